Source: an optimization exercise on an open RTL-to-GDS flow (aim: small area, a short achievable clock period and few clock cycles). Production flows keep margins and buffers that such runs may drop.
RTL that was checked went through simulation tests only; none was proved equivalent to the original.
Order is by start time. A run may have started before the one above it ended, and the first run may already hold edits.
The series may have gaps, and a smaller design here may also do less where the tests do not look.
The RTL of runs 3, 4, 12 and 13 was laid out without a check of its function.
No activity file was given, so power comes from the tool's default toggle rates.

$ cat flow/design.v
`timescale 1ns / 1ps
module HDC(
    input clk,
    input [127:0] vectorA, vectorB,
    output [7:0] distance
    );
reg [127:0] vector;
always @(posedge clk)
	vector <= vectorA ^ vectorB;
HWC u_hwc(
    .clk(clk),
    .vector(vector),
    .weight(distance)
    );
endmodule
module HWC(
    input clk,
    input [127:0] vector,
    output reg [7:0] weight
    );
reg [6:0] W1, W2;
always @(posedge clk) begin
        W1     <= vector[000]
                + vector[001]
                + vector[002]
                + vector[003]
                + vector[004]
                + vector[005]
                + vector[006]
                + vector[007]
                + vector[008]
                + vector[009]
                + vector[010]
                + vector[011]
                + vector[012]
                + vector[013]
                + vector[014]
                + vector[015]
                + vector[016]
                + vector[017]
                + vector[018]
                + vector[019]
                + vector[020]
                + vector[021]
                + vector[022]
                + vector[023]
                + vector[024]
                + vector[025]
                + vector[026]
                + vector[027]
                + vector[028]
                + vector[029]
                + vector[030]
                + vector[031]
                + vector[032]
                + vector[033]
                + vector[034]
                + vector[035]
                + vector[036]
                + vector[037]
                + vector[038]
                + vector[039]
                + vector[040]
                + vector[041]
                + vector[042]
                + vector[043]
                + vector[044]
                + vector[045]
                + vector[046]
                + vector[047]
                + vector[048]
                + vector[049]
                + vector[050]
                + vector[051]
                + vector[052]
                + vector[053]
                + vector[054]
                + vector[055]
                + vector[056]
                + vector[057]
                + vector[058]
                + vector[059]
                + vector[060]
                + vector[061]
                + vector[062]
                + vector[063];
end
always @(posedge clk) begin
       W2      <= vector[064]
                + vector[065]
                + vector[066]
                + vector[067]
                + vector[068]
                + vector[069]
                + vector[070]
                + vector[071]
                + vector[072]
                + vector[073]
                + vector[074]
                + vector[075]
                + vector[076]
                + vector[077]
                + vector[078]
                + vector[079]
                + vector[080]
                + vector[081]
                + vector[082]
                + vector[083]
                + vector[084]
                + vector[085]
                + vector[086]
                + vector[087]
                + vector[088]
                + vector[089]
                + vector[090]
                + vector[091]
                + vector[092]
                + vector[093]
                + vector[094]
                + vector[095]
                + vector[096]
                + vector[097]
                + vector[098]
                + vector[099]
                + vector[100]
                + vector[101]
                + vector[102]
                + vector[103]
                + vector[104]
                + vector[105]
                + vector[106]
                + vector[107]
                + vector[108]
                + vector[109]
                + vector[110]
                + vector[111]
                + vector[112]
                + vector[113]
                + vector[114]
                + vector[115]
                + vector[116]
                + vector[117]
                + vector[118]
                + vector[119]
                + vector[120]
                + vector[121]
                + vector[122]
                + vector[123]
                + vector[124]
                + vector[125]
                + vector[126]
                + vector[127];
end
always @(posedge clk)
    weight <= W1 + W2;
endmodule
`timescale 1ns / 1ps
module match_core(
    input clk,en,clear,
    input [147:0]coor_des_Main, coor_des_Slave,
    output [9:0]index_Slave,
    output [19:0]coor_Slave,
    output reg [7:0] min_hd,
    output done
    );
wire [127:0] des_Main, des_Slave;
wire [7:0] hd_MS;  
assign des_Main = coor_des_Main[127:0];
assign des_Slave = coor_des_Slave[127:0];
HDC u_HDC(
    .clk(clk),
    .vectorA(des_Main),
    .vectorB(des_Slave),
    .distance(hd_MS)
    );
localparam HDC_latency = 3;
reg [HDC_latency:0] _delay;
integer i;
always @(posedge clk) begin
    for(i=0; i<HDC_latency; i=i+1)
        _delay[i+1] <= _delay[i];
    _delay[0] <= en;
end
wire HDC_valid; 
assign HDC_valid = _delay[HDC_latency-1];
reg  [19:0]__delay[HDC_latency-1:0];
always @(posedge clk) begin
    for(i=0; i<HDC_latency-1; i=i+1)
        __delay[i+1] <= __delay[i];
    __delay[0] <= coor_des_Slave[147:128];
end
wire [19:0]coor_Slave_temp; 
assign coor_Slave_temp = __delay[HDC_latency-1];
wire hd_update;
assign hd_update = HDC_valid? min_hd > hd_MS : 0;
reg [19:0] coor_;
always @(posedge clk) begin
    coor_ <= hd_update ? coor_Slave_temp : coor_;
    if(clear)
        coor_ <= 20'bx;
end
always @(posedge clk) begin
    min_hd <= hd_update ? hd_MS : min_hd;
    if(clear)
        min_hd <= 8'hFF;
end
reg [9:0] index_cnt;
always @(posedge clk) begin
    if(HDC_valid)
        index_cnt <= index_cnt + 1;
    if(clear)
        index_cnt <= 0;
end
reg [9:0] index_;
always @(posedge clk) begin
    if(hd_update)
        index_ <= index_cnt;
end
assign index_Slave = index_;
assign coor_Slave = coor_;
assign done = ~_delay[HDC_latency-1] & _delay[HDC_latency];
endmodule
`timescale 1ns / 1ps
module Match_Ctrl #(
    parameter Match_Threshold = 10,
    parameter PSR = 5  
)
(
    input clk,
    input rst,
    input start,
    output [59:0] dout,
    output dout_valid,
    output match_done,
    input wire [9:0] DesNum_RP,
    input wire [9:0] DesNum_RR,
    input wire [9:0] DesNum_RL,
    output  [9:0] R_R_addr,
    input [147:0] R_R_data,
    output  [9:0] R_P_addr,
    input [147:0] R_P_data,
    output [9:0] R_L_addr,
    input [147:0] R_L_data
    );
localparam  IDEL          = 4'd0, 
            LOAD_RR       = 4'd1,
            LOAD_RR_2     = 4'd2,
            LOAD_RR_3     = 4'd3,
            LOAD_RR_4     = 4'd4,
            MC_WORKING    = 4'd5,
            TRANSFER      = 4'd6,
            TRANSFER_2    = 4'd7,
            TRANSFER_3    = 4'd8,
            TRANSFER_4    = 4'd9,
            DONE          = 4'd10,
            CLEAR         = 4'b1111,
            UNK           = 4'bXXXX;
reg [147:0] coor_des_Main_1,coor_des_Main_2,coor_des_Main_3,coor_des_Main_4;
wire [147:0] coor_des_Slave,coor_des_Slave_LR;
assign coor_des_Slave = R_P_data;
assign coor_des_Slave_LR = R_R_data;
wire [9:0] index_Slave_1,index_Slave_2,index_Slave_3,index_Slave_4;
wire [19:0] coor_Slave_1,coor_Slave_2,coor_Slave_3,coor_Slave_4;
wire [7:0] minHD_Slave_1,minHD_Slave_2,minHD_Slave_3,minHD_Slave_4;
wire [9:0] index_Slave_1_LR,index_Slave_2_LR,index_Slave_3_LR,index_Slave_4_LR;
wire [19:0] coor_Slave_1_LR,coor_Slave_2_LR,coor_Slave_3_LR,coor_Slave_4_LR;
wire [7:0] minHD_Slave_1_LR,minHD_Slave_2_LR,minHD_Slave_3_LR,minHD_Slave_4_LR;
reg [3:0] state;
reg [9:0] RL_addr, RR_addr, RP_addr;
wire [59:0] txFifo_dout;
reg [59:0] txFifo_din;
reg txFifo_wr_en;
wire txFifo_rd_en,txFifo_empty;
wire match_core_done, match_core_done_LR;
reg Slave_valid, Slave_valid_RR;
reg mc_clr; 
reg [10:0] cnt;
reg [4:1] core_enable;
reg [1:0] match_core_done_both;
wire zero;
assign zero = (DesNum_RL==0) || (DesNum_RR==0) || (DesNum_RP==0); 
always @(posedge clk) begin
    if(rst) begin
        state <= IDEL;
        RL_addr <= 0;
        RR_addr <= 0;
        RP_addr <= 0;
        mc_clr <= 1;
        match_core_done_both <= 0;
        Slave_valid <= 0;
        Slave_valid_RR <= 0;
        core_enable <= 0;
    end
    else begin
        case(state) 
            IDEL: begin
                state <= IDEL;
                RL_addr <= 0;
                RR_addr <= 0;
                RP_addr <= 0;
                mc_clr <= 1;
                match_core_done_both <= 0;
                Slave_valid <= 0;
                Slave_valid_RR <= 0;
                core_enable <= 0;
                if(start == 1)
                    state <= zero? DONE : CLEAR;
            end
            LOAD_RR: begin
                coor_des_Main_1 <= R_L_data;
                RL_addr <= RL_addr + 1;
                core_enable <= 4'b1111;
                state <= LOAD_RR_2;
                if(RL_addr==DesNum_RL) begin
                    core_enable <= 4'b0001;
                    state <= MC_WORKING;
                end
            end
            LOAD_RR_2: begin
                coor_des_Main_2 <= R_L_data;
                RL_addr <= RL_addr + 1;
                core_enable <= 4'b1111;
                state <= LOAD_RR_3;
                if(RL_addr==DesNum_RL) begin
                    core_enable <= 4'b0011;
                    state <= MC_WORKING;
                end
            end
            LOAD_RR_3: begin
                coor_des_Main_3 <= R_L_data;
                RL_addr <= RL_addr + 1;
                core_enable <= 4'b1111;
                state <= LOAD_RR_4;
                if(RL_addr==DesNum_RL) begin
                    core_enable <= 4'b0111;
                    state <= MC_WORKING;
                end
            end
            LOAD_RR_4: begin
                coor_des_Main_4 <= R_L_data;
                state <= MC_WORKING;
                core_enable <= 4'b1111;
                if(RL_addr==DesNum_RL) begin
                    core_enable <= 4'b1111;
                end
            end
            MC_WORKING: begin
                mc_clr <= 0;
                Slave_valid <= 1;
                Slave_valid_RR <= 1;
                RR_addr <= RR_addr + 1;
                RP_addr <= RP_addr + 1;
                if(RP_addr >= DesNum_RP) begin  
                    RP_addr <= RP_addr;  
                    Slave_valid <= 0;
                    if(match_core_done) begin  
                        match_core_done_both[0] <= 1'b1;
                    end
                end
                if(RR_addr >= DesNum_RR) begin  
                    RR_addr <= RR_addr;
                    Slave_valid_RR <= 0;
                    if(match_core_done_LR) begin
                        match_core_done_both[1] <= 1'b1;
                    end
                end
                if(match_core_done_both == 2'b11)
                    state <= TRANSFER;
            end
            TRANSFER: begin  
                state <= TRANSFER_2;
            end
            TRANSFER_2: begin  
                state <= TRANSFER_3;
            end
            TRANSFER_3: begin  
                state <= TRANSFER_4;
            end
            TRANSFER_4: begin  
                state <= CLEAR; 
                if(core_enable != 4'b1111)
                    state <= DONE;
            end
            CLEAR: begin
                RR_addr <= 0;
                RP_addr <= 0;
                mc_clr <= 1;
                match_core_done_both <= 0;
                cnt <= 0;
                core_enable <= 0;
                RL_addr <= RL_addr + 1; 
                core_enable <= 4'b1111;
                state <= LOAD_RR; 
                if(RL_addr==DesNum_RL) begin
                    core_enable <= 4'b0000;
                    state <= DONE;
                end
            end
            DONE: begin
                state <= IDEL;
            end
            default: state <= UNK;
        endcase
     end
end
function [9:0] col_distance; 
    input [9:0] col_A, col_B;
    col_distance = col_A>col_B ? col_A-col_B : col_B-col_A;
endfunction
always @* begin
    txFifo_din = coor_Slave_1;
    txFifo_wr_en = 0;
case(state)
    TRANSFER: begin  
        txFifo_din = {coor_Slave_1_LR,coor_Slave_1,coor_des_Main_1[147:128]};
        if(minHD_Slave_1 < Match_Threshold && core_enable[1] && col_distance(coor_Slave_1_LR[9:0],coor_des_Main_1[137:128])<PSR)
            txFifo_wr_en = 1;
    end
    TRANSFER_2: begin  
        txFifo_din =  {coor_Slave_2_LR,coor_Slave_2,coor_des_Main_2[147:128]};
        if(minHD_Slave_2 < Match_Threshold && core_enable[2] && col_distance(coor_Slave_2_LR[9:0],coor_des_Main_2[137:128])<PSR)
            txFifo_wr_en = 1;
    end
    TRANSFER_3: begin  
        txFifo_din =  {coor_Slave_3_LR,coor_Slave_3,coor_des_Main_3[147:128]};
        if(minHD_Slave_3 < Match_Threshold && core_enable[3] && col_distance(coor_Slave_3_LR[9:0],coor_des_Main_3[137:128])<PSR)
            txFifo_wr_en = 1;
    end
    TRANSFER_4: begin  
        txFifo_din =  {coor_Slave_4_LR,coor_Slave_4,coor_des_Main_4[147:128]};
        if(minHD_Slave_4 < Match_Threshold && core_enable[4] && col_distance(coor_Slave_4_LR[9:0],coor_des_Main_4[137:128])<PSR)
            txFifo_wr_en = 1;
    end
endcase
end
match_core u_core_1(
    .clk(clk),
    .en(Slave_valid),
    .clear(mc_clr),
    .coor_des_Main(coor_des_Main_1),
    .coor_des_Slave(coor_des_Slave),
    .index_Slave(index_Slave_1),
    .coor_Slave(coor_Slave_1),
    .min_hd(minHD_Slave_1),
    .done(match_core_done)  
    );
match_core u_core_2(
    .clk(clk),
    .en(Slave_valid),
    .clear(mc_clr),
    .coor_des_Main(coor_des_Main_2),
    .coor_des_Slave(coor_des_Slave),
    .index_Slave(index_Slave_2),
    .min_hd(minHD_Slave_2),
    .coor_Slave(coor_Slave_2)
    );
match_core u_core_3(
    .clk(clk),
    .en(Slave_valid),
    .clear(mc_clr),
    .coor_des_Main(coor_des_Main_3),
    .coor_des_Slave(coor_des_Slave),
    .index_Slave(index_Slave_3),
    .min_hd(minHD_Slave_3),
    .coor_Slave(coor_Slave_3)
    );
match_core u_core_4(
    .clk(clk),
    .en(Slave_valid),
    .clear(mc_clr),
    .coor_des_Main(coor_des_Main_4),
    .coor_des_Slave(coor_des_Slave),
    .index_Slave(index_Slave_4),
    .min_hd(minHD_Slave_4),
    .coor_Slave(coor_Slave_4)
    );
match_core u_core_1_LR(
    .clk(clk),
    .en(Slave_valid_RR),
    .clear(mc_clr),
    .coor_des_Main(coor_des_Main_1),
    .coor_des_Slave(coor_des_Slave_LR),
    .index_Slave(index_Slave_1_LR),
    .coor_Slave(coor_Slave_1_LR),
    .min_hd(minHD_Slave_1_LR),
    .done(match_core_done_LR)
    );
match_core u_core_2_LR(
    .clk(clk),
    .en(Slave_valid_RR),
    .clear(mc_clr),
    .coor_des_Main(coor_des_Main_2),
    .coor_des_Slave(coor_des_Slave_LR),
    .index_Slave(index_Slave_2_LR),
    .min_hd(minHD_Slave_2_LR),
    .coor_Slave(coor_Slave_2_LR)
    );
match_core u_core_3_LR(
    .clk(clk),
    .en(Slave_valid_RR),
    .clear(mc_clr),
    .coor_des_Main(coor_des_Main_3),
    .coor_des_Slave(coor_des_Slave_LR),
    .index_Slave(index_Slave_3_LR),
    .min_hd(minHD_Slave_3_LR),
    .coor_Slave(coor_Slave_3_LR)
    );
match_core u_core_4_LR(
    .clk(clk),
    .en(Slave_valid_RR),
    .clear(mc_clr),
    .coor_des_Main(coor_des_Main_4),
    .coor_des_Slave(coor_des_Slave_LR),
    .index_Slave(index_Slave_4_LR),
    .min_hd(minHD_Slave_4_LR),
    .coor_Slave(coor_Slave_4_LR)
    );
assign R_L_addr = RL_addr;
assign R_R_addr = RR_addr;
assign R_P_addr = RP_addr;
assign dout = txFifo_din;
assign dout_valid = txFifo_wr_en;
assign match_done = state == DONE;
endmodule
$ cat flow/run.sh
#!/bin/bash
# synth_recipe.tcl (not shown) runs the flow's synth.tcl, then flattens the netlist and writes it again
# the make line also repeats each setting of config.mk as NAME=value (left out here)
make -C /OpenROAD-flow-scripts/flow DESIGN_CONFIG=/design/flow/config.mk WORK_HOME=/design/flow/orfs CLKGATE_MAP_FILE= SYNTH_SCRIPT=/design/flow/synth_recipe.tcl finish
$ cat flow/config.mk
export PLATFORM = sky130hd
export DESIGN_NAME = Match_Ctrl
export DESIGN_NICKNAME = Match_Ctrl
export VERILOG_FILES = /design/flow/design.v
export SDC_FILE = /design/flow/constraint.sdc
export NUM_CORES = 4
export LEC_CHECK = 0
export CAP_MARGIN = 20
export CORE_MARGIN = 2
export CORE_UTILIZATION = 40
export SLEW_MARGIN = 20
$ cat flow/constraint.sdc
create_clock -name core_clock -period 6.6 [get_ports {clk}]
set_input_delay 1.3200 -clock core_clock [delete_from_list [all_inputs] [get_ports {clk}]]
set_output_delay 1.3200 -clock core_clock [all_outputs]
set_load 0.01 [all_outputs]
==> notes.md, run 1 <==
- Status: no timing/DRC/antenna violations
- Share of cells above drive strength 1: 5.59%
- Fin. Hold Viols: 0
- CP bufs+invs: 2
- Hold-fix buffers at CTS: 0
- Crit share post-route: 98.5%
- RR Startpoint: u_core_1.u_HDC.vector[2]$_DFF_P_
- EDFF count, synth: 752
- Die width: ~500 um
- Final-report max-slew violation count: 0
- Total routed wirelength: 261000 um
- Die Area: 253000 um2
- Critical Path Start: u_core_1.u_HDC.vector[2]$_DFF_P_
- Mapped cell area: roughly 100000 um2
- First-pass GRT wire length: around 380000 um
- CP delay by family, top: adder cells
- Final ANT Viol Nets: 0
- Via density: 4.56
- Commonest non-fill, non-tap cell in the layout: inv_1
- Fmax: roughly 150 MHz
- Crit path launch type: register
- Area of placed instances: 110000 um2
- DR vias: 55100
- RSZ-0062 raised after global routing: true
- Ys async rst share: 0%
- Final design area excluding fillers: 118000 um2
- Die Span Y: 503 um
- Vias in the first global route: between 50000 and 60000
- Seq/Total Area, Yosys: 51.5%
- Mapped Cells: 7771
- Initial antenna violation count: 59
- Clock Latency Late Sink: 0.88 ns
- Area Overhead vs Synth: 18.2%
- Predominant post-synthesis flop cell: dfxtp_1
- Synthesized flop and latch total: 2187
- CTS tree: built
- Iter 0 DRT Violations: 3421
- Sink Count: 2187
- Clk buf depth: 3
- Overall Global Routing Usage: between 20% and 30%
- Worst-path fanout max: 2
- CP endpoint kind: register
- 1st-pass router iterations: 5
- Post-synthesis average cell area: 12.8 um2
- Grt total ovfl: 0
- Met3 Use GR: 3.86%
- CTS Root Cell: clkbuf_16
- Synth unique cells: 81
- Drt drc: 0
- Fin nets: 10300
- Critical-path cell list: inv_1 -> fa_1 -> fa_1 -> fa_2 -> fa_1 -> fa_2 -> fa_2 -> fa_1 -> fa_1 -> fa_1 -> inv_1 -> ha_2 -> fa_2 -> a21oi_1 -> nor2_1 -> nor2_2 -> nor2b_1 -> o21ai_1 -> nand2b_1
- Number of setup buffers added after CTS: 0
- Initial core utilization: 40.2%
- Final HPWL DP: ~200000 um
- Crit path arrival time: about 7.2 ns
- MaxCap Viol Count: 0
- Filler Cell Count: about 22000
- Final worst path period need: 6.50 ns
- Clock slew at reported path FFs: 0.06 ns
- Yosys warns: 5
- Routed len/inst: approximately 22 um
- Slew @ Worst Pin: between 1 and 1.5 ns
- CP Class: reg -> reg
- Most frequent CP cell: fa_1
- Final setup violation count: 0
- Core Region: 248000 um2
- Final clock skew: 0.0930 ns
- CP max stage delay: 0.65 ns
- I/O pin total: 569
- Crit-path slowest cell: fa_2
- GPL Wtd Cong: 0.890
- Worst Path Required: 7.32 ns
- Gr busiest metal: met2
- Pin count of the biggest net entering global routing: 85
- Row count: 183
- M2 GR Usage: 33.2%
- Num CTS Buffers: 228
- Max transition margin: around a third
- Most frequent cells in the layout: 1795 x inv_1, 1435 x dfxtp_1, 1084 x xor2_1, 852 x fa_1, 752 x edfxtp_1
- IO Port Bufs: 568
- R2R setup slack: 0.10 ns
- Met1 GRT Util: 29.0%
- H-tree depth: 4
- Worst hold path type: reg -> reg
- Worst Min Path Start: u_core_3_LR.__delay[0][4]$_DFF_P_
## layer usage
| layer | routed length (um) | part of all wire (%) | vias to the layer above |
|---|---|---|---|
| met5 | 327 | 0.13 | - |
| met4 | 5470 | 2.1 | 50 |
| met3 | 16500 | 6.3 | 361 |
| met2 | 120000 | 46 | 1439 |
| met1 | 119000 | 45 | 27500 |
| li1 | - | - | 25700 |
## final cells by class
| type | instances | area (um2) | share of cell area [%] |
|---|---|---|---|
| Timing Repair Buffer | 594 | 5990 | 5.09 |
| Antenna cell | 14 | 35.0 | 0.0297 |
| Multi-Input combinational cell | 3706 | 41500 | 35.2 |
| Inverter | 1797 | 6750 | 5.73 |
| Clock inverter | 101 | 1270 | 1.08 |
| Sequential cell | 2187 | 51300 | 43.6 |
| Tap cell | 3330 | 4170 | 3.54 |
| Clock buffer | 334 | 6800 | 5.77 |
## synthesized netlist by cell type (44+ instances only)
cell         n  area, um2
fa_1       880      17600
o21ai_0     83        415
nor2_1     116        435
clkbuf_1    65        244
edfxtp_1   752      22600
xor2_1    1084       9490
ha_1       475       5940
dfxtp_1   1435      28700
mux2i_1     56        561
nand2_1    108        405
o21bai_1    44        330
a21o_1      79        593
xnor2_1     88        771
a21oi_1    179        896
inv_1     1797       6750
## registers in the layout, summed over array words and instances (netlist names), 60 cells and up
signal / flops
coor_des_Main_4: 148
u_core_3.u_HDC.vector: 128
u_core_2_LR.u_HDC.vector: 128
coor_des_Main_3: 148
u_core_4.u_HDC.vector: 128
u_core_4.__delay: 60
u_core_2.u_HDC.vector: 128
u_core_4_LR.u_HDC.vector: 128
u_core_1.u_HDC.vector: 128
u_core_1_LR.u_HDC.vector: 128
u_core_3_LR.__delay: 60
coor_des_Main_1: 148
u_core_3_LR.u_HDC.vector: 128
coor_des_Main_2: 148
## final timing paths
check                                        to  cells after the start
max reg2reg  u_core_1.u_HDC.u_hwc.W1[6]$_DFF_P_                     19
max          u_core_1.u_HDC.u_hwc.W1[6]$_DFF_P_                     19
min           u_core_3_LR.__delay[1][4]$_DFF_P_                      0
min reg2reg   u_core_3_LR.__delay[1][4]$_DFF_P_                      0
## logic make-up (layout without fill, tap and decap cells)
| group | count (synthesis) | in the layout | share of synthesized area, % |
|---|---|---|---|
| fa+ha+maj | 1356 | 1356 | 23.6 |
| flops | 2187 | 2187 | 51.5 |
| simple gates | 467 | 467 | 2.40 |
| other cells | 0 | 14 | 0 |
| mux | 62 | 62 | 0.641 |
| buf+inv | 1878 | 2826 | 7.10 |
| compound gates | 649 | 649 | 4.44 |
| xor+xnor | 1172 | 1172 | 10.3 |
## worst reg2reg max path, cell delays in order (launching register included)
cell and delay (ns):
dfxtp_1 0.30, inv_1 0.05, fa_1 0.57, fa_1 0.47
fa_2 0.54, fa_1 0.61, fa_2 0.54, fa_2 0.65
fa_1 0.45, fa_1 0.46, fa_1 0.49, inv_1 0.04
ha_2 0.18, fa_2 0.40, a21oi_1 0.13, nor2_1 0.07
nor2_2 0.14, nor2b_1 0.06, o21ai_1 0.12, nand2b_1 0.06
## per-stage QoR
stage | setup TNS [ns] | util, % | worst slack [ns] | instances | hold slack (ns)
final | 0 | 47.5 | 0.100 | 12100 | 0.283
after global routing | -0.0665 | 47.5 | -0.0521 | 12100 | 0.306
after CTS | 0 | 47.4 | 0.00800 | 12000 | 0.287
after detailed placement | -0.000320 | 44.1 | -0.000320 | 11600 | 0.312
after global placement | -0.0478 | 44.1 | -0.0478 | 11600 | 0.310
after floorplan | -415.34 | - | -1.39 | 7771 | 0.310
## what timing repair did
action | 4_1_cts | 5_1_grt
setup endpoints to repair | 1 | 20
pin swaps | 1 | 29
resized for setup | 1 | 45
Testbench counts, summed over its fixed seeds: cycles 154,402.
Power of run 1 is left out: the tool's default activity adds up to more than one toggle a clock period on the data nets, which glitch-free logic cannot reach.
==> inputs of run 2 (changes only) <==
==> flow/design.v (replaced) <==
module hd_s1(input [127:0] a, input [127:0] b, output [39:0] y);
  wire [127:0] x = a ^ b;
  wire s1 = x[0] ^ x[1] ^ x[2];
  wire c2 = (x[0] & x[1]) | (x[0] & x[2]) | (x[1] & x[2]);
  wire s3 = x[3] ^ x[4] ^ x[5];
  wire c4 = (x[3] & x[4]) | (x[3] & x[5]) | (x[4] & x[5]);
  wire s5 = x[6] ^ x[7] ^ x[8];
  wire c6 = (x[6] & x[7]) | (x[6] & x[8]) | (x[7] & x[8]);
  wire s7 = x[9] ^ x[10] ^ x[11];
  wire c8 = (x[9] & x[10]) | (x[9] & x[11]) | (x[10] & x[11]);
  wire s9 = x[12] ^ x[13] ^ x[14];
  wire c10 = (x[12] & x[13]) | (x[12] & x[14]) | (x[13] & x[14]);
  wire s11 = x[15] ^ x[16] ^ x[17];
  wire c12 = (x[15] & x[16]) | (x[15] & x[17]) | (x[16] & x[17]);
  wire s13 = x[18] ^ x[19] ^ x[20];
  wire c14 = (x[18] & x[19]) | (x[18] & x[20]) | (x[19] & x[20]);
  wire s15 = x[21] ^ x[22] ^ x[23];
  wire c16 = (x[21] & x[22]) | (x[21] & x[23]) | (x[22] & x[23]);
  wire s17 = x[24] ^ x[25] ^ x[26];
  wire c18 = (x[24] & x[25]) | (x[24] & x[26]) | (x[25] & x[26]);
  wire s19 = x[27] ^ x[28] ^ x[29];
  wire c20 = (x[27] & x[28]) | (x[27] & x[29]) | (x[28] & x[29]);
  wire s21 = x[30] ^ x[31] ^ x[32];
  wire c22 = (x[30] & x[31]) | (x[30] & x[32]) | (x[31] & x[32]);
  wire s23 = x[33] ^ x[34] ^ x[35];
  wire c24 = (x[33] & x[34]) | (x[33] & x[35]) | (x[34] & x[35]);
  wire s25 = x[36] ^ x[37] ^ x[38];
  wire c26 = (x[36] & x[37]) | (x[36] & x[38]) | (x[37] & x[38]);
  wire s27 = x[39] ^ x[40] ^ x[41];
  wire c28 = (x[39] & x[40]) | (x[39] & x[41]) | (x[40] & x[41]);
  wire s29 = x[42] ^ x[43] ^ x[44];
  wire c30 = (x[42] & x[43]) | (x[42] & x[44]) | (x[43] & x[44]);
  wire s31 = x[45] ^ x[46] ^ x[47];
  wire c32 = (x[45] & x[46]) | (x[45] & x[47]) | (x[46] & x[47]);
  wire s33 = x[48] ^ x[49] ^ x[50];
  wire c34 = (x[48] & x[49]) | (x[48] & x[50]) | (x[49] & x[50]);
  wire s35 = x[51] ^ x[52] ^ x[53];
  wire c36 = (x[51] & x[52]) | (x[51] & x[53]) | (x[52] & x[53]);
  wire s37 = x[54] ^ x[55] ^ x[56];
  wire c38 = (x[54] & x[55]) | (x[54] & x[56]) | (x[55] & x[56]);
  wire s39 = x[57] ^ x[58] ^ x[59];
  wire c40 = (x[57] & x[58]) | (x[57] & x[59]) | (x[58] & x[59]);
  wire s41 = x[60] ^ x[61] ^ x[62];
  wire c42 = (x[60] & x[61]) | (x[60] & x[62]) | (x[61] & x[62]);
  wire s43 = x[63] ^ x[64] ^ x[65];
  wire c44 = (x[63] & x[64]) | (x[63] & x[65]) | (x[64] & x[65]);
  wire s45 = x[66] ^ x[67] ^ x[68];
  wire c46 = (x[66] & x[67]) | (x[66] & x[68]) | (x[67] & x[68]);
  wire s47 = x[69] ^ x[70] ^ x[71];
  wire c48 = (x[69] & x[70]) | (x[69] & x[71]) | (x[70] & x[71]);
  wire s49 = x[72] ^ x[73] ^ x[74];
  wire c50 = (x[72] & x[73]) | (x[72] & x[74]) | (x[73] & x[74]);
  wire s51 = x[75] ^ x[76] ^ x[77];
  wire c52 = (x[75] & x[76]) | (x[75] & x[77]) | (x[76] & x[77]);
  wire s53 = x[78] ^ x[79] ^ x[80];
  wire c54 = (x[78] & x[79]) | (x[78] & x[80]) | (x[79] & x[80]);
  wire s55 = x[81] ^ x[82] ^ x[83];
  wire c56 = (x[81] & x[82]) | (x[81] & x[83]) | (x[82] & x[83]);
  wire s57 = x[84] ^ x[85] ^ x[86];
  wire c58 = (x[84] & x[85]) | (x[84] & x[86]) | (x[85] & x[86]);
  wire s59 = x[87] ^ x[88] ^ x[89];
  wire c60 = (x[87] & x[88]) | (x[87] & x[89]) | (x[88] & x[89]);
  wire s61 = x[90] ^ x[91] ^ x[92];
  wire c62 = (x[90] & x[91]) | (x[90] & x[92]) | (x[91] & x[92]);
  wire s63 = x[93] ^ x[94] ^ x[95];
  wire c64 = (x[93] & x[94]) | (x[93] & x[95]) | (x[94] & x[95]);
  wire s65 = x[96] ^ x[97] ^ x[98];
  wire c66 = (x[96] & x[97]) | (x[96] & x[98]) | (x[97] & x[98]);
  wire s67 = x[99] ^ x[100] ^ x[101];
  wire c68 = (x[99] & x[100]) | (x[99] & x[101]) | (x[100] & x[101]);
  wire s69 = x[102] ^ x[103] ^ x[104];
  wire c70 = (x[102] & x[103]) | (x[102] & x[104]) | (x[103] & x[104]);
  wire s71 = x[105] ^ x[106] ^ x[107];
  wire c72 = (x[105] & x[106]) | (x[105] & x[107]) | (x[106] & x[107]);
  wire s73 = x[108] ^ x[109] ^ x[110];
  wire c74 = (x[108] & x[109]) | (x[108] & x[110]) | (x[109] & x[110]);
  wire s75 = x[111] ^ x[112] ^ x[113];
  wire c76 = (x[111] & x[112]) | (x[111] & x[113]) | (x[112] & x[113]);
  wire s77 = x[114] ^ x[115] ^ x[116];
  wire c78 = (x[114] & x[115]) | (x[114] & x[116]) | (x[115] & x[116]);
  wire s79 = x[117] ^ x[118] ^ x[119];
  wire c80 = (x[117] & x[118]) | (x[117] & x[119]) | (x[118] & x[119]);
  wire s81 = x[120] ^ x[121] ^ x[122];
  wire c82 = (x[120] & x[121]) | (x[120] & x[122]) | (x[121] & x[122]);
  wire s83 = x[123] ^ x[124] ^ x[125];
  wire c84 = (x[123] & x[124]) | (x[123] & x[125]) | (x[124] & x[125]);
  wire s85 = s1 ^ s3 ^ s5;
  wire c86 = (s1 & s3) | (s1 & s5) | (s3 & s5);
  wire s87 = s7 ^ s9 ^ s11;
  wire c88 = (s7 & s9) | (s7 & s11) | (s9 & s11);
  wire s89 = s13 ^ s15 ^ s17;
  wire c90 = (s13 & s15) | (s13 & s17) | (s15 & s17);
  wire s91 = s19 ^ s21 ^ s23;
  wire c92 = (s19 & s21) | (s19 & s23) | (s21 & s23);
  wire s93 = s25 ^ s27 ^ s29;
  wire c94 = (s25 & s27) | (s25 & s29) | (s27 & s29);
  wire s95 = s31 ^ s33 ^ s35;
  wire c96 = (s31 & s33) | (s31 & s35) | (s33 & s35);
  wire s97 = s37 ^ s39 ^ s41;
  wire c98 = (s37 & s39) | (s37 & s41) | (s39 & s41);
  wire s99 = s43 ^ s45 ^ s47;
  wire c100 = (s43 & s45) | (s43 & s47) | (s45 & s47);
  wire s101 = s49 ^ s51 ^ s53;
  wire c102 = (s49 & s51) | (s49 & s53) | (s51 & s53);
  wire s103 = s55 ^ s57 ^ s59;
  wire c104 = (s55 & s57) | (s55 & s59) | (s57 & s59);
  wire s105 = s61 ^ s63 ^ s65;
  wire c106 = (s61 & s63) | (s61 & s65) | (s63 & s65);
  wire s107 = s67 ^ s69 ^ s71;
  wire c108 = (s67 & s69) | (s67 & s71) | (s69 & s71);
  wire s109 = s73 ^ s75 ^ s77;
  wire c110 = (s73 & s75) | (s73 & s77) | (s75 & s77);
  wire s111 = s79 ^ s81 ^ s83;
  wire c112 = (s79 & s81) | (s79 & s83) | (s81 & s83);
  wire s113 = c2 ^ c4 ^ c6;
  wire c114 = (c2 & c4) | (c2 & c6) | (c4 & c6);
  wire s115 = c8 ^ c10 ^ c12;
  wire c116 = (c8 & c10) | (c8 & c12) | (c10 & c12);
  wire s117 = c14 ^ c16 ^ c18;
  wire c118 = (c14 & c16) | (c14 & c18) | (c16 & c18);
  wire s119 = c20 ^ c22 ^ c24;
  wire c120 = (c20 & c22) | (c20 & c24) | (c22 & c24);
  wire s121 = c26 ^ c28 ^ c30;
  wire c122 = (c26 & c28) | (c26 & c30) | (c28 & c30);
  wire s123 = c32 ^ c34 ^ c36;
  wire c124 = (c32 & c34) | (c32 & c36) | (c34 & c36);
  wire s125 = c38 ^ c40 ^ c42;
  wire c126 = (c38 & c40) | (c38 & c42) | (c40 & c42);
  wire s127 = c44 ^ c46 ^ c48;
  wire c128 = (c44 & c46) | (c44 & c48) | (c46 & c48);
  wire s129 = c50 ^ c52 ^ c54;
  wire c130 = (c50 & c52) | (c50 & c54) | (c52 & c54);
  wire s131 = c56 ^ c58 ^ c60;
  wire c132 = (c56 & c58) | (c56 & c60) | (c58 & c60);
  wire s133 = c62 ^ c64 ^ c66;
  wire c134 = (c62 & c64) | (c62 & c66) | (c64 & c66);
  wire s135 = c68 ^ c70 ^ c72;
  wire c136 = (c68 & c70) | (c68 & c72) | (c70 & c72);
  wire s137 = c74 ^ c76 ^ c78;
  wire c138 = (c74 & c76) | (c74 & c78) | (c76 & c78);
  wire s139 = c80 ^ c82 ^ c84;
  wire c140 = (c80 & c82) | (c80 & c84) | (c82 & c84);
  wire s141 = s85 ^ s87 ^ s89;
  wire c142 = (s85 & s87) | (s85 & s89) | (s87 & s89);
  wire s143 = s91 ^ s93 ^ s95;
  wire c144 = (s91 & s93) | (s91 & s95) | (s93 & s95);
  wire s145 = s97 ^ s99 ^ s101;
  wire c146 = (s97 & s99) | (s97 & s101) | (s99 & s101);
  wire s147 = s103 ^ s105 ^ s107;
  wire c148 = (s103 & s105) | (s103 & s107) | (s105 & s107);
  wire s149 = s109 ^ s111 ^ x[126];
  wire c150 = (s109 & s111) | (s109 & x[126]) | (s111 & x[126]);
  wire s151 = c86 ^ c88 ^ c90;
  wire c152 = (c86 & c88) | (c86 & c90) | (c88 & c90);
  wire s153 = c92 ^ c94 ^ c96;
  wire c154 = (c92 & c94) | (c92 & c96) | (c94 & c96);
  wire s155 = c98 ^ c100 ^ c102;
  wire c156 = (c98 & c100) | (c98 & c102) | (c100 & c102);
  wire s157 = c104 ^ c106 ^ c108;
  wire c158 = (c104 & c106) | (c104 & c108) | (c106 & c108);
  wire s159 = c110 ^ c112 ^ s113;
  wire c160 = (c110 & c112) | (c110 & s113) | (c112 & s113);
  wire s161 = s115 ^ s117 ^ s119;
  wire c162 = (s115 & s117) | (s115 & s119) | (s117 & s119);
  wire s163 = s121 ^ s123 ^ s125;
  wire c164 = (s121 & s123) | (s121 & s125) | (s123 & s125);
  wire s165 = s127 ^ s129 ^ s131;
  wire c166 = (s127 & s129) | (s127 & s131) | (s129 & s131);
  wire s167 = s133 ^ s135 ^ s137;
  wire c168 = (s133 & s135) | (s133 & s137) | (s135 & s137);
  wire s169 = c114 ^ c116 ^ c118;
  wire c170 = (c114 & c116) | (c114 & c118) | (c116 & c118);
  wire s171 = c120 ^ c122 ^ c124;
  wire c172 = (c120 & c122) | (c120 & c124) | (c122 & c124);
  wire s173 = c126 ^ c128 ^ c130;
  wire c174 = (c126 & c128) | (c126 & c130) | (c128 & c130);
  wire s175 = c132 ^ c134 ^ c136;
  wire c176 = (c132 & c134) | (c132 & c136) | (c134 & c136);
  assign y = {c176, c174, c172, c170, c140, c138, s175, s173, s171, s169, c168, c166, c164, c162, c160, c158, c156, c154, c152, s139, s167, s165, s163, s161, s159, s157, s155, s153, s151, c150, c148, c146, c144, c142, x[127], s149, s147, s145, s143, s141};
endmodule
module hd_s2(input [39:0] y, output [7:0] d);
  wire s1 = y[0] ^ y[1] ^ y[2];
  wire c2 = (y[0] & y[1]) | (y[0] & y[2]) | (y[1] & y[2]);
  wire s3 = y[3] ^ y[4] ^ y[5];
  wire c4 = (y[3] & y[4]) | (y[3] & y[5]) | (y[4] & y[5]);
  wire s5 = y[6] ^ y[7] ^ y[8];
  wire c6 = (y[6] & y[7]) | (y[6] & y[8]) | (y[7] & y[8]);
  wire s7 = y[9] ^ y[10] ^ y[11];
  wire c8 = (y[9] & y[10]) | (y[9] & y[11]) | (y[10] & y[11]);
  wire s9 = y[12] ^ y[13] ^ y[14];
  wire c10 = (y[12] & y[13]) | (y[12] & y[14]) | (y[13] & y[14]);
  wire s11 = y[15] ^ y[16] ^ y[17];
  wire c12 = (y[15] & y[16]) | (y[15] & y[17]) | (y[16] & y[17]);
  wire s13 = y[18] ^ y[19] ^ y[20];
  wire c14 = (y[18] & y[19]) | (y[18] & y[20]) | (y[19] & y[20]);
  wire s15 = y[21] ^ y[22] ^ y[23];
  wire c16 = (y[21] & y[22]) | (y[21] & y[23]) | (y[22] & y[23]);
  wire s17 = y[24] ^ y[25] ^ y[26];
  wire c18 = (y[24] & y[25]) | (y[24] & y[26]) | (y[25] & y[26]);
  wire s19 = y[27] ^ y[28] ^ y[29];
  wire c20 = (y[27] & y[28]) | (y[27] & y[29]) | (y[28] & y[29]);
  wire s21 = y[30] ^ y[31] ^ y[32];
  wire c22 = (y[30] & y[31]) | (y[30] & y[32]) | (y[31] & y[32]);
  wire s23 = y[33] ^ y[34] ^ y[35];
  wire c24 = (y[33] & y[34]) | (y[33] & y[35]) | (y[34] & y[35]);
  wire s25 = y[36] ^ y[37] ^ y[38];
  wire c26 = (y[36] & y[37]) | (y[36] & y[38]) | (y[37] & y[38]);
  wire s27 = c2 ^ c4 ^ s5;
  wire c28 = (c2 & c4) | (c2 & s5) | (c4 & s5);
  wire s29 = s7 ^ s9 ^ s11;
  wire c30 = (s7 & s9) | (s7 & s11) | (s9 & s11);
  wire s31 = c6 ^ c8 ^ c10;
  wire c32 = (c6 & c8) | (c6 & c10) | (c8 & c10);
  wire s33 = c12 ^ c14 ^ s15;
  wire c34 = (c12 & c14) | (c12 & s15) | (c14 & s15);
  wire s35 = s17 ^ s19 ^ s21;
  wire c36 = (s17 & s19) | (s17 & s21) | (s19 & s21);
  wire s37 = c16 ^ c18 ^ c20;
  wire c38 = (c16 & c18) | (c16 & c20) | (c18 & c20);
  wire s39 = c22 ^ c24 ^ s25;
  wire c40 = (c22 & c24) | (c22 & s25) | (c24 & s25);
  wire s41 = s27 ^ s29 ^ s13;
  wire c42 = (s27 & s29) | (s27 & s13) | (s29 & s13);
  wire s43 = c28 ^ c30 ^ s31;
  wire c44 = (c28 & c30) | (c28 & s31) | (c30 & s31);
  wire s45 = s33 ^ s35 ^ s23;
  wire c46 = (s33 & s35) | (s33 & s23) | (s35 & s23);
  wire s47 = c32 ^ c34 ^ c36;
  wire c48 = (c32 & c34) | (c32 & c36) | (c34 & c36);
  wire s49 = s37 ^ s39 ^ y[39];
  wire c50 = (s37 & s39) | (s37 & y[39]) | (s39 & y[39]);
  wire s51 = c38 ^ c40 ^ c26;
  wire c52 = (c38 & c40) | (c38 & c26) | (c40 & c26);
  wire s53 = c42 ^ s43 ^ s45;
  wire c54 = (c42 & s43) | (c42 & s45) | (s43 & s45);
  wire s55 = c44 ^ c46 ^ s47;
  wire c56 = (c44 & c46) | (c44 & s47) | (c46 & s47);
  wire s57 = c48 ^ c50 ^ s51;
  wire c58 = (c48 & c50) | (c48 & s51) | (c50 & s51);
  wire s59 = c54 ^ s55 ^ s49;
  wire c60 = (c54 & s55) | (c54 & s49) | (s55 & s49);
  wire s61 = c60 ^ c56 ^ s57;
  wire c62 = (c60 & c56) | (c60 & s57) | (c56 & s57);
  wire s63 = c62 ^ c58 ^ c52;
  wire c64 = (c62 & c58) | (c62 & c52) | (c58 & c52);
  wire [6:0] ra = {c64, s63, s61, s59, s53, s41, s1};
  wire [6:0] rb = {1'b0, 1'b0, 1'b0, 1'b0, 1'b0, 1'b0, s3};
  assign d = ra + rb;
endmodule
module hd_pipe(input clk, input [127:0] a, input [127:0] b, output [7:0] d);
  wire [39:0] y;
  reg [39:0] y_r;
  hd_s1 u_s1(.a(a), .b(b), .y(y));
  always @(posedge clk) y_r <= y;
  hd_s2 u_s2(.y(y_r), .d(d));
endmodule
`timescale 1ns / 1ps
module tracker(
    input clk, rst,
    input v, vP, vR, last,
    input [3:0] hdP,
    input ltP,
    input [7:0] hdR,
    input rok,
    output reg fin,
    output hit,
    output reg [9:0] bestP,
    output reg [9:0] bestR
    );
reg fresh;
reg [9:0] jt;
reg [3:0] minP;
reg [7:0] minR;
reg rokR;
wire first = fresh;
wire [9:0] jc = first ? 10'd0 : jt;
wire [3:0] baseP = first ? 4'hF : minP;
wire updP = v && vP && ltP && (hdP < baseP);
wire updR = v && vR && (first || (hdR < minR));
always @(posedge clk) begin
    if (v)
        jt <= jc + 10'd1;
    if (updP) begin
        minP <= hdP;
        bestP <= jc;
    end else if (v && first)
        minP <= 4'hF;
    if (updR) begin
        minR <= hdR;
        bestR <= jc;
        rokR <= rok;
    end
    if (rst) begin
        fresh <= 1'b1;
        fin <= 1'b0;
    end else begin
        if (v)
            fresh <= last;
        fin <= v && last;
    end
end
assign hit = (minP != 4'hF) && rokR;
endmodule
`timescale 1ns / 1ps
module Match_Ctrl #(
    parameter Match_Threshold = 10,
    parameter PSR = 5  
)
(
    input clk,
    input rst,
    input start,
    output [59:0] dout,
    output dout_valid,
    output match_done,
    input wire [9:0] DesNum_RP,
    input wire [9:0] DesNum_RR,
    input wire [9:0] DesNum_RL,
    output  [9:0] R_R_addr,
    input [147:0] R_R_data,
    output  [9:0] R_P_addr,
    input [147:0] R_P_data,
    output [9:0] R_L_addr,
    input [147:0] R_L_data
    );
localparam IDLE = 2'd0, RUN = 2'd1, DRAIN = 2'd2;
reg [1:0] state;
reg [9:0] a, aprev, j;
wire       fin, hit;
wire [9:0] bestP, bestR;
wire       rr_now = fin & hit;      
wire zero = (DesNum_RL == 10'd0) || (DesNum_RP == 10'd0) || (DesNum_RR == 10'd0);
wire [10:0] j1 = {1'b0, j} + 11'd1;
wire lastj = (j >= 10'd4) && (j1 >= {1'b0, DesNum_RP}) && (j1 >= {1'b0, DesNum_RR});
wire [9:0] a1 = a + 10'd1;
wire lastL = (a1 == DesNum_RL);
wire go    = (state == IDLE) && start && !zero;
wire issue = go || ((state == RUN) && !rr_now);
reg f1v, f1p, f1r, f1l;
reg f2v, f2p, f2r, f2l;
reg f3v, f3p, f3r, f3l;
reg rr_d1, done_r;
always @(posedge clk) begin
    f1p <= (j < DesNum_RP);
    f1r <= (j < DesNum_RR);
    f1l <= lastj;
    f2p <= f1p; f2r <= f1r; f2l <= f1l;
    f3p <= f2p; f3r <= f2r; f3l <= f2l;
    if (rst) begin
        state <= IDLE;
        a <= 0;
        j <= 0;
        f1v <= 0; f2v <= 0; f3v <= 0;
        rr_d1 <= 0;
        done_r <= 0;
    end else begin
        f1v <= issue;
        f2v <= f1v;
        f3v <= f2v;
        rr_d1 <= rr_now;
        done_r <= ((state == IDLE) && start && zero) || ((state == DRAIN) && fin);
        case (state)
            IDLE: begin
                a <= 0;
                j <= 0;
                if (go) begin
                    j <= 1;
                    state <= RUN;
                end
            end
            RUN: begin
                if (!rr_now) begin
                    if (lastj) begin
                        j <= 0;
                        a <= a1;
                        aprev <= a;
                        if (lastL)
                            state <= DRAIN;
                    end else
                        j <= j1[9:0];
                end
            end
            default: begin  
                if (fin)
                    state <= IDLE;
            end
        endcase
    end
end
wire [127:0] dL = R_L_data[127:0];
wire [9:0] rowL = R_L_data[137:128];
wire [9:0] rowR = R_R_data[137:128];
wire [10:0] rdiff = {1'b0, rowR} - {1'b0, rowL} + 11'd4;    
wire rowok = (rdiff <= 11'd8);
reg rok2;
always @(posedge clk)
    rok2 <= rowok;
wire [7:0] dP, dR;
hd_pipe u_hdP(.clk(clk), .a(dL), .b(R_P_data[127:0]), .d(dP));
hd_pipe u_hdR(.clk(clk), .a(dL), .b(R_R_data[127:0]), .d(dR));
reg [7:0] hdR;
reg [3:0] hdP;
reg ltP, rok3;
always @(posedge clk) begin
    hdR <= dR;
    hdP <= dP[3:0];
    ltP <= (dP < Match_Threshold);
    rok3 <= rok2;
end
tracker u_trk(
    .clk(clk), .rst(rst),
    .v(f3v), .vP(f3p), .vR(f3r), .last(f3l),
    .hdP(hdP), .ltP(ltP), .hdR(hdR), .rok(rok3),
    .fin(fin), .hit(hit), .bestP(bestP), .bestR(bestR)
);
assign R_L_addr = rr_now ? aprev : a;
assign R_P_addr = rr_now ? bestP : j;
assign R_R_addr = rr_now ? bestR : j;
assign dout = {R_R_data[147:128], R_P_data[147:128], R_L_data[147:128]};
assign dout_valid = rr_d1;
assign match_done = done_r;
endmodule
==> notes.md, run 2 <==
- Mapped Cells: 1512
- Via density: 4.62
- Max IR drop VDD: 1.42 mV
- Worst Path Required: 6.95 ns
- CP delay by family, top: adder cells
- Post-synthesis average cell area: ~11 um2
- Leak: 0.00916 uW
- Initial antenna violation count: 7
- Initial core utilization: 40.6%
- Drt drc: 0
- 1st-pass router iterations: 4
- Final HPWL DP: 42100 um
- Sink Count: 186
- Critical-path cell list: inv_1 -> fa_1 -> inv_1 -> fa_1 -> fa_1 -> fa_1 -> inv_1 -> fa_1 -> fa_1 -> inv_1 -> fa_1 -> nand4b_1 -> xnor2_1
- Synth unique cells: 56
- Commonest non-fill, non-tap cell in the layout: clkdlybuf4s50_1
- GPL Wtd Cong: 0.888
- Fmax: 240 MHz
- Worst hold path type: reg -> reg
- EDFF count, synth: 53
- Mapped cell area: 16200 um2
- Final worst path period need: 4.17 ns
- Crit-path slowest cell: fa_1
- RSZ-0062 raised after global routing: false
- CTS tree: built
- Yosys warns: 3
- Hold-fix buffers at CTS: 0
- Post-place setup slack: 2.36 ns
- Die Span Y: 205 um
- Die Area: around 42000 um2
- Share of cells above drive strength 1: 2.04%
- Area Overhead vs Synth: 35.1%
- Crit path launch type: register
- Top-count cell post-synth: inv_1
- MaxCap Viol Count: 0
- Storage cell area: 4250 um2
- Crit path arrival time: 4.52 ns
- Number of setup buffers added after CTS: 0
- Synthesized flop and latch total: 186
- Seq/Total Area, Yosys: 26.3%
- Routed len/inst: around 19 um
- Power per Cell Area: between 500 and 600 nW/um2
- Overall Global Routing Usage: 22.3%
- Num CTS Buffers: 17
- Yosys top cell area share: between 20 and 30%
- Worst-path fanout max: 3
- Slew @ Worst Pin: around 1.0 ns
- Total routed wirelength: 46400 um
- Fin nets: 2738
- Top cell type by total area after synthesis: fa_1
- Pin count of the biggest net entering global routing: 36
- Final design area excluding fillers: about 22000 um2
- Area of placed instances: 21200 um2
- Resized Gates After CTS: 0
- R2R setup slack: roughly 2.4 ns
- Predominant post-synthesis flop cell: dfxtp_1
- Max transition margin: 30.1%
- DR vias: 11500
- CP endpoint kind: register
- Grt total ovfl: 0
- Crit share post-route: a little over three fifths
- CP max stage delay: around 0.55 ns
- CP bufs+invs: 4
- Die width: about 210 um
- Registers with the most flip-flops: u_hdP.y_r (40), u_hdR.y_r (40)
- CP Class: reg -> reg
- Final ANT Viol Nets: 0
- Core Region: 39800 um2
- I/O pin total: 569
- Synth top cells by count: 267 x inv_1, 241 x fa_1, 230 x xnor2_1
- Final clock skew: 0.0144 ns
- Row count: 73
- Most frequent cells in the layout: 488 x clkdlybuf4s50_1, 267 x inv_1, 241 x fa_1, 230 x xnor2_1, 133 x dfxtp_1
- Status: no timing/DRC/antenna violations
- IO Port Bufs: slightly below 500
- Clk buf depth: 2
- Vias in the first global route: 12800
- Final setup violation count: 0
- Fin. Hold Viols: 0
- PnR worst setup slack: 2.43 ns
- CTS Root Cell: clkbuf_16
- Filler Cell Count: 3594
- Most frequent CP cell: fa_1
- Synth top area cells: fa_1 30%, dfxtp_1 16%, xnor2_1 12%, edfxtp_1 9.8%, inv_1 6.2%
- Clock slew at reported path FFs: 0.07 ns
- Iter 0 DRT Violations: ~470
- Final-report max-slew violation count: 0
- Clock Latency Late Sink: ~0.44 ns
- First-pass GRT wire length: 69900 um
- H-tree depth: 4
- TNS Setup: 0 ns
- Multi-input gate area: 10400 um2
- Ys async rst share: 0%
## run 2: changes by cell type after synthesis, sizes merged, moves of 142 or more
cell    previous run  this run
xor2            1084        70
a21oi            179        25
ha               475        77
edfxtp           752        53
inv             1797       267
xnor2             88       230
dfxtp           1435       133
fa               880       241
## run 2: area by class of cell
| class | instances | share of cell area [%] |
|---|---|---|
| multi-input combinational | 979 | 47.6 |
| timing repair buffer | 492 | 22.5 |
| sequential | 186 | 19.5 |
| inverter | 267 | 4.59 |
| tap | 525 | 3.01 |
| clock buffer | 19 | 1.98 |
| clock inverter | 13 | 0.710 |
| antenna | 9 | 0.103 |
## run 2: path summary, 6_finish.rpt
kind | end | from | depth (start not counted)
setup / recovery | hdR[6]$_DFF_P_ | u_hdR.y_r[22]$_DFF_P_ | 13
hold reg to reg | f2r$_DFF_P_ | f1r$_DFF_P_ | 0
hold / removal | f2r$_DFF_P_ | f1r$_DFF_P_ | 0
setup reg to reg | hdR[6]$_DFF_P_ | u_hdR.y_r[22]$_DFF_P_ | 13
## run 2: kinds of logic after synthesis
family | synth area share (%)
flops | 26.3
compound gates | 4.55
buf+inv | 9.48
fa+ha+maj | 35.8
simple gates | 7.49
mux | 0.124
xor+xnor | 16.3
## run 2: per-stage QoR
| step | std cells | hold WS (ns) | utilization, % | power [uW] |
|---|---|---|---|---|
| 2_1_floorplan | 1512 | 0.310 | - | 7910 |
| 3_3_place_gp | 2449 | 0.317 | 53.3 | 9800 |
| 3_5_place_dp | 2449 | 0.314 | 53.3 | 10100 |
| 4_1_cts | 2481 | 0.331 | 54.8 | 11100 |
| 5_1_grt | 2488 | 0.339 | 54.8 | 12300 |
| 6_report | 2490 | 0.329 | 54.8 | 11000 |
## run 2: layer usage
layer	GRT usage (%)	wire length [um]	up-vias
li1	-	-	5522
met1	26.5	18000	5511
met2	40.5	24500	396
met3	4.18	2720	62
met4	7.25	1120	2
met5	0.595	33	-
## run 2: where the power goes
group	internal (uW)	switching, uW
logic	3800	4320
registers	1650	172
clock network	570	461
total	6020	4950
## run 2: worst reg2reg max path: stages, from the launching register on
cell	delay, ns
dfxtp_1	0.34
inv_1	0.06
fa_1	0.50
inv_1	0.06
fa_1	0.44
fa_1	0.50
fa_1	0.55
inv_1	0.05
fa_1	0.41
fa_1	0.38
inv_1	0.09
fa_1	0.45
nand4b_1	0.15
xnor2_1	0.13
Testbench counts for the RTL of run 2, summed over its fixed seeds: cycles 533,308.
==> inputs of run 3 (changes only) <==
==> flow/design.v (replaced) <==
module fa3(input a, input b, input c, output s, output co);
  assign s = a ^ b ^ c;
  assign co = (a & b) | (a & c) | (b & c);
endmodule
module hd_s1(input [127:0] a, input [127:0] b, output [39:0] y);
  wire [127:0] x = a ^ b;
  wire s1, c2;
  fa3 u_s1(.a(x[0]), .b(x[1]), .c(x[2]), .s(s1), .co(c2));
  wire s3, c4;
  fa3 u_s3(.a(x[3]), .b(x[4]), .c(x[5]), .s(s3), .co(c4));
  wire s5, c6;
  fa3 u_s5(.a(x[6]), .b(x[7]), .c(x[8]), .s(s5), .co(c6));
  wire s7, c8;
  fa3 u_s7(.a(x[9]), .b(x[10]), .c(x[11]), .s(s7), .co(c8));
  wire s9, c10;
  fa3 u_s9(.a(x[12]), .b(x[13]), .c(x[14]), .s(s9), .co(c10));
  wire s11, c12;
  fa3 u_s11(.a(x[15]), .b(x[16]), .c(x[17]), .s(s11), .co(c12));
  wire s13, c14;
  fa3 u_s13(.a(x[18]), .b(x[19]), .c(x[20]), .s(s13), .co(c14));
  wire s15, c16;
  fa3 u_s15(.a(x[21]), .b(x[22]), .c(x[23]), .s(s15), .co(c16));
  wire s17, c18;
  fa3 u_s17(.a(x[24]), .b(x[25]), .c(x[26]), .s(s17), .co(c18));
  wire s19, c20;
  fa3 u_s19(.a(x[27]), .b(x[28]), .c(x[29]), .s(s19), .co(c20));
  wire s21, c22;
  fa3 u_s21(.a(x[30]), .b(x[31]), .c(x[32]), .s(s21), .co(c22));
  wire s23, c24;
  fa3 u_s23(.a(x[33]), .b(x[34]), .c(x[35]), .s(s23), .co(c24));
  wire s25, c26;
  fa3 u_s25(.a(x[36]), .b(x[37]), .c(x[38]), .s(s25), .co(c26));
  wire s27, c28;
  fa3 u_s27(.a(x[39]), .b(x[40]), .c(x[41]), .s(s27), .co(c28));
  wire s29, c30;
  fa3 u_s29(.a(x[42]), .b(x[43]), .c(x[44]), .s(s29), .co(c30));
  wire s31, c32;
  fa3 u_s31(.a(x[45]), .b(x[46]), .c(x[47]), .s(s31), .co(c32));
  wire s33, c34;
  fa3 u_s33(.a(x[48]), .b(x[49]), .c(x[50]), .s(s33), .co(c34));
  wire s35, c36;
  fa3 u_s35(.a(x[51]), .b(x[52]), .c(x[53]), .s(s35), .co(c36));
  wire s37, c38;
  fa3 u_s37(.a(x[54]), .b(x[55]), .c(x[56]), .s(s37), .co(c38));
  wire s39, c40;
  fa3 u_s39(.a(x[57]), .b(x[58]), .c(x[59]), .s(s39), .co(c40));
  wire s41, c42;
  fa3 u_s41(.a(x[60]), .b(x[61]), .c(x[62]), .s(s41), .co(c42));
  wire s43, c44;
  fa3 u_s43(.a(x[63]), .b(x[64]), .c(x[65]), .s(s43), .co(c44));
  wire s45, c46;
  fa3 u_s45(.a(x[66]), .b(x[67]), .c(x[68]), .s(s45), .co(c46));
  wire s47, c48;
  fa3 u_s47(.a(x[69]), .b(x[70]), .c(x[71]), .s(s47), .co(c48));
  wire s49, c50;
  fa3 u_s49(.a(x[72]), .b(x[73]), .c(x[74]), .s(s49), .co(c50));
  wire s51, c52;
  fa3 u_s51(.a(x[75]), .b(x[76]), .c(x[77]), .s(s51), .co(c52));
  wire s53, c54;
  fa3 u_s53(.a(x[78]), .b(x[79]), .c(x[80]), .s(s53), .co(c54));
  wire s55, c56;
  fa3 u_s55(.a(x[81]), .b(x[82]), .c(x[83]), .s(s55), .co(c56));
  wire s57, c58;
  fa3 u_s57(.a(x[84]), .b(x[85]), .c(x[86]), .s(s57), .co(c58));
  wire s59, c60;
  fa3 u_s59(.a(x[87]), .b(x[88]), .c(x[89]), .s(s59), .co(c60));
  wire s61, c62;
  fa3 u_s61(.a(x[90]), .b(x[91]), .c(x[92]), .s(s61), .co(c62));
  wire s63, c64;
  fa3 u_s63(.a(x[93]), .b(x[94]), .c(x[95]), .s(s63), .co(c64));
  wire s65, c66;
  fa3 u_s65(.a(x[96]), .b(x[97]), .c(x[98]), .s(s65), .co(c66));
  wire s67, c68;
  fa3 u_s67(.a(x[99]), .b(x[100]), .c(x[101]), .s(s67), .co(c68));
  wire s69, c70;
  fa3 u_s69(.a(x[102]), .b(x[103]), .c(x[104]), .s(s69), .co(c70));
  wire s71, c72;
  fa3 u_s71(.a(x[105]), .b(x[106]), .c(x[107]), .s(s71), .co(c72));
  wire s73, c74;
  fa3 u_s73(.a(x[108]), .b(x[109]), .c(x[110]), .s(s73), .co(c74));
  wire s75, c76;
  fa3 u_s75(.a(x[111]), .b(x[112]), .c(x[113]), .s(s75), .co(c76));
  wire s77, c78;
  fa3 u_s77(.a(x[114]), .b(x[115]), .c(x[116]), .s(s77), .co(c78));
  wire s79, c80;
  fa3 u_s79(.a(x[117]), .b(x[118]), .c(x[119]), .s(s79), .co(c80));
  wire s81, c82;
  fa3 u_s81(.a(x[120]), .b(x[121]), .c(x[122]), .s(s81), .co(c82));
  wire s83, c84;
  fa3 u_s83(.a(x[123]), .b(x[124]), .c(x[125]), .s(s83), .co(c84));
  wire s85, c86;
  fa3 u_s85(.a(s1), .b(s3), .c(s5), .s(s85), .co(c86));
  wire s87, c88;
  fa3 u_s87(.a(s7), .b(s9), .c(s11), .s(s87), .co(c88));
  wire s89, c90;
  fa3 u_s89(.a(s13), .b(s15), .c(s17), .s(s89), .co(c90));
  wire s91, c92;
  fa3 u_s91(.a(s19), .b(s21), .c(s23), .s(s91), .co(c92));
  wire s93, c94;
  fa3 u_s93(.a(s25), .b(s27), .c(s29), .s(s93), .co(c94));
  wire s95, c96;
  fa3 u_s95(.a(s31), .b(s33), .c(s35), .s(s95), .co(c96));
  wire s97, c98;
  fa3 u_s97(.a(s37), .b(s39), .c(s41), .s(s97), .co(c98));
  wire s99, c100;
  fa3 u_s99(.a(s43), .b(s45), .c(s47), .s(s99), .co(c100));
  wire s101, c102;
  fa3 u_s101(.a(s49), .b(s51), .c(s53), .s(s101), .co(c102));
  wire s103, c104;
  fa3 u_s103(.a(s55), .b(s57), .c(s59), .s(s103), .co(c104));
  wire s105, c106;
  fa3 u_s105(.a(s61), .b(s63), .c(s65), .s(s105), .co(c106));
  wire s107, c108;
  fa3 u_s107(.a(s67), .b(s69), .c(s71), .s(s107), .co(c108));
  wire s109, c110;
  fa3 u_s109(.a(s73), .b(s75), .c(s77), .s(s109), .co(c110));
  wire s111, c112;
  fa3 u_s111(.a(s79), .b(s81), .c(s83), .s(s111), .co(c112));
  wire s113, c114;
  fa3 u_s113(.a(c2), .b(c4), .c(c6), .s(s113), .co(c114));
  wire s115, c116;
  fa3 u_s115(.a(c8), .b(c10), .c(c12), .s(s115), .co(c116));
  wire s117, c118;
  fa3 u_s117(.a(c14), .b(c16), .c(c18), .s(s117), .co(c118));
  wire s119, c120;
  fa3 u_s119(.a(c20), .b(c22), .c(c24), .s(s119), .co(c120));
  wire s121, c122;
  fa3 u_s121(.a(c26), .b(c28), .c(c30), .s(s121), .co(c122));
  wire s123, c124;
  fa3 u_s123(.a(c32), .b(c34), .c(c36), .s(s123), .co(c124));
  wire s125, c126;
  fa3 u_s125(.a(c38), .b(c40), .c(c42), .s(s125), .co(c126));
  wire s127, c128;
  fa3 u_s127(.a(c44), .b(c46), .c(c48), .s(s127), .co(c128));
  wire s129, c130;
  fa3 u_s129(.a(c50), .b(c52), .c(c54), .s(s129), .co(c130));
  wire s131, c132;
  fa3 u_s131(.a(c56), .b(c58), .c(c60), .s(s131), .co(c132));
  wire s133, c134;
  fa3 u_s133(.a(c62), .b(c64), .c(c66), .s(s133), .co(c134));
  wire s135, c136;
  fa3 u_s135(.a(c68), .b(c70), .c(c72), .s(s135), .co(c136));
  wire s137, c138;
  fa3 u_s137(.a(c74), .b(c76), .c(c78), .s(s137), .co(c138));
  wire s139, c140;
  fa3 u_s139(.a(c80), .b(c82), .c(c84), .s(s139), .co(c140));
  wire s141, c142;
  fa3 u_s141(.a(s85), .b(s87), .c(s89), .s(s141), .co(c142));
  wire s143, c144;
  fa3 u_s143(.a(s91), .b(s93), .c(s95), .s(s143), .co(c144));
  wire s145, c146;
  fa3 u_s145(.a(s97), .b(s99), .c(s101), .s(s145), .co(c146));
  wire s147, c148;
  fa3 u_s147(.a(s103), .b(s105), .c(s107), .s(s147), .co(c148));
  wire s149, c150;
  fa3 u_s149(.a(s109), .b(s111), .c(x[126]), .s(s149), .co(c150));
  wire s151, c152;
  fa3 u_s151(.a(c86), .b(c88), .c(c90), .s(s151), .co(c152));
  wire s153, c154;
  fa3 u_s153(.a(c92), .b(c94), .c(c96), .s(s153), .co(c154));
  wire s155, c156;
  fa3 u_s155(.a(c98), .b(c100), .c(c102), .s(s155), .co(c156));
  wire s157, c158;
  fa3 u_s157(.a(c104), .b(c106), .c(c108), .s(s157), .co(c158));
  wire s159, c160;
  fa3 u_s159(.a(c110), .b(c112), .c(s113), .s(s159), .co(c160));
  wire s161, c162;
  fa3 u_s161(.a(s115), .b(s117), .c(s119), .s(s161), .co(c162));
  wire s163, c164;
  fa3 u_s163(.a(s121), .b(s123), .c(s125), .s(s163), .co(c164));
  wire s165, c166;
  fa3 u_s165(.a(s127), .b(s129), .c(s131), .s(s165), .co(c166));
  wire s167, c168;
  fa3 u_s167(.a(s133), .b(s135), .c(s137), .s(s167), .co(c168));
  wire s169, c170;
  fa3 u_s169(.a(c114), .b(c116), .c(c118), .s(s169), .co(c170));
  wire s171, c172;
  fa3 u_s171(.a(c120), .b(c122), .c(c124), .s(s171), .co(c172));
  wire s173, c174;
  fa3 u_s173(.a(c126), .b(c128), .c(c130), .s(s173), .co(c174));
  wire s175, c176;
  fa3 u_s175(.a(c132), .b(c134), .c(c136), .s(s175), .co(c176));
  assign y = {c176, c174, c172, c170, c140, c138, s175, s173, s171, s169, c168, c166, c164, c162, c160, c158, c156, c154, c152, s139, s167, s165, s163, s161, s159, s157, s155, s153, s151, c150, c148, c146, c144, c142, x[127], s149, s147, s145, s143, s141};
endmodule
module hd_s2(input [39:0] y, output [10:0] z);
  wire s1, c2;
  fa3 u_s1(.a(y[0]), .b(y[1]), .c(y[2]), .s(s1), .co(c2));
  wire s3, c4;
  fa3 u_s3(.a(y[3]), .b(y[4]), .c(y[5]), .s(s3), .co(c4));
  wire s5, c6;
  fa3 u_s5(.a(y[6]), .b(y[7]), .c(y[8]), .s(s5), .co(c6));
  wire s7, c8;
  fa3 u_s7(.a(y[9]), .b(y[10]), .c(y[11]), .s(s7), .co(c8));
  wire s9, c10;
  fa3 u_s9(.a(y[12]), .b(y[13]), .c(y[14]), .s(s9), .co(c10));
  wire s11, c12;
  fa3 u_s11(.a(y[15]), .b(y[16]), .c(y[17]), .s(s11), .co(c12));
  wire s13, c14;
  fa3 u_s13(.a(y[18]), .b(y[19]), .c(y[20]), .s(s13), .co(c14));
  wire s15, c16;
  fa3 u_s15(.a(y[21]), .b(y[22]), .c(y[23]), .s(s15), .co(c16));
  wire s17, c18;
  fa3 u_s17(.a(y[24]), .b(y[25]), .c(y[26]), .s(s17), .co(c18));
  wire s19, c20;
  fa3 u_s19(.a(y[27]), .b(y[28]), .c(y[29]), .s(s19), .co(c20));
  wire s21, c22;
  fa3 u_s21(.a(y[30]), .b(y[31]), .c(y[32]), .s(s21), .co(c22));
  wire s23, c24;
  fa3 u_s23(.a(y[33]), .b(y[34]), .c(y[35]), .s(s23), .co(c24));
  wire s25, c26;
  fa3 u_s25(.a(y[36]), .b(y[37]), .c(y[38]), .s(s25), .co(c26));
  wire s27, c28;
  fa3 u_s27(.a(c2), .b(c4), .c(s5), .s(s27), .co(c28));
  wire s29, c30;
  fa3 u_s29(.a(s7), .b(s9), .c(s11), .s(s29), .co(c30));
  wire s31, c32;
  fa3 u_s31(.a(c6), .b(c8), .c(c10), .s(s31), .co(c32));
  wire s33, c34;
  fa3 u_s33(.a(c12), .b(c14), .c(s15), .s(s33), .co(c34));
  wire s35, c36;
  fa3 u_s35(.a(s17), .b(s19), .c(s21), .s(s35), .co(c36));
  wire s37, c38;
  fa3 u_s37(.a(c16), .b(c18), .c(c20), .s(s37), .co(c38));
  wire s39, c40;
  fa3 u_s39(.a(c22), .b(c24), .c(s25), .s(s39), .co(c40));
  wire s41, c42;
  fa3 u_s41(.a(s27), .b(s29), .c(s13), .s(s41), .co(c42));
  wire s43, c44;
  fa3 u_s43(.a(c28), .b(c30), .c(s31), .s(s43), .co(c44));
  wire s45, c46;
  fa3 u_s45(.a(s33), .b(s35), .c(s23), .s(s45), .co(c46));
  wire s47, c48;
  fa3 u_s47(.a(c32), .b(c34), .c(c36), .s(s47), .co(c48));
  wire s49, c50;
  fa3 u_s49(.a(s37), .b(s39), .c(y[39]), .s(s49), .co(c50));
  wire s51, c52;
  fa3 u_s51(.a(c38), .b(c40), .c(c26), .s(s51), .co(c52));
  wire s53, c54;
  fa3 u_s53(.a(c42), .b(s43), .c(s45), .s(s53), .co(c54));
  wire s55, c56;
  fa3 u_s55(.a(c44), .b(c46), .c(s47), .s(s55), .co(c56));
  wire s57, c58;
  fa3 u_s57(.a(c48), .b(c50), .c(s51), .s(s57), .co(c58));
  assign z = {c52, c58, s57, c56, s49, s55, c54, s53, s41, s3, s1};
endmodule
module hd_s3(input [10:0] z, output [7:0] d);
  wire s1, c2;
  fa3 u_s1(.a(z[4]), .b(z[5]), .c(z[6]), .s(s1), .co(c2));
  wire s3 = z[7] ^ z[8];
  wire c4 = z[7] & z[8];
  wire s5 = z[9] ^ z[10];
  wire c6 = z[9] & z[10];
  wire [7:0] ra = {1'b0, c6, c4, c2, s1, z[3], z[2], z[0]};
  wire [7:0] rb = {1'b0, 1'b0, s5, s3, 1'b0, 1'b0, 1'b0, z[1]};
  cpa8 u_add(.a(ra), .b(rb), .s(d));
endmodule
module cpa8(input [7:0] a, input [7:0] b, output [7:0] s);
  wire [7:0] p = a ^ b;
  wire [7:0] g = a & b;
  wire G1_1 = g[1] | (p[1] & g[0]);
  wire P1_1 = p[1] & p[0];
  wire G1_3 = g[3] | (p[3] & g[2]);
  wire P1_3 = p[3] & p[2];
  wire G1_5 = g[5] | (p[5] & g[4]);
  wire P1_5 = p[5] & p[4];
  wire G1_7 = g[7] | (p[7] & g[6]);
  wire P1_7 = p[7] & p[6];
  wire G2_2 = g[2] | (p[2] & G1_1);
  wire P2_2 = p[2] & P1_1;
  wire G2_3 = G1_3 | (P1_3 & G1_1);
  wire P2_3 = P1_3 & P1_1;
  wire G2_6 = g[6] | (p[6] & G1_5);
  wire P2_6 = p[6] & P1_5;
  wire G2_7 = G1_7 | (P1_7 & G1_5);
  wire P2_7 = P1_7 & P1_5;
  wire G3_4 = g[4] | (p[4] & G2_3);
  wire P3_4 = p[4] & P2_3;
  wire G3_5 = G1_5 | (P1_5 & G2_3);
  wire P3_5 = P1_5 & P2_3;
  wire G3_6 = G2_6 | (P2_6 & G2_3);
  wire P3_6 = P2_6 & P2_3;
  wire G3_7 = G2_7 | (P2_7 & G2_3);
  wire P3_7 = P2_7 & P2_3;
  assign s = {p[7] ^ G3_6, p[6] ^ G3_5, p[5] ^ G3_4, p[4] ^ G2_3, p[3] ^ G2_2, p[2] ^ G1_1, p[1] ^ g[0], p[0]};
endmodule
`timescale 1ns / 1ps
module row_window(
    input [9:0] rowA,
    input [9:0] rowB,
    output ok
    );
wire [10:0] d = {1'b0, rowA} - {1'b0, rowB};
wire hi0 = (d[10:3] == 8'h00);
wire hi1 = (d[10:3] == 8'hFF);
assign ok = (hi0 && (d[2:0] <= 3'd4)) || (hi1 && d[2]);
endmodule
`timescale 1ns / 1ps
module Match_Ctrl #(
    parameter Match_Threshold = 10,
    parameter PSR = 5  
)
(
    input clk,
    input rst,
    input start,
    output [59:0] dout,
    output dout_valid,
    output match_done,
    input wire [9:0] DesNum_RP,
    input wire [9:0] DesNum_RR,
    input wire [9:0] DesNum_RL,
    output  [9:0] R_R_addr,
    input [147:0] R_R_data,
    output  [9:0] R_P_addr,
    input [147:0] R_P_data,
    output [9:0] R_L_addr,
    input [147:0] R_L_data
    );
localparam IDLE = 2'd0, RUN = 2'd1, DRAIN = 2'd2;
reg [1:0] state;
reg [9:0] a, aprev, j;
reg rr_q;                        
reg fin;                         
reg [9:0] bestP, bestR;
wire zero = (DesNum_RL == 10'd0) || (DesNum_RP == 10'd0) || (DesNum_RR == 10'd0);
wire [9:0] j1 = j + 10'd1;
wire lastj = (j >= 10'd4) && (j >= DesNum_RP - 10'd1) && (j >= DesNum_RR - 10'd1);
wire [9:0] a1 = a + 10'd1;
wire lastL = (a1 == DesNum_RL);
wire go    = (state == IDLE) && start && !zero;
wire issue = go || ((state == RUN) && !rr_q);
reg v1, p1, r1, l1;
reg v2, p2, r2, l2;
reg v3, p3, r3, l3;
reg v4, p4, r4, l4;
reg dv1, dv2, done1, done2;
always @(posedge clk) begin
    p1 <= (j < DesNum_RP);
    r1 <= (j < DesNum_RR);
    l1 <= lastj;
    p2 <= p1; r2 <= r1; l2 <= l1;
    p3 <= p2; r3 <= r2; l3 <= l2;
    p4 <= p3; r4 <= r3; l4 <= l3;
    if (rst) begin
        state <= IDLE;
        a <= 0;
        j <= 0;
        v1 <= 0; v2 <= 0; v3 <= 0; v4 <= 0;
        dv1 <= 0; dv2 <= 0;
        done1 <= 0; done2 <= 0;
    end else begin
        v1 <= issue;
        v2 <= v1;
        v3 <= v2;
        v4 <= v3;
        dv1 <= rr_q;
        dv2 <= dv1;
        done1 <= ((state == IDLE) && start && zero) || ((state == DRAIN) && fin);
        done2 <= done1;
        case (state)
            IDLE: begin
                a <= 0;
                j <= 0;
                if (go) begin
                    j <= 1;
                    state <= RUN;
                end
            end
            RUN: begin
                if (!rr_q) begin
                    if (lastj) begin
                        j <= 0;
                        a <= a1;
                        aprev <= a;
                        if (lastL)
                            state <= DRAIN;
                    end else
                        j <= j1;
                end
            end
            default: begin  
                if (fin)
                    state <= IDLE;
            end
        endcase
    end
end
wire [127:0] dL = R_L_data[127:0];
wire rowok;
row_window u_row(.rowA(R_R_data[137:128]), .rowB(R_L_data[137:128]), .ok(rowok));
wire [39:0] yP, yR;
reg  [39:0] yP1, yR1;
wire [10:0] zP, zR;
reg  [10:0] zP2, zR2;
wire [7:0] dP, dR;
reg rk2, rk3, rk4;
hd_s1 u_s1P(.a(dL), .b(R_P_data[127:0]), .y(yP));
hd_s1 u_s1R(.a(dL), .b(R_R_data[127:0]), .y(yR));
hd_s2 u_s2P(.y(yP1), .z(zP));
hd_s2 u_s2R(.y(yR1), .z(zR));
hd_s3 u_s3P(.z(zP2), .d(dP));
hd_s3 u_s3R(.z(zR2), .d(dR));
reg [7:0] hdR;
reg [3:0] hdP;
reg ltP;
always @(posedge clk) begin
    yP1 <= yP;
    yR1 <= yR;
    zP2 <= zP;
    zR2 <= zR;
    hdR <= dR;
    hdP <= dP[3:0];
    ltP <= (dP < Match_Threshold);
    rk2 <= rowok;
    rk3 <= rk2;
    rk4 <= rk3;
end
reg fresh;
reg [9:0] jt;
reg [3:0] minP;
reg [7:0] minR;
reg rokR;
wire first = fresh;
wire [9:0] jc = first ? 10'd0 : jt;
wire [3:0] baseP = first ? 4'hF : minP;
wire updP = v4 && p4 && ltP && (hdP < baseP);
wire updR = v4 && r4 && (first || (hdR < minR));
wire [3:0] minP_n = updP ? hdP : ((v4 && first) ? 4'hF : minP);
wire rokR_n = updR ? rk4 : rokR;
wire fin_n = v4 && l4;
always @(posedge clk) begin
    if (v4)
        jt <= jc + 10'd1;
    minP <= minP_n;
    if (updP)
        bestP <= jc;
    if (updR) begin
        minR <= hdR;
        bestR <= jc;
    end
    rokR <= rokR_n;
    if (rst) begin
        fresh <= 1'b1;
        fin <= 1'b0;
        rr_q <= 1'b0;
    end else begin
        if (v4)
            fresh <= l4;
        fin <= fin_n;
        rr_q <= fin_n && (minP_n != 4'hF) && rokR_n;
    end
end
reg [59:0] dout_r;
always @(posedge clk)
    dout_r <= {R_R_data[147:128], R_P_data[147:128], R_L_data[147:128]};
assign R_L_addr = rr_q ? aprev : a;
assign R_P_addr = rr_q ? bestP : j;
assign R_R_addr = rr_q ? bestR : j;
assign dout = dout_r;
assign dout_valid = dv2;
assign match_done = done2;
endmodule
--- a/flow/config.mk
+++ b/flow/config.mk
@@ -10,2 +10,4 @@
 export CORE_UTILIZATION = 40
 export SLEW_MARGIN = 20
+export SYNTH_HIERARCHICAL = 1
+export SYNTH_MINIMUM_KEEP_SIZE = 0
==> notes.md, run 3 <==
- Worst Path Required: ~7 ns
- Area Overhead vs Synth: 36.5%
- Slew @ Worst Pin: 0.773 ns
- Synth top cells by count: 270 x xor2_1, 243 x fa_1, 228 x dfxtp_1
- Final-report max-slew violation count: 0
- Filler Cell Count: 3904
- Worst Min Path Start: l3$_DFF_P_
- Final HPWL DP: 45300 um
- Iter 0 DRT Violations: 454
- Yosys warns: 7
- Worst hold path type: reg -> reg
- Storage cell area: 6010 um2
- Area of placed instances: 23900 um2
- Mapped Cells: 1533
- Number of setup buffers added after CTS: 0
- Number of flip-flops in the largest register: 60
- First-pass GRT wire length: 76000 um
- Top cell type by total area after synthesis: fa_1
- Routed len/inst: 19.3 um
- Share of cells above drive strength 1: under 10%
- Sink of the worst hold path: l4$_DFF_P_
- Hold-fix buffers at CTS: 0
- Power per Cell Area: roughly 340 nW/um2
- Fin nets: 2830
- EDFF count, synth: 48
- Initial antenna violation count: 9
- Clock slew at reported path FFs: 0.06 ns
- Drt drc: 0
- Reg2reg path depth: 11
- Die width: 217 um
- Resized Gates After CTS: 0
- IO Port Bufs: 568
- Combinational share of power: 50.4%
- Vias in the first global route: approximately 14000
- R2R setup slack: about 3.6 ns
- CP Class: in -> reg
- Die Area: 47200 um2
- Final clock skew: between 0.008 and 0.009 ns
- I/O pin total: 569
- Mapped cell area: 18200 um2
- Synthesized flop and latch total: 276
- Internal: 5350 uW
- Grt total ovfl: 0
- Top-count cell post-synth: xor2_1
- Via density: 4.64
- Post-synthesis average cell area: around 12 um2
- Commonest non-fill, non-tap cell in the layout: clkdlybuf4s50_1
- Sw power: roughly 3000 uW
- Clock Latency Late Sink: 0.55 ns
- RSZ-0062 raised after global routing: false
- Crit share post-route: roughly 71%
- Predominant post-synthesis flop cell: dfxtp_1
- Crit path arrival time: 5.13 ns
- Core Region: between 40000 and 50000 um2
- Max IR drop VDD: 0.263 mV
- Total routed wirelength: 51200 um
- Sw Ratio: 35.8%
- CTS Root Cell: clkbuf_16
- TNS Setup: 0 ns
- GPL Wtd Cong: 0.909
- Most frequent cells in the layout: 568 x clkdlybuf4s50_1, 270 x xor2_1, 243 x fa_1, 228 x dfxtp_1, 95 x nand2_1
- 1st-pass router iterations: 5
- Sink Count: 276
- Final ANT Viol Nets: 0
- Clock Power Share: 19.6%
- Clk buf depth: 3
- Final setup violation count: 0
- MaxCap Viol Count: 0
- Die Span Y: 217 um
- Final worst path period need: 4.71 ns
- Ys async rst share: 0%
- Num CTS Buffers: 28
- Crit path launch type: input port
- H-tree depth: 1
- Register share of total power: a little under a third
- Multi-input gate area: 11100 um2
- Pin count of the biggest net entering global routing: 36
- Worst-path fanout max: 14
- Yosys top cell area share: between 20% and 30%
- Max transition margin: about half
- Initial core utilization: between 40% and 50%
- Synth unique cells: 69
- RR Startpoint: j[0]$_SDFFE_PP0P_
- Final design area excluding fillers: 24900 um2
- Registers with the most flip-flops: dout_r (60), yP1 (40), yR1 (40)
- Seq/Total Area, Yosys: 33.0%
- Fin. Hold Viols: 0
- Largest register by flop count: dout_r
- Synth top area cells: fa_1 27%, dfxtp_1 25%, xor2_1 13%, edfxtp_1 7.9%, ha_1 5.7%
- Overall Global Routing Usage: 21.4%
- Hold Path Stages: 0
- Worst r2r dst: a[4]$_SDFFE_PP0P_
- CP endpoint kind: register
- Row count: 78
- Status: no timing/DRC/antenna violations
- Leak: 0.0101 uW
- Fmax: 212 MHz
- DR vias: 12300
- CTS tree: built
run 3: changes by cell type after synthesis, moves of 8 or more:
cell     before  now
and2_1        0    8
inv_1       267   76
nand3_1      16   26
dfxtp_1     133  228
a21oi_1      25   40
mux2_2        0   10
xnor2_1     230   39
a21o_1        9   17
xor2_1       70  270
nor3_1        4   15
nand2_1     110   95
buf_4        60  102
run 3: logic make-up (layout without fill, tap and decap cells):
group | after synthesis | after routing | synth area share, %
AOI/OAI and AO/OA | 141 | 141 | 5.42
xor gates and xnor gates | 309 | 309 | 14.9
adders and majority gates | 326 | 326 | 32.4
buffers and inverters | 196 | 699 | 6.14
DFF | 276 | 276 | 33.0
muxes | 12 | 12 | 0.728
other | 2 | 20 | 0.0412
and+or+nand+nor | 271 | 271 | 7.40
run 3: cell type report:
type	instances	share of cell area, %
flip-flops and latches	276	24.2
clock inverters	7	0.352
well taps	600	3.02
diodes	6	0.0604
repair buffers	572	23.0
clock buffers	44	3.52
inverters	76	1.15
multi-input cells	1073	44.8
run 3: power by group through the flow:
stage	Combinational, uW	Sequential [uW]	Clock (uW)
3_3_place_gp	4220	2550	0
3_5_place_dp	4310	2550	0
2_1_floorplan	4910	2460	0
5_1_grt	4990	2540	1750
6_report	4200	2500	1630
4_1_cts	4320	2520	1690
run 3: through the flow:
stage               setup WS [ns]  hold slack, ns  std cells  utilization [%]  power [uW]
finish                       1.89           0.326       2654             55.0        8340
global placement             1.49           0.319       2596             52.8        6770
floorplan                    2.39           0.310       1545                -        7370
detailed placement           1.41           0.312       2596             52.8        6860
global route                 1.70           0.328       2654             55.0        9280
CTS                          1.99           0.331       2647             55.0        8520
run 3: how the worst max path moves through the flow:
stage / from / cells after the start / to
final: DesNum_RP[3] / 15 / a[4]$_SDFFE_PP0P_
after CTS: DesNum_RP[3] / 15 / a[4]$_SDFFE_PP0P_
after global placement: DesNum_RP[3] / 15 / a[4]$_SDFFE_PP0P_
after detailed placement: DesNum_RP[3] / 15 / a[4]$_SDFFE_PP0P_
after floorplan: DesNum_RP[5] / 12 / j[0]$_SDFFE_PP0P_
after global routing: DesNum_RP[3] / 14 / a[4]$_SDFFE_PP0P_
run 3: metal layers:
metal | track usage [%] | share of wire [%] | vias up
li1 | - | - | 5903
met1 | 23.7 | 37 | 5953
met2 | 40.4 | 55 | 370
met3 | 3.69 | 5.0 | 76
met4 | 8.24 | 2.9 | 2
met5 | 0 | 0.021 | -
run 3: per-module statistics from Yosys (local to each module, per instance):
module,flops+latches,copies in the design
cpa8,0,2
Match_Ctrl,276,1
hd_s3,0,2
fa3,0,236
hd_s1,0,2
hd_s2,0,2
row_window,0,1
run 3: worst max-delay path: stages:
cell and delay, ns:
clkdlybuf4s50_1 0.47, or4_1 0.59, nor3_1 0.26, nand2_1 0.16, xnor2_1 0.15, ha_1 0.30
a21oi_1 0.16, nand2_1 0.07, a221o_1 0.37, a2bb2oi_2 0.36, nor2_2 0.19, nand2_1 0.17
inv_1 0.26, a31oi_1 0.25, a31oi_1 0.05
==> inputs of run 4 (changes only) <==
--- a/flow/config.mk
+++ b/flow/config.mk
@@ -9,4 +9,5 @@
 export CORE_MARGIN = 2
 export CORE_UTILIZATION = 40
+export SETUP_SLACK_MARGIN = 3.8
 export SLEW_MARGIN = 20
 export SYNTH_HIERARCHICAL = 1
==> notes.md, run 4 <==
- Fin. Hold Viols: 0
- Clk buf depth: 3
- Fmax: between 200 and 300 MHz
- CP endpoint kind: register
- Filler Cell Count: 3702
- Worst r2r dst: a[3]$_SDFFE_PP0P_
- Final HPWL DP: 44900 um
- Mapped Cells: between 1500 and 2000
- Final-report max-slew violation count: 0
- Routed metal-1 wirelength: 20300 um
- Synth top area cells: fa_1 27%, dfxtp_1 25%, xor2_1 13%, edfxtp_1 7.9%, ha_1 5.7%
- Area of placed instances: 25000 um2
- Initial antenna violation count: 7
- EDFF count, synth: 48
- Max transition margin: 48.0%
- Predominant post-synthesis flop cell: dfxtp_1
- R2R setup slack: 3.85 ns
- Die width: 217 um
- Worst hold path type: reg -> reg
- CP max stage delay: approximately 0.55 ns
- Crit path arrival time: 4.14 ns
- Synth top cells by count: 270 x xor2_1, 243 x fa_1, 228 x dfxtp_1
- Post-synthesis average cell area: 11.9 um2
- Commonest non-fill, non-tap cell in the layout: dfxtp_1
- Row count: around 80
- Final design area excluding fillers: 27300 um2
- CTS Root Cell: clkbuf_16
- Crit-path slowest cell: or4_4
- Area Overhead vs Synth: 49.8%
- Final ANT Viol Nets: 0
- RSZ-0062 raised after global routing: true
- Synth unique cells: 69
- RR Startpoint: j[0]$_SDFFE_PP0P_
- Registers with the most flip-flops: dout_r (60), yP1 (40), yR1 (40)
- Share of cells above drive strength 1: 43.4%
- Sink Count: ~280
- Most frequent cells in the layout: 225 x dfxtp_1, 206 x xor2_2, 163 x buf_2, 135 x clkdlybuf4s50_1, 131 x fa_2
- Critical-path cell list: buf_6 -> or4_4 -> nor3_4 -> nand4_1 -> xnor2_1 -> ha_1 -> and4_4 -> a221o_1 -> a2bb2oi_4 -> buf_4 -> buf_6 -> or4_4 -> nand3_2 -> o31ai_1
- Overall Global Routing Usage: between 20 and 25%
- Largest register by flop count: dout_r
- CTS tree: built
- IO Port Bufs: 568
- Mapped cell area: between 15000 and 20000 um2
- Worst Path Required: ~7 ns
- Status: no timing/DRC/antenna violations
- Post-place setup slack: 1.76 ns
- Power per Cell Area: 320 nW/um2
- Total routed wirelength: around 53000 um
- Pin count of the biggest net entering global routing: 28
- Final clock skew: 0.00899 ns
- Crit path launch type: input port
- Iter 0 DRT Violations: 449
- Top cell type by total area after synthesis: fa_1
- I/O pin total: about 570
- Final setup violation count: 0
- Die Area: 47200 um2
- First-pass GRT wire length: 80000 um
- Slew @ Worst Pin: between 0.7 and 0.8 ns
- Uppermost layer routed: met5
- Final worst path period need: 3.73 ns
- Hold slack: 0.327 ns
- Met2 wire length: 29000 um
- Grt total ovfl: 0
- MaxCap Viol Count: 0
- Via density: 4.59
- TNS Setup: 0 ns
- Worst-path fanout max: 4
- Fin nets: about 2900
- Leak: 0.0111 uW
- Synthesized flop and latch total: 276
- Ys async rst share: 0%
- Initial core utilization: between 40% and 50%
- GPL Wtd Cong: 0.883
- Tot Pwr: 8720 uW
- CP Class: in -> reg
- Yosys top cell area share: 26.7%
- Critical Path Start: DesNum_RP[4]
- 1st-pass router iterations: 5
- DR vias: 12400
- Num CTS Buffers: 28
- Hold-fix buffers at CTS: 0
- Die Span Y: 217 um
- WL met3: between 2000 and 2500 um
- Core Region: 45200 um2
- Number of flip-flops in the largest register: 60
- PnR worst setup slack: 2.87 ns
- H-tree depth: 1
- Yosys warns: 7
- Crit share post-route: 56.5%
- Clock slew at reported path FFs: 0.06 ns
- Clock Latency Late Sink: 0.54 ns
- Drt drc: 0
- Vias in the first global route: 14200
- Max IR drop VDD: 0.324 mV
- Hold Path Stages: 0
- Seq/Total Area, Yosys: 33.0%
- Routed len/inst: about 20 um
- Reg2reg path depth: 11
- Top-count cell post-synth: xor2_1
- Worst Setup EP: a[3]$_SDFFE_PP0P_
-- run 4: stage by stage --
step,util [%],cells
finish,60.4,2698
global route,60.4,2698
CTS,59.7,2677
detailed placement,55.3,2595
global placement,55.3,2595
floorplan,-,1545
-- run 4: per-module statistics from Yosys (local to each module, per instance) --
| module | times used | area [um2] | cells inside |
|---|---|---|---|
| Match_Ctrl | 1 | 9250 | 779 |
| hd_s1 | 2 | 1420 | 168 |
| row_window | 1 | 558 | 82 |
| cpa8 | 2 | 304 | 36 |
| hd_s2 | 2 | 82.6 | 11 |
| hd_s3 | 2 | 28.8 | 3 |
| fa3 | 236 | 20.0 | 1 |
-- run 4: routing by layer --
layer  global-route usage [%]  up-vias
met5                        0        -
met4                     4.91        2
met2                     42.6      358
li1                         -     5767
met3                     3.07       63
met1                     26.6     6183
-- run 4: how the worst min path moves through the flow --
stage	endpoint	from	slack, ns
finish	r4$_DFF_P_	r3$_DFF_P_	0.33
global route	p2$_DFF_P_	p1$_DFF_P_	0.33
CTS	r4$_DFF_P_	r3$_DFF_P_	0.33
detailed placement	r2$_DFF_P_	r1$_DFF_P_	0.31
global placement	l4$_DFF_P_	l3$_DFF_P_	0.31
floorplan	l2$_DFF_P_	l1$_DFF_P_	0.31
-- run 4: worst max-delay path, delay by kind of cell --
family,cells,cell delay [ns]
adder cells (fa/ha/maj),1,0.30
AO/OA/AOI/OAI,3,0.35
AND/OR/NAND/NOR,6,1.66
buffers and inverters,3,0.36
XOR/XNOR,1,0.15
-- run 4: timing repair --
item                                     CTS  global route
gates resized for setup                 1483           323
cloned                                     3             2
endpoints found under the setup margin   152            90
setup buffers                             27            15
pin swaps                                384           236
-- run 4: cell type report --
class / instances / area (um2) / share of cell area [%]
clock buffer: 34 / 797 / 2.92
antenna: 4 / 10.0 / 0.0367
clock inverter: 18 / 241 / 0.885
timing repair inverter: 1 / 11.3 / 0.0413
sequential: 276 / 6010 / 22.0
timing repair buffer: 616 / 5070 / 18.6
tap: 600 / 751 / 2.75
inverter: 76 / 304 / 1.11
multi-input combinational: 1073 / 14100 / 51.6
-- run 4: where the power goes --
group,internal [uW],switching [uW]
clock network,1090,655
registers,2250,264
logic,2240,2230
-- run 4: kinds of logic (layout without fill, tap and decap cells) --
kind of cell | count (synthesis) | in the layout | share of synthesized area [%]
muxes | 12 | 12 | 0.728
adders and majority gates | 326 | 326 | 32.4
and+or+nand+nor | 271 | 271 | 7.40
other | 2 | 18 | 0.0412
xor gates and xnor gates | 309 | 309 | 14.9
AOI/OAI and AO/OA | 141 | 141 | 5.42
DFF | 276 | 276 | 33.0
buffers and inverters | 196 | 745 | 6.14
==> inputs of run 5 (changes only) <==
--- a/flow/design.v
+++ b/flow/design.v
@@ -325,5 +325,8 @@
 wire zero = (DesNum_RL == 10'd0) || (DesNum_RP == 10'd0) || (DesNum_RR == 10'd0);
 wire [9:0] j1 = j + 10'd1;
-wire lastj = (j >= 10'd4) && (j >= DesNum_RP - 10'd1) && (j >= DesNum_RR - 10'd1);
+reg [9:0] mx;
+always @(posedge clk)
+    mx <= (DesNum_RP > DesNum_RR) ? DesNum_RP : DesNum_RR;
+wire lastj = (j >= 10'd4) && (j1 >= mx);
 wire [9:0] a1 = a + 10'd1;
 wire lastL = (a1 == DesNum_RL);
==> notes.md, run 5 <==
- Commonest non-fill, non-tap cell in the layout: dfxtp_1
- Final worst path period need: 3.26 ns
- Hold-fix buffers at CTS: 0
- Final clock skew: 0.0112 ns
- Internal: 5590 uW
- RSZ-0062 raised after global routing: true
- Post-synthesis average cell area: 12.1 um2
- Most frequent cells in the layout: 225 x dfxtp_1, 192 x xor2_2, 136 x clkdlybuf4s50_1, 129 x fa_2, 127 x buf_2
- 1st-pass router iterations: 5
- Final-report max-slew violation count: 0
- Crit share post-route: 49.3%
- Max transition margin: a little over half
- Initial antenna violation count: 9
- Crit path launch type: input port
- I/O pin total: 569
- Crit path arrival time: around 3.8 ns
- Register share of total power: 29.3%
- Fin. Hold Viols: 0
- Synth unique cells: 67
- Final ANT Viol Nets: 0
- Predominant post-synthesis flop cell: dfxtp_1
- Overall Global Routing Usage: 22.8%
- DR vias: between 10000 and 15000
- Top-count cell post-synth: xor2_1
- Yosys warns: 7
- Initial core utilization: 40.6%
- Worst-path fanout max: 2
- First-pass GRT wire length: 81400 um
- Critical-path cell list: buf_6 -> inv_4 -> ha_4 -> inv_2 -> fa_2 -> buf_4 -> buf_6 -> xnor2_2 -> or3_4 -> or4_1 -> or4_1 -> mux2i_1
- Registers with the most flip-flops: dout_r (60), yP1 (40), yR1 (40)
- Yosys top cell area share: approximately a quarter
- IO Port Bufs: 568
- Number of flip-flops in the largest register: 60
- Synthesized flop and latch total: 286
- Seq/Total Area, Yosys: 33.7%
- Via density: 4.64
- Post-place setup slack: approximately 2.3 ns
- Final setup violation count: 0
- Routed len/inst: 20.3 um
- Hold Path Stages: 0
- Drt drc: 0
- Num CTS Buffers: 30
- Sw power: 3200 uW
- Pin count of the biggest net entering global routing: 35
- TNS Setup: 0 ns
- CP delay by family, top: simple AND/OR/NAND/NOR gates
- Iter 0 DRT Violations: 447
- Vias in the first global route: 14300
- Clock Power Share: between 10% and 20%
- Die width: 219 um
- Clock Latency Late Sink: between 0.5 and 0.6 ns
- GPL Wtd Cong: 0.894
- Max IR drop VDD: 0.319 mV
- Fin nets: just under 3000
- Filler Cell Count: 3716
- PnR worst setup slack: 3.34 ns
- CP endpoint kind: register
- Sink Count: 286
- Power per Cell Area: 316 nW/um2
- Synth top cells by count: 274 x xor2_1, 243 x fa_1, 238 x dfxtp_1
- CP Class: in -> reg
- Ys async rst share: 0%
- Clock slew at reported path FFs: 0.06 ns
- Die Span Y: 219 um
- Worst Path Required: 7.09 ns
- Reg2reg path depth: 13
- Largest register by flop count: dout_r
- Slew @ Worst Pin: 0.669 ns
- CTS tree: built
- EDFF count, synth: 48
- Sw Ratio: a little over a third
- Mapped cell area: 18400 um2
- Leak: 0.0114 uW
- CP max stage delay: 0.46 ns
- Mapped Cells: 1528
- Clk buf depth: 3
- H-tree depth: 1
- MaxCap Viol Count: 0
- Share of cells above drive strength 1: 42.4%
- Synth top area cells: fa_1 26%, dfxtp_1 26%, xor2_1 13%, edfxtp_1 7.8%, ha_1 5.3%
- Critical path depth: 12
- Die Area: approximately 48000 um2
- Top cell type by total area after synthesis: fa_1
- CP bufs+invs: 5
- Fmax: 307 MHz
- Tot Pwr: 8790 uW
- Combinational share of power: roughly 51%
- Crit-path slowest cell: or4_1
- Core Region: 45400 um2
- Worst hold path type: reg -> reg
- CTS Root Cell: clkbuf_16
- Area Overhead vs Synth: 50.8%
- Final HPWL DP: 46200 um
- Status: no timing/DRC/antenna violations
- Grt total ovfl: 0
- Row count: 78
- Total routed wirelength: 55200 um
run 5: per-module statistics from Yosys (local to each module, per instance):
module      cells  times used
row_window     82           1
hd_s2          11           2
fa3             1         236
hd_s1         168           2
cpa8           36           2
hd_s3           3           2
Match_Ctrl    774           1
run 5: cell type report:
cell class / instances / area [um2] / area share, %
inverter: 82 / 319 / 1.15
clock inverter: 10 / 78.8 / 0.284
tap: 600 / 751 / 2.70
multi-input combinational: 1048 / 14000 / 50.3
antenna: 6 / 15.0 / 0.0540
clock buffer: 46 / 947 / 3.41
timing repair buffer: 644 / 5460 / 19.7
sequential: 286 / 6240 / 22.5
run 5: cell families after synthesis:
logic type | synth area share (%)
xor+xnor | 14.1
flops | 33.7
simple gates | 6.95
compound gates | 5.69
other cells | 0.0408
fa+ha+maj | 31.7
buf+inv | 6.35
mux | 1.46
run 5: power by group through the flow:
stage	clock (uW)	sequential (uW)	combinational [uW]
floorplan	0	2530	5110
global placement	0	2630	4490
detailed placement	0	2630	4590
CTS	1770	2590	4610
global route	1850	2620	5290
finish	1720	2580	4490
run 5: path summary, 6_finish.rpt:
path / start / slack (ns) / to
max: R_R_data[128] / 3.34 / rk2$_DFF_P_
max reg2reg: j[6]$_SDFFE_PP0P_ / 3.80 / a[8]$_SDFFE_PP0P_
min reg2reg: l3$_DFF_P_ / 0.33 / l4$_DFF_P_
min: l3$_DFF_P_ / 0.33 / l4$_DFF_P_
run 5: stage by stage:
stage	hold slack (ns)	cell area, um2	util, %	instances
CTS	0.331	27300	60.2	2687
finish	0.328	27800	61.2	2722
detailed placement	0.316	25300	55.7	2588
global route	0.336	27800	61.2	2721
global placement	0.314	25300	55.7	2588
floorplan	0.310	19700	-	1540
run 5: what timing repair did:
item / in CTS / in global routing
endpoints found under the setup margin: 163 / 101
gates cloned: 4 / 3
pin swaps: 344 / 242
gates resized for setup: 1232 / 391
buffers inserted: 39 / 26
run 5: layer usage:
layer / track usage (%) / share of wire, % / vias up
li1: - / - / 5875
met1: 26.5 / 37 / 6297
met2: 43.3 / 56 / 399
met3: 3.35 / 5.0 / 70
met4: 6.42 / 2.3 / 0
met5: 0 / 0 / -
Testbench counts for the RTL of run 5, summed over its fixed seeds: cycles 533,436.
==> inputs of run 6 (changes only) <==
--- a/flow/config.mk
+++ b/flow/config.mk
@@ -9,5 +9,5 @@
 export CORE_MARGIN = 2
 export CORE_UTILIZATION = 40
-export SETUP_SLACK_MARGIN = 3.8
+export SETUP_SLACK_MARGIN = 3.3
 export SLEW_MARGIN = 20
 export SYNTH_HIERARCHICAL = 1
==> notes.md, run 6 <==
- Routed len/inst: between 15 and 20 um
- Slew @ Worst Pin: 0.744 ns
- Final HPWL DP: 45100 um
- Worst Path Required: 7.09 ns
- Via density: 4.66
- Mapped Cells: 1528
- Filler Cell Count: 3900
- TNS Setup: 0 ns
- Most frequent cells in the layout: 547 x clkdlybuf4s50_1, 273 x xor2_1, 242 x fa_1, 229 x dfxtp_1, 77 x inv_1
- 1st-pass router iterations: 5
- Synth top cells by count: 274 x xor2_1, 243 x fa_1, 238 x dfxtp_1
- Pin count of the biggest net entering global routing: 35
- Final worst path period need: around 3.3 ns
- Tot Pwr: 8690 uW
- GPL Wtd Cong: 0.871
- Ys async rst share: 0%
- Mapped cell area: 18400 um2
- Crit path launch type: input port
- Clock Latency Late Sink: 0.56 ns
- Final setup violation count: 0
- Fmax: approximately 300 MHz
- EDFF count, synth: 48
- Num CTS Buffers: 31
- Vias in the first global route: 13800
- CTS Root Cell: clkbuf_16
- CP endpoint kind: register
- Total routed wirelength: about 52000 um
- Worst hold path type: reg -> reg
- Initial core utilization: 40.6%
- Row count: 78
- Critical-path cell list: buf_6 -> inv_4 -> ha_4 -> inv_2 -> fa_2 -> buf_6 -> a21o_1 -> a221oi_4 -> o21ai_2 -> or4_1 -> or4_1 -> mux2i_1
- Overall Global Routing Usage: 21.4%
- Die Span Y: 219 um
- Multi-input gate area: roughly 11000 um2
- Leak: 0.0106 uW
- Crit-path slowest cell: or4_1
- Final clock skew: 0.0142 ns
- IO Port Bufs: about 570
- Die width: 219 um
- Synthesized flop and latch total: 286
- CP max stage delay: between 0.4 and 0.5 ns
- Drt drc: 0
- CP Class: in -> reg
- Yosys top cell area share: 26.4%
- Commonest non-fill, non-tap cell in the layout: clkdlybuf4s50_1
- Fin. Hold Viols: 0
- Worst-path fanout max: 3
- H-tree depth: 1
- Registers with the most flip-flops: dout_r (60), yP1 (40), yR1 (40)
- Final design utilization: 56.4%
- Clock slew at reported path FFs: ~0.060 ns
- MaxCap Viol Count: 0
- Largest register by flop count: dout_r
- Grt total ovfl: 0
- Max IR drop VDD: 0.251 mV
- Predominant post-synthesis flop cell: dfxtp_1
- Storage cell area: 6230 um2
- Top-count cell post-synth: xor2_1
- Final-report max-slew violation count: 0
- First-pass GRT wire length: 76700 um
- Clk buf depth: 3
- Iter 0 DRT Violations: ~430
- Post-synthesis average cell area: 12.1 um2
- Number of flip-flops in the largest register: 60
- Synth unique cells: 67
- DR vias: 12500
- Core Region: 45400 um2
- CTS tree: built
- Initial antenna violation count: 7
- Yosys warns: 7
- Fin nets: around 2800
- Die Area: ~48000 um2
- Crit path arrival time: 3.82 ns
- Status: no timing/DRC/antenna violations
- Max transition margin: roughly 50%
- Power per Cell Area: 340 nW/um2
- Crit share post-route: about half
- Area Overhead vs Synth: 38.9%
- Final ANT Viol Nets: 0
- Top cell type by total area after synthesis: fa_1
- Synth top area cells: fa_1 26%, dfxtp_1 26%, xor2_1 13%, edfxtp_1 7.8%, ha_1 5.3%
- Sink Count: 286
- I/O pin total: 569
- RSZ-0062 raised after global routing: true
- Share of cells above drive strength 1: 7.24%
- Seq/Total Area, Yosys: about 34%
==> run 6: per-module statistics from Yosys (local to each module, per instance) <==
module      times used  cell area (um2)
Match_Ctrl           1             9470
cpa8                 2              304
fa3                236             20.0
hd_s1                2             1420
hd_s2                2             82.6
hd_s3                2             28.8
row_window           1              558
==> run 6: layer usage <==
layer | routed length [um] | track usage (%) | share of wire, % | vias to the layer above
met5 | 12 | 0 | 0.023 | -
met4 | 1880 | 8.41 | 3.6 | 2
met3 | 2800 | 3.63 | 5.4 | 91
met2 | 27800 | 39.6 | 54 | 404
met1 | 19400 | 24.2 | 37 | 5993
li1 | - | - | - | 5981
==> run 6: metrics by stage <==
stage          cell area [um2]  instances  setup WS, ns  hold WS (ns)
6_report                 25600       2676          3.27         0.326
5_1_grt                  25600       2676          3.17         0.337
4_1_cts                  25500       2664          3.30         0.331
3_5_place_dp             24100       2589          2.35         0.313
3_3_place_gp             24100       2589          2.43         0.314
2_1_floorplan            18500       1540          2.98         0.310
==> run 6: where the power goes <==
group | switching [uW] | internal [uW] | total [uW]
clock | 709 | 1090 | 1800
sequential | 266 | 2320 | 2590
combinational | 2130 | 2170 | 4300
==> run 6: final cells by class <==
cell class / instances / share of cell area, %
clock buffer: 41 / 3.42
timing repair buffer: 597 / 23.3
clock inverter: 17 / 0.846
inverter: 82 / 1.23
sequential: 286 / 24.3
tap: 600 / 2.93
multi-input combinational: 1048 / 43.9
antenna: 5 / 0.0489
==> run 6: kinds of logic (layout without fill, tap and decap cells) <==
logic type	Yosys count	in the layout	share of synthesized area, %
AND/OR/NAND/NOR	250	250	6.95
adder cells (fa/ha/maj)	321	321	31.7
AO/OA/AOI/OAI	141	141	5.69
other	2	19	0.0408
multiplexers	25	25	1.46
buffers and inverters	206	737	6.35
XOR/XNOR	297	297	14.1
flip-flops	286	286	33.7
==> run 6: path summary, 6_finish.rpt <==
check,start,endpoint,slack [ns],depth (start not counted)
setup / recovery,R_R_data[128],rk2$_DFF_P_,3.27,12
hold / removal,p1$_DFF_P_,p2$_DFF_P_,0.33,0
setup reg to reg,j[0]$_SDFFE_PP0P_,a[8]$_SDFFE_PP0P_,3.48,14
hold reg to reg,p1$_DFF_P_,p2$_DFF_P_,0.33,0
==> run 6: worst max-delay path: cells and delay by family <==
family          cells  cell delay [ns]
simple gates        2             0.85
compound gates      3             0.69
fa+ha+maj           2             0.52
buf+inv             4             0.32
mux                 1             0.13
==> run 6: what timing repair did <==
item / in CTS / in global routing
hold buffers: 0 / 0
gates resized for setup: 58 / 17
pin swaps: 14 / 7
endpoints found under the setup margin: 58 / 30
cloned: 1 / 1
hold endpoints to repair: 0 / 0
setup buffers: 16 / 6
==> inputs of run 7 (changes only) <==
--- a/flow/config.mk
+++ b/flow/config.mk
@@ -6,8 +6,9 @@
 export NUM_CORES = 4
 export LEC_CHECK = 0
+export ABC_CLOCK_PERIOD_IN_PS = 2800
 export CAP_MARGIN = 20
 export CORE_MARGIN = 2
 export CORE_UTILIZATION = 40
-export SETUP_SLACK_MARGIN = 3.3
+export SETUP_SLACK_MARGIN = 3.5
 export SLEW_MARGIN = 20
 export SYNTH_HIERARCHICAL = 1
==> notes.md, run 7 <==
- Status: no timing/DRC/antenna violations
- Final clock skew: 0.0129 ns
- Slew @ Worst Pin: 0.805 ns
- Sw power: 3220 uW
- Hold slack: roughly 0.33 ns
- Clock slew at reported path FFs: 0.06 ns
- Gr busiest metal: met2
- Num CTS Buffers: 31
- Iter 0 DRT Violations: 482
- Power per Cell Area: 327 nW/um2
- Final-report max-slew violation count: 0
- CP Class: in -> reg
- Storage cell area: ~6200 um2
- Number of flip-flops in the largest register: 60
- Clock Power Share: roughly a fifth
- Crit-path slowest cell: or4_1
- Final setup violation count: 0
- Share of cells above drive strength 1: 19.2%
- Critical-path cell list: buf_6 -> inv_4 -> ha_4 -> inv_2 -> fa_2 -> a21o_1 -> buf_6 -> a221oi_4 -> o21ai_2 -> or4_1 -> or4_1 -> mux2i_1
- Most frequent cells in the layout: 320 x clkdlybuf4s50_1, 227 x dfxtp_1, 168 x fa_1, 161 x xor2_2, 123 x dlymetal6s2s_1
- DR vias: 12400
- Area of placed instances: ~24000 um2
- Synth unique cells: 67
- Final HPWL DP: 45400 um
- Final ANT Viol Nets: 0
- Register share of total power: 29.0%
- MaxCap Viol Count: 0
- Worst Path Required: 7.08 ns
- Pin count of the biggest net entering global routing: 35
- Via density: approximately 4.6
- Ys async rst share: 0%
- Initial antenna violation count: 6
- Area Overhead vs Synth: 47.8%
- TNS Setup: 0 ns
- Overall Global Routing Usage: a little over a fifth
- Clk buf depth: 3
- Final design area excluding fillers: roughly 27000 um2
- Internal: between 5000 and 6000 uW
- Die Area: between 40000 and 50000 um2
- Multi-input gate area: 12600 um2
- Total routed wirelength: 53200 um
- Met3 Use GR: approximately 3.2%
- CP endpoint kind: register
- Combinational share of power: 50.5%
- Mapped cell area: 18400 um2
- 1st-pass router iterations: 5
- I/O pin total: ~570
- Predominant post-synthesis flop cell: dfxtp_1
- Row count: 78
- Synth top area cells: fa_1 26%, dfxtp_1 26%, xor2_1 13%, edfxtp_1 7.8%, ha_1 5.3%
- Crit path launch type: input port
- Clock Latency Late Sink: 0.55 ns
- Initial core utilization: 40.6%
- CTS Root Cell: clkbuf_16
- CTS tree: built
- CP max stage delay: between 0.4 and 0.5 ns
- GPL Wtd Cong: between 0.8 and 0.9
- Sw Ratio: 36.2%
- Yosys warns: 7
- Die Span Y: between 200 and 250 um
- Synth top cells by count: 274 x xor2_1, 243 x fa_1, 238 x dfxtp_1
- Registers with the most flip-flops: dout_r (60), yP1 (40), yR1 (40)
- Max transition margin: 46.3%
- Worst hold path type: reg -> reg
- IO Port Bufs: 568
- Fin. Hold Viols: 0
- RSZ-0062 raised after global routing: true
- Top cell type by total area after synthesis: fa_1
- Die width: around 220 um
- Grt total ovfl: 0
- Top-count cell post-synth: xor2_1
- Fmax: 304 MHz
- Final worst path period need: 3.29 ns
- Commonest non-fill, non-tap cell in the layout: clkdlybuf4s50_1
- Post-synthesis average cell area: about 12 um2
- Max IR drop VDD: 0.301 mV
- H-tree depth: 1
- Leak: 0.0120 uW
- Filler Cell Count: 3728
- Worst-path fanout max: 3
- M2 GR Usage: 40.9%
- Crit path arrival time: 3.77 ns
- Vias in the first global route: around 14000
- Crit share post-route: 49.8%
- Core Region: 45400 um2
- Synthesized flop and latch total: 286
- Largest register by flop count: dout_r
- Hold-fix buffers at CTS: 0
- Mapped Cells: 1528
- EDFF count, synth: 48
- Routed len/inst: 19.9 um
- Fin nets: 2847
- Seq/Total Area, Yosys: 33.7%
- Sink Count: 286
- Drt drc: 0
- First-pass GRT wire length: 78400 um
- Yosys top cell area share: 26.4%
- Met1 GRT Util: around 26%
==> run 7: per-module statistics from Yosys, one instance, submodules excluded <==
module,cells inside,area (um2),flops+latches,copies in the design
hd_s1,168,1420,0,2
Match_Ctrl,774,9470,286,1
cpa8,36,304,0,2
hd_s3,3,28.8,0,2
fa3,1,20.0,0,236
hd_s2,11,82.6,0,2
row_window,82,558,0,1
==> run 7: power groups by stage <==
| stage | Clock (uW) | Sequential (uW) | Combinational, uW |
|---|---|---|---|
| after floorplan | 0 | 2530 | 5030 |
| after global placement | 0 | 2630 | 4430 |
| after detailed placement | 0 | 2640 | 4540 |
| after CTS | 1890 | 2610 | 4600 |
| after global routing | 1950 | 2630 | 5220 |
| final | 1830 | 2590 | 4500 |
==> run 7: area by class of cell <==
type	count	area share (%)
Multi-Input combinational cell	1048	46.4
Clock buffer	36	3.07
Clock inverter	21	0.965
Sequential cell	286	22.9
Antenna cell	6	0.0551
Inverter	82	1.15
Tap cell	600	2.76
Timing Repair Buffer	600	22.7
==> run 7: per-layer routing <==
layer  vias up  part of all wire [%]
met2       409                    55
li1       5809                     -
met5         -                     0
met3        83                   5.1
met4         0                   2.7
met1      6126                    38
==> run 7: worst paths after layout <==
kind                     startpoint                 to  slack [ns]  cells after the start
setup / recovery      R_R_data[128]        rk2$_DFF_P_        3.31                     12
hold / removal           l3$_DFF_P_         l4$_DFF_P_        0.33                      0
setup reg to reg  j[2]$_SDFFE_PP0P_  a[8]$_SDFFE_PP0P_        3.64                     13
hold reg to reg          l3$_DFF_P_         l4$_DFF_P_        0.33                      0
==> run 7: critical path: cells and delay by family <==
family                   cells  cell delay (ns)
multiplexers                 1             0.13
AND/OR/NAND/NOR              2             0.86
AO/OA/AOI/OAI                3             0.68
adder cells (fa/ha/maj)      2             0.48
buffers and inverters        4             0.30
==> run 7: through the flow <==
step           cells  utilization (%)  setup WS [ns]  power (uW)
6_report        2679             60.0           3.31        8910
5_1_grt         2678             60.0           3.27        9800
4_1_cts         2664             57.9           3.31        9090
3_5_place_dp    2589             53.8           2.36        7180
3_3_place_gp    2589             53.8           2.43        7070
2_1_floorplan   1540                -           2.98        7560
==> run 7: cells by family after synthesis <==
| logic type | synth area share (%) |
|---|---|
| mux | 1.46 |
| xor+xnor | 14.1 |
| fa+ha+maj | 31.7 |
| simple gates | 6.95 |
| other cells | 0.0408 |
| buf+inv | 6.35 |
| compound gates | 5.69 |
| flops | 33.7 |
==> run 7: timing repair <==
action | CTS | global route
setup endpoints to repair | 93 | 66
setup buffers | 17 | 7
gates resized for setup | 250 | 217
endpoints found under the hold margin | 0 | 0
pin swaps | 95 | 168
gates cloned | 1 | 2
==> inputs of run 8 (changes only) <==
--- a/flow/design.v
+++ b/flow/design.v
@@ -317,149 +317,202 @@
     input [147:0] R_L_data
     );
-localparam IDLE = 2'd0, RUN = 2'd1, DRAIN = 2'd2;
+localparam IDLE = 2'd0, LOAD = 2'd1, STREAM = 2'd2, DRAIN = 2'd3;
 reg [1:0] state;
-reg [9:0] a, aprev, j;
-reg rr_q;                        
-reg fin;                         
-reg [9:0] bestP, bestR;
-wire zero = (DesNum_RL == 10'd0) || (DesNum_RP == 10'd0) || (DesNum_RR == 10'd0);
-wire [9:0] j1 = j + 10'd1;
-reg [9:0] mx;
-always @(posedge clk)
+reg [9:0] la, pa, ra;            
+reg [7:0] grp;                   
+reg [7:0] gprev;                 
+reg [9:0] rem;                   
+reg [1:0] ldk;                   
+reg [9:0] j;                     
+reg [9:0] mx, mlast;             
+reg [3:0] svq;                   
+reg [3:0] pend;                  
+reg fin;
+reg [4*10-1:0] bestP, bestR;
+wire [3:0] hitP;
+always @(posedge clk) begin
     mx <= (DesNum_RP > DesNum_RR) ? DesNum_RP : DesNum_RR;
-wire lastj = (j >= 10'd4) && (j1 >= mx);
-wire [9:0] a1 = a + 10'd1;
-wire lastL = (a1 == DesNum_RL);
-wire go    = (state == IDLE) && start && !zero;
-wire issue = go || ((state == RUN) && !rr_q);
+    mlast <= (mx > 10'd5) ? mx - 10'd1 : 10'd4;
+end
+wire zero = (DesNum_RL == 10'd0) || (DesNum_RP == 10'd0) || (DesNum_RR == 10'd0);
+wire lastj = (j == mlast);
+wire lastg = (rem <= 10'd4);
+wire [3:0] svalid = {rem > 10'd3, rem > 10'd2, rem > 10'd1, 1'b1};
+wire [3:0] H  = fin ? (hitP & svq) : pend;
+wire [3:0] Hlow = H & (~H + 4'd1);
+wire [3:0] Hrest = H & ~Hlow;
+wire rb = (H != 4'd0);
+wire [1:0] rbk = Hlow[1] ? 2'd1 : Hlow[2] ? 2'd2 : Hlow[3] ? 2'd3 : 2'd0;
+wire done_c = (state == DRAIN) && (fin || rb) && (Hrest == 4'd0);
+reg v0, p0, r0, l0;
 reg v1, p1, r1, l1;
 reg v2, p2, r2, l2;
 reg v3, p3, r3, l3;
 reg v4, p4, r4, l4;
-reg dv1, dv2, done1, done2;
+reg lq0, lq1;
+reg [1:0] lk0, lk1;
+reg rq0, rq1, dv, dn0, dn1, dn2;
+wire do_el = !rb && (state == STREAM);
+wire do_ld = !rb && (state == LOAD) && (rem > {8'd0, ldk});
 always @(posedge clk) begin
-    p1 <= (j < DesNum_RP);
-    r1 <= (j < DesNum_RR);
-    l1 <= lastj;
+    p0 <= (j < DesNum_RP);
+    r0 <= (j < DesNum_RR);
+    l0 <= lastj;
+    p1 <= p0; r1 <= r0; l1 <= l0;
     p2 <= p1; r2 <= r1; l2 <= l1;
     p3 <= p2; r3 <= r2; l3 <= l2;
     p4 <= p3; r4 <= r3; l4 <= l3;
+    lk0 <= ldk;
+    lk1 <= lk0;
     if (rst) begin
         state <= IDLE;
-        a <= 0;
-        j <= 0;
-        v1 <= 0; v2 <= 0; v3 <= 0; v4 <= 0;
-        dv1 <= 0; dv2 <= 0;
-        done1 <= 0; done2 <= 0;
+        pend <= 0;
+        v0 <= 0; v1 <= 0; v2 <= 0; v3 <= 0; v4 <= 0;
+        lq0 <= 0; lq1 <= 0;
+        rq0 <= 0; rq1 <= 0;
+        dn0 <= 0; dn1 <= 0; dn2 <= 0;
     end else begin
-        v1 <= issue;
-        v2 <= v1;
-        v3 <= v2;
-        v4 <= v3;
-        dv1 <= rr_q;
-        dv2 <= dv1;
-        done1 <= ((state == IDLE) && start && zero) || ((state == DRAIN) && fin);
-        done2 <= done1;
-        case (state)
-            IDLE: begin
-                a <= 0;
-                j <= 0;
-                if (go) begin
-                    j <= 1;
-                    state <= RUN;
+        v0 <= do_el;
+        v1 <= v0; v2 <= v1; v3 <= v2; v4 <= v3;
+        lq0 <= do_ld;
+        lq1 <= lq0;
+        rq0 <= rb;
+        rq1 <= rq0;
+        dn0 <= done_c || ((state == IDLE) && start && zero);
+        dn1 <= dn0;
+        dn2 <= dn1;
+        if (rb)
+            pend <= Hrest;
+        if (done_c)
+            state <= IDLE;
+        if (!rb) begin
+            case (state)
+                IDLE: begin
+                    grp <= 0;
+                    rem <= DesNum_RL;
+                    ldk <= 2'd1;
+                    j <= 0;
+                    if (start && !zero)
+                        state <= LOAD;
+                end
+                LOAD: begin
+                    if (ldk == 2'd3)
+                        state <= STREAM;
+                    else
+                        ldk <= ldk + 2'd1;
                 end
-            end
-            RUN: begin
-                if (!rr_q) begin
+                STREAM: begin
                     if (lastj) begin
                         j <= 0;
-                        a <= a1;
-                        aprev <= a;
-                        if (lastL)
-                            state <= DRAIN;
+                        gprev <= grp;
+                        svq <= svalid;
+                        grp <= grp + 8'd1;
+                        rem <= rem - 10'd4;
+                        ldk <= 2'd1;
+                        state <= lastg ? DRAIN : LOAD;
                     end else
-                        j <= j1;
+                        j <= j + 10'd1;
                 end
-            end
-            default: begin  
-                if (fin)
-                    state <= IDLE;
-            end
-        endcase
+                default: ;
+            endcase
+        end
     end
 end
-wire [127:0] dL = R_L_data[127:0];
-wire rowok;
-row_window u_row(.rowA(R_R_data[137:128]), .rowB(R_L_data[137:128]), .ok(rowok));
-wire [39:0] yP, yR;
-reg  [39:0] yP1, yR1;
-wire [10:0] zP, zR;
-reg  [10:0] zP2, zR2;
-wire [7:0] dP, dR;
-reg rk2, rk3, rk4;
-hd_s1 u_s1P(.a(dL), .b(R_P_data[127:0]), .y(yP));
-hd_s1 u_s1R(.a(dL), .b(R_R_data[127:0]), .y(yR));
-hd_s2 u_s2P(.y(yP1), .z(zP));
-hd_s2 u_s2R(.y(yR1), .z(zR));
-hd_s3 u_s3P(.z(zP2), .d(dP));
-hd_s3 u_s3R(.z(zR2), .d(dR));
-reg [7:0] hdR;
-reg [3:0] hdP;
-reg ltP;
-always @(posedge clk) begin
-    yP1 <= yP;
-    yR1 <= yR;
-    zP2 <= zP;
-    zR2 <= zR;
-    hdR <= dR;
-    hdP <= dP[3:0];
-    ltP <= (dP < Match_Threshold);
-    rk2 <= rowok;
-    rk3 <= rk2;
-    rk4 <= rk3;
+always @(posedge clk) begin
+    if (rb) begin
+        la <= {gprev, rbk};
+        pa <= bestP[rbk*10 +: 10];
+        ra <= bestR[rbk*10 +: 10];
+    end else if (state == LOAD) begin
+        la <= {grp, ldk};
+        pa <= j;
+        ra <= j;
+    end else begin
+        la <= {grp, 2'd0};
+        pa <= j;
+        ra <= j;
+    end
 end
+reg [127:0] Ls1, Ls2, Ls3;
+always @(posedge clk) begin
+    if (lq1 && lk1 == 2'd1) Ls1 <= R_L_data[127:0];
+    if (lq1 && lk1 == 2'd2) Ls2 <= R_L_data[127:0];
+    if (lq1 && lk1 == 2'd3) Ls3 <= R_L_data[127:0];
+end
+wire [4*128-1:0] Lslot = {Ls3, Ls2, Ls1, R_L_data[127:0]};
+reg [4*40-1:0] yP1, yR1;
+reg [4*11-1:0] zP2, zR2;
+reg [4*8-1:0]  hdR;
+reg [4*4-1:0]  hdP;
+reg [3:0]      ltP;
+reg [4*4-1:0]  minP;
+reg [4*8-1:0]  minR;
 reg fresh;
 reg [9:0] jt;
-reg [3:0] minP;
-reg [7:0] minR;
-reg rokR;
 wire first = fresh;
 wire [9:0] jc = first ? 10'd0 : jt;
-wire [3:0] baseP = first ? 4'hF : minP;
-wire updP = v4 && p4 && ltP && (hdP < baseP);
-wire updR = v4 && r4 && (first || (hdR < minR));
-wire [3:0] minP_n = updP ? hdP : ((v4 && first) ? 4'hF : minP);
-wire rokR_n = updR ? rk4 : rokR;
-wire fin_n = v4 && l4;
+genvar k;
+generate
+for (k = 0; k < 4; k = k + 1) begin : g_slot
+    wire [39:0] yP, yR;
+    wire [10:0] zP, zR;
+    wire [7:0] dP, dR;
+    hd_s1 u_s1P(.a(Lslot[k*128 +: 128]), .b(R_P_data[127:0]), .y(yP));
+    hd_s1 u_s1R(.a(Lslot[k*128 +: 128]), .b(R_R_data[127:0]), .y(yR));
+    hd_s2 u_s2P(.y(yP1[k*40 +: 40]), .z(zP));
+    hd_s2 u_s2R(.y(yR1[k*40 +: 40]), .z(zR));
+    hd_s3 u_s3P(.z(zP2[k*11 +: 11]), .d(dP));
+    hd_s3 u_s3R(.z(zR2[k*11 +: 11]), .d(dR));
+    wire [3:0] baseP = first ? 4'hF : minP[k*4 +: 4];
+    wire updP = v4 && p4 && ltP[k] && (hdP[k*4 +: 4] < baseP);
+    wire updR = v4 && r4 && (first || (hdR[k*8 +: 8] < minR[k*8 +: 8]));
+    always @(posedge clk) begin
+        yP1[k*40 +: 40] <= yP;
+        yR1[k*40 +: 40] <= yR;
+        zP2[k*11 +: 11] <= zP;
+        zR2[k*11 +: 11] <= zR;
+        hdR[k*8 +: 8] <= dR;
+        hdP[k*4 +: 4] <= dP[3:0];
+        ltP[k] <= (dP < Match_Threshold);
+        if (updP) begin
+            minP[k*4 +: 4] <= hdP[k*4 +: 4];
+            bestP[k*10 +: 10] <= jc;
+        end else if (v4 && first)
+            minP[k*4 +: 4] <= 4'hF;
+        if (updR) begin
+            minR[k*8 +: 8] <= hdR[k*8 +: 8];
+            bestR[k*10 +: 10] <= jc;
+        end
+    end
+    assign hitP[k] = (minP[k*4 +: 4] != 4'hF);
+end
+endgenerate
 always @(posedge clk) begin
     if (v4)
         jt <= jc + 10'd1;
-    minP <= minP_n;
-    if (updP)
-        bestP <= jc;
-    if (updR) begin
-        minR <= hdR;
-        bestR <= jc;
-    end
-    rokR <= rokR_n;
     if (rst) begin
         fresh <= 1'b1;
         fin <= 1'b0;
-        rr_q <= 1'b0;
     end else begin
         if (v4)
             fresh <= l4;
-        fin <= fin_n;
-        rr_q <= fin_n && (minP_n != 4'hF) && rokR_n;
+        fin <= v4 && l4;
     end
 end
+wire rowok;
+row_window u_row(.rowA(R_R_data[137:128]), .rowB(R_L_data[137:128]), .ok(rowok));
 reg [59:0] dout_r;
-always @(posedge clk)
+always @(posedge clk) begin
     dout_r <= {R_R_data[147:128], R_P_data[147:128], R_L_data[147:128]};
-assign R_L_addr = rr_q ? aprev : a;
-assign R_P_addr = rr_q ? bestP : j;
-assign R_R_addr = rr_q ? bestR : j;
+    if (rst)
+        dv <= 1'b0;
+    else
+        dv <= rq1 && rowok;
+end
+assign R_L_addr = la;
+assign R_P_addr = pa;
+assign R_R_addr = ra;
 assign dout = dout_r;
-assign dout_valid = dv2;
-assign match_done = done2;
+assign dout_valid = dv;
+assign match_done = dn2;
 endmodule
==> notes.md, run 8 <==
- Power per Cell Area: 447 nW/um2
- Die Span Y: 417 um
- RR Startpoint: zP2[13]$_DFF_P_
- Sink Count: 1172
- Grt total ovfl: 0
- Vias in the first global route: 39800
- Slew @ Worst Pin: approximately 1.1 ns
- Hold-fix buffers at CTS: 0
- Synthesized flop and latch total: 1172
- Hold Path Stages: 0
- GPL Wtd Cong: approximately 0.93
- Fin nets: 6655
- Die Area: 174000 um2
- Max transition margin: 24.4%
- Final HPWL DP: 165000 um
- I/O pin total: 569
- Final-report max-slew violation count: 0
- Clk buf depth: 3
- Hold slack: 0.324 ns
- Status: no timing/DRC/antenna violations
- Register share of total power: a little under a third
- Row count: 151
- Most frequent cells in the layout: 921 x xor2_1, 675 x fa_1, 609 x dfxtp_1, 563 x edfxtp_1, 302 x clkdlybuf4s50_1
- Num CTS Buffers: 138
- CP endpoint kind: register
- Worst Path Required: 7.24 ns
- Ys async rst share: 0%
- Post-synthesis average cell area: about 14 um2
- Area Overhead vs Synth: 18.1%
- Pin count of the biggest net entering global routing: 129
- Tot Pwr: 36100 uW
- Registers with the most flip-flops: yP1 (160), yR1 (160)
- Synth top cells by count: 1047 x xor2_1, 969 x fa_1, 609 x dfxtp_1
- Worst r2r dst: ltP[1]$_DFF_P_
- Clock Power Share: between 20% and 30%
- Fmax: 319 MHz
- Final ANT Viol Nets: 0
- Initial core utilization: around two fifths
- Final worst path period need: 3.13 ns
- Crit path launch type: input port
- EDFF count, synth: between 500 and 600
- R2R setup slack: 3.67 ns
- TNS Setup: 0 ns
- Combinational share of power: 47.7%
- Internal: 22000 uW
- Post-place setup slack: between 2 and 2.5 ns
- Mapped cell area: 68400 um2
- CP Class: in -> reg
- Final clock skew: 0.0286 ns
- Worst Min Path Start: r1$_DFF_P_
- Max IR drop VDD: 0.515 mV
- Top-count cell post-synth: xor2_1
- Synth top area cells: fa_1 28%, edfxtp_1 25%, dfxtp_1 18%, xor2_1 13%, buf_4 4.5%
- Reg2reg path depth: 9
- RSZ-0062 raised after global routing: true
- Mapped Cells: 4721
- Top cell type by total area after synthesis: fa_1
- Sw Ratio: 39.1%
- Yosys top cell area share: 28.4%
- Total routed wirelength: 199000 um
- Iter 0 DRT Violations: 2540
- H-tree depth: 4
- Predominant post-synthesis flop cell: dfxtp_1
- Leak: 0.0320 uW
- Routed len/inst: 26.8 um
- PnR worst setup slack: between 3 and 4 ns
- 1st-pass router iterations: 5
- Via density: 4.85
- Clock Latency Late Sink: 0.78 ns
- Clock slew at reported path FFs: 0.06 ns
- Share of cells above drive strength 1: 14.3%
- Crit path arrival time: 3.77 ns
- Drt drc: 0
- DR vias: 35900
- Final setup violation count: 0
- IO Port Bufs: 568
- Crit share post-route: 47.4%
- Worst-path fanout max: 5
- MaxCap Viol Count: 0
- CTS tree: built
- Fin. Hold Viols: 0
- Seq/Total Area, Yosys: around 43%
- Yosys warns: 7
- Sw power: 14100 uW
- Final design utilization: between 40% and 50%
- Overall Global Routing Usage: 23.1%
- Commonest non-fill, non-tap cell in the layout: xor2_1
- Initial antenna violation count: 38
- Core Region: ~170000 um2
- Sink of the worst hold path: r2$_DFF_P_
- CTS Root Cell: clkbuf_16
- First-pass GRT wire length: 283000 um
- Synth unique cells: 74
- Worst hold path type: reg -> reg
- Die width: 417 um
-- run 8: cell types whose count changed in the layout (fill, tap and decap cells not counted), moves of 91 or more --
cell	change
edfxtp_1	+515
clkbuf_16	+111
fa_1	+507
xor2_1	+808
fa_2	+219
inv_1	+91
dfxtp_1	+382
-- run 8: metrics by stage --
stage                     instance area (um2)  cells
after floorplan                         69800   4769
final                                   80800   7407
after CTS                               80000   7390
after detailed placement                75300   7129
after global placement                  75300   7129
after global routing                    80800   7405
-- run 8: power groups by stage --
stage | registers [uW] | clock network (uW) | logic [uW]
global route | 11200 | 8220 | 19100
global placement | 11300 | 0 | 16900
floorplan | 10400 | 0 | 16700
CTS | 11100 | 7960 | 17200
finish | 11100 | 7790 | 17200
detailed placement | 11300 | 0 | 17100
-- run 8: critical path, cell delays in order --
cell and delay [ns]:
clkdlybuf4s50_1 0.57, xor2_1 0.19, fa_1 0.49, fa_2 0.73, fa_2 0.46
-- run 8: repair_timing --
item	in CTS	in global routing
resized for setup	129	208
pin swaps	12	6
buffers inserted	6	0
setup endpoints to repair	86	59
endpoints found under the hold margin	0	0
-- run 8: area by class of cell --
type	count	area, um2
well taps	2218	2780
diodes	17	42.5
clock inverters	64	726
inverters	168	631
multi-input cells	2983	37400
flip-flops and latches	1172	29100
clock buffers	191	3940
repair buffers	594	6170
fillers	14700	88900
-- run 8: how the worst max path moves through the flow --
stage                     cells past startpoint  slack (ns)     startpoint              end
after detailed placement                      8        2.26   DesNum_RR[7]    mx[3]$_DFF_P_
final                                         5        3.47  R_L_data[120]   yP1[4]$_DFF_P_
after CTS                                     5        3.45   R_P_data[73]  yP1[82]$_DFF_P_
after global placement                        8        1.86   DesNum_RR[7]    mx[1]$_DFF_P_
after global routing                          5        3.44   R_P_data[70]  yP1[42]$_DFF_P_
after floorplan                              12        3.18  R_R_data[128]    dv$_SDFF_PP0_
-- run 8: per-layer routing --
layer  GRT usage, %  wire, um
met1           29.4     81100
met2           39.8    100000
met3           3.28      9610
met4           8.66      7930
met5              0        39
-- run 8: cell families (layout without fill, tap and decap cells) --
kind of cell	after synthesis	after routing	synth area share, %
DFF	1172	1172	42.6
adders and majority gates	1121	1121	31.2
xor gates and xnor gates	1101	1101	14.1
buffers and inverters	614	1017	5.65
and+or+nand+nor	439	439	3.36
AOI/OAI and AO/OA	253	253	2.93
muxes	13	13	0.212
other	8	73	0.0439
-- run 8: modules after synthesis, one instance, submodules excluded --
module	flops+latches	area [um2]	cells inside	times used
hd_s3	0	28.8	3	8
hd_s1	0	1420	168	8
hd_s2	0	82.6	11	8
cpa8	0	303	36	8
Match_Ctrl	1172	34200	1947	1
fa3	0	20.0	1	944
row_window	0	587	86	1
Testbench counts for the RTL of run 8, summed over its fixed seeds: cycles 142,190.
==> inputs of run 9 (changes only) <==
--- a/flow/config.mk
+++ b/flow/config.mk
@@ -9,6 +9,7 @@
 export CAP_MARGIN = 20
 export CORE_MARGIN = 2
-export CORE_UTILIZATION = 40
-export SETUP_SLACK_MARGIN = 3.5
+export CORE_UTILIZATION = 55
+export CTS_BUF_LIST = sky130_fd_sc_hd__clkbuf_8
+export SETUP_SLACK_MARGIN = 3.3
 export SLEW_MARGIN = 20
 export SYNTH_HIERARCHICAL = 1
==> notes.md, run 9 <==
- Status: no timing/DRC/antenna violations
- Crit-path slowest cell: or4_1
- CP Class: in -> reg
- DR vias: 36100
- Routed len/inst: 27.5 um
- Num CTS Buffers: ~200
- CP endpoint kind: register
- CP delay by family, top: compound AO/OA/AOI/OAI gates
- Fin. Hold Viols: 0
- CTS Root Cell: clkbuf_8
- Reg2reg path depth: 10
- Mapped cell area: 68400 um2
- Top-count cell post-synth: xor2_1
- Synth unique cells: 74
- Final worst path period need: ~3.2 ns
- Critical-path cell list: clkdlybuf4s50_1 -> inv_1 -> ha_1 -> inv_1 -> fa_2 -> a21o_2 -> a221oi_4 -> a21oi_2 -> xnor2_1 -> or4_1 -> mux2i_1 -> nand2_1 -> nor2_1
- RR Startpoint: zP2[0]$_DFF_P_
- Iter 0 DRT Violations: 2930
- TNS Setup: 0 ns
- Sink Count: 1172
- Synth top cells by count: 1047 x xor2_1, 969 x fa_1, 609 x dfxtp_1
- MaxCap Viol Count: 0
- CTS tree: built
- Filler Cell Count: approximately 9400
- Final HPWL DP: between 150000 and 200000 um
- Worst hold path type: reg -> reg
- Synthesized flop and latch total: around 1200
- Max IR drop VDD: 0.505 mV
- Mapped Cells: between 4000 and 5000
- Critical path depth: 13
- Worst Path Required: 7.43 ns
- Most frequent CP cell: inv_1
- Seq/Total Area, Yosys: 42.6%
- Hold-fix buffers at CTS: 0
- Commonest non-fill, non-tap cell in the layout: xor2_1
- Clock Latency Late Sink: 0.92 ns
- Clock slew at reported path FFs: 0.06 ns
- Overall Global Routing Usage: 30.7%
- Fin nets: 6714
- Final ANT Viol Nets: 0
- Pin count of the biggest net entering global routing: 120
- Worst Min Path Start: p0$_DFF_P_
- Final-report max-slew violation count: 0
- Share of cells above drive strength 1: 7.44%
- Worst-path fanout max: 3
- Worst r2r dst: ltP[0]$_DFF_P_
- Ys async rst share: 0%
- Area Overhead vs Synth: 13.4%
- Die width: about 360 um
- Registers with the most flip-flops: yP1 (160), yR1 (160)
- CP max stage delay: 0.47 ns
- Final setup violation count: 0
- 1st-pass router iterations: 5
- Most frequent cells in the layout: 1047 x xor2_1, 968 x fa_1, 608 x dfxtp_1, 568 x clkdlybuf4s50_1, 563 x edfxtp_1
- I/O pin total: between 500 and 600
- Fmax: ~310 MHz
- Crit path arrival time: 4.01 ns
- Slew @ Worst Pin: 0.997 ns
- Post-synthesis average cell area: approximately 14 um2
- Die Span Y: approximately 360 um
- Drt drc: 0
- Die Area: 127000 um2
- Initial core utilization: between 50 and 60%
- IO Port Bufs: 568
- Top cell type by total area after synthesis: fa_1
- Predominant post-synthesis flop cell: dfxtp_1
- Row count: ~130
- Total routed wirelength: around 190000 um
- R2R setup slack: roughly 3.6 ns
- Grt total ovfl: 0
- Crit path launch type: input port
- RSZ-0062 raised after global routing: false
- Yosys top cell area share: 28.4%
- Max transition margin: 33.6%
- PnR worst setup slack: 3.41 ns
- Yosys warns: 7
- First-pass GRT wire length: 272000 um
- CP bufs+invs: 3
- Post-place setup slack: 2.32 ns
- Core Region: 123000 um2
- H-tree depth: 4
- Synth top area cells: fa_1 28%, edfxtp_1 25%, dfxtp_1 18%, xor2_1 13%, buf_4 4.5%
- Sink of the worst hold path: p1$_DFF_P_
- Vias in the first global route: a little under 40000
- Final clock skew: 0.0400 ns
- GPL Wtd Cong: 0.937
- Leak: 0.0305 uW
- Hold Path Stages: 0
- Via density: 5.21
- Initial antenna violation count: 17
- Clk buf depth: 3
- Crit share post-route: 48.3%
- Power per Cell Area: 439 nW/um2
- EDFF count, synth: 563
[run 9: where the power goes]
part	leakage [uW]	switching (uW)	internal, uW
Combinational	0.0177	8760	7380
Sequential	0.0105	1580	9590
Clock	0.00236	3070	3700
[run 9: per-layer routing]
metal | track usage, % | share of wire [%] | up-vias
li1 | - | - | 15900
met2 | 49.6 | 48 | 1234
met1 | 41.5 | 42 | 18700
met5 | 0 | 0.045 | -
met4 | 10.9 | 3.6 | 14
met3 | 6.36 | 6.4 | 265
[run 9: area by class of cell]
type	count	area (um2)	share of cell area, %
Sequential cell	1172	29100	37.5
Timing Repair Buffer	596	5930	7.65
Tap cell	1637	2050	2.64
Inverter	168	631	0.813
Clock inverter	120	816	1.05
Multi-Input combinational cell	2983	35700	46.0
Clock buffer	244	3360	4.33
Antenna cell	7	17.5	0.0226
[run 9: Yosys stat by module, one instance, submodules excluded]
module	flip-flops and latches	cells	cell area, um2
row_window	0	86	587
Match_Ctrl	1172	1947	34200
hd_s3	0	3	28.8
hd_s2	0	11	82.6
fa3	0	1	20.0
hd_s1	0	168	1420
cpa8	0	36	303
[run 9: through the flow]
step | util [%] | power, uW | std cells | hold WS (ns) | cell area [um2]
2_1_floorplan | - | 26900 | 4769 | 0.310 | 68600
3_3_place_gp | 59.4 | 27100 | 6549 | 0.311 | 73300
3_5_place_dp | 59.4 | 27400 | 6549 | 0.313 | 73300
4_1_cts | 62.8 | 34200 | 6913 | 0.327 | 77500
5_1_grt | 62.8 | 36600 | 6924 | 0.330 | 77600
6_report | 62.8 | 34100 | 6927 | 0.325 | 77600
[run 9: cell families after synthesis]
kind of cell    synth area share [%]
other cells                   0.0439
compound gates                  2.93
simple gates                    3.36
fa+ha+maj                       31.2
xor+xnor                        14.1
mux                            0.212
flops                           42.6
buf+inv                         5.65
[run 9: what timing repair did]
action	4_1_cts	5_1_grt
pin swaps	0	2
buffers inserted	0	7
cloned	0	0
setup endpoints to repair	4	10
gates resized for setup	2	1
[run 9: worst reg2reg max path: stages (launching register included)]
cell,delay [ns]
dfxtp_1,0.33
ha_1,0.15
inv_1,0.05
fa_1,0.47
nand2b_1,0.23
nand2b_1,0.09
a21oi_1,0.07
fa_1,0.38
xnor2_1,0.13
nor4_1,0.77
and2_1,0.26
[run 9: how the worst max path moves through the flow]
stage	from	endpoint	slack [ns]
floorplan	R_R_data[128]	dv$_SDFF_PP0_	3.18
global placement	DesNum_RR[7]	mx[6]$_DFF_P_	2.02
detailed placement	DesNum_RR[7]	mx[0]$_DFF_P_	2.32
CTS	dv$_SDFF_PP0_	dout_valid	3.32
global route	R_R_data[128]	dv$_SDFF_PP0_	3.32
finish	R_R_data[128]	dv$_SDFF_PP0_	3.41
==> inputs of run 10 (changes only) <==
==> flow/flow/run.sh (new file) <==
#!/bin/bash
# The standard layout (standard.sh, all steps), except that the port
# buffers that global placement inserts on every input and output are
# sky130_fd_sc_hd__buf_1 cells (ORFS's BUFFER_PORTS_ARGS); timing repair may
# still resize them.  The whole make output goes to standard.log, and ORFS
# keeps each step's own log under orfs/logs/.
set -euo pipefail
export BUFFER_PORTS_ARGS="-buffer_cell sky130_fd_sc_hd__buf_1"
bash standard.sh > standard.log 2>&1
==> flow/standard.sh (new file) <==
#!/bin/bash
# synth_recipe.tcl (not shown) runs the flow's synth.tcl, then flattens the netlist and writes it again
# the make line also repeats each setting of config.mk as NAME=value (left out here)
make -C /OpenROAD-flow-scripts/flow DESIGN_CONFIG=/design/flow/config.mk WORK_HOME=/design/flow/orfs CLKGATE_MAP_FILE= SYNTH_SCRIPT=/design/flow/synth_recipe.tcl "${@:-finish}"
--- a/flow/config.mk
+++ b/flow/config.mk
@@ -9,7 +9,6 @@
 export CAP_MARGIN = 20
 export CORE_MARGIN = 2
-export CORE_UTILIZATION = 55
-export CTS_BUF_LIST = sky130_fd_sc_hd__clkbuf_8
-export SETUP_SLACK_MARGIN = 3.3
+export CORE_UTILIZATION = 40
+export SETUP_SLACK_MARGIN = 3.5
 export SLEW_MARGIN = 20
 export SYNTH_HIERARCHICAL = 1
removed: flow/run.sh
==> notes.md, run 10 <==
- Status: no timing/DRC/antenna violations
- Drt drc: 0
- Seq/Total Area, Yosys: a little over two fifths
- Ys async rst share: 0%
- First-pass GRT wire length: between 200000 and 300000 um
- Initial core utilization: 40.3%
- GPL Wtd Cong: roughly 0.93
- Synthesized flop and latch total: 1172
- Slew @ Worst Pin: 1.03 ns
- Routed len/inst: ~26 um
- Core Region: 170000 um2
- Die Span Y: 417 um
- CTS Root Cell: clkbuf_16
- I/O pin total: 569
- Predominant post-synthesis flop cell: dfxtp_1
- CP endpoint kind: register
- Worst r2r dst: ltP[1]$_DFF_P_
- Worst Min Path Start: r2$_DFF_P_
- Final HPWL DP: 163000 um
- Storage cell area: 29100 um2
- Hold Path Stages: 0
- Crit path arrival time: ~3.6 ns
- Iter 0 DRT Violations: approximately 2700
- Most frequent cells in the layout: 976 x xor2_1, 680 x fa_1, 609 x dfxtp_1, 568 x buf_1, 563 x edfxtp_1
- H-tree depth: 4
- CTS tree: built
- Yosys warns: 7
- Final ANT Viol Nets: 0
- Share of cells above drive strength 1: 13.2%
- Filler Cell Count: 15100
- Row count: 151
- TNS Setup: 0 ns
- RR Startpoint: zP2[11]$_DFF_P_
- Worst-path fanout max: 11
- Post-synthesis average cell area: 14.5 um2
- Registers with the most flip-flops: yP1 (160), yR1 (160)
- Clock Latency Late Sink: 0.79 ns
- Sink of the worst hold path: r3$_DFF_P_
- Final clock skew: 0.0388 ns
- Area Overhead vs Synth: 11.8%
- Max IR drop VDD: 0.467 mV
- Die width: 417 um
- IO Port Bufs: 568
- Mapped cell area: 68400 um2
- Final setup violation count: 0
- Clock slew at reported path FFs: 0.06 ns
- Max transition margin: 31.4%
- Clk buf depth: 3
- Worst hold path type: reg -> reg
- DR vias: between 30000 and 40000
- Num CTS Buffers: 137
- Power per Cell Area: 452 nW/um2
- Grt total ovfl: 0
- Final worst path period need: just under 3 ns
- Crit path launch type: input port
- Sink Count: 1172
- Leak: 0.0287 uW
- 1st-pass router iterations: 5
- Commonest non-fill, non-tap cell in the layout: xor2_1
- Final std cells w/o fill: 7425
- Die Area: 174000 um2
- Fin nets: 6660
- Pin count of the biggest net entering global routing: 96
- Final-report max-slew violation count: 0
- CP Class: in -> reg
- Hold-fix buffers at CTS: 0
- RSZ-0062 raised after global routing: false
- Multi-input gate area: 36900 um2
- Initial antenna violation count: 50
- R2R setup slack: 3.62 ns
- MaxCap Viol Count: 0
- Overall Global Routing Usage: 22.6%
- Via density: 4.81
- Top-count cell post-synth: xor2_1
- Crit share post-route: a little under half
- Mapped Cells: about 4700
- Fin. Hold Viols: 0
- Yosys top cell area share: between 20% and 30%
- Vias in the first global route: slightly below 40000
- Synth top cells by count: 1047 x xor2_1, 969 x fa_1, 609 x dfxtp_1
- Total routed wirelength: 195000 um
- Synth top area cells: fa_1 28%, edfxtp_1 25%, dfxtp_1 18%, xor2_1 13%, buf_4 4.5%
- Worst Path Required: 7.22 ns
- Synth unique cells: 74
- Placed insts: 7132
- EDFF count, synth: 563
- Fmax: 335 MHz
- Reg2reg path depth: 10
- Top cell type by total area after synthesis: fa_1
run 10: cell counts after synthesis:
No cell type changed its count.
run 10: per-stage QoR:
step | hold slack (ns) | total power, uW | instance area (um2) | worst slack (ns) | util (%)
floorplan | 0.310 | 27100 | 69800 | 3.18 | -
global placement | 0.313 | 26800 | 71700 | 2.40 | 42.3
detailed placement | 0.314 | 27000 | 71700 | 2.66 | 42.3
CTS | 0.328 | 34800 | 76300 | 3.51 | 45.0
global route | 0.330 | 37000 | 76500 | 3.52 | 45.1
finish | 0.325 | 34600 | 76500 | 3.62 | 45.1
run 10: worst max-delay path, cell delays in order:
cell      delay, ns
buf_1          0.15
inv_1          0.10
ha_1           0.30
a21o_1         0.16
a21o_1         0.17
a21oi_1        0.81
o211a_1        0.42
o311ai_0       0.17
run 10: kinds of logic (layout without fill, tap and decap cells):
kind of cell    count (synthesis)  count (layout)  share of synthesized area (%)
flops                        1172            1172                           42.6
fa+ha+maj                    1121            1121                           31.2
xor+xnor                     1101            1101                           14.1
buf+inv                       614            1021                           5.65
simple gates                  439             439                           3.36
compound gates                253             253                           2.93
mux                            13              13                          0.212
other cells                     8              87                         0.0439
run 10: area by class of cell:
type	count	area share [%]
multi-input cells	2983	48.3
clock inverters	70	0.882
inverters	168	0.825
repair buffers	600	3.12
diodes	31	0.101
well taps	2218	3.63
clock buffers	183	5.09
flip-flops and latches	1172	38.1
run 10: per-layer routing:
layer / up-vias / share of wire [%] / GRT usage, %
li1: 15700 / - / -
met1: 18500 / 40 / 28.2
met2: 1122 / 49 / 38.1
met3: 341 / 4.9 / 3.81
met4: 30 / 5.6 / 11.4
met5: - / 0.11 / 0
run 10: per-module statistics from Yosys (local to each module, per instance):
module,copies in the design,cells inside
hd_s1,8,168
Match_Ctrl,1,1947
hd_s2,8,11
hd_s3,8,3
cpa8,8,36
row_window,1,86
fa3,944,1
run 10: worst max-delay path by stage:
stage	slack [ns]	to	from
finish	3.62	mx[8]$_DFF_P_	DesNum_RR[3]
global route	3.52	ltP[1]$_DFF_P_	zP2[11]$_DFF_P_
CTS	3.51	rem[5]$_DFFE_PP_	state[0]$_SDFF_PP0_
detailed placement	2.66	mx[8]$_DFF_P_	DesNum_RR[9]
global placement	2.40	mx[0]$_DFF_P_	DesNum_RR[7]
floorplan	3.18	dv$_SDFF_PP0_	R_R_data[128]
run 10: report_power, final:
part / internal (uW) / switching (uW) / leakage [uW] / total, uW
logic: 7210 / 8550 / 0.0160 / 15800
registers: 9580 / 1600 / 0.0105 / 11200
clock network: 4400 / 3230 / 0.00224 / 7630
run 10: timing repair:
action,CTS,global route
pin swaps,0,2
setup endpoints to repair,6,26
buffers inserted,0,9
resized for setup,2,1
==> inputs of run 11 (changes only) <==
--- a/flow/config.mk
+++ b/flow/config.mk
@@ -10,4 +10,5 @@
 export CORE_MARGIN = 2
 export CORE_UTILIZATION = 40
+export CTS_BUF_LIST = sky130_fd_sc_hd__clkbuf_8
 export SETUP_SLACK_MARGIN = 3.5
 export SLEW_MARGIN = 20
==> notes.md, run 11 <==
- Total routed wirelength: around 200000 um
- Clk buf depth: 3
- Sink of the worst hold path: l1$_DFF_P_
- Num CTS Buffers: 201
- EDFF count, synth: between 500 and 600
- Hold-fix buffers at CTS: 0
- Yosys top cell area share: 28.4%
- Die width: 417 um
- Slew @ Worst Pin: 1.04 ns
- Top-count cell post-synth: xor2_1
- Predominant post-synthesis flop cell: dfxtp_1
- MaxCap Viol Count: 0
- Routed len/inst: 26.0 um
- Hold Path Stages: 0
- Vias in the first global route: 39600
- Synthesized flop and latch total: 1172
- Drt drc: 0
- Synth top area cells: fa_1 28%, edfxtp_1 25%, dfxtp_1 18%, xor2_1 13%, buf_4 4.5%
- Row count: around 150
- Status: no timing/DRC/antenna violations
- Seq/Total Area, Yosys: 42.6%
- DR vias: 36100
- Final HPWL DP: 163000 um
- Crit path arrival time: 3.92 ns
- Registers with the most flip-flops: yP1 (160), yR1 (160)
- Final setup violation count: 0
- H-tree depth: 4
- Die Area: between 150000 and 200000 um2
- Initial core utilization: between 40% and 50%
- 1st-pass router iterations: 7
- Commonest non-fill, non-tap cell in the layout: xor2_1
- Fmax: 327 MHz
- Final-report max-slew violation count: 0
- TNS Setup: 0 ns
- Most frequent cells in the layout: 976 x xor2_1, 680 x fa_1, 609 x dfxtp_1, 568 x buf_1, 563 x edfxtp_1
- CTS tree: built
- Fin. Hold Viols: 0
- Final ANT Viol Nets: 0
- Yosys warns: 7
- Hold slack: about 0.33 ns
- Sink Count: 1172
- CTS Root Cell: clkbuf_8
- Die Span Y: 417 um
- Fin nets: 6719
- GPL Wtd Cong: 0.929
- I/O pin total: 569
- Final std cells w/o fill: approximately 7500
- Synth unique cells: 74
- Core Region: 170000 um2
- CP Class: reg -> reg
- Placed insts: 7132
- Worst hold path type: reg -> reg
- Overall Global Routing Usage: 22.8%
- Share of cells above drive strength 1: roughly 15%
- Synth top cells by count: 1047 x xor2_1, 969 x fa_1, 609 x dfxtp_1
- Final worst path period need: a little over 3 ns
- RSZ-0062 raised after global routing: false
- Worst Path Required: 7.46 ns
- Mapped Cells: 4721
- Power per Cell Area: 448 nW/um2
- Mapped cell area: 68400 um2
- Iter 0 DRT Violations: 2377
- Leak: 0.0290 uW
- Reg2reg path depth: 8
- Grt total ovfl: 0
- IO Port Bufs: 568
- Crit path launch type: register
- Clock slew at reported path FFs: ~0.07 ns
- Tot Pwr: about 34000 uW
- First-pass GRT wire length: 279000 um
- Worst r2r dst: ltP[1]$_DFF_P_
- Ys async rst share: 0%
- Worst Min Path Start: l0$_DFF_P_
- RR Startpoint: zP2[20]$_DFF_P_
- Top cell type by total area after synthesis: fa_1
- Crit share post-route: 46.3%
- Max transition margin: approximately 30%
- Via density: 4.79
- Clock Latency Late Sink: 0.95 ns
- Initial antenna violation count: 51
- Max IR drop VDD: 0.456 mV
- R2R setup slack: ~3.5 ns
- Post-synthesis average cell area: around 14 um2
- CP endpoint kind: register
- Pin count of the biggest net entering global routing: 96
- Area Overhead vs Synth: 11.7%
- Worst-path fanout max: 3
- Final clock skew: approximately 0.06 ns
## run 11: cell counts after synthesis
No cell type changed its count.
## run 11: layout make-up
cell class	count	area, um2
antenna	33	82.6
clock buffer	238	3280
clock inverter	141	1260
fill	15100	93300
inverter	168	631
multi-input combinational	2983	36900
sequential	1172	29100
tap	2218	2780
timing repair buffer	595	2350
## run 11: through the flow
stage	setup WS, ns	utilization (%)	area (um2)
finish	3.54	45.0	76400
CTS	3.50	45.0	76300
global placement	2.40	42.3	71700
floorplan	3.18	-	69800
global route	3.49	45.0	76400
detailed placement	2.66	42.3	71700
## run 11: critical path, stage by stage (launching register included)
cell and delay, ns:
dfxtp_1 0.31, ha_1 0.29, ha_1 0.34, and2_1 0.21
or4_1 0.48, nor2_1 0.15, a2111oi_2 0.07, nor4_1 0.90
and2_1 0.23
## run 11: timing repair
item / CTS / global route
gates resized for setup: 0 / 3
buffers inserted: 0 / 4
setup endpoints to repair: 0 / 26
endpoints found under the hold margin: 0 / 0
## run 11: kinds of logic after synthesis
family,after synthesis,synth area share (%)
simple gates,439,3.36
buf+inv,614,5.65
compound gates,253,2.93
flops,1172,42.6
other cells,8,0.0439
mux,13,0.212
fa+ha+maj,1121,31.2
xor+xnor,1101,14.1
## run 11: report_power, final
part | leakage (uW) | switching (uW) | internal [uW]
combinational | 0.0160 | 8510 | 7190
clock | 0.00251 | 3280 | 4090
sequential | 0.0105 | 1600 | 9580
## run 11: per-module statistics from Yosys, one instance, submodules excluded
module	times used	cells	flip-flops and latches	cell area, um2
hd_s3	8	3	0	28.8
hd_s1	8	168	0	1420
cpa8	8	36	0	303
Match_Ctrl	1	1947	1172	34200
row_window	1	86	0	587
hd_s2	8	11	0	82.6
fa3	944	1	0	20.0
## run 11: metal layers
metal  global-route usage [%]  up-vias  wire [um]
li1                         -    15900          -
met1                     28.2    18700      78900
met2                     37.9     1190      96600
met3                     4.09      362       9990
met4                     12.3       30      10800
met5                        0        -        201
## run 11: how the worst max path moves through the flow
stage                     cells after the start           startpoint                    to
after floorplan                              12        R_R_data[128]         dv$_SDFF_PP0_
after global placement                        8         DesNum_RR[7]         mx[0]$_DFF_P_
after detailed placement                      8         DesNum_RR[9]         mx[8]$_DFF_P_
after CTS                                     4  state[0]$_SDFF_PP0_  grp[7]$_SDFFCE_PN0P_
after global routing                          9         DesNum_RR[7]         mx[8]$_DFF_P_
final                                         8      zP2[20]$_DFF_P_        ltP[1]$_DFF_P_
==> inputs of run 12 (changes only) <==
--- a/flow/design.v
+++ b/flow/design.v
@@ -325,5 +325,6 @@
 reg [1:0] ldk;                   
 reg [9:0] j;                     
-reg [9:0] mx, mlast;             
+reg [9:0] nPr, nRr, mlast;       
+wire [9:0] mx;                   
 reg [3:0] svq;                   
 reg [3:0] pend;                  
@@ -332,7 +333,9 @@
 wire [3:0] hitP;
 always @(posedge clk) begin
-    mx <= (DesNum_RP > DesNum_RR) ? DesNum_RP : DesNum_RR;
+    nPr <= DesNum_RP;
+    nRr <= DesNum_RR;
     mlast <= (mx > 10'd5) ? mx - 10'd1 : 10'd4;
 end
+assign mx = (nPr > nRr) ? nPr : nRr;
 wire zero = (DesNum_RL == 10'd0) || (DesNum_RP == 10'd0) || (DesNum_RR == 10'd0);
 wire lastj = (j == mlast);
@@ -445,5 +448,5 @@
 reg [4*8-1:0]  hdR;
 reg [4*4-1:0]  hdP;
-reg [3:0]      ltP;
+reg [3:0]      hiP;             
 reg [4*4-1:0]  minP;
 reg [4*8-1:0]  minR;
@@ -464,6 +467,6 @@
     hd_s3 u_s3P(.z(zP2[k*11 +: 11]), .d(dP));
     hd_s3 u_s3R(.z(zR2[k*11 +: 11]), .d(dR));
-    wire [3:0] baseP = first ? 4'hF : minP[k*4 +: 4];
-    wire updP = v4 && p4 && ltP[k] && (hdP[k*4 +: 4] < baseP);
+    wire [3:0] baseP = first ? Match_Threshold : minP[k*4 +: 4];
+    wire updP = v4 && p4 && !hiP[k] && (hdP[k*4 +: 4] < baseP);
     wire updR = v4 && r4 && (first || (hdR[k*8 +: 8] < minR[k*8 +: 8]));
     always @(posedge clk) begin
@@ -474,10 +477,10 @@
         hdR[k*8 +: 8] <= dR;
         hdP[k*4 +: 4] <= dP[3:0];
-        ltP[k] <= (dP < Match_Threshold);
+        hiP[k] <= (dP[7:4] != 4'd0);
         if (updP) begin
             minP[k*4 +: 4] <= hdP[k*4 +: 4];
             bestP[k*10 +: 10] <= jc;
         end else if (v4 && first)
-            minP[k*4 +: 4] <= 4'hF;
+            minP[k*4 +: 4] <= Match_Threshold;
         if (updR) begin
             minR[k*8 +: 8] <= hdR[k*8 +: 8];
@@ -485,5 +488,5 @@
         end
     end
-    assign hitP[k] = (minP[k*4 +: 4] != 4'hF);
+    assign hitP[k] = (minP[k*4 +: 4] != Match_Threshold);
 end
 endgenerate
--- a/flow/config.mk
+++ b/flow/config.mk
@@ -10,5 +10,4 @@
 export CORE_MARGIN = 2
 export CORE_UTILIZATION = 40
-export CTS_BUF_LIST = sky130_fd_sc_hd__clkbuf_8
 export SETUP_SLACK_MARGIN = 3.5
 export SLEW_MARGIN = 20
==> notes.md, run 12 <==
- Status: no timing/DRC/antenna violations
- Seq/Total Area, Yosys: 42.9%
- I/O pin total: approximately 570
- Registers with the most flip-flops: yP1 (160), yR1 (160)
- Initial core utilization: between 40 and 50%
- EDFF count, synth: between 500 and 600
- Final clock skew: 0.0468 ns
- Mux contribution to synthesized area: 0.712%
- Largest family of logic cells by synthesized area: adder cells
- Synthesized flop and latch total: 1182
- Yosys top cell area share: 28.4%
- Die width: 417 um
- Total routed wirelength: ~190000 um
- DR vias: 35400
- Final setup violation count: 0
- Fin. Hold Viols: 0
- Final ANT Viol Nets: 0
- Worst r2r dst: mlast[7]$_SDFF_PP0_
- Worst-path fanout max: 3
- Fin nets: 6597
- TNS Setup: 0 ns
- Synth top cells by count: 1059 x xor2_1, 969 x fa_1, 619 x dfxtp_1
- CP Class: in -> reg
- Worst Path Required: 7.31 ns
- Vias in the first global route: 38400
- Multi-input gate area: 36800 um2
- First-pass GRT wire length: around 270000 um
- RSZ-0062 raised after global routing: true
- Synth Area in Simple Gates: 2.83%
- Top cell type by total area after synthesis: fa_1
- Final worst path period need: 3.25 ns
- Grt total ovfl: 0
- Row count: 151
- Routed len/inst: 26.5 um
- Clock Latency Late Sink: 0.78 ns
- Synth top area cells: fa_1 28%, edfxtp_1 25%, dfxtp_1 18%, xor2_1 14%, buf_4 4.5%
- CTS Root Cell: clkbuf_16
- Commonest non-fill, non-tap cell in the layout: xor2_1
- Max IR drop VDD: a little under 0.5 mV
- Placed insts: 7075
- Num CTS Buffers: 138
- Hold-fix buffers at CTS: 0
- Crit share post-route: 49.2%
- Area Overhead vs Synth: 12.1%
- Tot Pwr: 35000 uW
- Final std cells w/o fill: 7360
- Die Area: about 170000 um2
- Mapped cell area: 68300 um2
- Sw power: 13500 uW
- Hold Path Stages: 0
- Max transition margin: 24.5%
- H-tree depth: 4
- Synth unique cells: 72
- Drt drc: 0
- Clock Power Share: 22.5%
- Leak: 0.0288 uW
- Ys async rst share: 0%
- 1st-pass router iterations: 7
- Pin count of the biggest net entering global routing: between 100 and 150
- Worst Min Path Start: l3$_DFF_P_
- CP endpoint kind: register
- Crit path arrival time: between 3 and 4 ns
- MaxCap Viol Count: 0
- Filler Cell Count: 15000
- R2R setup slack: 3.69 ns
- Clock slew at reported path FFs: roughly 0.05 ns
- Initial antenna violation count: 53
- Sw Ratio: between 30% and 40%
- Final HPWL DP: about 160000 um
- Fmax: 308 MHz
- Predominant post-synthesis flop cell: dfxtp_1
- Sink Count: 1182
- Top-count cell post-synth: xor2_1
- Via density: 4.81
- Worst hold path type: reg -> reg
- Clk buf depth: 3
- Internal: 21500 uW
- Combinational share of power: 45.6%
- Slew @ Worst Pin: between 1 and 1.5 ns
- Sink of the worst hold path: l4$_DFF_P_
- Iter 0 DRT Violations: between 2000 and 3000
- RR Startpoint: nRr[5]$_DFF_P_
- Post-Synth Adder-Cell Area: between 30% and 40%
- IO Port Bufs: 568
- Overall Global Routing Usage: about 23%
- Storage cell area: ~30000 um2
- Synth Area in XOR/XNOR: ~14%
- Final-report max-slew violation count: 0
- Die Span Y: approximately 420 um
- Crit path launch type: input port
- Share of cells above drive strength 1: 13.2%
- Reg2reg path depth: 12
- Mapped Cells: 4664
- CTS tree: built
- Most frequent cells in the layout: 988 x xor2_1, 680 x fa_1, 612 x dfxtp_1, 566 x buf_1, 563 x edfxtp_1
- GPL Wtd Cong: between 0.9 and 1
- Power per Cell Area: 457 nW/um2
- Core Region: 169000 um2
- Yosys warns: 7
- Post-synthesis average cell area: 14.7 um2
- Register share of total power: between 30% and 40%
- Compound-gate portion of the synthesized area: 2.50%
-- run 12: power by group through the flow --
stage          Clock, uW  Sequential [uW]  Combinational (uW)
6_report            7870            11200               16000
5_1_grt             8320            11200               17800
4_1_cts             8040            11200               15900
3_5_place_dp           0            11300               15800
3_3_place_gp           0            11300               15600
2_1_floorplan          0            10400               16500
-- run 12: worst max-delay path by stage --
| stage | from | to | cells after the start | slack (ns) |
|---|---|---|---|---|
| 2_1_floorplan | R_R_data[128] | dv$_SDFF_PP0_ | 12 | 2.86 |
| 3_3_place_gp | R_R_data[128] | dv$_SDFF_PP0_ | 13 | 2.56 |
| 3_5_place_dp | R_R_data[128] | dv$_SDFF_PP0_ | 13 | 2.53 |
| 4_1_cts | R_R_data[128] | dv$_SDFF_PP0_ | 13 | 3.43 |
| 5_1_grt | R_R_data[128] | dv$_SDFF_PP0_ | 13 | 3.24 |
| 6_report | R_R_data[128] | dv$_SDFF_PP0_ | 13 | 3.35 |
-- run 12: timing repair --
item,in CTS,in global routing
buffers inserted,2,0
pin swaps,3,17
endpoints found under the hold margin,0,0
endpoints found under the setup margin,26,29
resized for setup,10,33
-- run 12: layer usage --
metal	track usage [%]	up-vias	share of wire, %
met1	28.9	18300	41
met5	0	-	0.083
met4	11.0	24	4.9
met3	3.39	335	5.0
li1	-	15500	-
met2	37.4	1229	49
-- run 12: logic make-up (layout without fill, tap and decap cells) --
kind of cell / after synthesis / in the layout
other: 8 / 83
AOI/OAI and AO/OA: 210 / 210
buffers and inverters: 611 / 1014
muxes: 47 / 47
and+or+nand+nor: 378 / 378
xor gates and xnor gates: 1107 / 1107
adders and majority gates: 1121 / 1121
DFF: 1182 / 1182
-- run 12: Yosys stat by module, one instance, submodules excluded --
module	area (um2)	flip-flops and latches	times used	cells inside
cpa8	303	0	8	36
hd_s3	28.8	0	8	3
hd_s2	82.6	0	8	11
fa3	20.0	0	944	1
row_window	558	0	1	82
hd_s1	1420	0	8	168
Match_Ctrl	34200	1182	1	1894
-- run 12: area by class of cell --
type | instances | share of cell area (%)
inverters | 173 | 0.851
repair buffers | 585 | 2.99
clock inverters | 58 | 0.913
diodes | 27 | 0.0882
clock buffers | 198 | 5.27
multi-input cells | 2919 | 48.0
well taps | 2218 | 3.62
flip-flops and latches | 1182 | 38.3
-- run 12: metrics by stage --
stage | instance area, um2 | utilization, % | setup WS [ns] | hold slack, ns
floorplan | 69800 | - | 2.86 | 0.310
global placement | 71600 | 42.3 | 2.56 | 0.313
detailed placement | 71600 | 42.3 | 2.53 | 0.312
CTS | 76400 | 45.1 | 3.43 | 0.315
global route | 76600 | 45.2 | 3.24 | 0.330
finish | 76600 | 45.2 | 3.35 | 0.312
-- run 12: critical path: stages --
cell	delay [ns]
buf_8	0.10
inv_4	0.04
ha_4	0.13
inv_2	0.04
fa_2	0.38
a21o_1	0.24
a221oi_4	0.38
o21ai_2	0.09
or4_4	0.47
or4_1	0.48
mux2i_1	0.16
nand2_1	0.07
nor2_1	0.07
==> inputs of run 13 (changes only) <==
--- a/flow/config.mk
+++ b/flow/config.mk
@@ -10,5 +10,5 @@
 export CORE_MARGIN = 2
 export CORE_UTILIZATION = 40
-export SETUP_SLACK_MARGIN = 3.5
+export SETUP_SLACK_MARGIN = 3.9
 export SLEW_MARGIN = 20
 export SYNTH_HIERARCHICAL = 1
==> notes.md, run 13 <==
- Worst Path Required: 7.29 ns
- IO Port Bufs: 568
- Slew @ Worst Pin: 1.02 ns
- Clock Power Share: between 20% and 30%
- Die Span Y: 417 um
- Fin. Hold Viols: 0
- Synth unique cells: between 70 and 80
- Sw Ratio: 37.8%
- Final setup violation count: 0
- Synth top area cells: fa_1 28%, edfxtp_1 25%, dfxtp_1 18%, xor2_1 14%, buf_4 4.5%
- Final ANT Viol Nets: 0
- Clock Latency Late Sink: 0.79 ns
- Row count: 151
- Internal: about 22000 uW
- Most frequent cells in the layout: 801 x xor2_1, 604 x dfxtp_1, 563 x edfxtp_1, 495 x fa_2, 474 x fa_1
- MaxCap Viol Count: 0
- Hold-fix buffers at CTS: 0
- Sink Count: 1182
- Sw power: 13100 uW
- PnR worst setup slack: around 3.4 ns
- Core Region: 169000 um2
- Ys async rst share: 0%
- CP endpoint kind: register
- Max transition margin: 32.2%
- Final HPWL DP: 163000 um
- CTS Root Cell: clkbuf_16
- Overall Global Routing Usage: 22.9%
- Final-report max-slew violation count: 0
- Top-count cell post-synth: xor2_1
- Routed len/inst: 26.6 um
- Yosys top cell area share: 28.4%
- Area Overhead vs Synth: 16.5%
- CP Class: in -> reg
- Synthesized flop and latch total: 1182
- Via density: 4.76
- I/O pin total: 569
- Fin nets: 6618
- Crit path launch type: input port
- Critical-path cell list: buf_2 -> ha_4 -> inv_2 -> fa_2 -> a211oi_2 -> nor2_1 -> or3_4 -> or4_4 -> or4_4 -> mux2i_1 -> nand2_1 -> nor2_1
- First-pass GRT wire length: 278000 um
- Combinational share of power: about 45%
- EDFF count, synth: 563
- Final clock skew: 0.0255 ns
- Synth top cells by count: 1059 x xor2_1, 969 x fa_1, 619 x dfxtp_1
- Pin count of the biggest net entering global routing: 60
- Mapped Cells: 4664
- Initial core utilization: 40.3%
- Post-place setup slack: roughly 2.6 ns
- Registers with the most flip-flops: yP1 (160), yR1 (160)
- Die Area: ~170000 um2
- GPL Wtd Cong: about 0.90
- Iter 0 DRT Violations: 2326
- Leak: roughly 0.03 uW
- Predominant post-synthesis flop cell: dfxtp_1
- CP delay by family, top: simple AND/OR/NAND/NOR gates
- Power per Cell Area: between 400 and 500 nW/um2
- Post-synthesis average cell area: 14.7 um2
- TNS Setup: 0 ns
- Commonest non-fill, non-tap cell in the layout: xor2_1
- RSZ-0062 raised after global routing: true
- Yosys warns: 7
- Crit share post-route: 49.2%
- Worst hold path type: reg -> reg
- Total routed wirelength: 196000 um
- Final worst path period need: between 3 and 4 ns
- CP bufs+invs: 2
- Clock slew at reported path FFs: approximately 0.06 ns
- H-tree depth: 4
- CP max stage delay: 0.53 ns
- Placed insts: 7080
- Met2 wire length: 99000 um
- Share of cells above drive strength 1: around 28%
- Initial antenna violation count: 57
- 1st-pass router iterations: 5
- CTS tree: built
- Grt total ovfl: 0
- Routed metal-1 wirelength: around 80000 um
- R2R setup slack: 3.67 ns
- Seq/Total Area, Yosys: 42.9%
- Max IR drop VDD: 0.320 mV
- Final std cells w/o fill: 7381
- Clk buf depth: 3
- Uppermost layer routed: met5
- Status: no timing/DRC/antenna violations
- Vias in the first global route: 38900
- Drt drc: 0
- Fmax: 308 MHz
- Worst-path fanout max: 3
- WL met3: 10800 um
- Register share of total power: 32.1%
- DR vias: 35200
- Crit-path slowest cell: or4_4
- Crit path arrival time: 3.94 ns
- Die width: 417 um
- Num CTS Buffers: 139
- Mapped cell area: 68300 um2
- Top cell type by total area after synthesis: fa_1
[run 13: area by class of cell]
cell class                      instances  area, um2
Fill cell                           14700      89900
Multi-Input combinational cell       2919      39100
Sequential cell                      1182      29300
Clock buffer                          193       4070
Timing Repair Buffer                  605       2880
Tap cell                             2218       2780
Clock inverter                         64        696
Inverter                              173        654
Antenna cell                           27       67.6
[run 13: routing by layer]
layer | track usage [%] | vias to the layer above
met5 | 0 | -
met3 | 4.22 | 319
li1 | - | 15300
met1 | 28.6 | 18400
met2 | 39.1 | 1120
met4 | 9.13 | 44
[run 13: power by group through the flow]
stage | clock [uW] | combinational, uW | sequential (uW)
5_1_grt | 8420 | 17500 | 11200
4_1_cts | 8140 | 15600 | 11100
6_report | 7980 | 15500 | 11100
3_3_place_gp | 0 | 15100 | 11300
3_5_place_dp | 0 | 15400 | 11300
2_1_floorplan | 0 | 16700 | 10400
[run 13: repair_timing]
item,CTS,global route
buffers inserted,10,7
resized for setup,224,218
pin swaps,18,28
endpoints found under the hold margin,0,0
endpoints found under the setup margin,260,104
[run 13: cells by family (layout without fill, tap and decap cells)]
logic type               count (synthesis)  count (layout)  synth area share (%)
flip-flops                            1182            1182                  42.9
adder cells (fa/ha/maj)               1121            1121                  31.2
XOR/XNOR                              1107            1107                  14.2
buffers and inverters                  611            1035                  5.68
AND/OR/NAND/NOR                        378             378                  2.83
AO/OA/AOI/OAI                          210             210                  2.50
multiplexers                            47              47                 0.712
other                                    8              83                0.0439
[run 13: worst paths after layout]
kind	start	endpoint	depth (start not counted)
max	R_L_data[128]	dv$_SDFF_PP0_	12
min	l0$_DFF_P_	l1$_DFF_P_	0
max reg2reg	nRr[2]$_DFF_P_	mlast[6]$_SDFF_PP0_	13
min reg2reg	l0$_DFF_P_	l1$_DFF_P_	0
[run 13: stage by stage]
| step | utilization (%) | hold slack (ns) | total power (uW) | cell area (um2) |
|---|---|---|---|---|
| after detailed placement | 43.4 | 0.312 | 26700 | 73600 |
| final | 47.0 | 0.325 | 34600 | 79600 |
| after floorplan | - | 0.310 | 27100 | 71700 |
| after global placement | 43.4 | 0.313 | 26300 | 73600 |
| after global routing | 47.0 | 0.330 | 37100 | 79600 |
| after CTS | 46.6 | 0.326 | 34800 | 78900 |
[run 13: per-module statistics from Yosys (local to each module, per instance)]
module	cell area [um2]	cells	flops+latches
Match_Ctrl	34200	1894	1182
hd_s1	1420	168	0
row_window	558	82	0
cpa8	303	36	0
hd_s2	82.6	11	0
hd_s3	28.8	3	0
fa3	20.0	1	0
==> inputs of run 14 (changes only) <==
--- a/flow/design.v
+++ b/flow/design.v
@@ -290,8 +290,33 @@
     output ok
     );
-wire [10:0] d = {1'b0, rowA} - {1'b0, rowB};
-wire hi0 = (d[10:3] == 8'h00);
-wire hi1 = (d[10:3] == 8'hFF);
-assign ok = (hi0 && (d[2:0] <= 3'd4)) || (hi1 && d[2]);
+function plus1;
+    input [6:0] x, y;
+    integer k, i;
+    reg lo, hi, r;
+    begin
+        r = 1'b0;
+        for (k = 0; k < 7; k = k + 1) begin
+            lo = 1'b1;
+            hi = 1'b1;
+            for (i = 0; i < 7; i = i + 1) begin
+                if (i < k) lo = lo & ~x[i] & y[i];
+                if (i > k) hi = hi & ~(x[i] ^ y[i]);
+            end
+            r = r | (x[k] & ~y[k] & lo & hi);
+        end
+        plus1 = r;
+    end
+endfunction
+wire [6:0] A = rowA[9:3];
+wire [6:0] B = rowB[9:3];
+wire [3:0] a = {1'b0, rowA[2:0]};
+wire [3:0] b = {1'b0, rowB[2:0]};
+wire eq  = (A == B);
+wire aup = plus1(A, B);
+wire bup = plus1(B, A);
+wire near = (a <= b + 4'd4) && (b <= a + 4'd4);
+wire bfar = (b >= a + 4'd4);
+wire afar = (a >= b + 4'd4);
+assign ok = (eq && near) || (aup && bfar) || (bup && afar);
 endmodule
 `timescale 1ns / 1ps
@@ -325,6 +350,6 @@
 reg [1:0] ldk;                   
 reg [9:0] j;                     
-reg [9:0] nPr, nRr, mlast;       
-wire [9:0] mx;                   
+reg [9:0] nPm1, nRm1, mlast;     
+wire [9:0] mx4;                  
 reg [3:0] svq;                   
 reg [3:0] pend;                  
@@ -333,9 +358,9 @@
 wire [3:0] hitP;
 always @(posedge clk) begin
-    nPr <= DesNum_RP;
-    nRr <= DesNum_RR;
-    mlast <= (mx > 10'd5) ? mx - 10'd1 : 10'd4;
+    nPm1 <= DesNum_RP - 10'd1;
+    nRm1 <= DesNum_RR - 10'd1;
+    mlast <= (nPm1 > mx4) ? nPm1 : mx4;
 end
-assign mx = (nPr > nRr) ? nPr : nRr;
+assign mx4 = (nRm1 > 10'd4) ? nRm1 : 10'd4;
 wire zero = (DesNum_RL == 10'd0) || (DesNum_RP == 10'd0) || (DesNum_RR == 10'd0);
 wire lastj = (j == mlast);
@@ -449,4 +474,5 @@
 reg [4*4-1:0]  hdP;
 reg [3:0]      hiP;             
+reg [3:0]      hitr;
 reg [4*4-1:0]  minP;
 reg [4*8-1:0]  minR;
@@ -488,5 +514,10 @@
         end
     end
-    assign hitP[k] = (minP[k*4 +: 4] != Match_Threshold);
+    always @(posedge clk)
+        if (updP)
+            hitr[k] <= 1'b1;
+        else if (v4 && first)
+            hitr[k] <= 1'b0;
+    assign hitP[k] = hitr[k];
 end
 endgenerate
--- a/flow/config.mk
+++ b/flow/config.mk
@@ -10,5 +10,5 @@
 export CORE_MARGIN = 2
 export CORE_UTILIZATION = 40
-export SETUP_SLACK_MARGIN = 3.9
+export SETUP_SLACK_MARGIN = 3.5
 export SLEW_MARGIN = 20
 export SYNTH_HIERARCHICAL = 1
==> notes.md, run 14 <==
- Clock Latency Late Sink: 0.80 ns
- Register share of total power: 32.3%
- Sw power: 13700 uW
- 1st-pass router iterations: 5
- Final clock skew: 0.0478 ns
- Fin. Hold Viols: 0
- Share of cells above drive strength 1: 7.92%
- Final worst path period need: between 2 and 3 ns
- Worst-path fanout max: 10
- Slew @ Worst Pin: 1.24 ns
- Area Overhead vs Synth: 10.6%
- Seq/Total Area, Yosys: about 43%
- Row count: between 150 and 200
- EDFF count, synth: 563
- Final ANT Viol Nets: 0
- Critical-path cell list: nor4_1 -> nand3_1 -> nand2_1 -> ha_1 -> nor2b_1 -> o211ai_1 -> a21oi_1 -> o41ai_4 -> mux2_2
- Initial core utilization: 40.4%
- Total routed wirelength: 197000 um
- DR vias: 35900
- Most frequent cells in the layout: 1037 x xor2_1, 856 x fa_1, 623 x dfxtp_1, 568 x buf_1, 563 x edfxtp_1
- Routed len/inst: between 20 and 30 um
- Via density: between 4 and 5
- Sink Count: between 1000 and 1500
- Initial antenna violation count: 34
- Worst hold path type: reg -> reg
- Hold slack: 0.321 ns
- Die Area: roughly 170000 um2
- Pin count of the biggest net entering global routing: 129
- Mapped cell area: 68600 um2
- First-pass GRT wire length: 280000 um
- Crit path arrival time: 3.62 ns
- Clock slew at reported path FFs: 0.06 ns
- Hold-fix buffers at CTS: 0
- Clock Power Share: 22.6%
- Final-report max-slew violation count: 0
- Max transition margin: around 18%
- CP endpoint kind: register
- H-tree depth: 4
- Leak: 0.0292 uW
- Commonest non-fill, non-tap cell in the layout: xor2_1
- TNS Setup: 0 ns
- Crit share post-route: 44.7%
- Synthesized flop and latch total: 1186
- Sw Ratio: 38.9%
- CTS tree: built
- I/O pin total: between 500 and 600
- Fmax: 339 MHz
- Mapped Cells: 4701
- Top cell type by total area after synthesis: fa_1
- Post-place setup slack: 2.85 ns
- Clk buf depth: 3
- Yosys warns: 8
- Synth top cells by count: 1047 x xor2_1, 968 x fa_1, 623 x dfxtp_1
- Drt drc: 0
- IO Port Bufs: 568
- MaxCap Viol Count: 0
- Die Span Y: 418 um
- Combinational share of power: 45.1%
- Post-synthesis average cell area: 14.6 um2
- Status: no timing/DRC/antenna violations
- CP Class: reg -> reg
- PnR worst setup slack: ~3.6 ns
- Core Region: 170000 um2
- GPL Wtd Cong: 0.942
- Iter 0 DRT Violations: 2708
- Final setup violation count: 0
- Final HPWL DP: 164000 um
- Crit-path slowest cell: o41ai_4
- Internal: 21500 uW
- Tot Pwr: about 35000 uW
- Num CTS Buffers: around 140
- Ys async rst share: 0%
- Die width: 418 um
- CTS Root Cell: clkbuf_16
- Max IR drop VDD: 0.488 mV
- Top-count cell post-synth: xor2_1
- Grt total ovfl: 0
- Crit path launch type: register
- RSZ-0062 raised after global routing: false
- Yosys top cell area share: approximately 28%
- Overall Global Routing Usage: 22.8%
- Synth top area cells: fa_1 28%, edfxtp_1 25%, dfxtp_1 18%, xor2_1 13%, buf_4 4.5%
- Worst Path Required: 7.27 ns
- CP max stage delay: ~0.71 ns
- Predominant post-synthesis flop cell: dfxtp_1
- Power per Cell Area: 463 nW/um2
- Vias in the first global route: 39500
- Synth unique cells: 61
- Fin nets: between 6000 and 7000
- Registers with the most flip-flops: yP1 (160), yR1 (160)
## run 14: changes by cell type in the layout (fill, tap and decap cells not counted), sizes merged, moves of 21 or more
cell	previous run	this run
clkbuf	331	187
buf	467	587
a211oi	21	73
nor2	102	76
mux2i	44	22
o221ai	22	0
nor3	31	10
## run 14: layout make-up
cell class | count | area, um2
sequential | 1186 | 29400
clock buffer | 187 | 4020
timing repair buffer | 587 | 2290
antenna | 13 | 32.5
multi-input combinational | 2936 | 35900
clock inverter | 67 | 753
fill | 15100 | 94000
inverter | 190 | 713
tap | 2218 | 2780
## run 14: power groups by stage
| stage | logic, uW | registers (uW) | clock network, uW |
|---|---|---|---|
| final | 15900 | 11300 | 7920 |
| after global routing | 17600 | 11400 | 8350 |
| after detailed placement | 15700 | 11500 | 0 |
| after floorplan | 16500 | 10500 | 0 |
| after global placement | 15400 | 11500 | 0 |
| after CTS | 15700 | 11400 | 8100 |
## run 14: metal layers
metal	vias to the layer above	track usage [%]	part of all wire, %
met2	1268	38.9	50
met4	10	9.21	4.3
met5	-	0	0.035
met3	297	4.00	5.9
li1	15600	-	-
met1	18700	28.8	40
## run 14: logic make-up (layout without fill, tap and decap cells)
family	count (synthesis)	in the layout	share of synthesized area (%)
DFF	1186	1186	42.8
adders and majority gates	1130	1130	31.2
xor gates and xnor gates	1108	1108	14.2
buffers and inverters	627	1031	5.69
and+or+nand+nor	357	357	2.68
AOI/OAI and AO/OA	255	255	2.83
muxes	30	30	0.453
other	8	69	0.0438
## run 14: timing repair
action                                  CTS  global route
endpoints found under the setup margin   16            16
pin swaps                                 0             0
resized for setup                         3             2
setup buffers                             0             0
endpoints found under the hold margin     0             0
## run 14: final timing paths
kind	startpoint	end	slack, ns	cells after the start
setup reg to reg	nRm1[9]$_DFF_P_	mlast[6]$_DFF_P_	3.65	9
hold reg to reg	r2$_DFF_P_	r3$_DFF_P_	0.32	0
setup / recovery	nRm1[9]$_DFF_P_	mlast[6]$_DFF_P_	3.65	9
hold / removal	r2$_DFF_P_	r3$_DFF_P_	0.32	0
## run 14: Yosys stat by module (local to each module, per instance)
| module | copies in the design | cells inside |
|---|---|---|
| row_window | 1 | 78 |
| hd_s1 | 8 | 168 |
| hd_s2 | 8 | 11 |
| hd_s3 | 8 | 3 |
| fa3 | 944 | 1 |
| cpa8 | 8 | 38 |
| Match_Ctrl | 1 | 1919 |
## run 14: through the flow
| step | cells | area [um2] | util [%] |
|---|---|---|---|
| finish | 7384 | 75800 | 44.6 |
| global route | 7379 | 75800 | 44.6 |
| CTS | 7371 | 75800 | 44.6 |
| detailed placement | 7117 | 71000 | 41.8 |
| global placement | 7117 | 71000 | 41.8 |
| floorplan | 4749 | 69100 | - |
## run 14: worst max-delay path: cells and delay by family, from the launching register on
kind	cells	cell delay, ns
and+or+nand+nor	4	0.85
muxes	1	0.41
DFF	1	0.33
AOI/OAI and AO/OA	3	0.99
adders and majority gates	1	0.25
Testbench counts for the RTL of run 14, summed over its fixed seeds: cycles 142,190.
==> inputs of run 15 (changes only) <==
--- a/flow/config.mk
+++ b/flow/config.mk
@@ -10,5 +10,5 @@
 export CORE_MARGIN = 2
 export CORE_UTILIZATION = 40
-export SETUP_SLACK_MARGIN = 3.5
+export SETUP_SLACK_MARGIN = 4.3
 export SLEW_MARGIN = 20
 export SYNTH_HIERARCHICAL = 1
==> notes.md, run 15 <==
- Status: no timing/DRC/antenna violations
- MaxCap Viol Count: 0
- Registers with the most flip-flops: yP1 (160), yR1 (160)
- TNS Setup: 0 ns
- Power per Cell Area: 417 nW/um2
- Via density: 4.84
- Crit path launch type: input port
- I/O pin total: 569
- Yosys warns: 8
- Final design utilization: 54.4%
- Final-report max-slew violation count: 0
- Routed len/inst: 28.2 um
- Slew @ Worst Pin: 1.08 ns
- Initial core utilization: 40.4%
- IO Port Bufs: 568
- Worst r2r dst: zR2[36]$_DFF_P_
- 1st-pass router iterations: 5
- Share of cells above drive strength 1: a little over half
- Uppermost layer routed: met5
- R2R setup slack: 3.97 ns
- PnR worst setup slack: 3.92 ns
- Sink of the worst hold path: r3$_DFF_P_
- Synth top area cells: fa_1 28%, edfxtp_1 25%, dfxtp_1 18%, xor2_1 13%, buf_4 4.5%
- Leak: 0.0335 uW
- RR Startpoint: yR1[149]$_DFF_P_
- Die Area: 175000 um2
- Worst-path fanout max: 4
- Reg2reg path depth: 4
- Clock Latency Late Sink: 0.81 ns
- Sink Count: 1186
- CP endpoint kind: register
- Max transition margin: around 28%
- Drt drc: 0
- Synth top cells by count: 1047 x xor2_1, 968 x fa_1, 623 x dfxtp_1
- Hold Path Stages: 0
- Routed metal-1 wirelength: 81200 um
- Total routed wirelength: about 210000 um
- CTS tree: built
- CTS Root Cell: clkbuf_16
- Worst Min Path Start: r2$_DFF_P_
- Worst hold path type: reg -> reg
- Max IR drop VDD: 0.551 mV
- Final HPWL DP: around 170000 um
- Mapped cell area: 68600 um2
- Post-place setup slack: 2.67 ns
- Fin. Hold Viols: 0
- Storage cell area: between 20000 and 30000 um2
- Post-synthesis average cell area: 14.6 um2
- Final setup violation count: 0
- Top-count cell post-synth: xor2_1
- Crit share post-route: 40.7%
- RSZ-0062 raised after global routing: true
- Initial antenna violation count: 14
- Die Span Y: roughly 420 um
- Predominant post-synthesis flop cell: dfxtp_1
- CP Class: in -> reg
- Most frequent cells in the layout: 788 x fa_2, 668 x xor2_2, 563 x edfxtp_1, 443 x dfxtp_1, 199 x xor2_4
- H-tree depth: 4
- WL met3: 13600 um
- EDFF count, synth: 563
- Yosys top cell area share: 28.3%
- Final worst path period need: 2.68 ns
- Multi-input gate area: 46700 um2
- Fin nets: 6736
- Overall Global Routing Usage: 24.1%
- Seq/Total Area, Yosys: 42.8%
- Crit path arrival time: between 3 and 4 ns
- First-pass GRT wire length: 293000 um
- Pin count of the biggest net entering global routing: 129
- Ys async rst share: 0%
- Iter 0 DRT Violations: 3058
- GPL Wtd Cong: about 0.95
- Mapped Cells: 4701
- Hold-fix buffers at CTS: 0
- Grt total ovfl: 0
- Die width: 418 um
- Worst Path Required: about 7.3 ns
- Fmax: approximately 370 MHz
- Vias in the first global route: 40800
- Met2 wire length: 105000 um
- Row count: 151
- Final clock skew: 0.0426 ns
- Final ANT Viol Nets: 0
- Area Overhead vs Synth: 34.7%
- Clk buf depth: 3
- Core Region: 170000 um2
- Filler Cell Count: roughly 13000
- Synthesized flop and latch total: roughly 1200
- Clock slew at reported path FFs: 0.06 ns
- Top cell type by total area after synthesis: fa_1
- DR vias: 36100
- Synth unique cells: between 60 and 70
- Commonest non-fill, non-tap cell in the layout: fa_2
- Num CTS Buffers: 140
==> run 15: cell counts after synthesis <==
Identical to the previous run, type by type.
==> run 15: report_power, final <==
group / total (uW) / internal [uW] / switching, uW / leakage (uW)
logic: 18900 / 9180 / 9680 / 0.0205
clock network: 8040 / 4710 / 3320 / 0.00237
registers: 11600 / 9820 / 1760 / 0.0106
==> run 15: modules after synthesis, one instance, submodules excluded <==
module / flops+latches / area, um2 / copies in the design
row_window: 0 / 557 / 1
fa3: 0 / 20.0 / 944
hd_s3: 0 / 28.8 / 8
cpa8: 0 / 312 / 8
hd_s2: 0 / 82.6 / 8
Match_Ctrl: 1186 / 34400 / 1
hd_s1: 0 / 1420 / 8
==> run 15: area by class of cell <==
cell class                 count  area share, %
clock inverter                62          0.724
sequential                  1186           32.2
inverter                     190          0.778
timing repair buffer         672           8.31
multi-input combinational   2939           50.5
antenna                        6         0.0163
clock buffer                 196           4.48
tap                         2218           3.01
==> run 15: repair_timing <==
item / CTS / global route
resized for setup: 2621 / 712
gates cloned: 1 / 7
pin swaps: 865 / 435
buffers inserted: 50 / 32
setup endpoints to repair: 851 / 582
==> run 15: logic make-up after synthesis <==
family	synth area share (%)
AOI/OAI and AO/OA	2.83
xor gates and xnor gates	14.2
adders and majority gates	31.2
buffers and inverters	5.69
DFF	42.8
muxes	0.453
other	0.0438
and+or+nand+nor	2.68
==> run 15: layer usage <==
layer,vias to the layer above,track usage (%)
met4,2,10.8
li1,15100,-
met1,19300,30.4
met5,-,0
met2,1354,39.9
met3,321,4.96
==> run 15: worst max-delay path by stage <==
stage                     from                to  slack [ns]  cells after the start
2_1_floorplan      R_P_data[0]  yP1[120]$_DFF_P_        3.39                      5
3_3_place_gp     R_R_data[108]  yR1[139]$_DFF_P_        2.69                      5
3_5_place_dp     R_R_data[108]  yR1[139]$_DFF_P_        2.67                      5
4_1_cts        nRm1[9]$_DFF_P_  mlast[7]$_DFF_P_        3.97                     10
5_1_grt          R_P_data[106]  yP1[123]$_DFF_P_        3.95                      5
6_report         R_R_data[110]  yR1[139]$_DFF_P_        3.92                      5
==> run 15: critical path, cell delays in order <==
cell and delay [ns]:
buf_12 0.12, xor2_2 0.18, fa_2 0.41, fa_2 0.79, fa_2 0.50
==> run 15: metrics by stage <==
step | area (um2) | cells | hold slack (ns) | total power [uW]
2_1_floorplan | 70400 | 4749 | 0.310 | 27600
3_3_place_gp | 72200 | 7115 | 0.312 | 28100
3_5_place_dp | 72200 | 7115 | 0.313 | 28400
4_1_cts | 87800 | 7424 | 0.328 | 38000
5_1_grt | 92300 | 7467 | 0.333 | 41000
6_report | 92300 | 7469 | 0.325 | 38500
==> inputs of run 16 (changes only) <==
--- a/flow/config.mk
+++ b/flow/config.mk
@@ -10,5 +10,5 @@
 export CORE_MARGIN = 2
 export CORE_UTILIZATION = 40
-export SETUP_SLACK_MARGIN = 4.3
+export SETUP_SLACK_MARGIN = 3.9
 export SLEW_MARGIN = 20
 export SYNTH_HIERARCHICAL = 1
==> notes.md, run 16 <==
- Iter 0 DRT Violations: 2523
- Yosys top cell area share: 28.3%
- Ys async rst share: 0%
- Die Span Y: 418 um
- Fmax: 366 MHz
- Clock slew at reported path FFs: 0.06 ns
- CTS Root Cell: clkbuf_16
- Final-report max-slew violation count: 0
- Overall Global Routing Usage: around 23%
- Reg2reg path depth: 4
- M2 GR Usage: 38.9%
- Power per Cell Area: ~450 nW/um2
- Crit path arrival time: roughly 3.4 ns
- Initial core utilization: 40.4%
- Critical Path Start: R_P_data[14]
- Worst Min Path Start: r3$_DFF_P_
- IO Port Bufs: 568
- Slew @ Worst Pin: 1.18 ns
- Gr busiest metal: met2
- MaxCap Viol Count: 0
- DR vias: 35400
- Met1 GRT Util: between 20 and 30%
- Status: no timing/DRC/antenna violations
- Mapped Cells: 4701
- Yosys warns: 8
- Fin. Hold Viols: 0
- Top-count cell post-synth: xor2_1
- Top cell type by total area after synthesis: fa_1
- Predominant post-synthesis flop cell: dfxtp_1
- Clk buf depth: 3
- Seq/Total Area, Yosys: 42.8%
- Synth top area cells: fa_1 28%, edfxtp_1 25%, dfxtp_1 18%, xor2_1 13%, buf_4 4.5%
- Hold slack: 0.323 ns
- Mapped cell area: 68600 um2
- CP endpoint kind: register
- Final ANT Viol Nets: 0
- Commonest non-fill, non-tap cell in the layout: xor2_1
- Clock Latency Late Sink: 0.79 ns
- Crit path launch type: input port
- Row count: about 150
- Final setup violation count: 0
- Tot Pwr: roughly 35000 uW
- Worst-path fanout max: 4
- Area Overhead vs Synth: 12.7%
- Max IR drop VDD: 0.398 mV
- Worst r2r dst: zR2[36]$_DFF_P_
- RSZ-0062 raised after global routing: true
- Num CTS Buffers: 141
- Post-synthesis average cell area: about 15 um2
- Total routed wirelength: 196000 um
- Grt total ovfl: 0
- Synth top cells by count: 1047 x xor2_1, 968 x fa_1, 623 x dfxtp_1
- Hold-fix buffers at CTS: 0
- 1st-pass router iterations: 8
- Placed insts: just over 7000
- Via density: 4.78
- Fin nets: 6654
- Max transition margin: around 21%
- Die width: 418 um
- GPL Wtd Cong: 0.944
- Most frequent cells in the layout: 952 x xor2_1, 740 x fa_1, 615 x dfxtp_1, 563 x edfxtp_1, 274 x buf_1
- Final clock skew: ~0.033 ns
- Sink of the worst hold path: r4$_DFF_P_
- First-pass GRT wire length: 278000 um
- Worst Path Required: between 7 and 8 ns
- H-tree depth: 4
- Final std cells w/o fill: about 7400
- Vias in the first global route: a little under 40000
- Final worst path period need: 2.73 ns
- Filler Cell Count: 14900
- Die Area: 175000 um2
- EDFF count, synth: around 560
- RR Startpoint: yR1[144]$_DFF_P_
- CTS tree: built
- I/O pin total: 569
- TNS Setup: 0 ns
- Synthesized flop and latch total: 1186
- Core Region: 170000 um2
- Final HPWL DP: about 160000 um
- Share of cells above drive strength 1: 18.1%
- Registers with the most flip-flops: yP1 (160), yR1 (160)
- R2R setup slack: 3.93 ns
- Hold Path Stages: 0
- Leak: about 0.03 uW
- Synth unique cells: 61
- Initial antenna violation count: 44
- Met3 Use GR: 4.07%
- CP Class: in -> reg
- Sink Count: 1186
- Pin count of the biggest net entering global routing: 129
- Worst hold path type: reg -> reg
- Drt drc: 0
- Crit share post-route: 41.4%
- Routed len/inst: 26.5 um
==> run 16: cell counts after synthesis <==
Identical to the previous run, type by type.
==> run 16: where the power goes <==
part	internal, uW	total (uW)	switching [uW]	leakage (uW)
combinational	7220	15800	8540	0.0171
clock	4550	7790	3240	0.00233
sequential	9680	11300	1610	0.0106
==> run 16: stage by stage <==
step           area, um2  util (%)  setup WS, ns
6_report           77300      45.5          3.87
5_1_grt            77300      45.5          3.87
4_1_cts            76700      45.1          3.87
3_5_place_dp       71700      42.2          2.86
3_3_place_gp       71700      42.2          2.88
2_1_floorplan      69800         -          3.39
==> run 16: critical path, cell delays in order <==
cell and delay, ns:
buf_1 0.29, xor2_1 0.23, fa_2 0.51, fa_1 0.49, fa_1 0.53
==> run 16: how the worst max path moves through the flow <==
stage                            end  slack, ns  cells past startpoint
floorplan           yP1[120]$_DFF_P_       3.39                      5
global placement     yR1[55]$_DFF_P_       2.88                      5
detailed placement   yR1[55]$_DFF_P_       2.86                      5
CTS                  yP1[46]$_DFF_P_       3.87                      5
global route        yR1[120]$_DFF_P_       3.87                      5
finish              yP1[131]$_DFF_P_       3.87                      5
==> run 16: cells by family after synthesis <==
| kind of cell | after synthesis | share of synthesized area [%] |
|---|---|---|
| AOI/OAI and AO/OA | 255 | 2.83 |
| and+or+nand+nor | 357 | 2.68 |
| xor gates and xnor gates | 1108 | 14.2 |
| other | 8 | 0.0438 |
| muxes | 30 | 0.453 |
| buffers and inverters | 627 | 5.69 |
| DFF | 1186 | 42.8 |
| adders and majority gates | 1130 | 31.2 |
==> run 16: timing repair <==
item	CTS	global route
pin swaps	9	8
setup buffers	6	0
resized for setup	140	241
endpoints found under the setup margin	194	180
==> run 16: per-module statistics from Yosys (local to each module, per instance) <==
| module | area [um2] | flip-flops and latches | times used | cells inside |
|---|---|---|---|---|
| Match_Ctrl | 34400 | 1186 | 1 | 1919 |
| hd_s1 | 1420 | 0 | 8 | 168 |
| row_window | 557 | 0 | 1 | 78 |
| cpa8 | 312 | 0 | 8 | 38 |
| hd_s2 | 82.6 | 0 | 8 | 11 |
| hd_s3 | 28.8 | 0 | 8 | 3 |
| fa3 | 20.0 | 0 | 944 | 1 |
==> run 16: routing by layer <==
layer / vias to the layer above / routed length (um)
met1: 18300 / 77000
met5: - / 195
li1: 15600 / -
met2: 1114 / 98200
met4: 34 / 10100
met3: 369 / 10700
==> run 16: area by class of cell <==
class	count	area (um2)	area share, %
multi-input cells	2936	37000	47.8
flip-flops and latches	1186	29400	38.0
clock buffers	198	4160	5.38
well taps	2218	2780	3.59
repair buffers	592	2700	3.50
inverters	190	717	0.928
clock inverters	63	527	0.682
diodes	20	50.0	0.0648
==> inputs of run 17 (changes only) <==
--- a/flow/config.mk
+++ b/flow/config.mk
@@ -10,4 +10,6 @@
 export CORE_MARGIN = 2
 export CORE_UTILIZATION = 40
+export CTS_CLUSTER_DIAMETER = 80
+export CTS_CLUSTER_SIZE = 30
 export SETUP_SLACK_MARGIN = 3.9
 export SLEW_MARGIN = 20
==> notes.md, run 17 <==
- Routed len/inst: 26.7 um
- Storage cell area: 29400 um2
- Max transition margin: 24.7%
- Yosys warns: 8
- Grt total ovfl: 0
- Commonest non-fill, non-tap cell in the layout: xor2_1
- Via density: 4.78
- Top cell type by total area after synthesis: fa_1
- Fmax: approximately 360 MHz
- Power per Cell Area: approximately 440 nW/um2
- Final ANT Viol Nets: 0
- Max IR drop VDD: about 0.4 mV
- Met1 GRT Util: between 20 and 30%
- Synth top area cells: fa_1 28%, edfxtp_1 25%, dfxtp_1 18%, xor2_1 13%, buf_4 4.5%
- Sink of the worst hold path: l4$_DFF_P_
- RR Startpoint: yR1[108]$_DFF_P_
- Vias in the first global route: roughly 38000
- Most frequent CP cell: fa_1
- Clock Power Share: 18.6%
- CTS tree: built
- I/O pin total: 569
- Yosys top cell area share: 28.3%
- TNS Setup: 0 ns
- Predominant post-synthesis flop cell: dfxtp_1
- MaxCap Viol Count: 0
- Final setup violation count: 0
- Internal: around 20000 uW
- Overall Global Routing Usage: 22.5%
- Multi-input gate area: between 30000 and 40000 um2
- Sw power: 13500 uW
- Area Overhead vs Synth: 10.9%
- Fin nets: 6598
- Drt drc: 0
- Met3 Use GR: 3.55%
- Reg2reg path depth: 4
- Clock Latency Late Sink: 0.76 ns
- Critical-path cell list: buf_2 -> xor2_1 -> fa_1 -> fa_1 -> fa_1
- Worst hold path type: reg -> reg
- H-tree depth: 3
- Gr busiest metal: met2
- Initial core utilization: approximately two fifths
- Final-report max-slew violation count: 0
- 1st-pass router iterations: 5
- Clock slew at reported path FFs: 0.10 ns
- Final clock skew: 0.0684 ns
- Worst-path fanout max: 4
- M2 GR Usage: 38.9%
- CP max stage delay: approximately 0.65 ns
- Sink Count: 1186
- Mapped cell area: 68600 um2
- Leak: 0.0294 uW
- Mapped Cells: around 4700
- Final HPWL DP: 163000 um
- Crit share post-route: 41.8%
- First-pass GRT wire length: 277000 um
- Share of cells above drive strength 1: 17.8%
- Slew @ Worst Pin: 1.13 ns
- CTS Root Cell: clkbuf_16
- RSZ-0062 raised after global routing: true
- Register share of total power: 33.9%
- Die Area: 175000 um2
- CP Class: in -> reg
- Filler Cell Count: 15000
- CP endpoint kind: register
- Clk buf depth: 3
- Iter 0 DRT Violations: 2333
- IO Port Bufs: 568
- Synth unique cells: 61
- Worst Min Path Start: l3$_DFF_P_
- Pin count of the biggest net entering global routing: 129
- Top-count cell post-synth: xor2_1
- GPL Wtd Cong: 0.944
- Num CTS Buffers: 85
- Fin. Hold Viols: 0
- Status: no timing/DRC/antenna violations
- Hold-fix buffers at CTS: 0
- Ys async rst share: 0%
- Most frequent cells in the layout: 938 x xor2_1, 736 x fa_1, 617 x dfxtp_1, 563 x edfxtp_1, 251 x buf_1
- Hold Path Stages: 0
- Crit path launch type: input port
- Crit path arrival time: approximately 3.4 ns
- Row count: 151
- Synthesized flop and latch total: approximately 1200
- Seq/Total Area, Yosys: 42.8%
- Post-synthesis average cell area: about 15 um2
- EDFF count, synth: ~560
- Die width: 418 um
- Worst Path Required: 7.22 ns
- Initial antenna violation count: 41
- Registers with the most flip-flops: yP1 (160), yR1 (160)
- Crit-path slowest cell: fa_1
- Sw Ratio: 40.7%
- R2R setup slack: 3.93 ns
- Final design utilization: 44.8%
- DR vias: 34900
- Worst r2r dst: zR2[25]$_DFF_P_
- Synth top cells by count: 1047 x xor2_1, 968 x fa_1, 623 x dfxtp_1
- Final worst path period need: 2.76 ns
- Core Region: 170000 um2
- Die Span Y: 418 um
- Total routed wirelength: 195000 um
- Combinational share of power: 47.6%
==> run 17: cell counts after synthesis <==
Identical to the previous run, type by type.
==> run 17: layout make-up <==
cell class / count / area share, %
clock buffer: 95 / 2.93
inverter: 190 / 0.942
multi-input combinational: 2936 / 48.7
clock inverter: 65 / 1.44
sequential: 1186 / 38.6
tap: 2218 / 3.65
timing repair buffer: 592 / 3.59
antenna: 20 / 0.0658
==> run 17: cells by family after synthesis <==
group	Yosys count	share of synthesized area [%]
mux	30	0.453
other cells	8	0.0438
simple gates	357	2.68
flops	1186	42.8
fa+ha+maj	1130	31.2
buf+inv	627	5.69
xor+xnor	1108	14.2
compound gates	255	2.83
==> run 17: routing by layer <==
layer | wire length, um | vias up
met4 | 9210 | 30
met5 | 183 | -
met3 | 9450 | 314
met2 | 98400 | 938
li1 | - | 15400
met1 | 77900 | 18200
==> run 17: metrics by stage <==
| step | setup slack, ns | instance area (um2) | power (uW) | std cells | hold WS (ns) |
|---|---|---|---|---|---|
| finish | 3.84 | 76100 | 33300 | 7302 | 0.330 |
| global route | 3.85 | 76100 | 35700 | 7300 | 0.330 |
| CTS | 3.89 | 75400 | 33400 | 7282 | 0.332 |
| detailed placement | 2.86 | 71700 | 27100 | 7116 | 0.312 |
| global placement | 2.88 | 71700 | 26700 | 7116 | 0.313 |
| floorplan | 3.39 | 69800 | 27100 | 4749 | 0.310 |
==> run 17: power groups by stage <==
stage | clock network (uW) | registers, uW | logic [uW]
4_1_cts | 6350 | 11300 | 15800
3_5_place_dp | 0 | 11400 | 15700
5_1_grt | 6580 | 11300 | 17700
2_1_floorplan | 0 | 10500 | 16600
3_3_place_gp | 0 | 11400 | 15300
6_report | 6170 | 11300 | 15800
==> run 17: worst max-delay path by stage <==
| stage | slack [ns] | startpoint | cells past startpoint | endpoint |
|---|---|---|---|---|
| 4_1_cts | 3.89 | R_R_data[111] | 5 | yR1[4]$_DFF_P_ |
| 5_1_grt | 3.85 | R_P_data[101] | 5 | yP1[123]$_DFF_P_ |
| 3_3_place_gp | 2.88 | R_R_data[0] | 5 | yR1[55]$_DFF_P_ |
| 6_report | 3.84 | R_P_data[91] | 5 | yP1[123]$_DFF_P_ |
| 3_5_place_dp | 2.86 | R_R_data[0] | 5 | yR1[55]$_DFF_P_ |
| 2_1_floorplan | 3.39 | R_P_data[0] | 5 | yP1[120]$_DFF_P_ |
==> run 17: timing repair <==
action,4_1_cts,5_1_grt
setup buffers,6,0
pin swaps,11,7
gates resized for setup,183,237
setup endpoints to repair,203,182
==> run 17: per-module statistics from Yosys (local to each module, per instance) <==
module / copies in the design / flops+latches / cells / area [um2]
hd_s1: 8 / 0 / 168 / 1420
Match_Ctrl: 1 / 1186 / 1919 / 34400
cpa8: 8 / 0 / 38 / 312
hd_s3: 8 / 0 / 3 / 28.8
fa3: 944 / 0 / 1 / 20.0
row_window: 1 / 0 / 78 / 557
hd_s2: 8 / 0 / 11 / 82.6
==> run 17: critical path: cells and delay by family <==
kind	cells	cell delay, ns
fa+ha+maj	3	1.63
xor+xnor	1	0.26
buf+inv	1	0.16
==> inputs of run 18 (changes only) <==
--- a/flow/config.mk
+++ b/flow/config.mk
@@ -9,7 +9,7 @@
 export CAP_MARGIN = 20
 export CORE_MARGIN = 2
-export CORE_UTILIZATION = 40
-export CTS_CLUSTER_DIAMETER = 80
-export CTS_CLUSTER_SIZE = 30
+export CORE_UTILIZATION = 55
+export CTS_CLUSTER_DIAMETER = 100
+export CTS_CLUSTER_SIZE = 25
 export SETUP_SLACK_MARGIN = 3.9
 export SLEW_MARGIN = 20
==> notes.md, run 18 <==
- Routed len/inst: 28.1 um
- Largest family of logic cells by synthesized area: adder cells
- Initial antenna violation count: 15
- First-pass GRT wire length: 266000 um
- Total routed wirelength: 187000 um
- DR vias: 34700
- Synth Area in XOR/XNOR: 14.2%
- CTS Root Cell: clkbuf_16
- Synthesized flop and latch total: around 1200
- Final design utilization: between 60% and 70%
- Combinational share of power: 50.1%
- Mux contribution to synthesized area: 0.453%
- Register share of total power: 36.0%
- CP max stage delay: 0.64 ns
- EDFF count, synth: 563
- Crit share post-route: 42.1%
- Crit path arrival time: 3.36 ns
- Ys async rst share: 0%
- Status: no timing/DRC/antenna violations
- Clock Power Share: 14.0%
- I/O pin total: 569
- Crit-path slowest cell: fa_1
- GPL Wtd Cong: between 0.9 and 1
- Iter 0 DRT Violations: 2789
- Fin nets: 6567
- Mapped Cells: between 4000 and 5000
- H-tree depth: 2
- Vias in the first global route: 37400
- Final clock skew: 0.0406 ns
- Top cell type by total area after synthesis: fa_1
- Synth top cells by count: 1047 x xor2_1, 968 x fa_1, 623 x dfxtp_1
- CTS tree: built
- Area Overhead vs Synth: 11.0%
- Slew @ Worst Pin: 1.04 ns
- Crit path launch type: input port
- Hold-fix buffers at CTS: 0
- Final HPWL DP: about 160000 um
- Sw power: 12400 uW
- Most frequent CP cell: fa_1
- Predominant post-synthesis flop cell: dfxtp_1
- Via density: 5.22
- Sw Ratio: 39.9%
- Clk buf depth: 3
- Num CTS Buffers: 56
- Post-synthesis average cell area: 14.6 um2
- RSZ-0062 raised after global routing: true
- Fin. Hold Viols: 0
- Clock slew at reported path FFs: 0.10 ns
- Mapped cell area: 68600 um2
- Post-Synth Adder-Cell Area: 31.2%
- CP Class: in -> reg
- Row count: 129
- Die Span Y: approximately 360 um
- Synth top area cells: fa_1 28%, edfxtp_1 25%, dfxtp_1 18%, xor2_1 13%, buf_4 4.5%
- Worst-path fanout max: 4
- CP endpoint kind: register
- Power per Cell Area: 409 nW/um2
- Max IR drop VDD: 0.461 mV
- 1st-pass router iterations: 5
- Internal: 18700 uW
- Most frequent cells in the layout: 709 x xor2_1, 676 x fa_1, 620 x dfxtp_1, 563 x edfxtp_1, 329 x xor2_2
- Compound-gate portion of the synthesized area: 2.83%
- Final ANT Viol Nets: 0
- Initial core utilization: 55.5%
- Seq/Total Area, Yosys: a little over two fifths
- Synth Area in Simple Gates: 2.68%
- Pin count of the biggest net entering global routing: 122
- Final-report max-slew violation count: 0
- Storage cell area: 29400 um2
- Max transition margin: 31.0%
- Filler Cell Count: 9534
- Registers with the most flip-flops: yP1 (160), yR1 (160)
- Multi-input gate area: 39000 um2
- MaxCap Viol Count: 0
- Fmax: roughly 360 MHz
- Grt total ovfl: 0
- Final worst path period need: approximately 2.8 ns
- Final setup violation count: 0
- Drt drc: 0
- Clock Latency Late Sink: a little over 0.7 ns
- Die Area: 128000 um2
- Critical-path cell list: buf_2 -> xor2_1 -> fa_2 -> fa_1 -> fa_1
- TNS Setup: 0 ns
- Die width: ~360 um
- Share of cells above drive strength 1: 23.2%
- Worst hold path type: reg -> reg
- Top-count cell post-synth: xor2_1
- Overall Global Routing Usage: 29.9%
- Core Region: ~120000 um2
- Leak: ~0.029 uW
- Yosys warns: 8
- Worst Path Required: 7.19 ns
- IO Port Bufs: about 570
- Synth unique cells: 61
- Yosys top cell area share: between 20% and 30%
- Commonest non-fill, non-tap cell in the layout: xor2_1
- Sink Count: roughly 1200
[run 18: cell count changes in the layout (fill, tap and decap cells not counted), sizes merged]
cell      delta
diode       -11
clkbuf      -89
inv         -33
clkinv      -20
clkinvlp     -1
bufinv       +2
buf         +82
[run 18: kinds of logic after synthesis]
kind of cell | count (synthesis)
mux | 30
simple gates | 357
buf+inv | 627
compound gates | 255
other cells | 8
fa+ha+maj | 1130
xor+xnor | 1108
flops | 1186
[run 18: path summary, 6_finish.rpt]
path | start | end | cells past startpoint | slack (ns)
setup / recovery | R_P_data[99] | yP1[43]$_DFF_P_ | 5 | 3.82
hold / removal | l3$_DFF_P_ | l4$_DFF_P_ | 0 | 0.33
setup reg to reg | yR1[144]$_DFF_P_ | zR2[36]$_DFF_P_ | 4 | 3.94
hold reg to reg | l3$_DFF_P_ | l4$_DFF_P_ | 0 | 0.33
[run 18: routing by layer]
metal	up-vias	track usage (%)	share of wire, %	routed length, um
li1	15100	-	-	-
met1	18400	41.2	41	77300
met2	988	51.2	51	95500
met3	199	3.35	4.7	8880
met4	8	7.41	2.9	5500
met5	-	0	0.027	51
[run 18: area by class of cell]
cell class / instances / share of cell area (%)
multi-input cells: 2936 / 51.3
diodes: 9 / 0.0296
clock buffers: 90 / 2.16
clock inverters: 13 / 0.248
inverters: 190 / 0.937
flip-flops and latches: 1186 / 38.6
well taps: 1637 / 2.69
repair buffers: 590 / 4.04
[run 18: modules after synthesis, one instance, submodules excluded]
module      cells inside  times used  cell area (um2)
Match_Ctrl          1919           1            34400
fa3                    1         944             20.0
hd_s1                168           8             1420
hd_s3                  3           8             28.8
cpa8                  38           8              312
hd_s2                 11           8             82.6
row_window            78           1              557
[run 18: what timing repair did]
action | 4_1_cts | 5_1_grt
buffers inserted | 2 | 1
setup endpoints to repair | 270 | 163
gates resized for setup | 460 | 437
cloned | 0 | 0
pin swaps | 54 | 115
[run 18: stage by stage]
stage	setup WS (ns)	cells	hold WS (ns)	area [um2]	total power (uW)
floorplan	3.39	4749	0.310	69800	27100
global placement	2.81	6536	0.312	71000	26400
detailed placement	2.79	6536	0.314	71000	26700
CTS	3.87	6641	0.338	74000	31100
global route	3.80	6647	0.343	76100	33400
finish	3.82	6651	0.327	76100	31200
[run 18: power groups by stage]
stage	logic [uW]	registers, uW	clock network, uW
final	15600	11200	4350
after global routing	17500	11300	4690
after global placement	15100	11400	0
after detailed placement	15300	11400	0
after floorplan	16600	10500	0
after CTS	15500	11200	4430
[run 18: worst max-delay path: cells and delay by family]
kind       cells  cell delay (ns)
buf+inv        1             0.21
xor+xnor       1             0.25
fa+ha+maj      3             1.58
==> inputs of run 19 (changes only) <==
--- a/flow/design.v
+++ b/flow/design.v
@@ -255,4 +255,66 @@
   cpa8 u_add(.a(ra), .b(rb), .s(d));
 endmodule
+module hd_s2p(input [39:0] y, output [7:0] z);
+  wire s1, c2;
+  fa3 u_s1(.a(y[0]), .b(y[1]), .c(y[2]), .s(s1), .co(c2));
+  wire s3, c4;
+  fa3 u_s3(.a(y[3]), .b(y[4]), .c(y[5]), .s(s3), .co(c4));
+  wire s5, c6;
+  fa3 u_s5(.a(y[6]), .b(y[7]), .c(y[8]), .s(s5), .co(c6));
+  wire s7, c8;
+  fa3 u_s7(.a(y[9]), .b(y[10]), .c(y[11]), .s(s7), .co(c8));
+  wire s9, c10;
+  fa3 u_s9(.a(y[12]), .b(y[13]), .c(y[14]), .s(s9), .co(c10));
+  wire s11, c12;
+  fa3 u_s11(.a(y[15]), .b(y[16]), .c(y[17]), .s(s11), .co(c12));
+  wire s13, c14;
+  fa3 u_s13(.a(y[18]), .b(y[19]), .c(y[20]), .s(s13), .co(c14));
+  wire s15, c16;
+  fa3 u_s15(.a(y[21]), .b(y[22]), .c(y[23]), .s(s15), .co(c16));
+  wire s17, c18;
+  fa3 u_s17(.a(y[24]), .b(y[25]), .c(y[26]), .s(s17), .co(c18));
+  wire s19, c20;
+  fa3 u_s19(.a(y[27]), .b(y[28]), .c(y[29]), .s(s19), .co(c20));
+  wire s21, c22;
+  fa3 u_s21(.a(y[30]), .b(y[31]), .c(y[32]), .s(s21), .co(c22));
+  wire s23, c24;
+  fa3 u_s23(.a(y[33]), .b(y[34]), .c(y[35]), .s(s23), .co(c24));
+  wire s25, c26;
+  fa3 u_s25(.a(y[36]), .b(y[37]), .c(y[38]), .s(s25), .co(c26));
+  wire s27, c28;
+  fa3 u_s27(.a(c2), .b(c4), .c(s5), .s(s27), .co(c28));
+  wire s29, c30;
+  fa3 u_s29(.a(s7), .b(s9), .c(s11), .s(s29), .co(c30));
+  wire s31, c32;
+  fa3 u_s31(.a(c6), .b(c8), .c(c10), .s(s31), .co(c32));
+  wire s33, c34;
+  fa3 u_s33(.a(c12), .b(c14), .c(s15), .s(s33), .co(c34));
+  wire s35, c36;
+  fa3 u_s35(.a(s17), .b(s19), .c(s21), .s(s35), .co(c36));
+  wire s37, c38;
+  fa3 u_s37(.a(c16), .b(c18), .c(c20), .s(s37), .co(c38));
+  wire s39, c40;
+  fa3 u_s39(.a(c22), .b(c24), .c(s25), .s(s39), .co(c40));
+  wire s41, c42;
+  fa3 u_s41(.a(s27), .b(s29), .c(s13), .s(s41), .co(c42));
+  wire s43, c44;
+  fa3 u_s43(.a(c28), .b(c30), .c(s31), .s(s43), .co(c44));
+  wire s45, c46;
+  fa3 u_s45(.a(s33), .b(s35), .c(s23), .s(s45), .co(c46));
+  wire s47, c48;
+  fa3 u_s47(.a(c32), .b(c34), .c(c36), .s(s47), .co(c48));
+  wire s49, c50;
+  fa3 u_s49(.a(s37), .b(s39), .c(y[39]), .s(s49), .co(c50));
+  wire s51, c52;
+  fa3 u_s51(.a(c42), .b(s43), .c(s45), .s(s51), .co(c52));
+  wire s53, c54;
+  fa3 u_s53(.a(c44), .b(c46), .c(s47), .s(s53), .co(c54));
+  assign z = {c26 | c38 | c40 | c48 | c50 | c54, s49, s53, c52, s51, s41, s3, s1};
+endmodule
+module hd_s3p(input [7:0] z, output [3:0] d, output hi);
+  wire [4:0] t = (5'd1 & {5{z[0]}}) + (5'd1 & {5{z[1]}}) + (5'd2 & {5{z[2]}}) + (5'd4 & {5{z[3]}}) + (5'd8 & {5{z[4]}}) + (5'd8 & {5{z[5]}}) + (5'd8 & {5{z[6]}});
+  assign d = t[3:0];
+  assign hi = t[4] | z[7];
+endmodule
 module cpa8(input [7:0] a, input [7:0] b, output [7:0] s);
   wire [7:0] p = a ^ b;
@@ -470,5 +532,6 @@
 wire [4*128-1:0] Lslot = {Ls3, Ls2, Ls1, R_L_data[127:0]};
 reg [4*40-1:0] yP1, yR1;
-reg [4*11-1:0] zP2, zR2;
+reg [4*8-1:0]  zP2;
+reg [4*11-1:0] zR2;
 reg [4*8-1:0]  hdR;
 reg [4*4-1:0]  hdP;
@@ -485,11 +548,14 @@
 for (k = 0; k < 4; k = k + 1) begin : g_slot
     wire [39:0] yP, yR;
-    wire [10:0] zP, zR;
-    wire [7:0] dP, dR;
+    wire [7:0] zP;
+    wire [10:0] zR;
+    wire [3:0] dP;
+    wire hP;
+    wire [7:0] dR;
     hd_s1 u_s1P(.a(Lslot[k*128 +: 128]), .b(R_P_data[127:0]), .y(yP));
     hd_s1 u_s1R(.a(Lslot[k*128 +: 128]), .b(R_R_data[127:0]), .y(yR));
-    hd_s2 u_s2P(.y(yP1[k*40 +: 40]), .z(zP));
+    hd_s2p u_s2P(.y(yP1[k*40 +: 40]), .z(zP));
     hd_s2 u_s2R(.y(yR1[k*40 +: 40]), .z(zR));
-    hd_s3 u_s3P(.z(zP2[k*11 +: 11]), .d(dP));
+    hd_s3p u_s3P(.z(zP2[k*8 +: 8]), .d(dP), .hi(hP));
     hd_s3 u_s3R(.z(zR2[k*11 +: 11]), .d(dR));
     wire [3:0] baseP = first ? Match_Threshold : minP[k*4 +: 4];
@@ -499,9 +565,9 @@
         yP1[k*40 +: 40] <= yP;
         yR1[k*40 +: 40] <= yR;
-        zP2[k*11 +: 11] <= zP;
+        zP2[k*8 +: 8] <= zP;
         zR2[k*11 +: 11] <= zR;
         hdR[k*8 +: 8] <= dR;
-        hdP[k*4 +: 4] <= dP[3:0];
-        hiP[k] <= (dP[7:4] != 4'd0);
+        hdP[k*4 +: 4] <= dP;
+        hiP[k] <= hP;
         if (updP) begin
             minP[k*4 +: 4] <= hdP[k*4 +: 4];
--- a/flow/config.mk
+++ b/flow/config.mk
@@ -9,5 +9,5 @@
 export CAP_MARGIN = 20
 export CORE_MARGIN = 2
-export CORE_UTILIZATION = 55
+export CORE_UTILIZATION = 40
 export CTS_CLUSTER_DIAMETER = 100
 export CTS_CLUSTER_SIZE = 25
==> notes.md, run 19 <==
- Max IR drop VDD: 0.338 mV
- Fmax: 364 MHz
- Grt total ovfl: 0
- I/O pin total: 569
- H-tree depth: 2
- Hold-fix buffers at CTS: 0
- Max transition margin: between 10% and 20%
- Crit path launch type: input port
- Most frequent cells in the layout: 907 x xor2_1, 695 x fa_1, 563 x edfxtp_1, 555 x dfxtp_1, 253 x fa_2
- Status: no timing/DRC/antenna violations
- CP max stage delay: 0.66 ns
- Synth top area cells: fa_1 28%, edfxtp_1 25%, dfxtp_1 18%, xor2_1 14%, buf_4 4.4%
- GPL Wtd Cong: 0.924
- Synth unique cells: 66
- Area Overhead vs Synth: 9.80%
- Final clock skew: between 0.04 and 0.05 ns
- Final ANT Viol Nets: 0
- Via density: 4.78
- Routed len/inst: between 20 and 30 um
- Share of cells above drive strength 1: 20.3%
- Core Region: 167000 um2
- Initial antenna violation count: 38
- Most frequent CP cell: fa_1
- Yosys warns: 8
- Crit path arrival time: 3.39 ns
- Final design utilization: 44.1%
- Top-count cell post-synth: xor2_1
- Crit-path slowest cell: fa_1
- Power per Cell Area: 403 nW/um2
- MaxCap Viol Count: 0
- Drt drc: 0
- Iter 0 DRT Violations: 2549
- IO Port Bufs: 568
- Fin nets: 6338
- Pin count of the biggest net entering global routing: between 100 and 150
- Row count: 150
- Clock Latency Late Sink: roughly 0.75 ns
- Overall Global Routing Usage: 22.3%
- Final worst path period need: roughly 2.7 ns
- EDFF count, synth: 563
- Slew @ Worst Pin: around 1.3 ns
- Initial core utilization: 40.1%
- Clk buf depth: 3
- Final design area excluding fillers: 73400 um2
- Yosys top cell area share: roughly 28%
- Die Span Y: 413 um
- Mapped Cells: 4513
- Synthesized flop and latch total: 1174
- 1st-pass router iterations: 5
- CTS tree: built
- Total routed wirelength: 190000 um
- Sink Count: about 1200
- Final setup violation count: 0
- CP endpoint kind: register
- Top cell type by total area after synthesis: fa_1
- Worst hold path type: reg -> reg
- CP Class: in -> reg
- RSZ-0062 raised after global routing: true
- Worst Path Required: ~7.3 ns
- Seq/Total Area, Yosys: 43.6%
- Die width: 413 um
- TNS Setup: 0 ns
- DR vias: 33600
- Post-synthesis average cell area: 14.8 um2
- Area of placed instances: 70100 um2
- First-pass GRT wire length: 266000 um
- Commonest non-fill, non-tap cell in the layout: xor2_1
- Final HPWL DP: 159000 um
- Die Area: 170000 um2
- Crit share post-route: between 40 and 50%
- Clock slew at reported path FFs: 0.10 ns
- Synth top cells by count: 1046 x xor2_1, 948 x fa_1, 611 x dfxtp_1
- Num CTS Buffers: 58
- CTS Root Cell: clkbuf_16
- Critical-path cell list: clkbuf_4 -> xor2_2 -> fa_1 -> fa_1 -> fa_1
- Fin. Hold Viols: 0
- Final-report max-slew violation count: 0
- Registers with the most flip-flops: yP1 (160), yR1 (160)
- Leak: between 0.02 and 0.03 uW
- Predominant post-synthesis flop cell: dfxtp_1
- Vias in the first global route: about 37000
- Mapped cell area: 66900 um2
- Worst-path fanout max: 4
- Ys async rst share: 0%
-- run 19: changes by cell type after synthesis, sizes merged, moves of 20 or more --
cell    before  now
a211oi      73    6
mux2i       22   46
o221ai       0   20
inv        190  146
fa         968  948
ha         162  141
-- run 19: final timing paths --
kind | from | end | slack, ns | depth (start not counted)
setup / recovery | R_P_data[28] | yP1[132]$_DFF_P_ | 3.86 | 5
hold / removal | r3$_DFF_P_ | r4$_DFF_P_ | 0.34 | 0
setup reg to reg | yR1[49]$_DFF_P_ | zR2[14]$_DFF_P_ | 3.92 | 4
hold reg to reg | r3$_DFF_P_ | r4$_DFF_P_ | 0.34 | 0
-- run 19: final cells by class --
| class | instances | area [um2] |
|---|---|---|
| Inverter | 146 | 548 |
| Clock inverter | 20 | 224 |
| Tap cell | 2204 | 2760 |
| Multi-Input combinational cell | 2799 | 36200 |
| Antenna cell | 10 | 25.0 |
| Fill cell | 15000 | 93200 |
| Clock buffer | 86 | 1620 |
| Timing Repair Buffer | 593 | 2860 |
| Sequential cell | 1174 | 29200 |
-- run 19: cells by family (layout without fill, tap and decap cells) --
| family | Yosys count | in the layout | share of synthesized area, % |
|---|---|---|---|
| DFF | 1174 | 1174 | 43.6 |
| adders and majority gates | 1089 | 1089 | 31.0 |
| AOI/OAI and AO/OA | 183 | 183 | 2.12 |
| buffers and inverters | 564 | 845 | 5.38 |
| xor gates and xnor gates | 1095 | 1095 | 14.4 |
| muxes | 56 | 56 | 0.857 |
| other | 4 | 38 | 0.0224 |
| and+or+nand+nor | 348 | 348 | 2.64 |
-- run 19: per-module statistics from Yosys (local to each module, per instance) --
module      flops+latches  cell area, um2  cells inside  times used
hd_s3                   0            28.8             3           4
hd_s2                   0            82.6            11           4
fa3                     0            20.0             1         932
hd_s3p                  0             105            12           4
cpa8                    0             324            38           4
row_window              0             557            78           1
Match_Ctrl           1174           33900          1863           1
hd_s2p                  0            66.3            10           4
hd_s1                   0            1420           168           8
-- run 19: power breakdown --
group	switching (uW)	leakage, uW	total, uW	internal, uW
Sequential	1660	0.0105	11200	9540
Combinational	7450	0.0167	14000	6590
Clock	2540	0.000905	4350	1810
-- run 19: critical path: cells and delay by family --
family                     cells  cell delay, ns
adders and majority gates      3            1.67
xor gates and xnor gates       1            0.21
buffers and inverters          1            0.19
-- run 19: stage by stage --
| step | total power (uW) | setup WS, ns | std cells | hold WS (ns) |
|---|---|---|---|---|
| 5_1_grt | 31900 | 3.82 | 7027 | 0.343 |
| 3_5_place_dp | 25200 | 2.86 | 6912 | 0.313 |
| 4_1_cts | 29700 | 3.88 | 7020 | 0.340 |
| 2_1_floorplan | 25600 | 3.39 | 4537 | 0.310 |
| 3_3_place_gp | 24900 | 2.88 | 6911 | 0.312 |
| 6_report | 29600 | 3.86 | 7032 | 0.337 |
-- run 19: timing repair --
item / 4_1_cts / 5_1_grt
buffers inserted: 2 / 2
endpoints found under the setup margin: 219 / 157
gates cloned: 0 / 0
pin swaps: 19 / 42
resized for setup: 325 / 267
hold endpoints to repair: 0 / 0
-- run 19: per-layer routing --
layer | share of wire [%] | wire length [um] | vias to the layer above | track usage (%)
li1 | - | - | 14700 | -
met4 | 3.4 | 6410 | 32 | 6.76
met3 | 5.9 | 11100 | 230 | 3.35
met1 | 42 | 78900 | 17600 | 29.8
met2 | 49 | 92900 | 1027 | 37.6
met5 | 0.096 | 182 | - | 0
Testbench counts for the RTL of run 19, summed over its fixed seeds: cycles 142,190.
==> inputs of run 20 (changes only) <==
--- a/flow/config.mk
+++ b/flow/config.mk
@@ -12,5 +12,5 @@
 export CTS_CLUSTER_DIAMETER = 100
 export CTS_CLUSTER_SIZE = 25
-export SETUP_SLACK_MARGIN = 3.9
+export SETUP_SLACK_MARGIN = 4.1
 export SLEW_MARGIN = 20
 export SYNTH_HIERARCHICAL = 1
==> notes.md, run 20 <==
- Final worst path period need: around 2.6 ns
- Clock slew at reported path FFs: 0.10 ns
- Share of cells above drive strength 1: 45.1%
- GPL Wtd Cong: 0.952
- Reg2reg path depth: 6
- Yosys top cell area share: 28.4%
- Routed len/inst: roughly 28 um
- MaxCap Viol Count: 0
- Post-place setup slack: 2.86 ns
- Worst r2r dst: zP2[7]$_DFF_P_
- Registers with the most flip-flops: yP1 (160), yR1 (160)
- R2R setup slack: 4.03 ns
- Die width: 413 um
- Slew @ Worst Pin: 1.22 ns
- Mapped cell area: 66900 um2
- RSZ-0062 raised after global routing: true
- Final HPWL DP: 162000 um
- RR Startpoint: yP1[29]$_DFF_P_
- Seq/Total Area, Yosys: 43.6%
- Synth top area cells: fa_1 28%, edfxtp_1 25%, dfxtp_1 18%, xor2_1 14%, buf_4 4.4%
- Hold slack: 0.306 ns
- TNS Setup: 0 ns
- Final clock skew: 0.0300 ns
- Max transition margin: 18.9%
- I/O pin total: 569
- Hold Path Stages: 0
- Final ANT Viol Nets: 0
- Top-count cell post-synth: xor2_1
- Vias in the first global route: 37300
- Routed metal-1 wirelength: 78700 um
- Crit path arrival time: 3.32 ns
- Worst Path Required: 7.27 ns
- Drt drc: 0
- CTS Root Cell: clkbuf_16
- Initial core utilization: 40.1%
- CTS tree: built
- Via density: about 4.8
- Fmax: 378 MHz
- Yosys warns: 8
- First-pass GRT wire length: 275000 um
- Fin. Hold Viols: 0
- Sink of the worst hold path: l1$_DFF_P_
- Tot Pwr: 30400 uW
- Mapped Cells: 4513
- Core Region: 167000 um2
- EDFF count, synth: 563
- Synthesized flop and latch total: 1174
- DR vias: 34000
- Crit share post-route: between 40% and 50%
- WL met3: 14200 um
- Die Area: around 170000 um2
- Commonest non-fill, non-tap cell in the layout: xor2_2
- Area Overhead vs Synth: 25.8%
- Row count: 150
- Final-report max-slew violation count: 0
- Status: no timing/DRC/antenna violations
- Area of placed instances: 70300 um2
- Met2 wire length: 98300 um
- Leak: 0.0305 uW
- Total routed wirelength: 199000 um
- Post-synthesis average cell area: about 15 um2
- Ys async rst share: 0%
- Worst Min Path Start: l0$_DFF_P_
- Predominant post-synthesis flop cell: dfxtp_1
- Synth unique cells: 66
- Iter 0 DRT Violations: between 2000 and 3000
- PnR worst setup slack: 3.95 ns
- Clock Latency Late Sink: 0.74 ns
- CP Class: in -> reg
- Sink Count: around 1200
- Fin nets: 6375
- Top cell type by total area after synthesis: fa_1
- Most frequent cells in the layout: 660 x xor2_2, 563 x edfxtp_1, 553 x fa_2, 443 x dfxtp_1, 395 x fa_1
- Crit path launch type: input port
- Clk buf depth: 3
- Filler Cell Count: 13600
- Worst-path fanout max: 4
- Worst hold path type: reg -> reg
- Power per Cell Area: between 300 and 400 nW/um2
- Final setup violation count: 0
- CP endpoint kind: register
- Uppermost layer routed: met5
- Die Span Y: 413 um
- Max IR drop VDD: 0.412 mV
- 1st-pass router iterations: 5
- H-tree depth: 2
- Num CTS Buffers: 59
- Pin count of the biggest net entering global routing: around 130
- Overall Global Routing Usage: 23.3%
- Synth top cells by count: 1046 x xor2_1, 948 x fa_1, 611 x dfxtp_1
- Initial antenna violation count: 32
- IO Port Bufs: 568
- Grt total ovfl: 0
- Final design area excluding fillers: 84100 um2
run 20: cell counts after synthesis:
Identical to the previous run, type by type.
run 20: area by class of cell:
cell class	count	area, um2	share of cell area [%]
multi-input cells	2800	43100	51.3
flip-flops and latches	1174	29400	35.0
repair buffers	628	6320	7.51
well taps	2204	2760	3.28
clock buffers	91	1650	1.96
inverters	146	562	0.668
clock inverters	18	244	0.290
diodes	6	15.0	0.0178
run 20: repair_timing:
action | CTS | global route
resized for setup | 2056 | 696
hold buffers | 0 | 0
setup buffers | 29 | 12
gates cloned | 0 | 2
endpoints found under the setup margin | 668 | 347
pin swaps | 652 | 385
run 20: kinds of logic (layout without fill, tap and decap cells):
group / after synthesis / after routing / synth area share (%)
compound gates: 183 / 183 / 2.12
xor+xnor: 1095 / 1095 / 14.4
fa+ha+maj: 1089 / 1089 / 31.0
buf+inv: 564 / 883 / 5.38
flops: 1174 / 1174 / 43.6
mux: 56 / 56 / 0.857
other cells: 4 / 34 / 0.0224
simple gates: 348 / 349 / 2.64
run 20: report_power, final:
| group | internal [uW] | switching, uW |
|---|---|---|
| combinational | 7090 | 7540 |
| sequential | 9630 | 1730 |
| clock | 1840 | 2570 |
| total | 18600 | 11800 |
run 20: through the flow:
step           std cells  utilization (%)
2_1_floorplan       4537                -
3_3_place_gp        6909             42.2
3_5_place_dp        6909             42.2
4_1_cts             7047             48.3
5_1_grt             7063             50.5
6_report            7067             50.5
run 20: worst max-delay path by stage:
stage | start | to | slack, ns | cells after the start
after floorplan | R_P_data[0] | yP1[120]$_DFF_P_ | 3.39 | 5
after global routing | R_P_data[94] | yP1[83]$_DFF_P_ | 3.95 | 5
after CTS | yP1[6]$_DFF_P_ | zP2[7]$_DFF_P_ | 3.96 | 6
after detailed placement | R_R_data[81] | yR1[123]$_DFF_P_ | 2.86 | 5
final | R_R_data[93] | yR1[3]$_DFF_P_ | 3.95 | 5
after global placement | R_R_data[81] | yR1[123]$_DFF_P_ | 2.90 | 5
run 20: per-module statistics from Yosys (local to each module, per instance):
module | flip-flops and latches | area (um2) | cells
Match_Ctrl | 1174 | 33900 | 1863
hd_s2p | 0 | 66.3 | 10
hd_s1 | 0 | 1420 | 168
hd_s2 | 0 | 82.6 | 11
hd_s3 | 0 | 28.8 | 3
hd_s3p | 0 | 105 | 12
cpa8 | 0 | 324 | 38
row_window | 0 | 557 | 78
fa3 | 0 | 20.0 | 1
run 20: layer usage:
| layer | vias up | track usage [%] |
|---|---|---|
| met3 | 254 | 4.54 |
| li1 | 14200 | - |
| met4 | 40 | 6.82 |
| met5 | - | 0 |
| met1 | 18300 | 30.8 |
| met2 | 1201 | 39.1 |
run 20: worst max-delay path: stages:
cell and delay (ns):
buf_12 0.12, xor2_4 0.18, fa_2 0.60, fa_2 0.52
fa_2 0.56
==> inputs of run 21 (changes only) <==
--- a/flow/config.mk
+++ b/flow/config.mk
@@ -12,5 +12,5 @@
 export CTS_CLUSTER_DIAMETER = 100
 export CTS_CLUSTER_SIZE = 25
-export SETUP_SLACK_MARGIN = 4.1
+export SETUP_SLACK_MARGIN = 3.7
 export SLEW_MARGIN = 20
 export SYNTH_HIERARCHICAL = 1
==> notes.md, run 21 <==
- Pin count of the biggest net entering global routing: 129
- Top-count cell post-synth: xor2_1
- Total routed wirelength: 192000 um
- Mapped cell area: approximately 67000 um2
- Crit path launch type: input port
- Registers with the most flip-flops: yP1 (160), yR1 (160)
- Fin nets: approximately 6300
- Fin. Hold Viols: 0
- Ys async rst share: 0%
- IO Port Bufs: 568
- Status: no timing/DRC/antenna violations
- I/O pin total: 569
- Synthesized flop and latch total: 1174
- First-pass GRT wire length: around 270000 um
- Fmax: 346 MHz
- Die width: 413 um
- 1st-pass router iterations: 7
- Die Span Y: 413 um
- Post-synthesis average cell area: 14.8 um2
- Grt total ovfl: 0
- Placed insts: 6912
- Sink of the worst hold path: r4$_DFF_P_
- Worst r2r dst: zP2[31]$_DFF_P_
- Uppermost layer routed: met5
- Final setup violation count: 0
- Filler Cell Count: 14900
- Iter 0 DRT Violations: 2229
- Die Area: 170000 um2
- Worst Min Path Start: r3$_DFF_P_
- Vias in the first global route: 36600
- Leak: 0.0272 uW
- Predominant post-synthesis flop cell: dfxtp_1
- RSZ-0062 raised after global routing: false
- Max transition margin: 33.9%
- CTS Root Cell: clkbuf_16
- Yosys warns: 8
- Synth top area cells: fa_1 28%, edfxtp_1 25%, dfxtp_1 18%, xor2_1 14%, buf_4 4.4%
- Yosys top cell area share: 28.4%
- Worst Path Required: 7.23 ns
- Via density: 4.75
- Final design utilization: between 40% and 50%
- Top cell type by total area after synthesis: fa_1
- Final clock skew: approximately 0.044 ns
- Num CTS Buffers: 59
- Share of cells above drive strength 1: 18.8%
- Routed len/inst: 27.2 um
- Max IR drop VDD: around 0.38 mV
- Clock Latency Late Sink: ~0.76 ns
- Hold Path Stages: 0
- Final HPWL DP: around 160000 um
- Slew @ Worst Pin: 0.988 ns
- Clk buf depth: 3
- Crit share post-route: 43.8%
- MaxCap Viol Count: 0
- Critical Path Start: R_R_data[81]
- Row count: 150
- Mapped Cells: 4513
- Initial core utilization: 40.1%
- Final std cells w/o fill: 7046
- Worst hold path type: reg -> reg
- CP endpoint kind: register
- EDFF count, synth: about 560
- Commonest non-fill, non-tap cell in the layout: xor2_1
- Seq/Total Area, Yosys: 43.6%
- Area Overhead vs Synth: 11.2%
- H-tree depth: 2
- RR Startpoint: yP1[150]$_DFF_P_
- Met2 wire length: ~93000 um
- Routed metal-1 wirelength: 79100 um
- GPL Wtd Cong: 0.970
- Synth unique cells: 66
- TNS Setup: 0 ns
- Initial antenna violation count: 44
- Sink Count: 1174
- Core Region: 167000 um2
- Reg2reg path depth: 6
- Final-report max-slew violation count: 0
- Most frequent cells in the layout: 821 x xor2_1, 605 x dfxtp_1, 563 x edfxtp_1, 546 x buf_1, 493 x fa_2
- Crit path arrival time: about 3.5 ns
- DR vias: between 30000 and 40000
- Synth top cells by count: 1046 x xor2_1, 948 x fa_1, 611 x dfxtp_1
- Power per Cell Area: 399 nW/um2
- Final worst path period need: 2.89 ns
- CTS tree: built
- Final ANT Viol Nets: 0
- Clock slew at reported path FFs: 0.10 ns
- CP Class: in -> reg
- Overall Global Routing Usage: 22.7%
- Worst-path fanout max: 4
- WL met3: ~12000 um
- R2R setup slack: 3.77 ns
- Drt drc: 0
-- run 21: cell counts after synthesis --
Identical to the previous run, type by type.
-- run 21: final cells by class --
type,count,area [um2],area share (%)
repair buffers,594,2390,3.22
diodes,18,45.0,0.0606
well taps,2204,2760,3.71
flip-flops and latches,1174,29100,39.2
inverters,146,552,0.742
multi-input cells,2799,37400,50.4
clock buffers,87,1630,2.20
clock inverters,24,370,0.498
-- run 21: Yosys stat by module, one instance, submodules excluded, excerpt --
| module | area, um2 | flip-flops and latches | cells inside | times used |
|---|---|---|---|---|
| Match_Ctrl | 33900 | 1174 | 1863 | 1 |
| cpa8 | 324 | 0 | 38 | 4 |
| fa3 | 20.0 | 0 | 1 | 932 |
| hd_s1 | 1420 | 0 | 168 | 8 |
| hd_s2 | 82.6 | 0 | 11 | 4 |
| hd_s2p | 66.3 | 0 | 10 | 4 |
| hd_s3 | 28.8 | 0 | 3 | 4 |
| row_window | 557 | 0 | 78 | 1 |
-- run 21: critical path, stage by stage --
cell	delay [ns]
buf_1	0.42
xor2_2	0.23
fa_2	0.46
fa_2	0.65
fa_2	0.43
-- run 21: kinds of logic after synthesis --
kind of cell / after synthesis / share of synthesized area [%]
AOI/OAI and AO/OA: 183 / 2.12
xor gates and xnor gates: 1095 / 14.4
adders and majority gates: 1089 / 31.0
buffers and inverters: 564 / 5.38
DFF: 1174 / 43.6
muxes: 56 / 0.857
other: 4 / 0.0224
and+or+nand+nor: 348 / 2.64
-- run 21: worst max-delay path by stage --
stage                        to  slack [ns]
2_1_floorplan  Ls1[0]$_DFFE_PP_        2.44
3_3_place_gp    yP1[41]$_DFF_P_        2.83
3_5_place_dp    yP1[81]$_DFF_P_        2.79
4_1_cts         yR1[42]$_DFF_P_        3.71
5_1_grt         zP2[31]$_DFF_P_        3.67
6_report       yR1[123]$_DFF_P_        3.71
-- run 21: per-layer routing --
layer  up-vias  GRT usage, %
met5         -             0
met4        60          6.71
met3       234          4.70
met2       975          38.1
met1     17600          29.7
li1      14600             -
-- run 21: repair_timing --
action	CTS	global route
setup endpoints to repair	52	39
resized for setup	11	25
hold buffers	0	0
pin swaps	1	0
setup buffers	3	1
-- run 21: report_power, final --
| group | internal, uW | switching [uW] |
|---|---|---|
| registers | 9500 | 1640 |
| logic | 6580 | 7390 |
| clock network | 1940 | 2610 |
-- run 21: metrics by stage --
stage | worst slack, ns | hold slack (ns) | total power, uW | instance area, um2
finish | 3.71 | 0.330 | 29700 | 74300
global route | 3.67 | 0.343 | 31900 | 74300
CTS | 3.71 | 0.332 | 30000 | 74200
detailed placement | 2.79 | 0.313 | 25400 | 72200
global placement | 2.83 | 0.314 | 25100 | 72200
floorplan | 2.44 | 0.310 | 25800 | 70100
==> inputs of run 22 (changes only) <==
--- a/flow/config.mk
+++ b/flow/config.mk
@@ -10,7 +10,7 @@
 export CORE_MARGIN = 2
 export CORE_UTILIZATION = 40
-export CTS_CLUSTER_DIAMETER = 100
-export CTS_CLUSTER_SIZE = 25
-export SETUP_SLACK_MARGIN = 3.7
+export CTS_CLUSTER_DIAMETER = 120
+export CTS_CLUSTER_SIZE = 20
+export SETUP_SLACK_MARGIN = 3.9
 export SLEW_MARGIN = 20
 export SYNTH_HIERARCHICAL = 1
==> notes.md, run 22 <==
- Die width: just over 400 um
- Pin count of the biggest net entering global routing: 129
- Power per Cell Area: between 300 and 400 nW/um2
- Post-synthesis average cell area: roughly 15 um2
- Sink Count: 1174
- Iter 0 DRT Violations: roughly 2700
- Yosys warns: 8
- IO Port Bufs: 568
- 1st-pass router iterations: 7
- CTS Root Cell: clkbuf_16
- Crit path launch type: input port
- Yosys top cell area share: 28.4%
- Most frequent cells in the layout: 716 x xor2_1, 677 x fa_1, 563 x edfxtp_1, 561 x dfxtp_1, 315 x xor2_2
- Final ANT Viol Nets: 0
- DR vias: 33700
- Row count: 150
- CP bufs+invs: 1
- Top-count cell post-synth: xor2_1
- Grt total ovfl: 0
- Clk buf depth: 3
- Synthesized flop and latch total: 1174
- Critical-path cell list: buf_2 -> xor2_1 -> fa_1 -> fa_2 -> fa_1
- EDFF count, synth: 563
- Die Area: 170000 um2
- Initial core utilization: 40.1%
- H-tree depth: 3
- CTS tree: built
- GPL Wtd Cong: 0.924
- Top cell type by total area after synthesis: fa_1
- RSZ-0062 raised after global routing: true
- Drt drc: 0
- Filler Cell Count: around 15000
- Fmax: 363 MHz
- Storage cell area: a little under 30000 um2
- Most frequent CP cell: fa_1
- Mapped Cells: 4513
- Synth top cells by count: 1046 x xor2_1, 948 x fa_1, 611 x dfxtp_1
- Max transition margin: 18.6%
- Synth unique cells: 66
- Area Overhead vs Synth: 13.0%
- Die Span Y: 413 um
- Status: no timing/DRC/antenna violations
- Final setup violation count: 0
- Clock slew at reported path FFs: 0.09 ns
- R2R setup slack: 3.96 ns
- Via density: ~4.8
- Crit-path slowest cell: fa_1
- Final clock skew: approximately 0.032 ns
- I/O pin total: roughly 570
- Core Region: 167000 um2
- Crit share post-route: 41.7%
- Ys async rst share: 0%
- Routed len/inst: 27.1 um
- CP max stage delay: 0.64 ns
- Max IR drop VDD: ~0.34 mV
- Share of cells above drive strength 1: 24.7%
- CP endpoint kind: register
- Mapped cell area: roughly 67000 um2
- Leak: 0.0286 uW
- Slew @ Worst Pin: between 1 and 1.5 ns
- Predominant post-synthesis flop cell: dfxtp_1
- First-pass GRT wire length: 267000 um
- Registers with the most flip-flops: yP1 (160), yR1 (160)
- Multi-input gate area: 37800 um2
- Commonest non-fill, non-tap cell in the layout: xor2_1
- Synth top area cells: fa_1 28%, edfxtp_1 25%, dfxtp_1 18%, xor2_1 14%, buf_4 4.4%
- Crit path arrival time: 3.37 ns
- CP delay by family, top: adder cells
- Clock Latency Late Sink: 0.70 ns
- CP Class: in -> reg
- Num CTS Buffers: 71
- Total routed wirelength: 191000 um
- MaxCap Viol Count: 0
- Initial antenna violation count: 44
- Tot Pwr: 30100 uW
- Worst Path Required: about 7 ns
- TNS Setup: 0 ns
- Worst-path fanout max: 4
- Overall Global Routing Usage: approximately 22%
- Fin nets: between 6000 and 7000
- Hold slack: 0.337 ns
- Vias in the first global route: 36800
- Fin. Hold Viols: 0
- Worst hold path type: reg -> reg
- Final HPWL DP: ~160000 um
- Final worst path period need: 2.75 ns
- Final-report max-slew violation count: 0
- Seq/Total Area, Yosys: 43.6%
-- run 22: path summary, 6_finish.rpt --
kind                   startpoint        endpoint  cells after the start
setup / recovery     R_P_data[65]  yP1[2]$_DFF_P_                      5
hold / removal         r2$_DFF_P_      r3$_DFF_P_                      0
setup reg to reg  yP1[21]$_DFF_P_  zP2[7]$_DFF_P_                      6
hold reg to reg        r2$_DFF_P_      r3$_DFF_P_                      0
-- run 22: routing by layer --
metal	GRT usage (%)	up-vias	routed length, um
met5	0	-	234
met3	3.80	250	11500
met2	37.6	1115	93800
met4	7.14	38	6320
met1	29.9	17700	79100
li1	-	14500	-
-- run 22: report_power, final --
part           switching, uW  total, uW  internal [uW]
registers               1660      11200           9540
clock network           2610       4770           2160
logic                   7480      14100           6640
-- run 22: Yosys stat by module (local to each module, per instance), excerpt --
module / flip-flops and latches / area [um2]
Match_Ctrl: 1174 / 33900
fa3: 0 / 20.0
hd_s1: 0 / 1420
hd_s3: 0 / 28.8
hd_s3p: 0 / 105
row_window: 0 / 557
-- run 22: stage by stage --
step | cell area (um2) | std cells | utilization, % | setup WS, ns
3_3_place_gp | 70100 | 6911 | 42.0 | 2.88
5_1_grt | 75600 | 7046 | 45.3 | 3.81
6_report | 75600 | 7047 | 45.3 | 3.85
3_5_place_dp | 70100 | 6912 | 42.0 | 2.86
4_1_cts | 73100 | 7042 | 43.8 | 3.88
2_1_floorplan | 68100 | 4537 | - | 3.39
-- run 22: cell type report --
class | count | share of cell area (%)
clock buffer | 116 | 2.63
tap | 2204 | 3.65
inverter | 146 | 0.725
antenna | 5 | 0.0166
multi-input combinational | 2799 | 50.0
sequential | 1174 | 38.7
clock inverter | 12 | 0.245
timing repair buffer | 591 | 4.10
-- run 22: logic make-up (layout without fill, tap and decap cells) --
group / Yosys count / count (layout) / synth area share (%)
compound gates: 183 / 183 / 2.12
xor+xnor: 1095 / 1095 / 14.4
fa+ha+maj: 1089 / 1089 / 31.0
buf+inv: 564 / 865 / 5.38
flops: 1174 / 1174 / 43.6
mux: 56 / 56 / 0.857
other cells: 4 / 33 / 0.0224
simple gates: 348 / 348 / 2.64
-- run 22: repair_timing --
action / in CTS / in global routing
pin swaps: 32 / 139
resized for setup: 436 / 513
setup buffers: 2 / 0
hold buffers: 0 / 0
setup endpoints to repair: 262 / 157
==> inputs of run 23 (changes only) <==
--- a/flow/config.mk
+++ b/flow/config.mk
@@ -6,10 +6,9 @@
 export NUM_CORES = 4
 export LEC_CHECK = 0
-export ABC_CLOCK_PERIOD_IN_PS = 2800
 export CAP_MARGIN = 20
 export CORE_MARGIN = 2
 export CORE_UTILIZATION = 40
-export CTS_CLUSTER_DIAMETER = 120
-export CTS_CLUSTER_SIZE = 20
+export CTS_CLUSTER_DIAMETER = 100
+export CTS_CLUSTER_SIZE = 25
 export SETUP_SLACK_MARGIN = 3.9
 export SLEW_MARGIN = 20
==> notes.md, run 23 <==
- Internal: between 15000 and 20000 uW
- Synth top cells by count: 1046 x xor2_1, 948 x fa_1, 611 x dfxtp_1
- Worst-path fanout max: 4
- Die Span Y: slightly above 400 um
- Clock Latency Late Sink: 0.75 ns
- Final design area excluding fillers: 73400 um2
- Tot Pwr: 29600 uW
- Grt total ovfl: 0
- Final worst path period need: about 2.7 ns
- Worst r2r dst: zR2[14]$_DFF_P_
- H-tree depth: 2
- First-pass GRT wire length: 266000 um
- Max IR drop VDD: 0.338 mV
- Fin. Hold Viols: 0
- Mapped cell area: 66900 um2
- Crit path arrival time: 3.39 ns
- CP max stage delay: 0.66 ns
- Predominant post-synthesis flop cell: dfxtp_1
- Storage cell area: 29200 um2
- Total routed wirelength: 190000 um
- EDFF count, synth: 563
- Sink Count: 1174
- Drt drc: 0
- DR vias: 33600
- Seq/Total Area, Yosys: 43.6%
- Sw Ratio: around 40%
- Mapped Cells: roughly 4500
- Sw power: 11700 uW
- Synth top area cells: fa_1 28%, edfxtp_1 25%, dfxtp_1 18%, xor2_1 14%, buf_4 4.4%
- Critical-path cell list: clkbuf_4 -> xor2_2 -> fa_1 -> fa_1 -> fa_1
- Final clock skew: 0.0407 ns
- Via density: between 4 and 5
- CTS Root Cell: clkbuf_16
- Area of placed instances: 70100 um2
- Overall Global Routing Usage: between 20% and 30%
- Critical path depth: 5
- IO Port Bufs: 568
- Final setup violation count: 0
- Final-report max-slew violation count: 0
- Slew @ Worst Pin: 1.29 ns
- Power per Cell Area: 403 nW/um2
- Clk buf depth: 3
- Iter 0 DRT Violations: 2549
- Leak: about 0.028 uW
- Worst hold path type: reg -> reg
- Registers with the most flip-flops: yP1 (160), yR1 (160)
- Sink of the worst hold path: r4$_DFF_P_
- Filler Cell Count: 15000
- RSZ-0062 raised after global routing: true
- Most frequent CP cell: fa_1
- Ys async rst share: 0%
- Reg2reg path depth: 4
- GPL Wtd Cong: 0.924
- CP delay by family, top: adder cells
- Combinational share of power: between 40% and 50%
- Status: no timing/DRC/antenna violations
- Clock slew at reported path FFs: 0.10 ns
- Yosys warns: 8
- TNS Setup: 0 ns
- Register share of total power: 37.9%
- Row count: 150
- Crit-path slowest cell: fa_1
- CTS tree: built
- Worst Min Path Start: r3$_DFF_P_
- Fin nets: 6338
- Core Region: 167000 um2
- Share of cells above drive strength 1: 20.3%
- Initial antenna violation count: 38
- Max transition margin: 13.7%
- Num CTS Buffers: 58
- Crit share post-route: 41.6%
- I/O pin total: 569
- 1st-pass router iterations: 5
- Commonest non-fill, non-tap cell in the layout: xor2_1
- Post-synthesis average cell area: 14.8 um2
- Clock Power Share: 14.7%
- Yosys top cell area share: 28.4%
- Crit path launch type: input port
- Hold-fix buffers at CTS: 0
- Multi-input gate area: 36200 um2
- Final ANT Viol Nets: 0
- Vias in the first global route: 36700
- Final HPWL DP: about 160000 um
- CP Class: in -> reg
- Top-count cell post-synth: xor2_1
- Area Overhead vs Synth: 9.80%
- MaxCap Viol Count: 0
- CP bufs+invs: 1
- RR Startpoint: yR1[49]$_DFF_P_
- Pin count of the biggest net entering global routing: 129
- Routed len/inst: 26.9 um
- Most frequent cells in the layout: 907 x xor2_1, 695 x fa_1, 563 x edfxtp_1, 555 x dfxtp_1, 253 x fa_2
- Synth unique cells: 66
- Die width: 413 um
- Top cell type by total area after synthesis: fa_1
- Initial core utilization: 40.1%
- Hold Path Stages: 0
- Die Area: about 170000 um2
- Fmax: 364 MHz
- Synthesized flop and latch total: 1174
- R2R setup slack: 3.92 ns
- Worst Path Required: 7.25 ns
- CP endpoint kind: register
- Final design utilization: 44.1%
-- run 23: metal layers --
metal	track usage, %	share of wire, %
met4	6.76	3.4
met1	29.8	42
met2	37.6	49
met3	3.35	5.9
met5	0	0.096
-- run 23: cell families (layout without fill, tap and decap cells) --
family	after synthesis	in the layout	share of synthesized area, %
buffers and inverters	564	845	5.38
AOI/OAI and AO/OA	183	183	2.12
adders and majority gates	1089	1089	31.0
DFF	1174	1174	43.6
xor gates and xnor gates	1095	1095	14.4
muxes	56	56	0.857
and+or+nand+nor	348	348	2.64
other	4	38	0.0224
-- run 23: timing repair --
action | in CTS | in global routing
pin swaps | 19 | 42
resized for setup | 325 | 267
endpoints found under the setup margin | 219 | 157
buffers inserted | 2 | 2
-- run 23: worst max-delay path by stage --
stage,from,endpoint
6_report,R_P_data[28],yP1[132]$_DFF_P_
5_1_grt,R_R_data[94],yR1[3]$_DFF_P_
4_1_cts,R_R_data[47],yR1[81]$_DFF_P_
3_5_place_dp,R_P_data[27],yP1[81]$_DFF_P_
3_3_place_gp,R_P_data[27],yP1[81]$_DFF_P_
2_1_floorplan,R_P_data[0],yP1[120]$_DFF_P_
-- run 23: through the flow --
stage	cells	hold WS, ns	setup slack (ns)
floorplan	4537	0.310	3.39
global placement	6911	0.312	2.88
detailed placement	6912	0.313	2.86
CTS	7020	0.340	3.88
global route	7027	0.343	3.82
finish	7032	0.337	3.86
-- run 23: power groups by stage --
stage	clock, uW	combinational [uW]	sequential, uW
floorplan	0	15300	10300
global placement	0	13500	11300
detailed placement	0	13800	11300
CTS	4480	14000	11200
global route	4690	16000	11300
finish	4350	14000	11200
-- run 23: Yosys stat by module (local to each module, per instance), excerpt --
module	area [um2]	times used
hd_s2p	66.3	4
cpa8	324	4
hd_s3p	105	4
Match_Ctrl	33900	1
hd_s1	1420	8
row_window	557	1
hd_s3	28.8	4
hd_s2	82.6	4
-- run 23: final cells by class --
type | instances | share of cell area, %
multi-input cells | 2799 | 49.3
clock buffers | 86 | 2.21
well taps | 2204 | 3.76
inverters | 146 | 0.746
flip-flops and latches | 1174 | 39.8
diodes | 10 | 0.0341
repair buffers | 593 | 3.90
clock inverters | 20 | 0.305
-- run 23: worst reg2reg max path, cell delays in order (launching register included) --
cell and delay (ns):
dfxtp_1 0.58, fa_1 0.49, fa_1 0.52, fa_1 0.44, fa_1 0.51
==> inputs of run 24 (changes only) <==
--- a/flow/design.v
+++ b/flow/design.v
@@ -313,7 +313,7 @@
 endmodule
 module hd_s3p(input [7:0] z, output [3:0] d, output hi);
-  wire [4:0] t = (5'd1 & {5{z[0]}}) + (5'd1 & {5{z[1]}}) + (5'd2 & {5{z[2]}}) + (5'd4 & {5{z[3]}}) + (5'd8 & {5{z[4]}}) + (5'd8 & {5{z[5]}}) + (5'd8 & {5{z[6]}});
+  wire [5:0] t = (6'd1 & {6{z[0]}}) + (6'd1 & {6{z[1]}}) + (6'd2 & {6{z[2]}}) + (6'd4 & {6{z[3]}}) + (6'd8 & {6{z[4]}}) + (6'd8 & {6{z[5]}}) + (6'd8 & {6{z[6]}});
   assign d = t[3:0];
-  assign hi = t[4] | z[7];
+  assign hi = (t[5:4] != 0) | z[7];
 endmodule
 module cpa8(input [7:0] a, input [7:0] b, output [7:0] s);
--- a/flow/config.mk
+++ b/flow/config.mk
@@ -6,4 +6,5 @@
 export NUM_CORES = 4
 export LEC_CHECK = 0
+export ABC_CLOCK_PERIOD_IN_PS = 2800
 export CAP_MARGIN = 20
 export CORE_MARGIN = 2
==> notes.md, run 24 <==
- EDFF count, synth: 563
- Post-synthesis average cell area: 14.9 um2
- Overall Global Routing Usage: 22.5%
- Routed metal-1 wirelength: between 70000 and 80000 um
- Clk buf depth: 3
- Initial core utilization: 40.4%
- Met2 wire length: 92200 um
- Crit path launch type: input port
- Sink Count: ~1200
- H-tree depth: 2
- RR Startpoint: yP1[151]$_DFF_P_
- Clock Latency Late Sink: 0.72 ns
- Row count: 149
- Die Area: between 150000 and 200000 um2
- Registers with the most flip-flops: yP1 (160), yR1 (160)
- Core Region: between 150000 and 200000 um2
- Die width: 413 um
- Max transition margin: 38.1%
- Worst Min Path Start: l2$_DFF_P_
- Area Overhead vs Synth: 10.1%
- 1st-pass router iterations: 7
- Pin count of the biggest net entering global routing: 51
- Max IR drop VDD: 0.352 mV
- Fmax: between 300 and 400 MHz
- CTS Root Cell: clkbuf_16
- Post-place setup slack: between 2 and 3 ns
- Final worst path period need: between 2 and 3 ns
- Vias in the first global route: 36500
- Drt drc: 0
- Leak: 0.0281 uW
- Slew @ Worst Pin: 0.929 ns
- Mapped cell area: 66800 um2
- Worst Path Required: 7.19 ns
- Routed len/inst: 27.2 um
- R2R setup slack: a little under 4 ns
- Total routed wirelength: 191000 um
- Predominant post-synthesis flop cell: dfxtp_1
- Final setup violation count: 0
- Sink of the worst hold path: l3$_DFF_P_
- Yosys top cell area share: 28.4%
- I/O pin total: 569
- RSZ-0062 raised after global routing: true
- Critical Path Start: R_P_data[30]
- Final clock skew: 0.0441 ns
- Share of cells above drive strength 1: 21.1%
- MaxCap Viol Count: 0
- CP endpoint kind: register
- Final-report max-slew violation count: 0
- Seq/Total Area, Yosys: 43.6%
- Top-count cell post-synth: xor2_1
- Crit share post-route: 42.0%
- Fin. Hold Viols: 0
- Fin nets: 6307
- CP Class: in -> reg
- CTS tree: built
- Commonest non-fill, non-tap cell in the layout: xor2_1
- Worst r2r dst: zP2[31]$_DFF_P_
- Crit path arrival time: 3.36 ns
- Via density: 4.81
- Final HPWL DP: 161000 um
- First-pass GRT wire length: 268000 um
- Initial antenna violation count: 50
- Most frequent cells in the layout: 878 x xor2_1, 694 x fa_1, 563 x edfxtp_1, 552 x dfxtp_1, 263 x buf_2
- Status: no timing/DRC/antenna violations
- Synth top cells by count: 1045 x xor2_1, 948 x fa_1, 611 x dfxtp_1
- Final ANT Viol Nets: 0
- GPL Wtd Cong: around 0.92
- Clock slew at reported path FFs: 0.10 ns
- IO Port Bufs: between 500 and 600
- DR vias: ~34000
- Synth top area cells: fa_1 28%, edfxtp_1 25%, dfxtp_1 18%, xor2_1 14%, buf_4 4.4%
- Top cell type by total area after synthesis: fa_1
- Mapped Cells: 4479
- Hold Path Stages: 0
- Iter 0 DRT Violations: about 2800
- Synth unique cells: 73
- TNS Setup: 0 ns
- Reg2reg path depth: 6
- WL met3: 12100 um
- Worst hold path type: reg -> reg
- Synthesized flop and latch total: between 1000 and 1500
- Power per Cell Area: ~400 nW/um2
- Die Span Y: a little over 400 um
- Worst-path fanout max: 4
- Grt total ovfl: 0
- Uppermost layer routed: met5
- Hold-fix buffers at CTS: 0
- Ys async rst share: 0%
- PnR worst setup slack: 3.83 ns
- Num CTS Buffers: 58
- Yosys warns: 8
## run 24: area by class of cell
cell class / count / area [um2]
Clock buffer: 90 / 1600
Timing Repair Buffer: 594 / 2820
Clock inverter: 17 / 254
Tap cell: 2189 / 2740
Antenna cell: 23 / 57.6
Multi-Input combinational cell: 2777 / 36400
Sequential cell: 1174 / 29200
Inverter: 137 / 527
Fill cell: 14700 / 91800
## run 24: worst max-delay path by stage
stage | depth (start not counted) | endpoint | slack [ns]
finish | 5 | yP1[81]$_DFF_P_ | 3.83
global route | 6 | zP2[15]$_DFF_P_ | 3.78
CTS | 6 | zP2[7]$_DFF_P_ | 3.85
detailed placement | 5 | yR1[43]$_DFF_P_ | 2.86
global placement | 5 | yR1[43]$_DFF_P_ | 2.87
floorplan | 5 | yP1[120]$_DFF_P_ | 3.39
## run 24: critical path, cell delays in order
cell    delay (ns)
buf_2         0.17
xor2_2        0.20
fa_1          0.66
fa_1          0.51
fa_1          0.49
## run 24: cells by family (layout without fill, tap and decap cells)
kind of cell | after synthesis | count (layout) | synth area share [%]
multiplexers | 58 | 58 | 0.899
other | 4 | 51 | 0.0225
adder cells (fa/ha/maj) | 1089 | 1089 | 31.0
AND/OR/NAND/NOR | 312 | 312 | 2.45
AO/OA/AOI/OAI | 197 | 197 | 2.28
flip-flops | 1174 | 1174 | 43.6
buffers and inverters | 552 | 838 | 5.32
XOR/XNOR | 1093 | 1093 | 14.4
## run 24: report_power, final
group          switching [uW]  total (uW)  internal [uW]
sequential               1670       11200           9550
combinational            7390       13900           6530
clock                    2530        4350           1820
## run 24: Yosys stat by module (local to each module, per instance), a selection
module | flip-flops and latches | copies in the design | cell area, um2
Match_Ctrl | 1174 | 1 | 33900
cpa8 | 0 | 4 | 324
fa3 | 0 | 932 | 20.0
hd_s2 | 0 | 4 | 82.6
hd_s2p | 0 | 4 | 66.3
hd_s3 | 0 | 4 | 28.8
hd_s3p | 0 | 4 | 91.3
row_window | 0 | 1 | 557
## run 24: per-layer routing
| layer | vias up | GRT usage (%) |
|---|---|---|
| met2 | 1111 | 37.2 |
| met1 | 17700 | 30.4 |
| li1 | 14600 | - |
| met4 | 42 | 7.03 |
| met3 | 249 | 3.52 |
| met5 | - | 0 |
## run 24: per-stage QoR
step	util (%)	area (um2)	std cells	hold slack, ns	total power [uW]
3_3_place_gp	42.3	70000	6865	0.312	24600
2_1_floorplan	-	68000	4503	0.310	25500
6_report	44.5	73600	7001	0.337	29500
4_1_cts	43.8	72500	6976	0.339	29500
3_5_place_dp	42.3	70000	6865	0.313	25000
5_1_grt	44.5	73600	6990	0.343	31800
## run 24: repair_timing
| item | in CTS | in global routing |
|---|---|---|
| pin swaps | 25 | 28 |
| gates resized for setup | 358 | 251 |
| setup endpoints to repair | 393 | 153 |
| setup buffers | 4 | 2 |
| endpoints found under the hold margin | 0 | 0 |
Testbench counts for the RTL of run 24, summed over its fixed seeds: cycles 142,190.
==> inputs of run 25 (changes only) <==
--- a/flow/design.v
+++ b/flow/design.v
@@ -183,5 +183,5 @@
   assign y = {c176, c174, c172, c170, c140, c138, s175, s173, s171, s169, c168, c166, c164, c162, c160, c158, c156, c154, c152, s139, s167, s165, s163, s161, s159, s157, s155, s153, s151, c150, c148, c146, c144, c142, x[127], s149, s147, s145, s143, s141};
 endmodule
-module hd_s2(input [39:0] y, output [10:0] z);
+module hd_s2(input [39:0] y, output [13:0] z);
   wire s1, c2;
   fa3 u_s1(.a(y[0]), .b(y[1]), .c(y[2]), .s(s1), .co(c2));
@@ -236,24 +236,24 @@
   wire s51, c52;
   fa3 u_s51(.a(c38), .b(c40), .c(c26), .s(s51), .co(c52));
-  wire s53, c54;
-  fa3 u_s53(.a(c42), .b(s43), .c(s45), .s(s53), .co(c54));
-  wire s55, c56;
-  fa3 u_s55(.a(c44), .b(c46), .c(s47), .s(s55), .co(c56));
-  wire s57, c58;
-  fa3 u_s57(.a(c48), .b(c50), .c(s51), .s(s57), .co(c58));
-  assign z = {c52, c58, s57, c56, s49, s55, c54, s53, s41, s3, s1};
+  assign z = {c52, s51, c50, c48, s49, s47, c46, c44, s45, s43, c42, s41, s3, s1};
 endmodule
-module hd_s3(input [10:0] z, output [7:0] d);
+module hd_s3(input [13:0] z, output [7:0] d);
   wire s1, c2;
-  fa3 u_s1(.a(z[4]), .b(z[5]), .c(z[6]), .s(s1), .co(c2));
-  wire s3 = z[7] ^ z[8];
-  wire c4 = z[7] & z[8];
-  wire s5 = z[9] ^ z[10];
-  wire c6 = z[9] & z[10];
-  wire [7:0] ra = {1'b0, c6, c4, c2, s1, z[3], z[2], z[0]};
-  wire [7:0] rb = {1'b0, 1'b0, s5, s3, 1'b0, 1'b0, 1'b0, z[1]};
+  fa3 u_s1(.a(z[3]), .b(z[4]), .c(z[5]), .s(s1), .co(c2));
+  wire s3, c4;
+  fa3 u_s3(.a(z[6]), .b(z[7]), .c(z[8]), .s(s3), .co(c4));
+  wire s5, c6;
+  fa3 u_s5(.a(z[10]), .b(z[11]), .c(z[12]), .s(s5), .co(c6));
+  wire s7, c8;
+  fa3 u_s7(.a(c2), .b(s3), .c(z[9]), .s(s7), .co(c8));
+  wire s9 = c4 ^ s5;
+  wire c10 = c4 & s5;
+  wire s11 = c6 ^ z[13];
+  wire c12 = c6 & z[13];
+  wire [7:0] ra = {1'b0, c12, c10, c8, s7, s1, z[2], z[0]};
+  wire [7:0] rb = {1'b0, 1'b0, s11, s9, 1'b0, 1'b0, 1'b0, z[1]};
   cpa8 u_add(.a(ra), .b(rb), .s(d));
 endmodule
-module hd_s2p(input [39:0] y, output [7:0] z);
+module hd_s2p(input [39:0] y, output [10:0] z);
   wire s1, c2;
   fa3 u_s1(.a(y[0]), .b(y[1]), .c(y[2]), .s(s1), .co(c2));
@@ -306,14 +306,10 @@
   wire s49, c50;
   fa3 u_s49(.a(s37), .b(s39), .c(y[39]), .s(s49), .co(c50));
-  wire s51, c52;
-  fa3 u_s51(.a(c42), .b(s43), .c(s45), .s(s51), .co(c52));
-  wire s53, c54;
-  fa3 u_s53(.a(c44), .b(c46), .c(s47), .s(s53), .co(c54));
-  assign z = {c26 | c38 | c40 | c48 | c50 | c54, s49, s53, c52, s51, s41, s3, s1};
+  assign z = {c26 | c38 | c40 | c48 | c50, s49, s47, c46, c44, s45, s43, c42, s41, s3, s1};
 endmodule
-module hd_s3p(input [7:0] z, output [3:0] d, output hi);
-  wire [5:0] t = (6'd1 & {6{z[0]}}) + (6'd1 & {6{z[1]}}) + (6'd2 & {6{z[2]}}) + (6'd4 & {6{z[3]}}) + (6'd8 & {6{z[4]}}) + (6'd8 & {6{z[5]}}) + (6'd8 & {6{z[6]}});
+module hd_s3p(input [10:0] z, output [3:0] d, output hi);
+  wire [5:0] t = (6'd1 & {6{z[0]}}) + (6'd1 & {6{z[1]}}) + (6'd2 & {6{z[2]}}) + (6'd4 & {6{z[3]}}) + (6'd4 & {6{z[4]}}) + (6'd4 & {6{z[5]}}) + (6'd8 & {6{z[6]}}) + (6'd8 & {6{z[7]}}) + (6'd8 & {6{z[8]}}) + (6'd8 & {6{z[9]}});
   assign d = t[3:0];
-  assign hi = (t[5:4] != 0) | z[7];
+  assign hi = (t[5:4] != 0) | z[10];
 endmodule
 module cpa8(input [7:0] a, input [7:0] b, output [7:0] s);
@@ -532,6 +528,6 @@
 wire [4*128-1:0] Lslot = {Ls3, Ls2, Ls1, R_L_data[127:0]};
 reg [4*40-1:0] yP1, yR1;
-reg [4*8-1:0]  zP2;
-reg [4*11-1:0] zR2;
+reg [4*11-1:0] zP2;
+reg [4*14-1:0] zR2;
 reg [4*8-1:0]  hdR;
 reg [4*4-1:0]  hdP;
@@ -548,6 +544,6 @@
 for (k = 0; k < 4; k = k + 1) begin : g_slot
     wire [39:0] yP, yR;
-    wire [7:0] zP;
-    wire [10:0] zR;
+    wire [10:0] zP;
+    wire [13:0] zR;
     wire [3:0] dP;
     wire hP;
@@ -557,6 +553,6 @@
     hd_s2p u_s2P(.y(yP1[k*40 +: 40]), .z(zP));
     hd_s2 u_s2R(.y(yR1[k*40 +: 40]), .z(zR));
-    hd_s3p u_s3P(.z(zP2[k*8 +: 8]), .d(dP), .hi(hP));
-    hd_s3 u_s3R(.z(zR2[k*11 +: 11]), .d(dR));
+    hd_s3p u_s3P(.z(zP2[k*11 +: 11]), .d(dP), .hi(hP));
+    hd_s3 u_s3R(.z(zR2[k*14 +: 14]), .d(dR));
     wire [3:0] baseP = first ? Match_Threshold : minP[k*4 +: 4];
     wire updP = v4 && p4 && !hiP[k] && (hdP[k*4 +: 4] < baseP);
@@ -565,6 +561,6 @@
         yP1[k*40 +: 40] <= yP;
         yR1[k*40 +: 40] <= yR;
-        zP2[k*8 +: 8] <= zP;
-        zR2[k*11 +: 11] <= zR;
+        zP2[k*11 +: 11] <= zP;
+        zR2[k*14 +: 14] <= zR;
         hdR[k*8 +: 8] <= dR;
         hdP[k*4 +: 4] <= dP;
==> notes.md, run 25 <==
- Status: no timing/DRC/antenna violations
- IO Port Bufs: 568
- Registers with the most flip-flops: yP1 (160), yR1 (160)
- Ys async rst share: 0%
- TNS Setup: 0 ns
- Worst-path fanout max: 4
- Clock slew at reported path FFs: 0.10 ns
- Hold-fix buffers at CTS: 0
- Synth top area cells: fa_1 28%, edfxtp_1 25%, dfxtp_1 19%, xor2_1 14%, buf_4 4.6%
- Sw power: 11400 uW
- MaxCap Viol Count: 0
- I/O pin total: 569
- Largest family of logic cells by synthesized area: adder cells
- Row count: 150
- Power per Cell Area: between 300 and 400 nW/um2
- Worst Path Required: 7.25 ns
- Post-Synth Adder-Cell Area: 30.8%
- Area Overhead vs Synth: 11.7%
- Compound-gate portion of the synthesized area: approximately 2.3%
- Synth Area in XOR/XNOR: between 10% and 20%
- Crit path launch type: input port
- Synthesized flop and latch total: between 1000 and 1500
- Clk buf depth: 3
- Leak: 0.0285 uW
- Crit share post-route: 41.7%
- Yosys top cell area share: between 20% and 30%
- Sw Ratio: between 30% and 40%
- H-tree depth: 2
- Die Area: 172000 um2
- Critical-path cell list: buf_1 -> xor2_1 -> fa_2 -> fa_2 -> fa_2
- Fin nets: approximately 6400
- Synth top cells by count: 1048 x xor2_1, 948 x fa_1, 635 x dfxtp_1
- RSZ-0062 raised after global routing: true
- Mux contribution to synthesized area: 0.799%
- Final ANT Viol Nets: 0
- Final setup violation count: 0
- Final-report max-slew violation count: 0
- 1st-pass router iterations: 5
- CP Class: in -> reg
- Fin. Hold Viols: 0
- Iter 0 DRT Violations: 2304
- Most frequent cells in the layout: 793 x xor2_1, 634 x dfxtp_1, 563 x edfxtp_1, 494 x fa_2, 454 x fa_1
- Clock Latency Late Sink: around 0.76 ns
- CP endpoint kind: register
- CP max stage delay: between 0.5 and 0.6 ns
- Final clock skew: 0.0559 ns
- Top-count cell post-synth: xor2_1
- Final std cells w/o fill: 7074
- Die width: about 420 um
- GPL Wtd Cong: between 0.8 and 0.9
- Initial antenna violation count: 28
- Pin count of the biggest net entering global routing: 100
- Placed insts: 6945
- Share of cells above drive strength 1: 25.7%
- First-pass GRT wire length: 273000 um
- Fmax: 363 MHz
- Max transition margin: 26.1%
- Synth Area in Simple Gates: 2.55%
- Core Region: 168000 um2
- Max IR drop VDD: 0.289 mV
- DR vias: 33500
- CP bufs+invs: 1
- Post-synthesis average cell area: between 10 and 15 um2
- Sink Count: ~1200
- Synth unique cells: 75
- Grt total ovfl: 0
- Register share of total power: 38.7%
- Seq/Total Area, Yosys: 43.8%
- Predominant post-synthesis flop cell: dfxtp_1
- EDFF count, synth: 563
- Final HPWL DP: 163000 um
- CP delay by family, top: adder cells
- Mapped Cells: 4570
- Worst hold path type: reg -> reg
- Final worst path period need: roughly 2.8 ns
- Routed len/inst: 27.4 um
- Initial core utilization: 40.4%
- CTS tree: built
- Vias in the first global route: 37200
- Clock Power Share: 15.8%
- Commonest non-fill, non-tap cell in the layout: xor2_1
- Total routed wirelength: between 150000 and 200000 um
- Overall Global Routing Usage: between 20 and 25%
- Most frequent CP cell: fa_2
- Combinational share of power: 45.5%
- Area of placed instances: 72700 um2
- Crit-path slowest cell: fa_2
- Crit path arrival time: 3.40 ns
- Yosys warns: 8
- Mapped cell area: 67700 um2
- Drt drc: 0
- Final design area excluding fillers: 75600 um2
- Slew @ Worst Pin: 1.11 ns
- Internal: ~18000 uW
- Num CTS Buffers: 61
- CTS Root Cell: clkbuf_16
- Via density: 4.73
- Top cell type by total area after synthesis: fa_1
- Die Span Y: 415 um
## run 25: cell types whose count changed in the layout (fill, tap and decap cells not counted), moves of 15 or more
cell	change
buf_2	-105
mux2_2	-16
dfxtp_1	+82
inv_1	+19
fa_1	-240
nand2_1	+16
dfxtp_2	-50
buf_1	+45
xor2_2	+74
nor2_1	+15
xor2_1	-85
fa_2	+240
clkbuf_2	+61
## run 25: cell families (layout without fill, tap and decap cells)
kind of cell | count (synthesis) | after routing
DFF | 1198 | 1198
adders and majority gates | 1096 | 1096
xor gates and xnor gates | 1089 | 1089
buffers and inverters | 600 | 864
and+or+nand+nor | 341 | 341
AOI/OAI and AO/OA | 192 | 192
muxes | 50 | 50
other | 4 | 40
## run 25: cell type report
| type | count | area [um2] |
|---|---|---|
| fill | 14800 | 92000 |
| multi-input combinational | 2796 | 37700 |
| sequential | 1198 | 29600 |
| timing repair buffer | 594 | 2790 |
| tap | 2204 | 2760 |
| clock buffer | 90 | 1750 |
| inverter | 158 | 601 |
| clock inverter | 21 | 268 |
| antenna | 12 | 30.0 |
| timing repair inverter | 1 | 7.51 |
## run 25: Yosys stat by module (local to each module, per instance)
module      cells inside  copies in the design  flops+latches
Match_Ctrl          1888                     1           1198
cpa8                  36                     4              0
fa3                    1                   924              0
hd_s1                168                     8              0
hd_s2                 14                     4              0
hd_s2p                13                     4              0
hd_s3                  3                     4              0
hd_s3p                18                     4              0
row_window            78                     1              0
## run 25: worst paths after layout
path                      end  slack [ns]             from  cells after the start
max          yP1[120]$_DFF_P_        3.85     R_P_data[15]                      5
min            lk1[1]$_DFF_P_        0.34   lk0[1]$_DFF_P_                      0
max reg2reg   hdR[15]$_DFF_P_        4.07  zR2[20]$_DFF_P_                      7
min reg2reg    lk1[1]$_DFF_P_        0.34   lk0[1]$_DFF_P_                      0
## run 25: per-stage QoR
step	hold slack [ns]	util, %	worst slack (ns)	total power [uW]
finish	0.336	45.1	3.85	29200
global route	0.345	45.1	3.84	31300
CTS	0.337	44.8	3.88	29400
detailed placement	0.312	43.4	2.84	24700
global placement	0.312	43.4	2.86	24400
floorplan	0.310	-	3.23	24300
## run 25: layer usage
metal	track usage, %	share of wire, %	vias to the layer above
met2	39.9	52	928
li1	-	-	14700
met4	8.05	3.8	10
met3	2.70	4.1	213
met5	0	0.029	-
met1	28.4	40	17600
## run 25: power by group through the flow
stage | clock network (uW) | logic (uW) | registers (uW)
after floorplan | 0 | 13800 | 10500
after global placement | 0 | 13000 | 11500
after detailed placement | 0 | 13300 | 11400
after CTS | 4740 | 13400 | 11300
after global routing | 4970 | 15000 | 11300
final | 4610 | 13300 | 11300
## run 25: repair_timing
action                                  4_1_cts  5_1_grt
pin swaps                                     3       10
gates resized for setup                     174      194
cloned                                        0        1
endpoints found under the setup margin      211      117
setup buffers                                 3        2
## run 25: worst register-to-register path, cell delays in order, from the launching register on
cell and delay, ns:
dfxtp_1 0.33, fa_1 0.49, fa_1 0.45, ha_1 0.21
and2_1 0.18, or4_1 0.49, nor2_1 0.16, a2111oi_2 0.07
Testbench counts for the RTL of run 25, summed over its fixed seeds: cycles 142,190.

==> port drivers added, routing unchanged <==
Ports are ideal in the flow. The routed layouts listed here were re-timed in OpenROAD.
Step 1 (the two cells are an assumption about what drives the block):
set clk [get_ports {clk}]
set_driving_cell -lib_cell sky130_fd_sc_hd__clkbuf_16 $clk
set_driving_cell -lib_cell sky130_fd_sc_hd__buf_2 [delete_from_list [all_inputs] $clk]
Step 2 moves the port delays by t, midway between the first and last clock arrival at a register: inputs arrive t later, outputs are due t later. That takes back most of the time a late clock gives input paths.
a / b / c = ideal ports / drivers / drivers and shift; a / b = the first two.
run	t (ns)	slack for setup (ns)	hold WS [ns]	worst slew at a driven data input, ns
run 1	0.928	0.100 / 0.100 / 0.100	0.283 / 0.283 / 0.283	0.19
run 2	0.475	2.429 / 2.429 / 2.298	0.329 / 0.329 / 0.329	0.11
run 3	0.599	1.894 / 1.923 / 1.324	0.326 / 0.326 / 0.326	0.12
run 4	0.592	2.868 / 2.888 / 2.296	0.327 / 0.327 / 0.327	0.17
run 5	0.612	3.344 / 3.362 / 2.750	0.328 / 0.328 / 0.328	0.11
run 6	0.609	3.272 / 3.292 / 2.683	0.326 / 0.326 / 0.326	0.12
run 7	0.605	3.315 / 3.340 / 2.735	0.326 / 0.326 / 0.326	0.11
run 8	0.863	3.470 / 3.358 / 2.495	0.324 / 0.324 / 0.324	0.23
run 9	0.974	3.412 / 3.359 / 2.486	0.325 / 0.325 / 0.325	0.18
run 10	0.859	3.619 / 3.624 / 2.827	0.325 / 0.325 / 0.325	0.22
run 11	1.010	3.545 / 3.545 / 2.746	0.326 / 0.326 / 0.326	0.23
run 12	0.851	3.351 / 3.395 / 2.544	0.312 / 0.312 / 0.312	0.20
run 13	0.863	3.352 / 3.415 / 2.552	0.325 / 0.325 / 0.325	0.23
run 14	0.867	3.649 / 3.649 / 2.794	0.321 / 0.321 / 0.321	0.21
run 15	0.873	3.917 / 3.913 / 3.039	0.325 / 0.325 / 0.325	0.26
run 16	0.859	3.869 / 3.804 / 2.944	0.323 / 0.323 / 0.323	0.20
run 17	0.807	3.842 / 3.759 / 2.952	0.330 / 0.330 / 0.330	0.23
run 18	0.767	3.822 / 3.851 / 3.084	0.327 / 0.327 / 0.327	0.16
run 19	0.811	3.856 / 3.852 / 3.041	0.337 / 0.337 / 0.337	0.20
run 20	0.805	3.953 / 3.861 / 3.056	0.306 / 0.306 / 0.306	0.27
run 21	0.827	3.709 / 3.634 / 2.807	0.330 / 0.330 / 0.330	0.24
run 22	0.772	3.846 / 3.826 / 3.054	0.337 / 0.337 / 0.337	0.21
run 23	0.811	3.856 / 3.852 / 3.041	0.337 / 0.337 / 0.337	0.20
run 24	0.786	3.831 / 3.841 / 3.055	0.337 / 0.337 / 0.337	0.23
run 25	0.831	3.847 / 3.866 / 3.035	0.336 / 0.336 / 0.336	0.25
After both steps setup and hold are still met in every run listed. The setup slack of run 8, which loses most, moves by -0.112 ns with the drivers and by -0.975 ns with both steps.
